This is an optimization exercise on Yosys and OpenROAD, whose aim is small area, a short achievable clock period and few clock cycles per item, not a production implementation. In this exercise RTL edits were held to simulation tests only and were not proved equivalent to the original. The runs stand in the order in which they began. Some may have run side by side, so a run need not build on the results above it, and the first need not be the original design. The series may have gaps, and a smaller design here may also do less where the tests do not look. Power is estimated from default activity; no workload was simulated.

--- config.mk ---
export PLATFORM = sky130hd
export DESIGN_NAME = BCDConvert
export DESIGN_NICKNAME = BCDConvert
export VERILOG_FILES = /design/flow/design.v
export SDC_FILE = /design/flow/constraint.sdc
export NUM_CORES = 4
export LEC_CHECK = 0
export CAP_MARGIN = 20
export CORE_MARGIN = 2
export CORE_UTILIZATION = 40
export SLEW_MARGIN = 20
--- constraint.sdc ---
create_clock -name core_clock -period 5.0 [get_ports {clk}]
set_input_delay 1.0000 -clock core_clock [delete_from_list [all_inputs] [get_ports {clk}]]
set_output_delay 1.0000 -clock core_clock [all_outputs]
set_load 0.01 [all_outputs]
--- design.v ---
module BCDConvert(
    input           clk,
    input           rst,
    input           en,
    input   [11:0]  bin_d_in,
    output  [15:0]  bcd_d_out,
    output          rdy
    );
    reg [11:0] bin_q;
    reg        rdy_q;
    always @(posedge clk) begin
        bin_q <= bin_d_in;
        if (rst) rdy_q <= 1'b0;
        else     rdy_q <= en;
    end
    reg [27:0] s;
    integer i;
    always @(*) begin
        s = {16'b0, bin_q};
        for (i = 0; i < 12; i = i + 1) begin
            if (s[15:12] > 4) s[15:12] = s[15:12] + 3;
            if (s[19:16] > 4) s[19:16] = s[19:16] + 3;
            if (s[23:20] > 4) s[23:20] = s[23:20] + 3;
            if (s[27:24] > 4) s[27:24] = s[27:24] + 3;
            s = s << 1;
        end
    end
    assign bcd_d_out = s[27:12];
    assign rdy       = rdy_q;
endmodule
--- run.sh ---
#!/bin/bash
# synth_recipe.tcl (not shown) runs the flow's synth.tcl, then flattens the netlist and writes it again
# the make line also repeats each setting of config.mk as NAME=value (left out here)
make -C /OpenROAD-flow-scripts/flow DESIGN_CONFIG=/design/flow/config.mk WORK_HOME=/design/flow/orfs CLKGATE_MAP_FILE= SYNTH_SCRIPT=/design/flow/synth_recipe.tcl finish
==> impl_metrics.json, run 1 <==
{
  "final_cells": 616,
  "setup_ws_ns": -2.08,
  "fin_crit_sh_pct": 142,
  "syn_avg_cell_area_um2": 7.45,
  "post-route-min-period_ns": 7.08,
  "routed_wl_um": 9950,
  "numCtsBuffers": 3,
  "nFillCells": 446,
  "total_leakage_power_nw": 2.17,
  "path_buf_inv": 5,
  "io_pins": 32,
  "placed_area_um2": 4240,
  "async_flop_share_pct": 0,
  "clock_path_buffers": 2,
  "grt_use_total_pct": 25.1,
  "synth-seq-area-share_pct": 9.84,
  "initial_core_util_pct": 41.4,
  "drt_iter0_drc": 197,
  "antenna_found_initial": 0,
  "whs_ns": 1.18,
  "utilization_pct": 78.4,
  "dp_hpwl_um": 6320,
  "final_cell_mix": "buf_4 (147), nor2_1 (29), buf_6 (24), nand2_1 (19), clkdlybuf4s50_1 (16)",
  "grt_max_degree": 13,
  "status": "failed layout checks",
  "synth_nets": 383,
  "dp_slack_ns": -2.10,
  "grt_pass1_wl_um": 15200,
  "hold_viol": 0,
  "cp.arrival_ns": 6.08,
  "setup_viol": 13,
  "drive_above_1_share_pct": 57.1,
  "irDropWorstVdd_v": 0.000917,
  "ys_seq_elements": 13,
  "overflow": 0,
  "final_common_cell": "buf_4",
  "drt_pass1_iterations": 5,
  "syn2layout_area_growth_pct": 89.4,
  "path_class": "reg -> out",
  "max_freq_mhz": 141,
  "drc": 0,
  "crit_cells": 29,
  "worst_path_most_repeated_cell": "ha_4",
  "place.gp.congestion": 0.864,
  "violations": "negative setup slack",
  "tritoncts": "done",
  "die_w_um": 85.3,
  "critical_path.top_delay_family": "compound AO/OA/AOI/OAI gates",
  "insertedDiodeCount": 0,
  "final_cell_area_um2": 5010,
  "holdCritPathClass": "in -> reg",
  "nets": 568,
  "cap_violations": 0,
  "report.final.slew_viol_count": 0,
  "num_rows": 29,
  "yosysWarnings": 1,
  "crit_path_end": "bcd_d_out[6]",
  "power.total_mw": 3.23,
  "place_inst": 570,
  "critical-path-max-stage-delay_ns": 0.41,
  "root_buffer": "clkbuf_8",
  "via_count": 3575,
  "die_h_um": 85.3,
  "critPathLaunchType": "register",
  "dieArea_um2": 7280,
  "clkTransAtPathRegs_ns": 0.06,
  "core_um2": 6390,
  "clkSinkCount": 13,
  "io_buffers": 30,
  "crit_path_end_kind": "primary output",
  "power_density_nw_per_um2": 644,
  "required_ns": 4.00,
  "viasPerCell": 5.80,
  "antenna_left": 0,
  "ys_types": 85,
  "wl_per_cell_um": 16.1,
  "synth_edf_count": 0,
  "fin_setup_tns_ns": -23.66,
  "htreeDepth": 1,
  "critPathLaunch": "bin_q[9]",
  "critPathSlowestCell": "o32a_4",
  "grt_setup_unrepaired": "yes",
  "grt_pass1_vias": 3311,
  "netlist_area_um2": 2640,
  "cp_max_fo": 8,
  "synthCells": 355,
  "cts_hold_buf": 0,
  "synth_flop_cell": "dfxtp_1"
}
-- metal layers --
| layer | track usage, % | routed length (µm) |
|---|---|---|
| met1 | 33.9 | 4410 |
| met2 | 42.2 | 4820 |
| met3 | 2.72 | 538 |
| met4 | 6.93 | 170 |
| met5 | 0 | 0 |
-- layout make-up --
type	instances	area, µm²	area share [%]
repair buffers	201	1650	32.9
clock buffers	4	45.0	0.900
multi-input cells	304	2890	57.6
well taps	77	96.3	1.92
flip-flops and latches	13	263	5.25
inverters	17	68.8	1.37
-- flip-flops by register name (all words and copies together), names as in the netlist --
| register | cells |
|---|---|
| bin_q | 12 |
| rdy_q | 1 |
-- report_power, final --
group          switching, mW  total, mW  internal [mW]
Sequential           0.00591      0.115          0.109
Clock                 0.0441      0.101         0.0565
Combinational           1.37       3.01           1.64
-- cell usage after synthesis, types with 3 or more instances --
cell,number,share of area (%)
a211o_1,3,0.99
a211oi_1,3,0.85
a21o_1,4,1.1
a21oi_1,17,3.2
a221o_1,4,1.5
a22oi_1,5,1.4
a31o_1,3,0.99
a31oi_1,4,0.95
a32oi_1,3,0.99
and2_1,5,1.2
and3_1,7,1.7
buf_4,5,1.4
clkbuf_1,11,1.6
dfxtp_1,13,9.8
ha_1,13,6.2
inv_1,17,2.4
mux2i_1,11,4.2
nand2_1,21,3.0
nand2b_1,6,1.4
nand3_1,10,1.9
nand4_1,3,0.71
nor2_1,38,5.4
nor2b_1,3,0.71
nor3_1,10,1.9
nor4_1,4,0.95
o2111ai_1,3,0.99
o211ai_1,4,1.1
o21a_1,4,1.1
o21ai_0,22,4.2
o21ai_1,3,0.57
o22ai_1,3,0.71
o2bb2ai_1,4,1.3
o31ai_1,6,1.7
or2_2,4,0.95
xnor2_1,12,4.0
xor2_1,3,0.99
-- worst min path at each step --
stage | startpoint | endpoint | slack, ns | cells past startpoint
finish | bin_d_in[10] | bin_q[10] | 1.18 | 1
global route | bin_d_in[1] | bin_q[1] | 1.18 | 1
CTS | bin_d_in[10] | bin_q[10] | 1.17 | 1
detailed placement | bin_d_in[10] | bin_q[10] | 1.45 | 1
global placement | bin_d_in[10] | bin_q[10] | 1.44 | 1
floorplan | bin_d_in[0] | bin_q[0] | 1.03 | 0
-- what timing repair did --
item,in CTS,in global routing
hold endpoints to repair,0,0
cloned,0,0
gates resized for setup,105,49
pin swaps,48,29
buffers inserted,31,19
endpoints found under the setup margin,14,14
-- cells by family (layout without fill, tap and decap cells) --
logic type / Yosys count / in the layout / synth area share (%)
AO/OA/AOI/OAI: 132 / 132 / 38.8
XOR/XNOR: 19 / 19 / 8.94
adder cells (fa/ha/maj): 13 / 13 / 6.15
buffers and inverters: 38 / 222 / 6.77
flip-flops: 13 / 13 / 9.84
multiplexers: 14 / 14 / 5.44
other: 1 / 1 / 0.142
AND/OR/NAND/NOR: 125 / 125 / 23.9
Testbench counts, summed over its fixed seeds: cycles 3,200, items 1,600.
==> run 2: changes to the inputs <==
==> design.v (replaced) <==
module BCDConvert(
    input           clk,
    input           rst,
    input           en,
    input   [11:0]  bin_d_in,
    output  [15:0]  bcd_d_out,
    output          rdy
    );
    wire [11:0] b = bin_d_in;
    reg         rdy_q;
    reg  [13:0] q;
    wire w1 = ((~b[11] & b[9]) | (b[11] & b[10] & ~b[9]));
    wire w2 = ((b[10] & (~b[11] | b[9])));
    wire w3 = ((b[11] & ~b[10] & ~b[9]));
    wire w4 = ((b[11] & (b[10] | b[9])));
    wire w5 = ((~w3 & ~w2 & b[8]) | (w2 & w1 & ~b[8]) | (w3 & ~b[8]));
    wire w6 = ((w1 & (~w2 | b[8])) | (w3 & ~b[8]));
    wire w7 = ((w2 & ~w1 & ~b[8]) | (w3 & b[8]));
    wire w8 = (w3 | (w2 & (w1 | b[8])));
    wire w9 = ((~w7 & ~w6 & b[7]) | (w6 & w5 & ~b[7]) | (w7 & ~b[7]));
    wire w10 = ((w5 & (~w6 | b[7])) | (w7 & ~b[7]));
    wire w11 = ((w6 & ~w5 & ~b[7]) | (w7 & b[7]));
    wire w12 = (w7 | (w6 & (w5 | b[7])));
    wire w13 = ((~w11 & ~w10 & b[6]) | (w10 & w9 & ~b[6]) | (w11 & ~b[6]));
    wire w14 = ((w9 & (~w10 | b[6])) | (w11 & ~b[6]));
    wire w15 = ((w10 & ~w9 & ~b[6]) | (w11 & b[6]));
    wire w16 = (w11 | (w10 & (w9 | b[6])));
    wire w17 = ((~w4 & w12) | (w4 & w8 & ~w12));
    wire w18 = ((w8 & (~w4 | w12)));
    wire w19 = ((w4 & ~w8 & ~w12));
    wire w20 = ((w4 & (w8 | w12)));
    wire w21 = ((~w15 & ~w14 & b[5]) | (w14 & w13 & ~b[5]) | (w15 & ~b[5]));
    wire w22 = ((w13 & (~w14 | b[5])) | (w15 & ~b[5]));
    wire w23 = ((w14 & ~w13 & ~b[5]) | (w15 & b[5]));
    wire w24 = (w15 | (w14 & (w13 | b[5])));
    wire w25 = ((~w19 & ~w18 & w16) | (w18 & w17 & ~w16) | (w19 & ~w16));
    wire w26 = ((w17 & (~w18 | w16)) | (w19 & ~w16));
    wire w27 = ((w18 & ~w17 & ~w16) | (w19 & w16));
    wire w28 = (w19 | (w18 & (w17 | w16)));
    wire w29 = ((~q[3] & ~q[2] & q[0]) | (q[2] & q[1] & ~q[0]) | (q[3] & ~q[0]));
    wire w30 = ((q[1] & (~q[2] | q[0])) | (q[3] & ~q[0]));
    wire w31 = ((q[2] & ~q[1] & ~q[0]) | (q[3] & q[0]));
    wire w32 = (q[3] | (q[2] & (q[1] | q[0])));
    wire w33 = ((~q[7] & ~q[6] & q[4]) | (q[6] & q[5] & ~q[4]) | (q[7] & ~q[4]));
    wire w34 = ((q[5] & (~q[6] | q[4])) | (q[7] & ~q[4]));
    wire w35 = ((q[6] & ~q[5] & ~q[4]) | (q[7] & q[4]));
    wire w36 = (q[7] | (q[6] & (q[5] | q[4])));
    wire w37 = ((~w31 & ~w30 & q[13]) | (w30 & w29 & ~q[13]) | (w31 & ~q[13]));
    wire w38 = ((w29 & (~w30 | q[13])) | (w31 & ~q[13]));
    wire w39 = ((w30 & ~w29 & ~q[13]) | (w31 & q[13]));
    wire w40 = (w31 | (w30 & (w29 | q[13])));
    wire w41 = ((~w35 & ~w34 & w32) | (w34 & w33 & ~w32) | (w35 & ~w32));
    wire w42 = ((w33 & (~w34 | w32)) | (w35 & ~w32));
    wire w43 = ((w34 & ~w33 & ~w32) | (w35 & w32));
    wire w44 = (w35 | (w34 & (w33 | w32)));
    wire w45 = ((~q[9] & w36) | (q[9] & q[8] & ~w36));
    wire w46 = ((q[8] & (~q[9] | w36)));
    wire w47 = ((q[9] & ~q[8] & ~w36));
    wire w48 = ((q[9] & (q[8] | w36)));
    wire w49 = ((~w39 & ~w38 & q[12]) | (w38 & w37 & ~q[12]) | (w39 & ~q[12]));
    wire w50 = ((w37 & (~w38 | q[12])) | (w39 & ~q[12]));
    wire w51 = ((w38 & ~w37 & ~q[12]) | (w39 & q[12]));
    wire w52 = (w39 | (w38 & (w37 | q[12])));
    wire w53 = ((~w43 & ~w42 & w40) | (w42 & w41 & ~w40) | (w43 & ~w40));
    wire w54 = ((w41 & (~w42 | w40)) | (w43 & ~w40));
    wire w55 = ((w42 & ~w41 & ~w40) | (w43 & w40));
    wire w56 = (w43 | (w42 & (w41 | w40)));
    wire w57 = ((~w47 & ~w46 & w44) | (w46 & w45 & ~w44) | (w47 & ~w44));
    wire w58 = ((w45 & (~w46 | w44)) | (w47 & ~w44));
    wire w59 = ((w46 & ~w45 & ~w44) | (w47 & w44));
    wire w60 = (w47 | (w46 & (w45 | w44)));
    wire w61 = ((~w51 & ~w50 & q[11]) | (w50 & w49 & ~q[11]) | (w51 & ~q[11]));
    wire w62 = ((w49 & (~w50 | q[11])) | (w51 & ~q[11]));
    wire w63 = ((w50 & ~w49 & ~q[11]) | (w51 & q[11]));
    wire w64 = (w51 | (w50 & (w49 | q[11])));
    wire w65 = ((~w55 & ~w54 & w52) | (w54 & w53 & ~w52) | (w55 & ~w52));
    wire w66 = ((w53 & (~w54 | w52)) | (w55 & ~w52));
    wire w67 = ((w54 & ~w53 & ~w52) | (w55 & w52));
    wire w68 = (w55 | (w54 & (w53 | w52)));
    wire w69 = ((~w59 & ~w58 & w56) | (w58 & w57 & ~w56) | (w59 & ~w56));
    wire w70 = ((w57 & (~w58 | w56)) | (w59 & ~w56));
    wire w71 = ((w58 & ~w57 & ~w56) | (w59 & w56));
    wire w72 = (w59 | (w58 & (w57 | w56)));
    always @(posedge clk) begin
        q[0] <= b[4];
        q[1] <= w21;
        q[2] <= w22;
        q[3] <= w23;
        q[4] <= w24;
        q[5] <= w25;
        q[6] <= w26;
        q[7] <= w27;
        q[8] <= w28;
        q[9] <= w20;
        q[10] <= b[0];
        q[11] <= b[1];
        q[12] <= b[2];
        q[13] <= b[3];
        rdy_q <= en & ~rst;
    end
    assign bcd_d_out = {1'b0, w48, w60, w72, w71, w70, w69, w68, w67, w66, w65, w64, w63, w62, w61, q[10]};
    assign rdy = rdy_q;
endmodule
==> run 2 against run 1 <==
Against the previous run: the run now finishes clean; combinational power fell by 85%; utilization down 34 points; hold slack improved by 0.018 ns; synthesized cell count rose by 2.3%.
==> impl_metrics.json, run 2 <==
{
  "grt_pass1_wl_um": 9770,
  "drc": 0,
  "async_flop_share_pct": 0,
  "nFillCells": 616,
  "whs_ns": 1.20,
  "synth_nets": 378,
  "whs_endpoint": "q[0]",
  "post-cts-setup-buffers": 0,
  "synth_edf_count": 0,
  "dieArea_um2": 6670,
  "wl_per_cell_um": 13.6,
  "hold_path_depth": 1,
  "holdCritPathClass": "in -> reg",
  "status": "timing/DRC/antenna clean",
  "max_freq_mhz": 234,
  "die_h_um": 81.7,
  "netlist_area_um2": 2410,
  "cp.arrival_ns": 3.27,
  "cts_resized": 0,
  "reg.largest.list": "q: 14 flops, rdy_q: 1 flops",
  "synth_commonest_cells": "nor2_1 (36), o21ai_0 (35), a21oi_1 (27)",
  "yosysTopAreaCell": "dfxtp_1",
  "dp_slack_ns": 1.02,
  "clkSinkCount": 15,
  "synth_top_area_share_pct": 12.4,
  "insertedDiodeCount": 0,
  "regMostFlops": "q",
  "tightestPinTransition_ns": 0.958,
  "synth_flop_cell": "dfxtp_1",
  "tritoncts": "done",
  "intPower_uw": 400,
  "grt_setup_unrepaired": "no",
  "irDropWorstVdd_v": 0.000137,
  "yosysWarnings": 1,
  "regArea_um2": 300,
  "p_clk_share_pct": 12.7,
  "synthCells": 363,
  "hold_viol": 0,
  "required_ns": 4.00,
  "crit_path_end_kind": "primary output",
  "power_density_nw_per_um2": 281,
  "largest_register_ffs": 14,
  "grt_use_total_pct": 17.5,
  "cp_max_fo": 23,
  "ys_types": 70,
  "htreeDepth": 1,
  "synth_area_leaders": "dfxtp_1 (12%), o21ai_0 (7.3%), buf_4 (5.9%)",
  "drt_iter0_drc": 220,
  "pwr-share-seq_pct": 23.5,
  "setup_ws_ns": 0.733,
  "core_um2": 5890,
  "die_w_um": 81.7,
  "path_class": "reg -> out",
  "dp_hpwl_um": 4000,
  "critPathLaunchType": "register",
  "synth_most_common_cell": "nor2_1",
  "initial_core_util_pct": 41.0,
  "final_common_cell": "nor2_1",
  "io_pins": 32,
  "clock_path_buffers": 2,
  "numCtsBuffers": 3,
  "antenna_found_initial": 0,
  "switching_share_pct": 45.1,
  "switchingPower_uw": 329,
  "power.total_uw": 729,
  "drive_above_1_share_pct": 6.00,
  "num_rows": 28,
  "grt_max_degree": 24,
  "multi_input_area_um2": 1790,
  "fin_setup_tns_ns": 0,
  "synth-seq-area-share_pct": 12.4,
  "syn_avg_cell_area_um2": 6.65,
  "place_inst": 421,
  "clkTransAtPathRegs_ns": 0.06,
  "fin_crit_sh_pct": 85.3,
  "slew_headroom_pct": 36.1,
  "io_buffers": 30,
  "drt_pass1_iterations": 4,
  "viasPerCell": 5.94,
  "grt_pass1_vias": 2162,
  "hold_start": "bin_d_in[4]",
  "routed_wl_um": 5760,
  "report.final.slew_viol_count": 0,
  "overflow": 0,
  "via_count": 2525,
  "cap_violations": 0,
  "nets": 366,
  "root_buffer": "clkbuf_8",
  "final_cell_mix": "nor2_1 (36), o21ai_0 (35), clkdlybuf4s50_1 (30), a21oi_1 (27), nand2_1 (23)",
  "place.gp.congestion": 0.879,
  "syn2layout_area_growth_pct": 7.41,
  "ys_seq_elements": 15,
  "post-route-min-period_ns": 4.27,
  "combPwrFrac_pct": 63.8,
  "cts_hold_buf": 0,
  "antenna_left": 0,
  "final_cells": 425,
  "total_leakage_power_nw": 0.892,
  "setup_viol": 0
}
==> run 2: how the worst max path moves through the flow <==
stage | startpoint | end | slack (ns) | cells after the start
CTS | q[2] | bcd_d_out[9] | 0.74 | 8
finish | q[2] | bcd_d_out[9] | 0.73 | 8
global route | q[2] | bcd_d_out[9] | 0.51 | 8
detailed placement | q[2] | bcd_d_out[9] | 1.02 | 8
floorplan | q[13] | bcd_d_out[7] | 2.04 | 10
global placement | q[2] | bcd_d_out[9] | 1.06 | 8
==> run 2: power by group through the flow <==
| stage | Clock [mW] | Combinational, mW | Sequential, mW |
|---|---|---|---|
| global route | 0.103 | 0.517 | 0.177 |
| finish | 0.0924 | 0.465 | 0.172 |
| floorplan | 0 | 0.410 | 0.142 |
| detailed placement | 0 | 0.460 | 0.173 |
| global placement | 0 | 0.458 | 0.173 |
| CTS | 0.0952 | 0.463 | 0.170 |
==> run 2: metal layers <==
layer	routed length (µm)	global-route usage [%]	up-vias
li1	-	-	1315
met1	2780	23.8	1163
met2	2770	29.9	42
met3	163	1.54	5
met4	44	4.17	0
met5	0	0	-
==> run 2: cell families (layout without fill, tap and decap cells) <==
group                    after synthesis  after routing  synth area share [%]
AO/OA/AOI/OAI                        137            137                  38.6
AND/OR/NAND/NOR                      135            135                  29.9
buffers and inverters                 61             48                  13.3
flip-flops                            15             15                  12.4
XOR/XNOR                               6              6                  2.18
multiplexers                           5              5                  2.13
adder cells (fa/ha/maj)                3              3                  1.24
other                                  1              1                 0.155
==> run 2: worst max-delay path, cell delays in order, from the launching register on <==
cell and delay [ns]:
dfxtp_1 0.75, o21ai_1 0.21, and2_1 0.35, a2111oi_4 0.40, nor3_2 0.14, or4_1 0.42
o2111ai_1 0.09, o21a_1 0.14, clkdlybuf4s50_1 0.52
==> run 2: final cells by class <==
type | instances | share of cell area [%]
repair buffers | 32 | 12.2
clock buffers | 3 | 1.59
well taps | 75 | 3.62
multi-input cells | 287 | 69.1
clock inverters | 1 | 0.193
inverters | 12 | 1.74
flip-flops and latches | 15 | 11.6
==> run 2: metrics by stage <==
step | util, % | cell area [µm²]
2_1_floorplan | - | 2410
6_report | 44.0 | 2590
3_5_place_dp | 43.3 | 2550
4_1_cts | 44.0 | 2590
5_1_grt | 44.0 | 2590
3_3_place_gp | 43.3 | 2550
Testbench counts for the RTL of run 2, summed over its fixed seeds: cycles 3,200, items 1,600.
==> run 3: changes to the inputs <==
--- a/config.mk
+++ b/config.mk
@@ -5,6 +5,7 @@
 export SDC_FILE = /design/flow/constraint.sdc
 export NUM_CORES = 4
 export LEC_CHECK = 0
+export ABC_AREA = 1
 export CAP_MARGIN = 20
 export CORE_MARGIN = 2
 export CORE_UTILIZATION = 40
==> run 3 against run 2 <==
Against the previous run: still clean on timing, DRC and antenna; sequential cell count unchanged; sequential share of layout area increased by 4.6 points; critical path depth increased by 3; utilization increased by 6.0 points; synthesized area decreased by 35%; clock-buffer cell count increased by 1.
==> impl_metrics.json, run 3 <==
{
  "final_cells": 357,
  "final_cell_mix": "nand2_1 (101), nand3_1 (43), inv_1 (42), clkdlybuf4s50_1 (30)",
  "cts_hold_buf": 0,
  "reg.largest.list": "q: 14 flops, rdy_q: 1 flops",
  "clock_path_buffers": 2,
  "synth_edf_count": 0,
  "critPathLaunch": "q[4]",
  "max_freq_mhz": 306,
  "async_flop_share_pct": 0,
  "insertedDiodeCount": 0,
  "core_um2": 3720,
  "required_ns": 4.00,
  "clkTransAtPathRegs_ns": 0.06,
  "htreeDepth": 1,
  "num_rows": 22,
  "grt_setup_unrepaired": "no",
  "irDropWorstVdd_v": 0.000178,
  "regArea_um2": 300,
  "cp_max_fo": 6,
  "netlist_area_um2": 1570,
  "antenna_found_initial": 0,
  "nets": 325,
  "yosysTopAreaCell": "nand2_1",
  "setup_viol": 0,
  "syn2layout_area_growth_pct": 18.1,
  "utilization_pct": 50.0,
  "largest_register_ffs": 14,
  "crit_path_end_kind": "primary output",
  "die_h_um": 66.7,
  "post-route-min-period_ns": 3.27,
  "dp_hpwl_um": 2430,
  "drive_above_1_share_pct": 7.77,
  "wl_per_cell_um": 7.93,
  "syn_avg_cell_area_um2": 5.40,
  "die_w_um": 66.7,
  "place.gp.congestion": 0.838,
  "drt_iter0_drc": 58,
  "synth_area_leaders": "nand2_1 (24%), dfxtp_1 (19%), nand3_1 (14%)",
  "synth_flop_cell": "dfxtp_1",
  "antenna_left": 0,
  "path_class": "reg -> out",
  "overflow": 0,
  "via_count": 1687,
  "grt_max_degree": 9,
  "cap_violations": 0,
  "power_density_nw_per_um2": 366,
  "io_pins": 32,
  "root_buffer": "clkbuf_8",
  "dieArea_um2": 4450,
  "place_inst": 353,
  "synth_nets": 306,
  "yosysWarnings": 1,
  "nFillCells": 395,
  "synth-seq-area-share_pct": 19.1,
  "synth_commonest_cells": "nand2_1 (101), nand3_1 (43), inv_1 (42)",
  "clkSinkCount": 15,
  "final_common_cell": "nand2_1",
  "grt_pass1_vias": 1425,
  "report.final.slew_viol_count": 0,
  "synth_top_area_share_pct": 24.1,
  "drc": 0,
  "cp.arrival_ns": 2.27,
  "synthCells": 291,
  "drt_pass1_iterations": 4,
  "fin_setup_tns_ns": 0,
  "initial_core_util_pct": 42.3,
  "critPathLaunchType": "register",
  "hold_viol": 0,
  "holdCritPathClass": "in -> reg",
  "post-cts-setup-buffers": 0,
  "grt_pass1_wl_um": 5270,
  "viasPerCell": 4.73,
  "numCtsBuffers": 3,
  "status": "timing/DRC/antenna clean",
  "cts_resized": 0,
  "fin_crit_sh_pct": 65.4,
  "regMostFlops": "q",
  "ys_seq_elements": 15,
  "hold_start": "bin_d_in[0]",
  "grt_use_total_pct": 14.2,
  "ys_types": 22,
  "multi_input_area_um2": 972,
  "synth_most_common_cell": "nand2_1",
  "tritoncts": "done",
  "total_leakage_power_nw": 0.994,
  "io_buffers": 30,
  "routed_wl_um": 2830
}
## run 3: worst paths after layout
check / endpoint / slack, ns / cells past startpoint
worst max-delay path: bcd_d_out[11] / 1.73 / 11
worst min-delay path: q[10] / 1.20 / 1
## run 3: per-stage QoR
step           setup slack [ns]  area [µm²]  power, mW  hold WS (ns)
4_1_cts                    1.69        1860      0.689          1.19
5_1_grt                    1.40        1860      0.759          1.19
2_1_floorplan              2.53        1570      0.508          1.03
3_3_place_gp               1.95        1810      0.594          1.45
6_report                   1.73        1860      0.680          1.20
3_5_place_dp               1.95        1810      0.593          1.45
## run 3: layout make-up
type	count	area share (%)
clock buffers	4	2.42
inverters	48	9.70
multi-input cells	212	52.3
flip-flops and latches	15	16.2
well taps	48	3.23
repair buffers	30	16.2
## run 3: per-layer routing
layer | track usage [%] | wire length (µm)
met1 | 17.8 | 1420
met2 | 26.4 | 1330
met3 | 1.52 | 60
met4 | 2.30 | 15
met5 | 0 | 0
## run 3: kinds of logic after synthesis
logic type / after synthesis / share of synthesized area [%]
DFF: 15 / 19.1
buffers and inverters: 64 / 19.1
AOI/OAI and AO/OA: 34 / 12.9
other: 1 / 0.238
and+or+nand+nor: 177 / 48.7
## run 3: worst max-delay path, stage by stage, from the launching register on
cell and delay [ns]:
dfxtp_1 0.36, inv_2 0.07, nand2_1 0.08, nand3_1 0.15, o21ai_0 0.17, nand2_1 0.13
nor2_2 0.16, nand2_1 0.06, nand2_1 0.10, inv_1 0.06, o22ai_1 0.15, clkdlybuf4s50_1 0.55
## run 3: power breakdown
group / total [mW] / leakage (nW) / switching (mW) / internal [mW]
logic: 0.441 / 0.845 / 0.241 / 0.200
clock network: 0.0922 / 0.0228 / 0.0360 / 0.0562
registers: 0.147 / 0.126 / 0.0124 / 0.135
total: 0.680 / 0.994 / 0.290 / 0.390
==> run 4: changes to the inputs <==
==> flow/run.sh (new file) <==
#!/bin/bash
# Standard synthesis and layout; the only change is that the port buffers
# are the platform's smallest buffer (buf_1) instead of the default choice.
set -euo pipefail
bash standard.sh synth > synth.log 2>&1
bash standard.sh "BUFFER_PORTS_ARGS=-buffer_cell sky130_fd_sc_hd__buf_1" finish > layout.log 2>&1
==> standard.sh (new file) <==
#!/bin/bash
# synth_recipe.tcl (not shown) runs the flow's synth.tcl, then flattens the netlist and writes it again
# the make line also repeats each setting of config.mk as NAME=value (left out here)
make -C /OpenROAD-flow-scripts/flow DESIGN_CONFIG=/design/flow/config.mk WORK_HOME=/design/flow/orfs CLKGATE_MAP_FILE= SYNTH_SCRIPT=/design/flow/synth_recipe.tcl "${@:-finish}"
removed: run.sh
==> run 4 against run 3 <==
Against the previous run: sequential share of layout area increased by 1.8 points; maximum frequency increased by 12%; global-route usage decreased by 0.81 points; utilization decreased by 5.0 points; die area unchanged; first-iteration DRC count decreased by 10%; total power decreased by 11%; hold slack got worse by 0.35 ns; sequential power about the same; cell count unchanged; clock power about the same; critical path type unchanged; critical endpoint unchanged; largest power group unchanged; highest routed layer unchanged.
==> impl_metrics.json, run 4 <==
{
  "netlist_area_um2": 1570,
  "synth_flop_cell": "dfxtp_1",
  "path_class": "reg -> out",
  "synthAdderAreaFrac_pct": 0,
  "grt_pass1_wl_um": 4930,
  "hold_viol": 0,
  "ys_seq_elements": 15,
  "holdCritPathClass": "in -> reg",
  "synth_area_leaders": "nand2_1 (24%), dfxtp_1 (19%), nand3_1 (14%)",
  "drt_pass1_iterations": 4,
  "fin_crit_sh_pct": 58.3,
  "synth_nets": 306,
  "dp_hpwl_um": 2330,
  "place.gp.congestion": 0.834,
  "irDropWorstVdd_v": 0.000136,
  "total_leakage_power_nw": 0.917,
  "wl_per_cell_um": 7.59,
  "synth_compound_area_share_pct": 12.9,
  "synth-seq-area-share_pct": 19.1,
  "cts_resized": 0,
  "die_w_um": 66.7,
  "overflow": 0,
  "dieArea_um2": 4450,
  "setup_viol": 0,
  "crit_path_end_kind": "primary output",
  "tritoncts": "done",
  "final_common_cell": "nand2_1",
  "clock_path_buffers": 2,
  "largest_register_ffs": 14,
  "whs_endpoint": "q[10]",
  "via_count": 1665,
  "nets": 325,
  "numCtsBuffers": 3,
  "htreeDepth": 1,
  "clkSinkCount": 15,
  "reg.largest.list": "q: 14 flops, rdy_q: 1 flops",
  "post-cts-setup-buffers": 0,
  "clkTransAtPathRegs_ns": 0.06,
  "initial_core_util_pct": 42.3,
  "drive_above_1_share_pct": 8.09,
  "drt_iter0_drc": 52,
  "ys_types": 22,
  "grt_max_degree": 10,
  "final_cell_mix": "nand2_1 (101), nand3_1 (43), inv_1 (42), buf_1 (30)",
  "routed_wl_um": 2710,
  "synth_edf_count": 0,
  "antenna_found_initial": 0,
  "required_ns": 4.00,
  "async_flop_share_pct": 0,
  "num_rows": 22,
  "utilization_pct": 45.0,
  "max_freq_mhz": 343,
  "insertedDiodeCount": 0,
  "cts_hold_buf": 0,
  "yosysWarnings": 1,
  "hold_path_depth": 1,
  "fin_setup_tns_ns": 0,
  "io_pins": 32,
  "syn2layout_area_growth_pct": 6.28,
  "grt_pass1_vias": 1358,
  "hold_start": "bin_d_in[0]",
  "cap_violations": 0,
  "synthCells": 291,
  "cp_max_fo": 6,
  "synthMuxAreaShare_pct": 0,
  "grt_use_total_pct": 13.4,
  "synth_top_family_by_area": "simple AND/OR/NAND/NOR gates",
  "regMostFlops": "q",
  "power_density_nw_per_um2": 361,
  "die_h_um": 66.7,
  "post-route-min-period_ns": 2.92,
  "synth_commonest_cells": "nand2_1 (101), nand3_1 (43), inv_1 (42)",
  "io_buffers": 30,
  "root_buffer": "clkbuf_8",
  "synthXorXnorAreaFrac_pct": 0,
  "synth-simple-area-share_pct": 48.7,
  "core_um2": 3720,
  "synth_top_area_share_pct": 24.1,
  "critPathLaunchType": "register",
  "status": "timing/DRC/antenna clean",
  "cp.arrival_ns": 1.92,
  "syn_avg_cell_area_um2": 5.40,
  "viasPerCell": 4.66,
  "yosysTopAreaCell": "nand2_1",
  "drc": 0,
  "synth_most_common_cell": "nand2_1",
  "antenna_left": 0,
  "grt_setup_unrepaired": "no",
  "report.final.slew_viol_count": 0
}
==> run 4: cell count changes in the layout (fill, tap and decap cells not counted) <==
cell             before  now
buf_1                 0   30
clkbuf_1              1    0
clkdlybuf4s50_1      30    0
clkinv_2              0    1
==> run 4: logic make-up after synthesis <==
kind of cell | after synthesis
AND/OR/NAND/NOR | 177
flip-flops | 15
other | 1
buffers and inverters | 64
AO/OA/AOI/OAI | 34
==> run 4: metrics by stage <==
step | power [mW] | worst slack, ns | std cells | hold WS, ns | area (µm²)
after floorplan | 0.508 | 2.53 | 291 | 1.03 | 1570
after global routing | 0.677 | 1.83 | 357 | 0.831 | 1670
final | 0.603 | 2.08 | 357 | 0.848 | 1670
after detailed placement | 0.516 | 2.34 | 353 | 1.10 | 1630
after CTS | 0.613 | 2.07 | 357 | 0.837 | 1670
after global placement | 0.515 | 2.35 | 353 | 1.09 | 1630
==> run 4: final cells by class <==
class | count | area, µm²
Inverter | 48 | 180
Sequential cell | 15 | 300
Clock inverter | 1 | 5.00
Timing Repair Buffer | 30 | 113
Fill cell | 425 | 2040
Multi-Input combinational cell | 212 | 972
Tap cell | 48 | 60.1
Clock buffer | 3 | 41.3
==> run 4: critical path, cell delays in order, from the launching register on <==
cell and delay, ns:
dfxtp_1 0.36, inv_2 0.08, nand2_1 0.08, nand3_1 0.15, o21ai_0 0.18, nand2_1 0.13
nor2_2 0.16, nand2_1 0.07, nand2_1 0.10, inv_1 0.06, o22ai_1 0.15, buf_1 0.16
==> run 4: worst max path at each step <==
stage | startpoint | slack, ns | end | depth (start not counted)
finish | q[4] | 2.08 | bcd_d_out[11] | 11
CTS | q[4] | 2.07 | bcd_d_out[11] | 11
detailed placement | q[4] | 2.34 | bcd_d_out[11] | 11
global placement | q[4] | 2.35 | bcd_d_out[11] | 11
global route | q[4] | 1.83 | bcd_d_out[9] | 11
floorplan | q[3] | 2.53 | bcd_d_out[12] | 12
==> run 4: per-layer routing <==
metal / global-route usage (%) / part of all wire (%)
met2: 24.0 / 45
met5: 0 / 0
met1: 16.8 / 52
met4: 3.83 / 0.63
met3: 1.52 / 3.1
==> run 4: report_power, final <==
| group | internal [mW] | switching (mW) | leakage [nW] |
|---|---|---|---|
| Combinational | 0.124 | 0.240 | 0.766 |
| Clock | 0.0549 | 0.0371 | 0.0255 |
| Sequential | 0.135 | 0.0123 | 0.126 |
==> run 5: changes to the inputs <==
==> design.v (replaced) <==
module BCDConvert(
    input           clk,
    input           rst,
    input           en,
    input   [11:0]  bin_d_in,
    output  [15:0]  bcd_d_out,
    output          rdy
    );
    reg         rdy_q;
    reg  [13:0] q;
    wire [13:0] nx;
    wire p27 = bin_d_in[10] & bin_d_in[11];
    wire p28 = ~bin_d_in[9] & ~p27;
    wire p29 = bin_d_in[9] & bin_d_in[10];
    wire p30 = ~bin_d_in[11] & p29;
    wire p31 = bin_d_in[11] & p28;
    wire p32 = ~p30 & ~p31;
    wire p33 = ~bin_d_in[8] & ~p32;
    wire p34 = p28 & ~p33;
    wire p35 = ~bin_d_in[11] & ~p33;
    wire p36 = bin_d_in[9] & ~p35;
    wire p37 = ~p34 & ~p36;
    wire p38 = ~bin_d_in[7] & p37;
    wire p39 = ~bin_d_in[9] & bin_d_in[11];
    wire p40 = bin_d_in[10] & ~p39;
    wire p41 = ~p31 & ~p40;
    wire p42 = bin_d_in[8] & p40;
    wire p43 = ~p41 & ~p42;
    wire p44 = ~p33 & p43;
    wire p45 = ~bin_d_in[7] & p44;
    wire p46 = bin_d_in[8] & p41;
    wire p47 = ~p33 & ~p46;
    wire p48 = ~p45 & p47;
    wire p49 = ~p38 & ~p48;
    wire p50 = ~bin_d_in[6] & p49;
    wire p51 = ~p38 & ~p43;
    wire p52 = p48 & ~p51;
    wire p53 = p37 & ~p52;
    wire p54 = ~p44 & ~p53;
    wire p55 = ~bin_d_in[7] & ~p54;
    wire p56 = bin_d_in[7] & p54;
    wire p57 = ~p55 & ~p56;
    wire p58 = p50 & p57;
    wire p59 = bin_d_in[6] & p52;
    wire p60 = ~p58 & ~p59;
    wire p61 = ~p49 & ~p52;
    wire p62 = ~p58 & ~p61;
    wire p63 = ~bin_d_in[6] & p62;
    wire p64 = p57 & ~p63;
    wire p65 = ~p50 & ~p64;
    wire p66 = ~bin_d_in[5] & p65;
    wire p67 = bin_d_in[6] & p61;
    wire p68 = ~p63 & ~p67;
    wire p69 = p66 & p68;
    wire p70 = p65 & ~p69;
    assign nx[4] = ~p60 | p70;
    wire p72 = ~bin_d_in[5] & nx[4];
    wire p73 = bin_d_in[5] & ~nx[4];
    assign nx[1] = p72 | p73;
    wire p75 = p68 & ~p72;
    assign nx[2] = ~p66 & ~p75;
    wire p77 = bin_d_in[5] & ~p60;
    assign nx[3] = p69 | p77;
    wire p79 = bin_d_in[11] & p54;
    wire p80 = ~p29 & p79;
    wire p81 = p32 & ~p42;
    wire p82 = ~p79 & ~p81;
    wire p83 = p29 & p79;
    wire p84 = ~p27 & ~p54;
    wire p85 = ~p83 & ~p84;
    wire p86 = ~p62 & p82;
    wire p87 = p85 & p86;
    wire p88 = p82 & ~p87;
    assign nx[8] = p80 | p88;
    wire p90 = ~p62 & nx[8];
    wire p91 = p62 & ~nx[8];
    assign nx[5] = p90 | p91;
    wire p93 = p85 & ~p90;
    assign nx[6] = ~p86 & ~p93;
    wire p95 = p62 & p80;
    assign nx[7] = p87 | p95;
    assign nx[9] = p27 & ~p80;
    assign nx[0] = bin_d_in[4];
    assign nx[10] = bin_d_in[0];
    assign nx[11] = bin_d_in[1];
    assign nx[12] = bin_d_in[2];
    assign nx[13] = bin_d_in[3];
    wire s32 = ~q[0] & q[2];
    wire s33 = q[1] & ~s32;
    wire s34 = ~q[0] & q[3];
    wire s35 = ~s33 & ~s34;
    wire s36 = ~q[1] & s32;
    wire s37 = q[2] & ~s36;
    wire s38 = ~q[3] & ~s37;
    wire s39 = ~q[0] & ~s38;
    wire s40 = q[0] & ~q[2];
    wire s41 = ~q[3] & s40;
    wire s42 = ~s39 & ~s41;
    wire s43 = ~q[13] & s42;
    wire s44 = ~s35 & ~s43;
    wire s45 = q[0] & q[3];
    wire s46 = ~s36 & ~s45;
    wire s47 = ~s44 & s46;
    wire s48 = ~q[13] & ~s47;
    wire s49 = q[13] & s47;
    wire s50 = ~s48 & ~s49;
    wire s51 = ~q[13] & ~s46;
    wire s52 = ~s42 & ~s48;
    wire s53 = ~s51 & ~s52;
    wire s54 = ~q[12] & ~s53;
    wire s55 = s50 & s54;
    wire s56 = ~s35 & s43;
    wire s57 = q[13] & ~s46;
    wire s58 = ~s56 & ~s57;
    wire s59 = q[12] & ~s58;
    wire s60 = ~s55 & ~s59;
    wire s61 = ~q[12] & ~s58;
    wire s62 = ~s50 & ~s54;
    wire s63 = ~s61 & ~s62;
    wire s64 = ~q[11] & ~s63;
    wire s65 = ~s53 & ~s55;
    wire s66 = s58 & ~s65;
    wire s67 = ~q[12] & ~s66;
    wire s68 = q[12] & s66;
    wire s69 = ~s67 & ~s68;
    wire s70 = s64 & s69;
    wire s71 = ~s63 & ~s70;
    assign bcd_d_out[4] = ~s60 | s71;
    wire s73 = q[11] & bcd_d_out[4];
    wire s74 = ~q[11] & ~bcd_d_out[4];
    assign bcd_d_out[1] = ~s73 & ~s74;
    wire s76 = ~q[11] & ~s60;
    wire s77 = ~s64 & ~s69;
    assign bcd_d_out[2] = s76 | s77;
    wire s79 = q[11] & ~s60;
    assign bcd_d_out[3] = s70 | s79;
    wire s81 = ~q[4] & q[6];
    wire s82 = q[5] & ~s81;
    wire s83 = ~q[4] & q[7];
    wire s84 = ~s82 & ~s83;
    wire s85 = s38 & ~s84;
    wire s86 = ~q[5] & s81;
    wire s87 = q[6] & ~s86;
    wire s88 = ~q[7] & ~s87;
    wire s89 = ~q[4] & ~s88;
    wire s90 = q[4] & ~q[6];
    wire s91 = ~q[7] & s90;
    wire s92 = ~s89 & ~s91;
    wire s93 = s85 & s92;
    wire s94 = q[4] & q[7];
    wire s95 = ~s86 & ~s94;
    wire s96 = ~s38 & ~s95;
    wire s97 = ~s93 & ~s96;
    wire s98 = s38 & ~s95;
    wire s99 = ~s85 & ~s92;
    wire s100 = ~s98 & ~s99;
    wire s101 = ~s38 & s84;
    wire s102 = ~s85 & ~s101;
    wire s103 = ~s92 & s102;
    wire s104 = s47 & s103;
    wire s105 = ~s100 & ~s104;
    wire s106 = s97 & ~s105;
    wire s107 = s47 & ~s106;
    wire s108 = s97 & ~s102;
    wire s109 = ~s98 & ~s108;
    wire s110 = ~s107 & ~s109;
    wire s111 = s47 & ~s97;
    wire s112 = ~s110 & ~s111;
    wire s113 = s66 & ~s112;
    wire s114 = ~s47 & s106;
    wire s115 = ~s107 & ~s114;
    wire s116 = s113 & s115;
    wire s117 = ~s112 & ~s116;
    wire s118 = ~s47 & ~s97;
    wire s119 = ~s104 & ~s118;
    assign bcd_d_out[8] = s117 | ~s119;
    wire s121 = s66 & bcd_d_out[8];
    wire s122 = ~s66 & ~bcd_d_out[8];
    assign bcd_d_out[5] = s121 | s122;
    wire s124 = ~s113 & ~s115;
    wire s125 = s66 & ~s119;
    assign bcd_d_out[6] = s124 | s125;
    wire s127 = ~s66 & ~s119;
    assign bcd_d_out[7] = s116 | s127;
    wire s129 = ~s84 & ~s93;
    wire s130 = s95 & ~s129;
    wire s131 = q[8] & s130;
    wire s132 = ~q[9] & s131;
    wire s133 = q[9] & s88;
    wire s134 = ~q[9] & ~s88;
    wire s135 = ~s133 & ~s134;
    wire s136 = ~q[8] & s133;
    wire s137 = ~s130 & s136;
    wire s138 = ~s135 & ~s137;
    wire s139 = ~s132 & s138;
    wire s140 = s106 & s139;
    wire s141 = q[8] & ~s133;
    wire s142 = ~s136 & ~s141;
    wire s143 = ~s130 & ~s142;
    wire s144 = s131 & s135;
    assign bcd_d_out[13] = ~s142 & ~s144;
    wire s146 = s130 & ~bcd_d_out[13];
    wire s147 = ~s143 & ~s146;
    wire s148 = s140 & ~s147;
    wire s149 = s139 & ~s148;
    wire s150 = ~s137 & ~s144;
    assign bcd_d_out[12] = s149 | ~s150;
    wire s152 = ~s106 & ~bcd_d_out[12];
    wire s153 = s106 & bcd_d_out[12];
    assign bcd_d_out[9] = s152 | s153;
    wire s155 = ~s147 & ~s153;
    assign bcd_d_out[10] = ~s140 & ~s155;
    wire s157 = ~s106 & ~s150;
    assign bcd_d_out[11] = s148 | s157;
    assign bcd_d_out[14] = q[9] & ~s136;
    assign bcd_d_out[15] = 1'b0;
    assign bcd_d_out[0] = q[10];
    always @(posedge clk) begin
        q     <= nx;
        rdy_q <= en & ~rst;
    end
    assign rdy = rdy_q;
endmodule
==> run 5 against run 4 <==
Against the previous run: still clean on timing, DRC and antenna; wire length shrank 17%; worst setup slack got worse by 0.58 ns; non-clock buffer count unchanged; die area decreased by 12%; critical path depth increased by 9; critical endpoint is now bcd_d_out[5]; largest cell class unchanged.
==> impl_metrics.json, run 5 <==
{
  "status": "timing/DRC/antenna clean",
  "reg.largest.list": "q: 14 flops, rdy_q: 1 flops",
  "grt_use_met2_pct": 21.9,
  "ys_seq_elements": 15,
  "nets": 281,
  "synth_flop_cell": "dfxtp_1",
  "critPathLaunch": "q[0]",
  "synth_most_common_cell": "nand2_1",
  "p_clk_share_pct": 9.6,
  "core_um2": 3310,
  "grt_use_total_pct": 12.9,
  "overflow": 0,
  "fin_crit_sh_pct": 70.0,
  "grt_pass1_wl_um": 4390,
  "cts_resized": 0,
  "grt_pass1_vias": 1189,
  "wl_per_cell_um": 7.41,
  "routed_wl_um": 2250,
  "syn2layout_area_growth_pct": 13.3,
  "drt_pass1_iterations": 4,
  "grtUsageMet1_pct": 17.1,
  "post-cts-setup-buffers": 0,
  "drive_above_1_share_pct": 11.3,
  "netlist_area_um2": 1370,
  "dp_slack_ns": 1.79,
  "viasPerCell": 4.43,
  "switchingPower_uw": 336,
  "synth_top_area_share_pct": 22.0,
  "async_flop_share_pct": 0,
  "largest_register_ffs": 14,
  "num_rows": 21,
  "intPower_uw": 329,
  "place.gp.congestion": 0.779,
  "combPwrFrac_pct": 68.3,
  "hold_viol": 0,
  "regMostFlops": "q",
  "dp_hpwl_um": 2000,
  "pwr-share-seq_pct": 22.1,
  "critPathLaunchType": "register",
  "setup_viol": 0,
  "die_h_um": 62.5,
  "dieArea_um2": 3900,
  "switching_share_pct": 50.5,
  "synth_edf_count": 0,
  "grt_setup_unrepaired": "no",
  "grt_util_met3_pct": 1.44,
  "grt_busiest_layer": "met2",
  "final_cell_mix": "nand2_1 (62), inv_1 (49), buf_1 (30), nand3_1 (16), dfxtp_1 (15)",
  "report.final.slew_viol_count": 0,
  "insertedDiodeCount": 0,
  "clkSinkCount": 15,
  "final_cells": 303,
  "drt_iter0_drc": 46,
  "holdCritPathClass": "in -> reg",
  "synth_area_leaders": "dfxtp_1 (22%), nand2_1 (17%), inv_1 (13%)",
  "synth_commonest_cells": "nand2_1 (62), inv_1 (49), nand3_1 (16)",
  "clock_path_buffers": 2,
  "io_buffers": 30,
  "post-route-min-period_ns": 3.50,
  "cp.arrival_ns": 2.50,
  "yosysWarnings": 1,
  "via_count": 1342,
  "die_w_um": 62.5,
  "tritoncts": "done",
  "yosysTopAreaCell": "dfxtp_1",
  "crit_path_end_kind": "primary output",
  "crit_path_end": "bcd_d_out[5]",
  "htreeDepth": 1,
  "utilization_pct": 46.8,
  "syn_avg_cell_area_um2": 6.08,
  "grt_max_degree": 9,
  "path_class": "reg -> out",
  "cts_hold_buf": 0,
  "drc": 0,
  "final_common_cell": "nand2_1",
  "clkTransAtPathRegs_ns": 0.08,
  "power_density_nw_per_um2": 429,
  "initial_core_util_pct": 41.3,
  "place_inst": 299,
  "synth-seq-area-share_pct": 22.0,
  "numCtsBuffers": 3,
  "setup_ws_ns": 1.50,
  "io_pins": 32,
  "total_leakage_power_nw": 0.860,
  "synth_nets": 248,
  "fin_setup_tns_ns": 0,
  "max_freq_mhz": 286,
  "ys_types": 32,
  "cap_violations": 0,
  "required_ns": 4.00,
  "cp_max_fo": 5,
  "root_buffer": "clkbuf_4",
  "antenna_left": 0,
  "synthCells": 225,
  "antenna_found_initial": 0,
  "irDropWorstVdd_v": 0.000124
}
-- run 5: cell types whose count changed after synthesis, moves of 5 or more --
cell / previous run / this run
buf_4: 16 / 2
ha_1: 0 / 8
inv_1: 42 / 49
nand2_1: 101 / 62
nand3_1: 43 / 16
nand4_1: 7 / 1
nor2_1: 15 / 10
-- run 5: critical path: stages (launching register included) --
cell,delay (ns)
dfxtp_1,0.35
o21ai_1,0.15
nand2_1,0.10
nand2_1,0.11
nand3_1,0.08
nand2_1,0.08
nand2_2,0.07
inv_2,0.07
nand3b_1,0.09
nand2_1,0.07
nand3_1,0.12
ha_1,0.21
inv_1,0.05
nand2_1,0.06
a21oi_1,0.16
nand2_1,0.09
nand2_1,0.08
nand2_1,0.07
nand2_1,0.07
nand2_1,0.04
buf_1,0.12
-- run 5: worst min-delay path by stage --
stage                startpoint    end  slack, ns  cells past startpoint
floorplan           bin_d_in[4]   q[0]       1.03                      0
global placement    bin_d_in[1]  q[11]       1.09                      1
detailed placement  bin_d_in[1]  q[11]       1.09                      1
CTS                 bin_d_in[1]  q[11]       0.80                      1
global route        bin_d_in[2]  q[12]       0.80                      1
finish              bin_d_in[4]   q[0]       0.82                      1
-- run 5: layout make-up --
type / instances / area, µm²
fill: 390 / 1760
multi-input combinational: 153 / 846
sequential: 15 / 300
tap: 46 / 57.6
timing repair buffer: 30 / 113
clock buffer: 4 / 26.3
inverter: 55 / 206
-- run 5: stage by stage --
stage	hold slack (ns)	cell area (µm²)	power, mW
6_report	0.817	1550	0.665
5_1_grt	0.796	1550	0.757
4_1_cts	0.805	1550	0.675
3_5_place_dp	1.09	1520	0.609
3_3_place_gp	1.09	1520	0.607
2_1_floorplan	1.03	1370	0.496
-- run 5: cell families after synthesis --
kind of cell | after synthesis | share of synthesized area (%)
AOI/OAI and AO/OA | 35 | 15.6
other | 1 | 0.274
DFF | 15 | 22.0
and+or+nand+nor | 109 | 38.7
adders and majority gates | 8 | 7.32
buffers and inverters | 57 | 16.2
-- run 5: power by group through the flow --
stage	registers, mW	logic, mW	clock network [mW]
finish	0.147	0.454	0.0636
global route	0.150	0.532	0.0754
CTS	0.147	0.460	0.0676
detailed placement	0.150	0.459	0
global placement	0.150	0.457	0
floorplan	0.149	0.348	0
-- run 5: layer usage --
layer  share of wire (%)  vias to the layer above
met4                 1.0                        0
met1                  52                      557
met5                   0                        -
met3                 2.7                        2
li1                    -                      766
met2                  45                       17
Testbench counts for the RTL of run 5, summed over its fixed seeds: cycles 3,200, items 1,600.
==> run 6: changes to the inputs <==
==> design.v: back to that of run 2 <==
--- a/config.mk
+++ b/config.mk
@@ -9,4 +9,6 @@
 export CAP_MARGIN = 20
 export CORE_MARGIN = 2
 export CORE_UTILIZATION = 40
+export CTS_BUF_LIST = sky130_fd_sc_hd__clkbuf_4
+export CTS_CLUSTER_SIZE = 30
 export SLEW_MARGIN = 20
==> run 6 against run 5 <==
Against the previous run: still clean on timing, DRC and antenna; sequential share of layout area shrank 1.2 points; die area grew 14%; sequential cell count unchanged; synthesized cell count rose by 29%; maximum frequency grew 18%; clock-buffer cell count is 1 lower; cell count increased by 18%; clock power rose by 1%; global-route usage rose by 0.51 points; critical path depth is 9 lower; synthesized area rose by 15%; largest power group unchanged.
==> impl_metrics.json, run 6 <==
{
  "status": "timing/DRC/antenna clean",
  "root_buffer": "clkbuf_4",
  "final_cells": 357,
  "cts_hold_buf": 0,
  "cap_violations": 0,
  "cts_resized": 0,
  "drt_pass1_iterations": 4,
  "reg.largest.list": "q: 14 flops, rdy_q: 1 flops",
  "total_leakage_power_nw": 0.910,
  "holdCritPathClass": "in -> reg",
  "irDropWorstVdd_v": 0.000121,
  "clkTransAtPathRegs_ns": 0.09,
  "hold_viol": 0,
  "cp.arrival_ns": 1.97,
  "synth_edf_count": 0,
  "post-route-min-period_ns": 2.97,
  "cp_max_fo": 6,
  "top_layer": "met4",
  "dp_hpwl_um": 2330,
  "dieArea_um2": 4450,
  "setup_viol": 0,
  "grt_setup_unrepaired": "no",
  "wl_per_cell_um": 7.62,
  "synth_nets": 306,
  "multi_input_area_um2": 972,
  "fin_crit_sh_pct": 59.3,
  "fin_setup_tns_ns": 0,
  "drt_iter0_drc": 51,
  "routed_wl_um": 2720,
  "place_inst": 353,
  "grt_use_total_pct": 13.4,
  "regArea_um2": 300,
  "place.gp.congestion": 0.834,
  "numCtsBuffers": 3,
  "drive_above_1_share_pct": 8.09,
  "synth_flop_cell": "dfxtp_1",
  "nFillCells": 424,
  "required_ns": 4.00,
  "overflow": 0,
  "setup_ws_ns": 2.03,
  "die_h_um": 66.7,
  "grt_max_degree": 10,
  "htreeDepth": 1,
  "yosysTopAreaCell": "nand2_1",
  "dp_slack_ns": 2.34,
  "crit_path_end_kind": "primary output",
  "ys_seq_elements": 15,
  "io_buffers": 30,
  "combPwrFrac_pct": 63.3,
  "netlist_area_um2": 1570,
  "power_density_nw_per_um2": 348,
  "synth_most_common_cell": "nand2_1",
  "synthCells": 291,
  "syn_avg_cell_area_um2": 5.40,
  "wl_met1_um": 1410,
  "synth-seq-area-share_pct": 19.1,
  "ys_types": 22,
  "final_cell_mix": "nand2_1 (101), nand3_1 (43), inv_1 (42), buf_1 (30)",
  "synth_top_area_share_pct": 24.1,
  "critPathLaunchType": "register",
  "clock_path_buffers": 2,
  "final_common_cell": "nand2_1",
  "async_flop_share_pct": 0,
  "switchingPower_uw": 287,
  "via_count": 1662,
  "intPower_uw": 288,
  "met2_length_um": 1210,
  "initial_core_util_pct": 42.3,
  "io_pins": 32,
  "antenna_found_initial": 0,
  "post-cts-setup-buffers": 0,
  "grt_pass1_wl_um": 4940,
  "viasPerCell": 4.66,
  "dr_wl_met3_um": 78,
  "drc": 0,
  "die_w_um": 66.7,
  "yosysWarnings": 1,
  "regMostFlops": "q",
  "antenna_left": 0,
  "grt_pass1_vias": 1365,
  "core_um2": 3720,
  "switching_share_pct": 49.9,
  "num_rows": 22,
  "p_clk_share_pct": 11.2,
  "synth_commonest_cells": "nand2_1 (101), nand3_1 (43), inv_1 (42)",
  "path_class": "reg -> out",
  "report.final.slew_viol_count": 0,
  "clkSinkCount": 15,
  "tritoncts": "done",
  "nets": 325,
  "insertedDiodeCount": 0,
  "largest_register_ffs": 14,
  "max_freq_mhz": 337,
  "syn2layout_area_growth_pct": 5.09,
  "pwr-share-seq_pct": 25.5,
  "synth_area_leaders": "nand2_1 (24%), dfxtp_1 (19%), nand3_1 (14%)"
}
## run 6: cell count changes after synthesis, moves of 5 or more
cell,delta
ha_1,-8
nand2_1,+39
buf_4,+14
inv_1,-7
nand4_1,+6
nor2_1,+5
nand3_1,+27
## run 6: cell type report
| cell class | instances | share of cell area [%] |
|---|---|---|
| sequential | 15 | 18.2 |
| clock inverter | 1 | 0.303 |
| multi-input combinational | 212 | 58.8 |
| clock buffer | 3 | 1.36 |
| tap | 48 | 3.63 |
| timing repair buffer | 30 | 6.81 |
| inverter | 48 | 10.9 |
## run 6: per-stage QoR
stage / hold slack [ns] / util [%] / power [mW] / area, µm²
2_1_floorplan: 1.03 / - / 0.508 / 1570
3_3_place_gp: 1.09 / 43.7 / 0.515 / 1630
3_5_place_dp: 1.10 / 43.7 / 0.516 / 1630
4_1_cts: 0.794 / 44.5 / 0.584 / 1650
5_1_grt: 0.779 / 44.5 / 0.649 / 1650
6_report: 0.811 / 44.5 / 0.575 / 1650
## run 6: kinds of logic (layout without fill, tap and decap cells)
| group | Yosys count | count (layout) | synth area share (%) |
|---|---|---|---|
| AOI/OAI and AO/OA | 34 | 34 | 12.9 |
| buffers and inverters | 64 | 82 | 19.1 |
| DFF | 15 | 15 | 19.1 |
| other | 1 | 1 | 0.238 |
| and+or+nand+nor | 177 | 177 | 48.7 |
## run 6: per-layer routing
| metal | GRT usage, % | vias up |
|---|---|---|
| met5 | 0 | - |
| met1 | 16.8 | 686 |
| met4 | 3.83 | 0 |
| met3 | 1.52 | 2 |
| li1 | - | 951 |
| met2 | 24.0 | 23 |
## run 6: final timing paths
check	startpoint	end	slack (ns)	cells past startpoint
worst max-delay path	q[4]	bcd_d_out[11]	2.03	11
worst min-delay path	bin_d_in[0]	q[10]	0.81	1
## run 6: worst max-delay path, stage by stage (launching register included)
cell and delay [ns]:
dfxtp_1 0.38, inv_2 0.08, nand2_1 0.08, nand3_1 0.15
o21ai_0 0.18, nand2_1 0.13, nor2_2 0.16, nand2_1 0.07
nand2_1 0.10, inv_1 0.06, o22ai_1 0.15, buf_1 0.16
## run 6: power by group through the flow
stage	combinational (mW)	clock (mW)	sequential, mW
detailed placement	0.367	0	0.149
global placement	0.365	0	0.150
global route	0.425	0.0744	0.150
CTS	0.368	0.0696	0.147
floorplan	0.361	0	0.147
finish	0.364	0.0643	0.147
Testbench counts for the RTL of run 6, summed over its fixed seeds: cycles 3,200, items 1,600.
==> run 7: changes to the inputs <==
==> design.v (replaced) <==
module BCDConvert(
    input           clk,
    input           rst,
    input           en,
    input   [11:0]  bin_d_in,
    output  [15:0]  bcd_d_out,
    output          rdy
    );
    reg         rdy_q;
    reg  [13:0] q;
    wire [13:0] nx;
    wire p27 = ~bin_d_in[9] & bin_d_in[11];
    wire p28 = bin_d_in[10] & ~p27;
    wire p29 = bin_d_in[9] & ~bin_d_in[11];
    wire p30 = ~bin_d_in[8] & ~p29;
    wire p31 = p28 & p30;
    wire p32 = bin_d_in[8] & ~bin_d_in[10];
    wire p33 = p27 & p32;
    wire p34 = ~p31 & ~p33;
    wire p35 = bin_d_in[7] & ~p34;
    wire p36 = p27 & ~p32;
    wire p37 = ~bin_d_in[8] & bin_d_in[10];
    wire p38 = p29 & ~p37;
    wire p39 = ~p36 & ~p38;
    wire p40 = ~bin_d_in[7] & ~p39;
    wire p41 = ~bin_d_in[10] & p27;
    wire p42 = p28 & p29;
    wire p43 = ~p41 & ~p42;
    wire p44 = ~bin_d_in[8] & ~p43;
    wire p45 = bin_d_in[8] & ~p28;
    wire p46 = ~p41 & p45;
    wire p47 = ~p44 & ~p46;
    wire p48 = p40 & p47;
    wire p49 = ~p35 & ~p48;
    wire p50 = bin_d_in[6] & ~p49;
    wire p51 = ~bin_d_in[7] & ~p34;
    wire p52 = ~p40 & ~p47;
    wire p53 = ~p51 & ~p52;
    wire p54 = ~bin_d_in[6] & ~p53;
    wire p55 = p40 & ~p47;
    wire p56 = bin_d_in[7] & p39;
    wire p57 = p34 & p56;
    wire p58 = ~p51 & ~p57;
    wire p59 = ~p55 & p58;
    wire p60 = p54 & p59;
    wire p61 = ~p50 & ~p60;
    wire p62 = ~bin_d_in[5] & ~p61;
    wire p63 = ~bin_d_in[6] & ~p49;
    wire p64 = ~p54 & ~p59;
    wire p65 = ~p63 & ~p64;
    wire p66 = ~bin_d_in[5] & ~p65;
    wire p67 = p54 & ~p59;
    wire p68 = bin_d_in[6] & p49;
    wire p69 = p53 & p68;
    wire p70 = ~p63 & ~p67;
    wire p71 = ~p69 & p70;
    wire p72 = ~p66 & ~p71;
    wire p73 = ~p62 & ~p72;
    wire p74 = ~bin_d_in[4] & ~p73;
    wire p75 = p66 & ~p71;
    wire p76 = bin_d_in[5] & p61;
    wire p77 = p65 & p76;
    wire p78 = ~p62 & ~p75;
    wire p79 = ~p77 & p78;
    wire p80 = p74 & ~p79;
    wire p81 = bin_d_in[5] & ~p61;
    wire p82 = p66 & p71;
    wire p83 = ~p81 & ~p82;
    wire p84 = ~bin_d_in[4] & ~p83;
    wire p85 = bin_d_in[4] & p73;
    wire p86 = p83 & p85;
    wire p87 = ~p80 & ~p84;
    assign nx[1] = p86 | ~p87;
    wire p89 = ~p74 & ~p79;
    assign nx[2] = p84 | p89;
    wire p91 = bin_d_in[4] & ~p83;
    wire p92 = p74 & p79;
    assign nx[3] = p91 | p92;
    wire p94 = ~bin_d_in[4] & p79;
    wire p95 = ~p73 & ~p94;
    assign nx[4] = ~p83 | p95;
    wire p97 = ~bin_d_in[6] & p59;
    wire p98 = ~p53 & ~p97;
    wire p99 = p49 & ~p98;
    wire p100 = ~bin_d_in[9] & ~bin_d_in[10];
    wire p101 = bin_d_in[11] & ~p100;
    wire p102 = p28 & ~p30;
    wire p103 = ~p41 & ~p102;
    wire p104 = ~bin_d_in[7] & p47;
    wire p105 = ~p39 & ~p104;
    wire p106 = p34 & ~p105;
    wire p107 = p103 & p106;
    wire p108 = p101 & p107;
    wire p109 = p99 & p108;
    wire p110 = p101 & p106;
    wire p111 = ~p103 & ~p110;
    wire p112 = p99 & p111;
    wire p113 = ~p101 & ~p106;
    wire p114 = ~p110 & ~p113;
    wire p115 = ~p107 & ~p114;
    wire p116 = ~p112 & p115;
    wire p117 = ~p109 & ~p116;
    wire p118 = ~bin_d_in[5] & p71;
    wire p119 = ~p65 & ~p118;
    wire p120 = p61 & ~p119;
    wire p121 = ~p117 & p120;
    wire p122 = ~p108 & ~p111;
    wire p123 = ~p99 & p122;
    wire p124 = p112 & p115;
    wire p125 = ~p109 & ~p123;
    wire p126 = ~p124 & p125;
    wire p127 = p121 & ~p126;
    wire p128 = ~p99 & p108;
    wire p129 = p112 & ~p115;
    wire p130 = ~p128 & ~p129;
    wire p131 = p120 & ~p130;
    wire p132 = p117 & p130;
    wire p133 = ~p120 & p132;
    wire p134 = ~p131 & ~p133;
    assign nx[5] = p127 | ~p134;
    wire p136 = ~p121 & ~p126;
    assign nx[6] = p131 | p136;
    wire p138 = ~p120 & ~p130;
    wire p139 = p121 & p126;
    assign nx[7] = p138 | p139;
    wire p141 = p120 & p126;
    wire p142 = ~p117 & ~p141;
    assign nx[8] = ~p130 | p142;
    wire p144 = p99 & p114;
    assign nx[9] = ~p122 & ~p144;
    assign nx[10] = p101 & ~p107;
    assign nx[0] = bin_d_in[3];
    assign nx[11] = bin_d_in[0];
    assign nx[12] = bin_d_in[1];
    assign nx[13] = bin_d_in[2];
    wire s32 = ~q[0] & q[3];
    wire s33 = ~q[0] & q[2];
    wire s34 = q[1] & ~s33;
    wire s35 = ~s32 & ~s34;
    wire s36 = ~q[13] & ~s35;
    wire s37 = q[1] & s33;
    wire s38 = q[0] & ~q[2];
    wire s39 = ~q[3] & s38;
    wire s40 = ~s32 & ~s39;
    wire s41 = ~s37 & s40;
    wire s42 = s36 & s41;
    wire s43 = q[0] & q[3];
    wire s44 = ~q[1] & s33;
    wire s45 = ~s43 & ~s44;
    wire s46 = q[13] & ~s45;
    wire s47 = ~s42 & ~s46;
    wire s48 = ~s36 & ~s41;
    wire s49 = ~q[13] & ~s45;
    wire s50 = ~s48 & ~s49;
    wire s51 = ~q[12] & ~s50;
    wire s52 = ~s35 & ~s42;
    wire s53 = s45 & ~s52;
    wire s54 = q[13] & ~s53;
    wire s55 = ~q[13] & s53;
    wire s56 = ~s54 & ~s55;
    wire s57 = s51 & ~s56;
    wire s58 = ~s50 & ~s57;
    assign bcd_d_out[4] = ~s47 | s58;
    wire s60 = q[12] & bcd_d_out[4];
    wire s61 = ~q[12] & ~bcd_d_out[4];
    assign bcd_d_out[1] = ~s60 & ~s61;
    wire s63 = ~q[12] & ~s47;
    wire s64 = ~s51 & s56;
    assign bcd_d_out[2] = s63 | s64;
    wire s66 = q[12] & ~s47;
    assign bcd_d_out[3] = s57 | s66;
    wire s68 = q[2] & ~s44;
    wire s69 = ~q[3] & ~s68;
    wire s70 = ~q[4] & q[7];
    wire s71 = ~q[4] & q[6];
    wire s72 = q[5] & ~s71;
    wire s73 = ~s70 & ~s72;
    wire s74 = s69 & ~s73;
    wire s75 = q[5] & s71;
    wire s76 = q[4] & ~q[6];
    wire s77 = ~q[7] & s76;
    wire s78 = ~s70 & ~s77;
    wire s79 = ~s75 & s78;
    wire s80 = s74 & s79;
    wire s81 = q[4] & q[7];
    wire s82 = ~q[5] & s71;
    wire s83 = ~s81 & ~s82;
    wire s84 = ~s69 & ~s83;
    wire s85 = ~s80 & ~s84;
    wire s86 = ~s74 & ~s79;
    wire s87 = s69 & ~s83;
    wire s88 = ~s86 & ~s87;
    wire s89 = s53 & ~s88;
    wire s90 = ~s73 & ~s80;
    wire s91 = s83 & ~s90;
    wire s92 = s69 & ~s91;
    wire s93 = ~s69 & s91;
    wire s94 = ~s92 & ~s93;
    wire s95 = s89 & s94;
    wire s96 = ~s88 & ~s95;
    assign bcd_d_out[8] = ~s85 | s96;
    wire s98 = s53 & bcd_d_out[8];
    wire s99 = ~s53 & ~bcd_d_out[8];
    assign bcd_d_out[5] = s98 | s99;
    wire s101 = s53 & ~s85;
    wire s102 = ~s89 & ~s94;
    assign bcd_d_out[6] = s101 | s102;
    wire s104 = ~s53 & ~s85;
    assign bcd_d_out[7] = s95 | s104;
    wire s106 = q[6] & ~s82;
    wire s107 = ~q[7] & ~s106;
    wire s108 = ~q[8] & q[10];
    wire s109 = ~q[9] & s108;
    wire s110 = s107 & s109;
    wire s111 = q[8] & ~q[10];
    wire s112 = q[9] & ~s108;
    wire s113 = s107 & s112;
    wire s114 = s111 & s113;
    wire s115 = ~s110 & ~s114;
    wire s116 = ~s109 & ~s113;
    wire s117 = s115 & ~s116;
    wire s118 = ~s108 & ~s111;
    wire s119 = s116 & ~s118;
    wire s120 = ~s110 & ~s119;
    wire s121 = s112 & ~s117;
    assign bcd_d_out[13] = s109 | s121;
    wire s123 = ~s107 & ~bcd_d_out[13];
    wire s124 = s115 & ~s123;
    wire s125 = s91 & ~s120;
    wire s126 = s124 & s125;
    wire s127 = ~s120 & ~s126;
    assign bcd_d_out[12] = s117 | s127;
    wire s129 = ~s91 & ~bcd_d_out[12];
    wire s130 = s91 & bcd_d_out[12];
    assign bcd_d_out[9] = s129 | s130;
    wire s132 = s124 & ~s130;
    assign bcd_d_out[10] = ~s125 & ~s132;
    wire s134 = ~s91 & s117;
    assign bcd_d_out[11] = s126 | s134;
    assign bcd_d_out[14] = q[10] & ~s109;
    assign bcd_d_out[15] = 1'b0;
    assign bcd_d_out[0] = q[11];
    always @(posedge clk) begin
        q     <= nx;
        rdy_q <= en & ~rst;
    end
    assign rdy = rdy_q;
endmodule
--- a/config.mk
+++ b/config.mk
@@ -9,6 +9,4 @@
 export CAP_MARGIN = 20
 export CORE_MARGIN = 2
 export CORE_UTILIZATION = 40
-export CTS_BUF_LIST = sky130_fd_sc_hd__clkbuf_4
-export CTS_CLUSTER_SIZE = 30
 export SLEW_MARGIN = 20
==> run 7 against run 6 <==
Against the previous run: global-route usage is 0.33 points higher; utilization is 2.8 points higher; total power is 4.4% higher; first-iteration DRC count is 3.9% lower; sequential cell count stayed put; critical path type unchanged; largest cell class unchanged; largest power group unchanged; highest routed layer unchanged.
==> impl_metrics.json, run 7 <==
{
  "synth_edf_count": 0,
  "netlist_area_um2": 1410,
  "post-route-min-period_ns": 3.12,
  "nets": 307,
  "grt_use_met2_pct": 24.2,
  "power_density_nw_per_um2": 377,
  "async_flop_share_pct": 0,
  "io_buffers": 30,
  "ys_seq_elements": 15,
  "report.final.slew_viol_count": 0,
  "fin_crit_sh_pct": 62.4,
  "grt_use_total_pct": 13.7,
  "synth-simple-area-share_pct": 42.1,
  "place.gp.congestion": 0.838,
  "synthXorXnorAreaFrac_pct": 2.48,
  "grt_setup_unrepaired": "no",
  "synth_most_common_cell": "nand2_1",
  "yosysTopAreaCell": "nand2_1",
  "initial_core_util_pct": 41.9,
  "cts_resized": 0,
  "synthCells": 255,
  "critPathLaunchType": "register",
  "dieArea_um2": 4020,
  "critical_path.top_delay_family": "simple AND/OR/NAND/NOR gates",
  "final_cell_mix": "nand2_1 (83), inv_1 (53), buf_1 (30), nor2_1 (24), nand3_1 (17)",
  "synth_top_area_share_pct": 22.1,
  "clock_path_buffers": 2,
  "viasPerCell": 4.39,
  "grt_pass1_wl_um": 4710,
  "synth_top_family_by_area": "simple AND/OR/NAND/NOR gates",
  "drt_iter0_drc": 49,
  "die_h_um": 63.4,
  "routed_wl_um": 2490,
  "synth-seq-area-share_pct": 21.3,
  "die_w_um": 63.4,
  "reg.largest.list": "q: 14 flops, rdy_q: 1 flops",
  "clkSinkCount": 15,
  "worstPathCellList": "inv_1 -> nor2_1 -> nand2_1 -> nand2_1 -> nand2_1 -> o21ai_0 -> nand2_1 -> o21ai_0 -> nand2_1 -> ha_1 -> o21ai_0 -> inv_1 -> buf_1",
  "antenna_left": 0,
  "final_common_cell": "nand2_1",
  "tritoncts": "done",
  "synth_nets": 274,
  "critical-path-max-stage-delay_ns": 0.33,
  "worst_path_most_repeated_cell": "nand2_1",
  "fin_setup_tns_ns": 0,
  "clkTransAtPathRegs_ns": 0.08,
  "drc": 0,
  "crit_cells": 13,
  "syn2layout_area_growth_pct": 12.9,
  "path_buf_inv": 3,
  "hold_viol": 0,
  "numCtsBuffers": 3,
  "setup_viol": 0,
  "critPathLaunch": "q[2]",
  "cp.arrival_ns": 2.12,
  "dp_hpwl_um": 2160,
  "core_um2": 3360,
  "path_class": "reg -> out",
  "drive_above_1_share_pct": 6.27,
  "wl_per_cell_um": 7.48,
  "status": "timing/DRC/antenna clean",
  "synth_flop_cell": "dfxtp_1",
  "holdCritPathClass": "in -> reg",
  "insertedDiodeCount": 0,
  "irDropWorstVdd_v": 0.0000906,
  "critPathSlowestCell": "dfxtp_1",
  "largest_register_ffs": 14,
  "synth_area_leaders": "nand2_1 (22%), dfxtp_1 (21%), inv_1 (14%)",
  "grt_busiest_layer": "met2",
  "num_rows": 21,
  "required_ns": 4.00,
  "yosysWarnings": 1,
  "synth_commonest_cells": "nand2_1 (83), inv_1 (53), nor2_1 (24)",
  "grt_max_degree": 9,
  "total_leakage_power_nw": 0.880,
  "antenna_found_initial": 0,
  "syn_avg_cell_area_um2": 5.53,
  "crit_path_end_kind": "primary output",
  "post-cts-setup-buffers": 0,
  "crit_path_end": "bcd_d_out[10]",
  "power.total_uw": 601,
  "max_freq_mhz": 321,
  "regMostFlops": "q",
  "synthAdderAreaFrac_pct": 3.55,
  "cap_violations": 0,
  "root_buffer": "clkbuf_4",
  "cts_hold_buf": 0,
  "grtUsageMet1_pct": 17.1,
  "ys_types": 26,
  "overflow": 0,
  "grt_util_met3_pct": 1.07,
  "io_pins": 32,
  "htreeDepth": 1,
  "synth_compound_area_share_pct": 14.6,
  "drt_pass1_iterations": 4,
  "via_count": 1462,
  "synthMuxAreaShare_pct": 0,
  "cp_max_fo": 4,
  "grt_pass1_vias": 1276
}
run 7: cell types whose count changed in the layout (fill, tap and decap cells not counted), moves of 5 or more:
| cell | change |
|---|---|
| nand3_1 | -26 |
| nand2_1 | -18 |
| inv_1 | +11 |
| nor2_1 | +9 |
| o21ai_0 | +6 |
| o21ai_1 | -6 |
| inv_2 | -5 |
run 7: power by group:
group / switching (mW) / internal (mW)
clock network: 0.0329 / 0.0308
registers: 0.0112 / 0.141
logic: 0.250 / 0.134
total: 0.294 / 0.307
run 7: how the worst min path moves through the flow:
stage / cells after the start / startpoint / end
finish: 1 / bin_d_in[3] / q[0]
global route: 1 / bin_d_in[3] / q[0]
CTS: 1 / bin_d_in[1] / q[12]
detailed placement: 1 / bin_d_in[1] / q[12]
global placement: 1 / bin_d_in[1] / q[12]
floorplan: 0 / bin_d_in[3] / q[0]
run 7: per-layer routing:
layer  share of wire [%]  up-vias
met5                   0        -
met3                 1.8        2
met2                  44       15
met1                  53      593
li1                    -      852
met4                 1.1        0
run 7: cell families after synthesis:
logic type | count (synthesis)
and+or+nand+nor | 140
buffers and inverters | 57
AOI/OAI and AO/OA | 34
DFF | 15
xor gates and xnor gates | 4
adders and majority gates | 4
other | 1
run 7: per-stage QoR:
step / utilization [%] / worst slack (ns) / hold WS (ns) / std cells / area, µm²
2_1_floorplan: - / 2.33 / 1.03 / 255 / 1410
3_3_place_gp: 46.5 / 2.18 / 1.09 / 329 / 1570
3_5_place_dp: 46.5 / 2.16 / 1.09 / 329 / 1570
4_1_cts: 47.3 / 1.84 / 0.805 / 333 / 1590
5_1_grt: 47.3 / 1.59 / 0.793 / 333 / 1590
6_report: 47.3 / 1.88 / 0.819 / 333 / 1590
run 7: cell type report:
| cell class | count | area [µm²] |
|---|---|---|
| multi-input cells | 183 | 888 |
| clock buffers | 4 | 26.3 |
| repair buffers | 30 | 113 |
| flip-flops and latches | 15 | 300 |
| fillers | 390 | 1770 |
| inverters | 55 | 206 |
| well taps | 46 | 57.6 |
Testbench counts for the RTL of run 7, summed over its fixed seeds: cycles 3,200, items 1,600.
==> run 8: changes to the inputs <==
==> design.v (replaced) <==
module BCDConvert(
    input           clk,
    input           rst,
    input           en,
    input   [11:0]  bin_d_in,
    output  [15:0]  bcd_d_out,
    output          rdy
    );
    reg         rdy_q;
    reg  [14:0] q;
    wire [14:0] nx;
    wire p28 = ~bin_d_in[9] & bin_d_in[11];
    wire p29 = ~bin_d_in[10] & p28;
    wire p30 = bin_d_in[8] & p29;
    wire p31 = bin_d_in[9] & ~bin_d_in[11];
    wire p32 = bin_d_in[10] & ~p28;
    wire p33 = ~bin_d_in[8] & p32;
    wire p34 = ~p31 & p33;
    wire p35 = ~p30 & ~p34;
    wire p36 = bin_d_in[7] & ~p35;
    wire p37 = ~p29 & ~p32;
    wire p38 = bin_d_in[8] & p37;
    wire p39 = ~bin_d_in[8] & p29;
    wire p40 = p31 & p33;
    wire p41 = ~p39 & ~p40;
    wire p42 = ~p38 & p41;
    wire p43 = bin_d_in[10] & p28;
    wire p44 = ~p31 & ~p43;
    wire p45 = ~p33 & ~p44;
    wire p46 = ~p39 & ~p45;
    wire p47 = ~bin_d_in[7] & ~p46;
    wire p48 = p42 & p47;
    wire p49 = ~p36 & ~p48;
    wire p50 = bin_d_in[6] & ~p49;
    wire p51 = ~p42 & p47;
    wire p52 = ~bin_d_in[7] & ~p35;
    wire p53 = p35 & p46;
    wire p54 = bin_d_in[7] & p53;
    wire p55 = ~p52 & ~p54;
    wire p56 = ~p51 & p55;
    wire p57 = ~p42 & ~p47;
    wire p58 = ~p52 & ~p57;
    wire p59 = ~bin_d_in[6] & ~p58;
    wire p60 = p56 & p59;
    wire p61 = ~p50 & ~p60;
    wire p62 = bin_d_in[5] & ~p61;
    wire p63 = ~bin_d_in[6] & ~p49;
    wire p64 = ~p56 & ~p59;
    wire p65 = ~p63 & ~p64;
    wire p66 = ~bin_d_in[5] & ~p65;
    wire p67 = ~p56 & p59;
    wire p68 = p49 & p58;
    wire p69 = bin_d_in[6] & p68;
    wire p70 = ~p67 & ~p69;
    wire p71 = ~p63 & p70;
    wire p72 = p66 & p71;
    wire p73 = ~p62 & ~p72;
    wire p74 = ~bin_d_in[4] & ~p73;
    wire p75 = ~bin_d_in[5] & ~p61;
    wire p76 = ~p66 & ~p71;
    wire p77 = ~p75 & ~p76;
    wire p78 = ~bin_d_in[4] & ~p77;
    wire p79 = p61 & p65;
    wire p80 = bin_d_in[5] & p79;
    wire p81 = p61 & p71;
    wire p82 = ~bin_d_in[5] & ~p79;
    wire p83 = ~p81 & p82;
    wire p84 = ~p80 & ~p83;
    wire p85 = ~p78 & ~p84;
    wire p86 = ~p74 & ~p85;
    wire p87 = bin_d_in[4] & ~p73;
    wire p88 = p78 & p84;
    wire p89 = ~p87 & ~p88;
    wire p90 = p86 & p89;
    wire p91 = bin_d_in[3] & ~p90;
    wire p92 = ~bin_d_in[3] & p89;
    wire p93 = p73 & p77;
    wire p94 = bin_d_in[4] & p93;
    wire p95 = p78 & ~p84;
    wire p96 = ~p74 & ~p95;
    wire p97 = ~p94 & p96;
    wire p98 = ~p86 & ~p97;
    wire p99 = p92 & ~p98;
    assign nx[1] = ~p91 & ~p99;
    wire p101 = ~bin_d_in[3] & ~p89;
    wire p102 = ~bin_d_in[3] & ~p86;
    wire p103 = ~p97 & ~p102;
    assign nx[2] = p101 | p103;
    wire p105 = bin_d_in[3] & ~p89;
    wire p106 = p97 & p102;
    assign nx[3] = p105 | p106;
    wire p108 = p92 & p97;
    assign nx[4] = ~p90 & ~p108;
    wire p110 = p73 & p84;
    wire p111 = ~bin_d_in[4] & p110;
    wire p112 = ~p93 & ~p111;
    wire p113 = ~bin_d_in[5] & p81;
    wire p114 = ~p79 & ~p113;
    wire p115 = p49 & p56;
    wire p116 = ~bin_d_in[6] & p115;
    wire p117 = ~p68 & ~p116;
    wire p118 = ~bin_d_in[8] & ~p31;
    wire p119 = ~p29 & p118;
    wire p120 = ~p37 & ~p119;
    wire p121 = ~bin_d_in[9] & ~bin_d_in[10];
    wire p122 = bin_d_in[11] & ~p121;
    wire p123 = ~bin_d_in[7] & p35;
    wire p124 = p42 & p123;
    wire p125 = ~p53 & ~p124;
    wire p126 = p122 & ~p125;
    wire p127 = ~p120 & p126;
    wire p128 = p117 & p127;
    wire p129 = ~p122 & p125;
    wire p130 = p120 & ~p126;
    wire p131 = ~p117 & p130;
    wire p132 = ~p129 & p131;
    wire p133 = ~p128 & ~p132;
    wire p134 = p114 & ~p133;
    wire p135 = ~p127 & ~p130;
    wire p136 = p117 & p135;
    wire p137 = ~p117 & p127;
    wire p138 = p129 & p131;
    wire p139 = ~p137 & ~p138;
    wire p140 = ~p136 & p139;
    wire p141 = p120 & p126;
    wire p142 = ~p129 & ~p141;
    wire p143 = ~p131 & ~p142;
    wire p144 = ~p137 & ~p143;
    wire p145 = ~p114 & ~p144;
    wire p146 = p140 & p145;
    wire p147 = ~p134 & ~p146;
    wire p148 = ~p114 & ~p133;
    wire p149 = ~p140 & ~p145;
    wire p150 = ~p148 & ~p149;
    wire p151 = p147 & p150;
    wire p152 = p112 & p151;
    wire p153 = ~p112 & ~p147;
    wire p154 = p133 & p144;
    wire p155 = p114 & p154;
    wire p156 = ~p140 & p145;
    wire p157 = ~p148 & ~p156;
    wire p158 = ~p155 & p157;
    wire p159 = ~p112 & ~p150;
    wire p160 = ~p158 & p159;
    wire p161 = ~p153 & ~p160;
    assign nx[5] = p152 | ~p161;
    wire p163 = ~p158 & ~p159;
    assign nx[6] = p153 | p163;
    wire p165 = p112 & ~p147;
    wire p166 = p158 & p159;
    assign nx[7] = p165 | p166;
    wire p168 = p147 & p158;
    wire p169 = ~p112 & p168;
    assign nx[8] = ~p151 & ~p169;
    wire p171 = ~p120 & ~p125;
    wire p172 = p122 & ~p171;
    wire p173 = p133 & p140;
    wire p174 = ~p114 & p173;
    wire p175 = ~p154 & ~p174;
    wire p176 = ~p172 & p175;
    wire p177 = p172 & ~p175;
    wire p178 = ~p117 & ~p129;
    wire p179 = ~p127 & p178;
    wire p180 = ~p135 & ~p179;
    wire p181 = p177 & p180;
    assign nx[9] = p176 | p181;
    assign nx[10] = ~p177 & p180;
    assign nx[11] = p177 & ~p180;
    wire p185 = ~p175 & ~p180;
    assign nx[12] = p172 & ~p185;
    assign nx[0] = bin_d_in[2];
    assign nx[13] = bin_d_in[0];
    assign nx[14] = bin_d_in[1];
    wire s33 = ~q[0] & q[3];
    wire s34 = ~q[0] & q[2];
    wire s35 = q[1] & ~s34;
    wire s36 = ~s33 & ~s35;
    wire s37 = q[0] & ~q[3];
    wire s38 = ~q[1] & q[2];
    wire s39 = ~q[0] & ~s38;
    wire s40 = ~s37 & ~s39;
    wire s41 = q[14] & ~s40;
    wire s42 = s36 & s41;
    wire s43 = ~q[14] & ~s36;
    wire s44 = q[1] & s34;
    wire s45 = ~q[2] & s37;
    wire s46 = ~s33 & ~s45;
    wire s47 = ~s44 & s46;
    wire s48 = s43 & ~s47;
    wire s49 = ~q[14] & s40;
    wire s50 = ~s48 & ~s49;
    assign bcd_d_out[1] = s42 | ~s50;
    wire s52 = ~s43 & ~s47;
    assign bcd_d_out[2] = s49 | s52;
    wire s54 = ~s36 & s47;
    wire s55 = ~q[14] & ~s54;
    assign bcd_d_out[3] = ~s41 & ~s55;
    wire s57 = ~q[14] & s50;
    assign bcd_d_out[4] = ~s42 & ~s57;
    wire s59 = ~q[4] & q[7];
    wire s60 = ~q[4] & q[6];
    wire s61 = q[5] & ~s60;
    wire s62 = ~s59 & ~s61;
    wire s63 = q[2] & ~s40;
    wire s64 = ~q[3] & ~s63;
    wire s65 = q[4] & ~q[7];
    wire s66 = ~q[5] & q[6];
    wire s67 = ~q[4] & ~s66;
    wire s68 = ~s65 & ~s67;
    wire s69 = ~s64 & ~s68;
    wire s70 = s62 & s69;
    wire s71 = ~s62 & s64;
    wire s72 = q[5] & s60;
    wire s73 = ~q[6] & s65;
    wire s74 = ~s59 & ~s73;
    wire s75 = ~s72 & s74;
    wire s76 = s71 & ~s75;
    wire s77 = s64 & s68;
    wire s78 = ~s76 & ~s77;
    assign bcd_d_out[5] = s70 | ~s78;
    wire s80 = ~s71 & ~s75;
    assign bcd_d_out[6] = s77 | s80;
    wire s82 = s61 & s74;
    wire s83 = s64 & ~s82;
    assign bcd_d_out[7] = ~s69 & ~s83;
    wire s85 = s64 & s78;
    assign bcd_d_out[8] = ~s70 & ~s85;
    wire s87 = ~q[8] & q[11];
    wire s88 = ~q[8] & q[10];
    wire s89 = q[9] & ~s88;
    wire s90 = ~s87 & ~s89;
    wire s91 = q[6] & ~s68;
    wire s92 = ~q[7] & ~s91;
    wire s93 = q[8] & ~q[11];
    wire s94 = ~q[9] & q[10];
    wire s95 = ~q[8] & ~s94;
    wire s96 = ~s93 & ~s95;
    wire s97 = ~s92 & ~s96;
    wire s98 = s90 & s97;
    wire s99 = ~s90 & s92;
    wire s100 = q[9] & s88;
    wire s101 = ~q[10] & s93;
    wire s102 = ~s87 & ~s101;
    wire s103 = ~s100 & s102;
    wire s104 = s99 & ~s103;
    wire s105 = s92 & s96;
    wire s106 = ~s104 & ~s105;
    assign bcd_d_out[9] = s98 | ~s106;
    wire s108 = ~s99 & ~s103;
    assign bcd_d_out[10] = s105 | s108;
    wire s110 = s89 & s102;
    wire s111 = s92 & ~s110;
    assign bcd_d_out[11] = ~s97 & ~s111;
    wire s113 = s92 & s106;
    assign bcd_d_out[12] = ~s98 & ~s113;
    wire s115 = q[10] & ~s96;
    assign bcd_d_out[13] = q[11] | s115;
    assign bcd_d_out[15] = 1'b0;
    assign bcd_d_out[0] = q[13];
    assign bcd_d_out[14] = q[12];
    always @(posedge clk) begin
        q     <= nx;
        rdy_q <= en & ~rst;
    end
    assign rdy = rdy_q;
endmodule
==> run 8 against run 7 <==
Against the previous run: still clean; global-route usage down 0.62 points; die area up 19%; sequential power up 18%; combinational power up 16%; first-iteration DRC count down 33%; sequential share of layout area down 1.9 points; wire length up 21%; critical path type is now in -> reg.
==> impl_metrics.json, run 8 <==
{
  "die_h_um": 69.1,
  "synth_compound_area_share_pct": 11.8,
  "io_buffers": 30,
  "synthXorXnorAreaFrac_pct": 0,
  "synth-simple-area-share_pct": 50.2,
  "final_cell_mix": "nand2_1 (81), inv_1 (49), nand3_1 (30), buf_1 (30), nor2_1 (28)",
  "synth_top_area_share_pct": 18.9,
  "insertedDiodeCount": 0,
  "clkSinkCount": 16,
  "placed_area_um2": 1850,
  "antenna_found_initial": 0,
  "switchingPower_uw": 346,
  "fin_setup_tns_ns": 0,
  "via_count": 1694,
  "holdCritPathClass": "in -> reg",
  "report.final.slew_viol_count": 0,
  "nFillCells": 449,
  "grt_setup_unrepaired": "no",
  "grt_pass1_vias": 1505,
  "synth_commonest_cells": "nand2_1 (81), inv_1 (49), nand3_1 (30)",
  "cp.arrival_ns": 3.30,
  "max_freq_mhz": 315,
  "drc": 0,
  "crit_path_end_kind": "register",
  "path_class": "in -> reg",
  "synthAdderAreaFrac_pct": 4.43,
  "required_ns": 5.13,
  "synth_most_common_cell": "nand2_1",
  "largest_register_ffs": 15,
  "hold_viol": 0,
  "cts_hold_buf": 0,
  "netlist_area_um2": 1690,
  "die_w_um": 69.1,
  "ys_types": 27,
  "routed_wl_um": 3020,
  "place.gp.congestion": 0.812,
  "grt_max_degree": 9,
  "combPwrFrac_pct": 62.3,
  "grt_use_total_pct": 13.1,
  "syn_avg_cell_area_um2": 5.65,
  "core_um2": 4030,
  "drt_iter0_drc": 33,
  "initial_core_util_pct": 42.0,
  "nets": 353,
  "intPower_uw": 368,
  "ys_seq_elements": 16,
  "num_rows": 23,
  "dieArea_um2": 4770,
  "numCtsBuffers": 3,
  "final_common_cell": "nand2_1",
  "fin_crit_sh_pct": 63.4,
  "dp_hpwl_um": 2630,
  "root_buffer": "clkbuf_8",
  "cap_violations": 0,
  "syn2layout_area_growth_pct": 11.4,
  "post-route-min-period_ns": 3.17,
  "htreeDepth": 1,
  "grt_pass1_wl_um": 5580,
  "switching_share_pct": 48.5,
  "status": "timing/DRC/antenna clean",
  "tritoncts": "done",
  "critPathLaunchType": "input port",
  "wl_per_cell_um": 7.93,
  "pwr-share-seq_pct": 25.1,
  "post-cts-setup-buffers": 0,
  "clkTransAtPathRegs_ns": 0.06,
  "setup_viol": 0,
  "cp_max_fo": 5,
  "power_density_nw_per_um2": 378,
  "drive_above_1_share_pct": 16.1,
  "reg.largest.list": "q: 15 flops, rdy_q: 1 flops",
  "p_clk_share_pct": 12.6,
  "whs_ns": 0.848,
  "overflow": 0,
  "final_cell_area_um2": 1890,
  "synthCells": 300,
  "antenna_left": 0,
  "synth_area_leaders": "dfxtp_1 (19%), nand2_1 (18%), inv_1 (11%)",
  "yosysWarnings": 1,
  "total_leakage_power_nw": 1.06,
  "synth_nets": 321,
  "synth_top_family_by_area": "simple AND/OR/NAND/NOR gates",
  "clock_path_buffers": 2,
  "synth_edf_count": 0,
  "drt_pass1_iterations": 4,
  "io_pins": 32,
  "synthMuxAreaShare_pct": 0,
  "synth_flop_cell": "dfxtp_1",
  "synth-seq-area-share_pct": 18.9,
  "viasPerCell": 4.46,
  "regMostFlops": "q",
  "cts_resized": 0,
  "async_flop_share_pct": 0,
  "yosysTopAreaCell": "dfxtp_1",
  "irDropWorstVdd_v": 0.000111
}
==> run 8: cell count changes after synthesis, moves of 3 or more <==
cell | previous run | this run
nor2_1 | 24 | 28
inv_2 | 1 | 10
a31oi_1 | 1 | 4
inv_1 | 53 | 49
o22ai_1 | 6 | 3
nand2_2 | 8 | 23
xor2_1 | 4 | 0
nor2_2 | 0 | 8
nand3_1 | 17 | 30
nand2_4 | 0 | 4
==> run 8: path summary, 6_finish.rpt <==
check	slack (ns)	endpoint	from	cells after the start
setup / recovery	1.83	q[5]	bin_d_in[9]	21
hold / removal	0.85	q[0]	bin_d_in[2]	1
==> run 8: critical path, stage by stage <==
cell and delay (ns):
buf_1 0.12, nor2_1 0.20, inv_1 0.06, ha_1 0.21
nand2_4 0.09, o21ai_1 0.10, nor2_1 0.13, nand2_1 0.06
nand2_1 0.09, inv_1 0.04, nor2_1 0.17, inv_1 0.07
ha_1 0.29, nand3_1 0.11, nand2_1 0.07, nor2_2 0.12
nand3_1 0.09, nand2_2 0.10, nor2_2 0.05, nand2_1 0.05
nand3_1 0.06
==> run 8: final cells by class <==
type | instances | area, µm² | share of cell area (%)
tap | 50 | 62.6 | 3.31
inverter | 59 | 221 | 11.7
timing repair buffer | 30 | 113 | 5.96
clock buffer | 3 | 41.3 | 2.19
multi-input combinational | 222 | 1130 | 59.8
sequential | 16 | 320 | 17.0
==> run 8: cells by family (layout without fill, tap and decap cells) <==
| logic type | count (synthesis) | after routing |
|---|---|---|
| fa+ha+maj | 6 | 6 |
| simple gates | 182 | 182 |
| compound gates | 33 | 33 |
| flops | 16 | 16 |
| other cells | 1 | 1 |
| buf+inv | 62 | 92 |
==> run 8: per-stage QoR <==
step	util (%)	worst slack [ns]	power, mW	std cells
after detailed placement	45.8	1.57	0.630	377
after global routing	46.9	1.49	0.801	380
after CTS	46.9	1.82	0.721	380
after global placement	45.8	1.63	0.626	377
final	46.9	1.83	0.714	380
after floorplan	-	1.91	0.528	300
==> run 8: per-layer routing <==
metal	vias to the layer above	global-route usage, %	part of all wire [%]
met4	0	4.58	0
li1	981	-	-
met3	0	1.46	2.5
met1	691	16.9	53
met5	-	0	0
met2	22	22.5	45
==> run 8: power by group through the flow <==
stage               sequential (mW)  combinational, mW  clock, mW
finish                        0.179              0.445     0.0902
global route                  0.184              0.517     0.0997
CTS                           0.179              0.449     0.0929
detailed placement            0.182              0.448          0
global placement              0.182              0.444          0
floorplan                     0.178              0.350          0
Testbench counts for the RTL of run 8, summed over its fixed seeds: cycles 3,200, items 1,600.
==> run 9: changes to the inputs <==
==> design.v (replaced) <==
module BCDConvert(
    input           clk,
    input           rst,
    input           en,
    input   [11:0]  bin_d_in,
    output  [15:0]  bcd_d_out,
    output          rdy
    );
    reg         rdy_q;
    reg  [13:0] q;
    wire [13:0] nx;
    bcd_pre  u_pre  (.b(bin_d_in), .s(nx));
    bcd_post u_post (.s(q), .d(bcd_d_out));
    always @(posedge clk) begin
        q     <= nx;
        rdy_q <= en & ~rst;
    end
    assign rdy = rdy_q;
endmodule
module bcd_pre(input [11:0] b, output [13:0] s);
    wire n27 = ~b[9] & b[11];
    wire n28 = b[10] & ~n27;
    wire n29 = b[9] & ~b[11];
    wire n30 = b[10] & b[11];
    wire n31 = ~b[9] & n30;
    wire n32 = ~n29 & ~n31;
    wire n33 = n28 & n32;
    wire n34 = ~b[8] & n33;
    wire n35 = ~b[10] & b[11];
    wire n36 = ~b[9] & n35;
    wire n37 = b[8] & n36;
    wire n38 = ~n34 & ~n37;
    wire n39 = ~b[8] & n28;
    wire n40 = ~n32 & ~n39;
    wire n41 = ~b[8] & n36;
    wire n42 = ~n40 & ~n41;
    wire n43 = n38 & n42;
    wire n44 = b[7] & n43;
    wire n45 = ~n28 & ~n36;
    wire n46 = b[8] & n45;
    wire n47 = n28 & ~n32;
    wire n48 = ~b[8] & n47;
    wire n49 = ~n46 & ~n48;
    wire n50 = ~n41 & n49;
    wire n51 = ~n42 & ~n50;
    wire n52 = ~b[7] & n51;
    wire n53 = ~n44 & ~n52;
    wire n54 = ~b[7] & ~n38;
    wire n55 = n53 & ~n54;
    wire n56 = ~b[7] & ~n42;
    wire n57 = ~n50 & ~n56;
    wire n58 = ~n54 & ~n57;
    wire n59 = ~b[6] & ~n58;
    wire n60 = ~n55 & ~n59;
    wire n61 = ~n42 & n50;
    wire n62 = ~b[7] & n61;
    wire n63 = b[7] & ~n38;
    wire n64 = ~n62 & ~n63;
    wire n65 = ~b[6] & ~n64;
    wire n66 = ~n60 & ~n65;
    wire n67 = n58 & n64;
    wire n68 = b[6] & n67;
    wire n69 = ~n55 & ~n58;
    wire n70 = ~b[6] & n69;
    wire n71 = ~n68 & ~n70;
    wire n72 = ~n65 & n71;
    wire n73 = ~n66 & n72;
    wire n74 = ~b[5] & n73;
    wire n75 = n55 & ~n58;
    wire n76 = ~b[6] & n75;
    wire n77 = b[6] & ~n64;
    wire n78 = ~n76 & ~n77;
    wire n79 = b[5] & ~n78;
    wire n80 = ~n74 & ~n79;
    wire n81 = ~b[5] & ~n66;
    wire n82 = ~n72 & ~n81;
    wire n83 = ~b[5] & ~n78;
    wire n84 = ~n82 & ~n83;
    wire n85 = n80 & n84;
    wire n86 = b[4] & n85;
    wire n87 = n66 & n78;
    wire n88 = b[5] & n87;
    wire n89 = ~n66 & ~n72;
    wire n90 = ~b[5] & n89;
    wire n91 = ~n88 & ~n90;
    wire n92 = ~n83 & n91;
    wire n93 = ~n84 & ~n92;
    wire n94 = ~b[4] & n93;
    wire n95 = ~n86 & ~n94;
    wire n96 = ~b[4] & ~n80;
    assign s[1] = ~n95 | n96;
    wire n98 = ~b[4] & ~n84;
    wire n99 = ~n92 & ~n98;
    assign s[2] = n96 | n99;
    wire n101 = ~n84 & n92;
    wire n102 = ~b[4] & n101;
    wire n103 = b[4] & ~n80;
    assign s[3] = n102 | n103;
    wire n105 = ~b[4] & n92;
    wire n106 = ~n84 & ~n105;
    assign s[4] = ~n80 | n106;
    wire n108 = ~b[8] & n32;
    wire n109 = n28 & ~n108;
    wire n110 = ~n36 & ~n109;
    wire n111 = ~b[9] & ~b[10];
    wire n112 = b[11] & ~n111;
    wire n113 = ~b[7] & n50;
    wire n114 = ~n42 & ~n113;
    wire n115 = n38 & ~n114;
    wire n116 = n112 & n115;
    wire n117 = ~n110 & ~n116;
    wire n118 = ~n112 & ~n115;
    wire n119 = ~n110 & n112;
    wire n120 = n115 & n119;
    wire n121 = ~n118 & ~n120;
    wire n122 = n117 & n121;
    wire n123 = ~b[6] & n55;
    wire n124 = ~n58 & ~n123;
    wire n125 = n64 & ~n124;
    wire n126 = n122 & n125;
    wire n127 = n110 & n112;
    wire n128 = n115 & n127;
    wire n129 = ~n125 & n128;
    wire n130 = ~n126 & ~n129;
    wire n131 = n117 & n125;
    wire n132 = ~n121 & ~n131;
    wire n133 = n125 & n128;
    wire n134 = ~n132 & ~n133;
    wire n135 = n130 & n134;
    wire n136 = ~b[5] & n72;
    wire n137 = ~n66 & ~n136;
    wire n138 = n78 & ~n137;
    wire n139 = n135 & ~n138;
    wire n140 = ~n117 & ~n128;
    wire n141 = ~n125 & n140;
    wire n142 = n117 & ~n121;
    wire n143 = n125 & n142;
    wire n144 = ~n141 & ~n143;
    wire n145 = ~n133 & n144;
    wire n146 = ~n134 & ~n145;
    wire n147 = n138 & n146;
    wire n148 = ~n139 & ~n147;
    wire n149 = ~n130 & n138;
    assign s[5] = ~n148 | n149;
    wire n151 = ~n134 & n138;
    wire n152 = ~n145 & ~n151;
    assign s[6] = n149 | n152;
    wire n154 = ~n134 & n145;
    wire n155 = n138 & n154;
    wire n156 = ~n130 & ~n138;
    assign s[7] = n155 | n156;
    wire n158 = n138 & n145;
    wire n159 = ~n134 & ~n158;
    assign s[8] = ~n130 | n159;
    wire n161 = n121 & n125;
    wire n162 = n117 & ~n161;
    assign s[9] = n128 | n162;
    wire n164 = n110 & n115;
    assign s[10] = n112 & ~n164;
    assign s[0] = b[3];
    assign s[11] = b[0];
    assign s[12] = b[1];
    assign s[13] = b[2];
endmodule
module bcd_post(input [13:0] s, output [15:0] d);
    wire n32 = ~s[0] & s[2];
    wire n33 = s[1] & ~n32;
    wire n34 = ~s[0] & s[3];
    wire n35 = ~n33 & ~n34;
    wire n36 = ~s[2] & ~s[3];
    wire n37 = s[0] & n36;
    wire n38 = s[1] & s[2];
    wire n39 = ~s[0] & n38;
    wire n40 = ~n37 & ~n39;
    wire n41 = ~n34 & n40;
    wire n42 = ~n35 & n41;
    wire n43 = ~s[13] & n42;
    wire n44 = ~s[1] & s[2];
    wire n45 = ~s[0] & n44;
    wire n46 = s[0] & s[3];
    wire n47 = ~n45 & ~n46;
    wire n48 = s[13] & ~n47;
    wire n49 = ~n43 & ~n48;
    wire n50 = ~s[13] & ~n35;
    wire n51 = ~n41 & ~n50;
    wire n52 = ~s[13] & ~n47;
    wire n53 = ~n51 & ~n52;
    wire n54 = n49 & n53;
    wire n55 = s[12] & n54;
    wire n56 = n35 & n47;
    wire n57 = s[13] & n56;
    wire n58 = ~n35 & ~n41;
    wire n59 = ~s[13] & n58;
    wire n60 = ~n57 & ~n59;
    wire n61 = ~n52 & n60;
    wire n62 = ~n53 & ~n61;
    wire n63 = ~s[12] & n62;
    wire n64 = ~n55 & ~n63;
    wire n65 = ~s[12] & ~n49;
    assign d[1] = ~n64 | n65;
    wire n67 = ~s[12] & ~n53;
    wire n68 = ~n61 & ~n67;
    assign d[2] = n65 | n68;
    wire n70 = ~n53 & n61;
    wire n71 = ~s[12] & n70;
    wire n72 = s[12] & ~n49;
    assign d[3] = n71 | n72;
    wire n74 = ~s[12] & n61;
    wire n75 = ~n53 & ~n74;
    assign d[4] = ~n49 | n75;
    wire n77 = ~s[4] & s[6];
    wire n78 = s[5] & ~n77;
    wire n79 = ~s[4] & s[7];
    wire n80 = ~n78 & ~n79;
    wire n81 = ~s[6] & ~s[7];
    wire n82 = s[4] & n81;
    wire n83 = s[5] & s[6];
    wire n84 = ~s[4] & n83;
    wire n85 = ~n82 & ~n84;
    wire n86 = ~n79 & n85;
    wire n87 = ~n80 & n86;
    wire n88 = ~s[0] & ~s[1];
    wire n89 = s[2] & ~n88;
    wire n90 = ~s[3] & ~n89;
    wire n91 = n87 & n90;
    wire n92 = ~s[5] & s[6];
    wire n93 = ~s[4] & n92;
    wire n94 = s[4] & s[7];
    wire n95 = ~n93 & ~n94;
    wire n96 = ~n90 & ~n95;
    wire n97 = ~n91 & ~n96;
    wire n98 = ~n80 & n90;
    wire n99 = ~n86 & ~n98;
    wire n100 = n90 & ~n95;
    wire n101 = ~n99 & ~n100;
    wire n102 = n97 & n101;
    wire n103 = ~s[13] & n41;
    wire n104 = ~n35 & ~n103;
    wire n105 = n47 & ~n104;
    wire n106 = n102 & ~n105;
    wire n107 = n80 & n95;
    wire n108 = ~n90 & n107;
    wire n109 = ~n80 & ~n86;
    wire n110 = n90 & n109;
    wire n111 = ~n108 & ~n110;
    wire n112 = ~n100 & n111;
    wire n113 = ~n101 & ~n112;
    wire n114 = n105 & n113;
    wire n115 = ~n106 & ~n114;
    wire n116 = ~n97 & n105;
    assign d[5] = ~n115 | n116;
    wire n118 = ~n101 & n105;
    wire n119 = ~n112 & ~n118;
    assign d[6] = n116 | n119;
    wire n121 = ~n101 & n112;
    wire n122 = n105 & n121;
    wire n123 = ~n97 & ~n105;
    assign d[7] = n122 | n123;
    wire n125 = n105 & n112;
    wire n126 = ~n101 & ~n125;
    assign d[8] = ~n97 | n126;
    wire n128 = ~s[8] & s[10];
    wire n129 = s[9] & ~n128;
    wire n130 = s[8] & ~s[10];
    wire n131 = s[9] & s[10];
    wire n132 = ~s[8] & n131;
    wire n133 = ~n130 & ~n132;
    wire n134 = n129 & n133;
    wire n135 = ~s[4] & ~s[5];
    wire n136 = s[6] & ~n135;
    wire n137 = ~s[7] & ~n136;
    wire n138 = n134 & n137;
    wire n139 = ~s[9] & s[10];
    wire n140 = ~s[8] & n139;
    wire n141 = ~n137 & n140;
    wire n142 = ~n138 & ~n141;
    wire n143 = n129 & n137;
    wire n144 = ~n133 & ~n143;
    wire n145 = n137 & n140;
    wire n146 = ~n144 & ~n145;
    wire n147 = n142 & n146;
    wire n148 = n86 & n90;
    wire n149 = ~n80 & ~n148;
    wire n150 = n95 & ~n149;
    wire n151 = n147 & ~n150;
    wire n152 = ~n129 & ~n140;
    wire n153 = ~n137 & n152;
    wire n154 = n129 & ~n133;
    wire n155 = n137 & n154;
    wire n156 = ~n153 & ~n155;
    wire n157 = ~n145 & n156;
    wire n158 = ~n146 & ~n157;
    wire n159 = n150 & n158;
    wire n160 = ~n151 & ~n159;
    wire n161 = ~n142 & n150;
    assign d[9] = ~n160 | n161;
    wire n163 = ~n146 & n150;
    wire n164 = ~n157 & ~n163;
    assign d[10] = n161 | n164;
    wire n166 = ~n146 & n157;
    wire n167 = n150 & n166;
    wire n168 = ~n142 & ~n150;
    assign d[11] = n167 | n168;
    wire n170 = n150 & n157;
    wire n171 = ~n146 & ~n170;
    assign d[12] = ~n142 | n171;
    wire n173 = n133 & n137;
    wire n174 = n129 & ~n173;
    assign d[13] = n140 | n174;
    wire n176 = ~s[8] & ~s[9];
    assign d[14] = s[10] & ~n176;
    assign d[15] = 1'b0;
    assign d[0] = s[11];
endmodule
==> flow/run.sh (replaced) <==
#!/bin/bash
# Layout flow: the standard flow (standard.sh), with two changes.
# 1. Synthesis is the standard one (ORFS synthesis, then flatten and rename as
#    synth_recipe.tcl does), except that the two logic submodules bcd_pre and
#    bcd_post are kept apart until after technology mapping, and each is mapped
#    by ABC with its own script (flow/abc_pre.script, flow/abc_post.script).
#    The registers are all in the top module and are mapped as usual.
# 2. The port buffers are the platform's smallest buffer (buf_1).
set -euo pipefail
W=$(pwd)
sed "s#SYNTH_SCRIPT=[^ ]*#SYNTH_SCRIPT=$W/flow/synth.tcl#" standard.sh > own.sh
export MY_ABC_PRE=$W/flow/abc_pre.script
export MY_ABC_POST=$W/flow/abc_post.script
bash own.sh "SYNTH_KEEP_MODULES=bcd_pre bcd_post" synth > synth.log 2>&1
bash own.sh "SYNTH_KEEP_MODULES=bcd_pre bcd_post" "BUFFER_PORTS_ARGS=-buffer_cell sky130_fd_sc_hd__buf_1" finish > layout.log 2>&1
==> flow/abc_post.script (new file) <==
strash
dch
amap
topo
stime -c
buffer -c
upsize -c
dnsize -c
==> flow/abc_pre.script (new file) <==
strash
dc2
dch
amap
topo
stime -c
buffer -c
upsize -c
dnsize -c
==> flow/synth.tcl (new file) <==
proc synth {args} { yosys synth -nofsm -noshare {*}$args }
# Same as synth_recipe.tcl (the standard synthesis), except that the technology-mapping abc call
# of ORFS synth.tcl is run once per module: bcd_pre with the ABC script in MY_ABC_PRE,
# bcd_post with the one in MY_ABC_POST, the top module (registers) with ORFS's own script.
proc abc {args} {
  set i [lsearch -exact $args -script]
  foreach {sel var} {bcd_pre MY_ABC_PRE bcd_post MY_ABC_POST BCDConvert NONE} {
    set a $args
    if { $i >= 0 && [info exists ::env($var)] } {
      lset a [expr {$i + 1}] $::env($var)
    }
    puts "abc on $sel: [lindex $a [expr {$i + 1}]]"
    yosys abc {*}$a $sel
  }
}
source $::env(SCRIPTS_DIR)/synth.tcl
# left out here: clear keep_hierarchy, flatten, clean up, hide names made inside functions, write 1_2_yosys.v
==> run 9 against run 8 <==
Against the previous run: still clean on timing, DRC and antenna; utilization fell by 0.25 points; total power fell by 12%; sequential share of layout area rose by 2.2 points; via count fell by 20%; synthesized area fell by 16%; critical path depth fell by 12; cell area fell by 17%; wire length fell by 20%; first-iteration DRC count rose by 110%; critical endpoint is now bcd_d_out[4]; largest cell class unchanged; highest routed layer unchanged.
==> impl_metrics.json, run 9 <==
{
  "post-route-min-period_ns": 3.07,
  "antenna_found_initial": 0,
  "final_cell_area_um2": 1570,
  "critPathLaunch": "q[0]",
  "switching_share_pct": 48.8,
  "synthCells": 206,
  "path_class": "reg -> out",
  "yosysWarnings": 1,
  "syn_avg_cell_area_um2": 6.88,
  "pwr-share-seq_pct": 25.5,
  "yosysTopAreaCell": "dfxtp_1",
  "grt_setup_unrepaired": "no",
  "p_clk_share_pct": 9.8,
  "die_h_um": 63.5,
  "root_buffer": "clkbuf_4",
  "irDropWorstVdd_v": 0.000129,
  "largest_register_ffs": 14,
  "dieArea_um2": 4030,
  "synth_area_leaders": "dfxtp_1 (21%), nor2_1 (8.5%), inv_1 (8.0%)",
  "synth-seq-area-share_pct": 21.2,
  "insertedDiodeCount": 0,
  "final_common_cell": "nor2_1",
  "synth_top_area_share_pct": 21.2,
  "place.gp.congestion": 0.730,
  "clkTransAtPathRegs_ns": 0.08,
  "io_pins": 32,
  "io_buffers": 30,
  "intPower_uw": 323,
  "drt_iter0_drc": 70,
  "grt_use_total_pct": 12.9,
  "power_density_nw_per_um2": 403,
  "initial_core_util_pct": 42.1,
  "dp_hpwl_um": 2080,
  "required_ns": 4.00,
  "status": "timing/DRC/antenna clean",
  "routed_wl_um": 2420,
  "critPathLaunchType": "register",
  "combPwrFrac_pct": 64.7,
  "post-cts-setup-buffers": 0,
  "synth_flop_cell": "dfxtp_1",
  "tritoncts": "done",
  "fin_crit_sh_pct": 61.3,
  "setup_viol": 0,
  "synth_most_common_cell": "nor2_1",
  "cts_hold_buf": 0,
  "netlist_area_um2": 1420,
  "die_w_um": 63.5,
  "reg.largest.list": "q: 14 flops, rdy_q: 1 flops",
  "viasPerCell": 4.87,
  "holdCritPathClass": "in -> reg",
  "report.final.slew_viol_count": 0,
  "cp.arrival_ns": 2.07,
  "drc": 0,
  "switchingPower_uw": 308,
  "regArea_um2": 300,
  "nFillCells": 373,
  "ys_seq_elements": 15,
  "regMostFlops": "q",
  "core_um2": 3360,
  "grt_pass1_vias": 1189,
  "drt_pass1_iterations": 6,
  "final_cell_mix": "nor2_1 (32), inv_1 (30), buf_1 (30), nand2_1 (17), dfxtp_1 (15)",
  "crit_path_end_kind": "primary output",
  "htreeDepth": 1,
  "numCtsBuffers": 3,
  "max_freq_mhz": 326,
  "hold_viol": 0,
  "multi_input_area_um2": 913,
  "num_rows": 21,
  "ys_types": 41,
  "clkSinkCount": 15,
  "hold_start": "bin_d_in[1]",
  "cp_max_fo": 4,
  "wl_per_cell_um": 8.65,
  "total_leakage_power_nw": 0.643,
  "cap_violations": 0,
  "clock_path_buffers": 2,
  "placed_area_um2": 1540,
  "nets": 250,
  "synth_commonest_cells": "nor2_1 (32), inv_1 (30), nand2_1 (17)",
  "overflow": 0,
  "via_count": 1363,
  "synth_nets": 221,
  "syn2layout_area_growth_pct": 10.7,
  "async_flop_share_pct": 0,
  "antenna_left": 0,
  "grt_pass1_wl_um": 4460,
  "fin_setup_tns_ns": 0,
  "drive_above_1_share_pct": 20.1,
  "cts_resized": 0,
  "grt_max_degree": 9,
  "synth_edf_count": 0
}
run 9: changes by cell type after synthesis, sizes merged, moves of 5 or more:
cell and change:
a21oi +5, ha -6, inv -18, nand2 -85, nand3 -29, nor2 +6, o221ai +6, o22ai +8
run 9: Yosys stat by module, one instance, submodules excluded:
| module | times used | cells | area [µm²] |
|---|---|---|---|
| bcd_pre | 1 | 93 | 611 |
| bcd_post | 1 | 96 | 495 |
| BCDConvert | 1 | 17 | 310 |
run 9: area by class of cell:
type | count | area share (%)
inverters | 42 | 10.1
multi-input cells | 143 | 58.3
repair buffers | 30 | 7.18
flip-flops and latches | 15 | 19.2
clock buffers | 4 | 1.68
well taps | 46 | 3.67
run 9: cell families after synthesis:
kind of cell | Yosys count | share of synthesized area [%]
buf+inv | 48 | 14.3
compound gates | 67 | 38.8
simple gates | 75 | 25.4
other cells | 1 | 0.265
flops | 15 | 21.2
run 9: final timing paths:
check	end	depth (start not counted)	slack (ns)
hold / removal	q[12]	1	0.82
setup / recovery	bcd_d_out[4]	9	1.93
run 9: power groups by stage:
| stage | Clock [mW] | Sequential (mW) | Combinational [mW] |
|---|---|---|---|
| floorplan | 0 | 0.160 | 0.322 |
| global placement | 0 | 0.164 | 0.409 |
| detailed placement | 0 | 0.164 | 0.411 |
| CTS | 0.0655 | 0.161 | 0.412 |
| global route | 0.0718 | 0.165 | 0.466 |
| finish | 0.0619 | 0.161 | 0.408 |
run 9: through the flow:
step           util [%]  hold slack [ns]  cells  total power [mW]  worst slack (ns)
5_1_grt            46.6            0.808    280             0.703              1.55
4_1_cts            46.6            0.806    280             0.639              1.92
3_3_place_gp       45.8             1.09    276             0.573              1.71
6_report           46.6            0.817    280             0.631              1.93
3_5_place_dp       45.8             1.10    276             0.574              1.70
2_1_floorplan         -             1.07    206             0.482              2.08
run 9: critical path, stage by stage, from the launching register on:
cell and delay [ns]:
dfxtp_1 0.33, inv_2 0.08, nor3_1 0.05, a311oi_2 0.40, inv_2 0.04, a222oi_1 0.47
inv_1 0.11, nor2_1 0.10, o21ai_1 0.06, buf_1 0.14
run 9: metal layers:
layer	routed length, µm	up-vias	global-route usage (%)
li1	-	750	-
met1	1240	591	17.1
met2	1130	22	21.8
met3	55	0	1.07
met4	0	0	4.08
met5	0	-	0
Testbench counts for the RTL of run 9, summed over its fixed seeds: cycles 3,200, items 1,600.
==> run 10: changes to the inputs <==
--- a/design.v
+++ b/design.v
@@ -163,152 +163,131 @@
     assign s[13] = b[2];
 endmodule
 module bcd_post(input [13:0] s, output [15:0] d);
-    wire n32 = ~s[0] & s[2];
-    wire n33 = s[1] & ~n32;
-    wire n34 = ~s[0] & s[3];
-    wire n35 = ~n33 & ~n34;
-    wire n36 = ~s[2] & ~s[3];
-    wire n37 = s[0] & n36;
-    wire n38 = s[1] & s[2];
-    wire n39 = ~s[0] & n38;
-    wire n40 = ~n37 & ~n39;
-    wire n41 = ~n34 & n40;
-    wire n42 = ~n35 & n41;
-    wire n43 = ~s[13] & n42;
-    wire n44 = ~s[1] & s[2];
-    wire n45 = ~s[0] & n44;
-    wire n46 = s[0] & s[3];
-    wire n47 = ~n45 & ~n46;
-    wire n48 = s[13] & ~n47;
-    wire n49 = ~n43 & ~n48;
-    wire n50 = ~s[13] & ~n35;
-    wire n51 = ~n41 & ~n50;
-    wire n52 = ~s[13] & ~n47;
-    wire n53 = ~n51 & ~n52;
-    wire n54 = n49 & n53;
-    wire n55 = s[12] & n54;
-    wire n56 = n35 & n47;
-    wire n57 = s[13] & n56;
-    wire n58 = ~n35 & ~n41;
-    wire n59 = ~s[13] & n58;
-    wire n60 = ~n57 & ~n59;
-    wire n61 = ~n52 & n60;
-    wire n62 = ~n53 & ~n61;
-    wire n63 = ~s[12] & n62;
-    wire n64 = ~n55 & ~n63;
-    wire n65 = ~s[12] & ~n49;
-    assign d[1] = ~n64 | n65;
-    wire n67 = ~s[12] & ~n53;
-    wire n68 = ~n61 & ~n67;
-    assign d[2] = n65 | n68;
-    wire n70 = ~n53 & n61;
-    wire n71 = ~s[12] & n70;
-    wire n72 = s[12] & ~n49;
-    assign d[3] = n71 | n72;
-    wire n74 = ~s[12] & n61;
-    wire n75 = ~n53 & ~n74;
-    assign d[4] = ~n49 | n75;
-    wire n77 = ~s[4] & s[6];
-    wire n78 = s[5] & ~n77;
-    wire n79 = ~s[4] & s[7];
-    wire n80 = ~n78 & ~n79;
-    wire n81 = ~s[6] & ~s[7];
-    wire n82 = s[4] & n81;
-    wire n83 = s[5] & s[6];
-    wire n84 = ~s[4] & n83;
-    wire n85 = ~n82 & ~n84;
-    wire n86 = ~n79 & n85;
-    wire n87 = ~n80 & n86;
-    wire n88 = ~s[0] & ~s[1];
-    wire n89 = s[2] & ~n88;
-    wire n90 = ~s[3] & ~n89;
+    wire n32 = s[0] & s[3];
+    wire n33 = ~s[0] & s[2];
+    wire n34 = ~s[1] & n33;
+    wire n35 = ~n32 & ~n34;
+    wire n36 = ~s[13] & ~n35;
+    wire n37 = s[1] & n33;
+    wire n38 = s[0] & ~s[2];
+    wire n39 = ~s[3] & ~n38;
+    wire n40 = ~n32 & ~n39;
+    wire n41 = ~n37 & ~n40;
+    wire n42 = ~s[0] & s[3];
+    wire n43 = s[1] & ~n33;
+    wire n44 = ~n42 & ~n43;
+    wire n45 = ~s[13] & ~n44;
+    wire n46 = ~n41 & ~n45;
+    wire n47 = ~n36 & ~n46;
+    wire n48 = s[13] & ~n35;
+    wire n49 = n41 & n45;
+    wire n50 = ~n48 & ~n49;
+    wire n51 = n47 & n50;
+    wire n52 = s[12] & ~n51;
+    wire n53 = ~s[12] & n50;
+    wire n54 = n35 & n44;
+    wire n55 = s[13] & ~n54;
+    wire n56 = ~s[13] & n35;
+    wire n57 = n40 & ~n44;
+    wire n58 = n56 & ~n57;
+    wire n59 = ~n55 & ~n58;
+    wire n60 = ~n47 & n59;
+    wire n61 = n53 & ~n60;
+    assign d[1] = ~n52 & ~n61;
+    wire n63 = ~s[12] & ~n50;
+    wire n64 = ~s[12] & ~n47;
+    wire n65 = n59 & ~n64;
+    assign d[2] = n63 | n65;
+    wire n67 = s[12] & ~n50;
+    wire n68 = ~n59 & n64;
+    assign d[3] = n67 | n68;
+    wire n70 = n53 & ~n59;
+    assign d[4] = ~n51 & ~n70;
+    wire n72 = n41 & n56;
+    wire n73 = ~n54 & ~n72;
+    wire n74 = ~s[0] & ~s[1];
+    wire n75 = s[2] & ~n74;
+    wire n76 = ~s[3] & ~n75;
+    wire n77 = s[4] & s[7];
+    wire n78 = ~s[4] & s[6];
+    wire n79 = ~s[5] & n78;
+    wire n80 = ~n77 & ~n79;
+    wire n81 = ~n76 & ~n80;
+    wire n82 = s[5] & n78;
+    wire n83 = ~s[4] & s[7];
+    wire n84 = s[4] & ~s[7];
+    wire n85 = ~s[6] & n84;
+    wire n86 = ~n83 & ~n85;
+    wire n87 = ~n82 & n86;
+    wire n88 = s[5] & ~n78;
+    wire n89 = ~n83 & ~n88;
+    wire n90 = n76 & ~n89;
     wire n91 = n87 & n90;
-    wire n92 = ~s[5] & s[6];
-    wire n93 = ~s[4] & n92;
-    wire n94 = s[4] & s[7];
+    wire n92 = ~n81 & ~n91;
+    wire n93 = n76 & ~n80;
+    wire n94 = ~n87 & ~n90;
     wire n95 = ~n93 & ~n94;
-    wire n96 = ~n90 & ~n95;
-    wire n97 = ~n91 & ~n96;
-    wire n98 = ~n80 & n90;
-    wire n99 = ~n86 & ~n98;
-    wire n100 = n90 & ~n95;
-    wire n101 = ~n99 & ~n100;
-    wire n102 = n97 & n101;
-    wire n103 = ~s[13] & n41;
-    wire n104 = ~n35 & ~n103;
-    wire n105 = n47 & ~n104;
-    wire n106 = n102 & ~n105;
-    wire n107 = n80 & n95;
-    wire n108 = ~n90 & n107;
-    wire n109 = ~n80 & ~n86;
-    wire n110 = n90 & n109;
-    wire n111 = ~n108 & ~n110;
-    wire n112 = ~n100 & n111;
-    wire n113 = ~n101 & ~n112;
-    wire n114 = n105 & n113;
-    wire n115 = ~n106 & ~n114;
-    wire n116 = ~n97 & n105;
-    assign d[5] = ~n115 | n116;
-    wire n118 = ~n101 & n105;
-    wire n119 = ~n112 & ~n118;
-    assign d[6] = n116 | n119;
-    wire n121 = ~n101 & n112;
-    wire n122 = n105 & n121;
-    wire n123 = ~n97 & ~n105;
-    assign d[7] = n122 | n123;
-    wire n125 = n105 & n112;
-    wire n126 = ~n101 & ~n125;
-    assign d[8] = ~n97 | n126;
-    wire n128 = ~s[8] & s[10];
-    wire n129 = s[9] & ~n128;
-    wire n130 = s[8] & ~s[10];
-    wire n131 = s[9] & s[10];
-    wire n132 = ~s[8] & n131;
-    wire n133 = ~n130 & ~n132;
-    wire n134 = n129 & n133;
-    wire n135 = ~s[4] & ~s[5];
-    wire n136 = s[6] & ~n135;
-    wire n137 = ~s[7] & ~n136;
-    wire n138 = n134 & n137;
-    wire n139 = ~s[9] & s[10];
-    wire n140 = ~s[8] & n139;
-    wire n141 = ~n137 & n140;
-    wire n142 = ~n138 & ~n141;
-    wire n143 = n129 & n137;
-    wire n144 = ~n133 & ~n143;
-    wire n145 = n137 & n140;
-    wire n146 = ~n144 & ~n145;
-    wire n147 = n142 & n146;
-    wire n148 = n86 & n90;
-    wire n149 = ~n80 & ~n148;
-    wire n150 = n95 & ~n149;
-    wire n151 = n147 & ~n150;
-    wire n152 = ~n129 & ~n140;
-    wire n153 = ~n137 & n152;
-    wire n154 = n129 & ~n133;
-    wire n155 = n137 & n154;
-    wire n156 = ~n153 & ~n155;
-    wire n157 = ~n145 & n156;
-    wire n158 = ~n146 & ~n157;
-    wire n159 = n150 & n158;
-    wire n160 = ~n151 & ~n159;
-    wire n161 = ~n142 & n150;
-    assign d[9] = ~n160 | n161;
-    wire n163 = ~n146 & n150;
-    wire n164 = ~n157 & ~n163;
-    assign d[10] = n161 | n164;
-    wire n166 = ~n146 & n157;
-    wire n167 = n150 & n166;
-    wire n168 = ~n142 & ~n150;
-    assign d[11] = n167 | n168;
-    wire n170 = n150 & n157;
-    wire n171 = ~n146 & ~n170;
-    assign d[12] = ~n142 | n171;
-    wire n173 = n133 & n137;
-    wire n174 = n129 & ~n173;
-    assign d[13] = n140 | n174;
-    wire n176 = ~s[8] & ~s[9];
-    assign d[14] = s[10] & ~n176;
+    wire n96 = n92 & n95;
+    wire n97 = n73 & n96;
+    wire n98 = ~n73 & ~n92;
+    wire n99 = n80 & n89;
+    wire n100 = ~n76 & n99;
+    wire n101 = ~n87 & n90;
+    wire n102 = ~n93 & ~n101;
+    wire n103 = ~n100 & n102;
+    wire n104 = ~n73 & ~n95;
+    wire n105 = ~n103 & n104;
+    wire n106 = ~n98 & ~n105;
+    assign d[5] = n97 | ~n106;
+    wire n108 = ~n103 & ~n104;
+    assign d[6] = n98 | n108;
+    wire n110 = n73 & ~n92;
+    wire n111 = n103 & n104;
+    assign d[7] = n110 | n111;
+    wire n113 = n92 & n103;
+    wire n114 = ~n73 & n113;
+    assign d[8] = ~n96 & ~n114;
+    wire n116 = n80 & n87;
+    wire n117 = n76 & n116;
+    wire n118 = ~n99 & ~n117;
+    wire n119 = s[8] & ~s[10];
+    wire n120 = ~s[4] & ~s[5];
+    wire n121 = s[6] & ~n120;
+    wire n122 = ~s[7] & ~n121;
+    wire n123 = s[9] & n122;
+    wire n124 = n119 & ~n123;
+    wire n125 = ~s[8] & s[10];
+    wire n126 = ~s[9] & ~n122;
+    wire n127 = n125 & ~n126;
+    wire n128 = ~n124 & ~n127;
+    wire n129 = ~n118 & ~n128;
+    wire n130 = ~s[9] & n125;
+    wire n131 = ~n119 & n122;
+    wire n132 = s[9] & ~n125;
+    wire n133 = ~n131 & n132;
+    assign d[13] = n130 | n133;
+    wire n135 = ~n122 & d[13];
+    wire n136 = n122 & ~d[13];
+    wire n137 = ~n135 & ~n136;
+    wire n138 = n129 & n137;
+    wire n139 = s[9] & n131;
+    wire n140 = ~n125 & ~n139;
+    wire n141 = ~n127 & ~n140;
+    wire n142 = ~n118 & ~n141;
+    wire n143 = n128 & n140;
+    wire n144 = n118 & ~n143;
+    wire n145 = ~n142 & ~n144;
+    assign d[9] = n138 | n145;
+    wire n147 = ~n118 & n141;
+    wire n148 = ~n129 & n137;
+    assign d[10] = n147 | n148;
+    wire n150 = n118 & n141;
+    wire n151 = n129 & ~n137;
+    assign d[11] = n150 | n151;
+    wire n153 = ~n137 & n142;
+    assign d[12] = ~n143 & ~n153;
+    wire n155 = ~s[8] & ~s[9];
+    assign d[14] = s[10] & ~n155;
     assign d[15] = 1'b0;
     assign d[0] = s[11];
 endmodule
==> flow/abc_post.script (replaced) <==
strash
balance -l
resub -K 6 -l
rewrite -l
resub -K 6 -N 2 -l
refactor -l
resub -K 8 -l
balance -l
resub -K 8 -N 2 -l
rewrite -l
resub -K 10 -l
rewrite -z -l
resub -K 10 -N 2 -l
balance -l
resub -K 12 -l
refactor -z -l
resub -K 12 -N 2 -l
rewrite -z -l
balance -l
dch
map -B 0.9
topo
stime -c
buffer -c
upsize -c
dnsize -c
==> flow/abc_pre.script (replaced) <==
strash
dch
map -a
topo
stime -c
buffer -c
upsize -c
dnsize -c
==> run 10 against run 9 <==
Against the previous run: sequential share of layout area grew 1.1 points; synthesized area shrank 5.7%; utilization grew 1.2 points; sequential power shrank 3%; critical path depth grew 2; non-clock buffer count is the same; sequential cell count is the same; cell count grew 8.2%; first-iteration DRC count shrank 61%; combinational power shrank 12%; die area shrank 5.4%; global-route usage grew 0.30 points; critical path type unchanged.
==> impl_metrics.json, run 10 <==
{
  "worstPathCellList": "o21ai_0 -> nand2_1 -> inv_1 -> nand2_1 -> nor2_1 -> a21oi_1 -> inv_1 -> o21ai_0 -> nand2_1 -> inv_1 -> buf_1",
  "utilization_pct": 47.9,
  "async_flop_share_pct": 0,
  "holdCritPathClass": "in -> reg",
  "drive_above_1_share_pct": 10.0,
  "reg.largest.list": "q: 14 flops, rdy_q: 1 flops",
  "synthCells": 231,
  "io_pins": 32,
  "grt_max_degree": 10,
  "regMostFlops": "q",
  "dieArea_um2": 3820,
  "place.gp.congestion": 0.741,
  "antenna_found_initial": 0,
  "critical_path.top_delay_family": "compound AO/OA/AOI/OAI gates",
  "post-route-min-period_ns": 2.84,
  "synth_commonest_cells": "inv_1 (55), nand2_1 (38), nor2_1 (28)",
  "core_um2": 3100,
  "critPathLaunchType": "register",
  "critical-path-max-stage-delay_ns": 0.38,
  "synth_most_common_cell": "inv_1",
  "synth_nets": 246,
  "cp_max_fo": 5,
  "ys_seq_elements": 15,
  "dp_hpwl_um": 1970,
  "total_leakage_power_nw": 0.761,
  "synth_top_area_share_pct": 22.5,
  "io_buffers": 30,
  "post-cts-setup-buffers": 0,
  "grt_pass1_vias": 1065,
  "status": "timing/DRC/antenna clean",
  "nFillCells": 362,
  "tritoncts": "done",
  "die_h_um": 61.8,
  "power_density_nw_per_um2": 391,
  "drt_iter0_drc": 27,
  "final_cells": 303,
  "irDropWorstVdd_v": 0.000131,
  "antenna_left": 0,
  "die_w_um": 61.8,
  "netlist_area_um2": 1340,
  "multi_input_area_um2": 779,
  "final_cell_mix": "inv_1 (55), nand2_1 (38), buf_1 (30), nor2_1 (28), dfxtp_1 (15)",
  "wl_per_cell_um": 7.41,
  "viasPerCell": 4.48,
  "synth-seq-area-share_pct": 22.5,
  "path_buf_inv": 4,
  "setup_ws_ns": 2.16,
  "hold_viol": 0,
  "syn2layout_area_growth_pct": 11.2,
  "htreeDepth": 1,
  "overflow": 0,
  "insertedDiodeCount": 0,
  "cap_violations": 0,
  "clkTransAtPathRegs_ns": 0.08,
  "grt_setup_unrepaired": "no",
  "drc": 0,
  "path_class": "reg -> out",
  "report.final.slew_viol_count": 0,
  "crit_path_end": "bcd_d_out[5]",
  "crit_cells": 11,
  "drt_pass1_iterations": 4,
  "initial_core_util_pct": 43.0,
  "synth_flop_cell": "dfxtp_1",
  "required_ns": 4.00,
  "crit_path_end_kind": "primary output",
  "place_inst": 299,
  "yosysWarnings": 1,
  "routed_wl_um": 2250,
  "via_count": 1356,
  "synth_area_leaders": "dfxtp_1 (22%), inv_1 (15%), nand2_1 (11%)",
  "setup_viol": 0,
  "largest_register_ffs": 14,
  "ys_types": 28,
  "grt_pass1_wl_um": 3900,
  "clkSinkCount": 15,
  "max_freq_mhz": 353,
  "dp_slack_ns": 1.91,
  "cp.arrival_ns": 1.84,
  "syn_avg_cell_area_um2": 5.78,
  "numCtsBuffers": 3,
  "cts_resized": 0,
  "root_buffer": "clkbuf_4",
  "final_common_cell": "inv_1",
  "regArea_um2": 300,
  "critPathSlowestCell": "dfxtp_1",
  "fin_crit_sh_pct": 56.7,
  "synth_edf_count": 0,
  "yosysTopAreaCell": "dfxtp_1",
  "num_rows": 20,
  "fin_setup_tns_ns": 0,
  "critPathLaunch": "q[0]",
  "cts_hold_buf": 0,
  "clock_path_buffers": 2,
  "nets": 275,
  "grt_use_total_pct": 13.1
}
## run 10: changes by cell type after synthesis, sizes merged, moves of 3 or more
cell	delta
nand3	+14
inv	+15
o21ai	+6
o22ai	-4
nor2	-6
o21a	-3
or2	-3
o221ai	-6
nand2	+20
a31oi	-3
## run 10: cell type report
type	count	area share, %
well taps	44	3.71
multi-input cells	154	52.5
clock inverters	1	0.337
inverters	56	14.2
flip-flops and latches	15	20.2
repair buffers	30	7.58
clock buffers	3	1.52
## run 10: worst min-delay path by stage
stage / start / endpoint / slack [ns] / cells after the start
3_3_place_gp: bin_d_in[1] / q[12] / 1.09 / 1
6_report: bin_d_in[1] / q[12] / 0.81 / 1
2_1_floorplan: rst / rdy_q / 1.07 / 1
4_1_cts: bin_d_in[0] / q[11] / 0.80 / 1
3_5_place_dp: bin_d_in[0] / q[11] / 1.10 / 1
5_1_grt: bin_d_in[1] / q[12] / 0.79 / 1
## run 10: per-stage QoR
stage	instance area, µm²	hold slack [ns]	total power [mW]
finish	1490	0.806	0.581
CTS	1490	0.798	0.588
floorplan	1340	1.07	0.441
global route	1490	0.791	0.656
detailed placement	1460	1.10	0.523
global placement	1460	1.09	0.523
## run 10: report_power, final
group	total, mW	leakage [nW]	internal [mW]	switching, mW
Sequential	0.156	0.126	0.141	0.0149
Combinational	0.360	0.618	0.127	0.233
Clock	0.0645	0.0177	0.0297	0.0348
Total	0.581	0.761	0.298	0.283
## run 10: cell families (layout without fill, tap and decap cells)
family	count (synthesis)	count (layout)	synth area share, %
simple gates	101	101	34.2
xor+xnor	1	1	0.656
compound gates	51	51	23.2
other cells	1	1	0.281
buf+inv	62	90	19.1
flops	15	15	22.5
## run 10: metal layers
metal / up-vias / part of all wire (%) / global-route usage, %
li1: 782 / - / -
met1: 549 / 52 / 17.4
met2: 21 / 44 / 22.0
met3: 4 / 2.4 / 1.24
met4: 0 / 1.8 / 5.47
met5: - / 0 / 0
## run 10: per-module statistics from Yosys, one instance, submodules excluded
module      cell area (µm²)  flops+latches  cells inside
bcd_post                492              0           106
bcd_pre                 533              0           108
BCDConvert              310             15            17
Testbench counts for the RTL of run 10, summed over its fixed seeds: cycles 3,200, items 1,600.
==> run 11: changes to the inputs <==
==> design.v (replaced) <==
module BCDConvert(
    input           clk,
    input           rst,
    input           en,
    input   [11:0]  bin_d_in,
    output  [15:0]  bcd_d_out,
    output          rdy
    );
    reg         rdy_q;
    reg  [13:0] q;
    wire [13:0] nx;
    bcd_pre  u_pre  (.b(bin_d_in), .s(nx));
    bcd_post u_post (.s(q), .d(bcd_d_out));
    always @(posedge clk) begin
        q     <= nx;
        rdy_q <= en & ~rst;
    end
    assign rdy = rdy_q;
endmodule
module bcd_pre(input [11:0] b, output [13:0] s);
    wire n27 = ~b[9] & b[11];
    wire n28 = ~b[10] & n27;
    wire n29 = b[8] & n28;
    wire n30 = b[10] & ~n27;
    wire n31 = ~n29 & ~n30;
    wire n32 = b[9] & ~b[11];
    wire n33 = ~b[8] & ~n32;
    wire n34 = ~n28 & ~n33;
    wire n35 = ~n31 & ~n34;
    wire n36 = b[7] & n35;
    wire n37 = ~b[8] & b[10];
    wire n38 = n32 & n37;
    wire n39 = ~b[8] & ~n28;
    wire n40 = n31 & ~n39;
    wire n41 = ~n38 & ~n40;
    wire n42 = b[8] & ~b[10];
    wire n43 = n27 & ~n42;
    wire n44 = n32 & ~n37;
    wire n45 = ~n43 & ~n44;
    wire n46 = ~b[7] & ~n45;
    wire n47 = n41 & n46;
    wire n48 = ~n36 & ~n47;
    wire n49 = b[6] & ~n48;
    wire n50 = ~b[7] & n35;
    wire n51 = ~n41 & ~n46;
    wire n52 = ~n50 & ~n51;
    wire n53 = ~b[6] & ~n52;
    wire n54 = ~n41 & n46;
    wire n55 = ~n35 & n45;
    wire n56 = b[7] & n55;
    wire n57 = ~n54 & ~n56;
    wire n58 = ~n50 & n57;
    wire n59 = n53 & n58;
    wire n60 = ~n49 & ~n59;
    wire n61 = ~b[5] & ~n60;
    wire n62 = ~b[6] & ~n48;
    wire n63 = ~n53 & ~n58;
    wire n64 = ~n62 & ~n63;
    wire n65 = ~b[5] & ~n64;
    wire n66 = n48 & n52;
    wire n67 = b[6] & n66;
    wire n68 = n48 & n58;
    wire n69 = ~b[6] & ~n66;
    wire n70 = ~n68 & n69;
    wire n71 = ~n67 & ~n70;
    wire n72 = ~n65 & ~n71;
    wire n73 = ~n61 & ~n72;
    wire n74 = b[5] & ~n60;
    wire n75 = n65 & n71;
    wire n76 = ~n74 & ~n75;
    wire n77 = n73 & n76;
    wire n78 = b[4] & ~n77;
    wire n79 = ~b[4] & n76;
    wire n80 = n60 & n64;
    wire n81 = b[5] & n80;
    wire n82 = n65 & ~n71;
    wire n83 = ~n61 & ~n82;
    wire n84 = ~n81 & n83;
    wire n85 = ~n73 & ~n84;
    wire n86 = n79 & ~n85;
    assign s[1] = ~n78 & ~n86;
    wire n88 = ~b[4] & ~n76;
    wire n89 = ~b[4] & ~n73;
    wire n90 = ~n84 & ~n89;
    assign s[2] = n88 | n90;
    wire n92 = b[4] & ~n76;
    wire n93 = n84 & n89;
    assign s[3] = n92 | n93;
    wire n95 = n79 & n84;
    assign s[4] = ~n77 & ~n95;
    wire n97 = n60 & n71;
    wire n98 = ~b[5] & n97;
    wire n99 = ~n80 & ~n98;
    wire n100 = ~b[6] & n68;
    wire n101 = ~n66 & ~n100;
    wire n102 = ~b[9] & ~b[10];
    wire n103 = b[11] & ~n102;
    wire n104 = n30 & ~n33;
    wire n105 = ~n28 & ~n104;
    wire n106 = ~n35 & n41;
    wire n107 = ~b[7] & n106;
    wire n108 = ~n55 & ~n107;
    wire n109 = n105 & ~n108;
    wire n110 = n103 & n109;
    wire n111 = n101 & n110;
    wire n112 = ~n103 & n108;
    wire n113 = n103 & ~n108;
    wire n114 = ~n105 & n113;
    wire n115 = ~n112 & ~n114;
    wire n116 = ~n105 & ~n113;
    wire n117 = ~n101 & n116;
    wire n118 = n115 & n117;
    wire n119 = ~n111 & ~n118;
    wire n120 = ~n101 & n110;
    wire n121 = ~n115 & ~n117;
    wire n122 = ~n120 & ~n121;
    wire n123 = n119 & n122;
    wire n124 = n99 & ~n123;
    wire n125 = ~n99 & n119;
    wire n126 = ~n115 & n117;
    wire n127 = ~n110 & ~n116;
    wire n128 = n101 & n127;
    wire n129 = ~n120 & ~n128;
    wire n130 = ~n126 & n129;
    wire n131 = ~n122 & ~n130;
    wire n132 = n125 & ~n131;
    assign s[5] = ~n124 & ~n132;
    wire n134 = ~n99 & ~n119;
    wire n135 = ~n99 & ~n122;
    wire n136 = ~n130 & ~n135;
    assign s[6] = n134 | n136;
    wire n138 = n99 & ~n119;
    wire n139 = n130 & n135;
    assign s[7] = n138 | n139;
    wire n141 = n125 & n130;
    assign s[8] = ~n123 & ~n141;
    wire n143 = ~n101 & ~n112;
    wire n144 = ~n110 & n143;
    assign s[9] = ~n127 & ~n144;
    assign s[10] = n103 & ~n109;
    assign s[0] = b[3];
    assign s[11] = b[0];
    assign s[12] = b[1];
    assign s[13] = b[2];
endmodule
module bcd_post(input [13:0] s, output [15:0] d);
    wire n32 = s[0] & s[3];
    wire n33 = ~s[0] & s[2];
    wire n34 = ~s[1] & n33;
    wire n35 = ~n32 & ~n34;
    wire n36 = ~s[13] & ~n35;
    wire n37 = s[1] & n33;
    wire n38 = s[0] & ~s[2];
    wire n39 = ~s[3] & ~n38;
    wire n40 = ~n32 & ~n39;
    wire n41 = ~n37 & ~n40;
    wire n42 = ~s[0] & s[3];
    wire n43 = s[1] & ~n33;
    wire n44 = ~n42 & ~n43;
    wire n45 = ~s[13] & ~n44;
    wire n46 = ~n41 & ~n45;
    wire n47 = ~n36 & ~n46;
    wire n48 = s[13] & ~n35;
    wire n49 = n41 & n45;
    wire n50 = ~n48 & ~n49;
    wire n51 = n47 & n50;
    wire n52 = s[12] & ~n51;
    wire n53 = ~s[12] & n50;
    wire n54 = n35 & n44;
    wire n55 = s[13] & ~n54;
    wire n56 = ~s[13] & n35;
    wire n57 = n40 & ~n44;
    wire n58 = n56 & ~n57;
    wire n59 = ~n55 & ~n58;
    wire n60 = ~n47 & n59;
    wire n61 = n53 & ~n60;
    assign d[1] = ~n52 & ~n61;
    wire n63 = ~s[12] & ~n50;
    wire n64 = ~s[12] & ~n47;
    wire n65 = n59 & ~n64;
    assign d[2] = n63 | n65;
    wire n67 = s[12] & ~n50;
    wire n68 = ~n59 & n64;
    assign d[3] = n67 | n68;
    wire n70 = n53 & ~n59;
    assign d[4] = ~n51 & ~n70;
    wire n72 = n41 & n56;
    wire n73 = ~n54 & ~n72;
    wire n74 = ~s[0] & ~s[1];
    wire n75 = s[2] & ~n74;
    wire n76 = ~s[3] & ~n75;
    wire n77 = s[4] & s[7];
    wire n78 = ~s[4] & s[6];
    wire n79 = ~s[5] & n78;
    wire n80 = ~n77 & ~n79;
    wire n81 = ~n76 & ~n80;
    wire n82 = s[5] & n78;
    wire n83 = ~s[4] & s[7];
    wire n84 = s[4] & ~s[7];
    wire n85 = ~s[6] & n84;
    wire n86 = ~n83 & ~n85;
    wire n87 = ~n82 & n86;
    wire n88 = s[5] & ~n78;
    wire n89 = ~n83 & ~n88;
    wire n90 = n76 & ~n89;
    wire n91 = n87 & n90;
    wire n92 = ~n81 & ~n91;
    wire n93 = n76 & ~n80;
    wire n94 = ~n87 & ~n90;
    wire n95 = ~n93 & ~n94;
    wire n96 = n92 & n95;
    wire n97 = n73 & n96;
    wire n98 = ~n73 & ~n92;
    wire n99 = n80 & n89;
    wire n100 = ~n76 & n99;
    wire n101 = ~n87 & n90;
    wire n102 = ~n93 & ~n101;
    wire n103 = ~n100 & n102;
    wire n104 = ~n73 & ~n95;
    wire n105 = ~n103 & n104;
    wire n106 = ~n98 & ~n105;
    assign d[5] = n97 | ~n106;
    wire n108 = ~n103 & ~n104;
    assign d[6] = n98 | n108;
    wire n110 = n73 & ~n92;
    wire n111 = n103 & n104;
    assign d[7] = n110 | n111;
    wire n113 = n92 & n103;
    wire n114 = ~n73 & n113;
    assign d[8] = ~n96 & ~n114;
    wire n116 = n80 & n87;
    wire n117 = n76 & n116;
    wire n118 = ~n99 & ~n117;
    wire n119 = s[8] & ~s[10];
    wire n120 = ~s[4] & ~s[5];
    wire n121 = s[6] & ~n120;
    wire n122 = ~s[7] & ~n121;
    wire n123 = s[9] & n122;
    wire n124 = n119 & ~n123;
    wire n125 = ~s[8] & s[10];
    wire n126 = ~s[9] & ~n122;
    wire n127 = n125 & ~n126;
    wire n128 = ~n124 & ~n127;
    wire n129 = ~n118 & ~n128;
    wire n130 = ~s[9] & n125;
    wire n131 = ~n119 & n122;
    wire n132 = s[9] & ~n125;
    wire n133 = ~n131 & n132;
    assign d[13] = n130 | n133;
    wire n135 = ~n122 & d[13];
    wire n136 = n122 & ~d[13];
    wire n137 = ~n135 & ~n136;
    wire n138 = n129 & n137;
    wire n139 = s[9] & n131;
    wire n140 = ~n125 & ~n139;
    wire n141 = ~n127 & ~n140;
    wire n142 = ~n118 & ~n141;
    wire n143 = n128 & n140;
    wire n144 = n118 & ~n143;
    wire n145 = ~n142 & ~n144;
    assign d[9] = n138 | n145;
    wire n147 = ~n118 & n141;
    wire n148 = ~n129 & n137;
    assign d[10] = n147 | n148;
    wire n150 = n118 & n141;
    wire n151 = n129 & ~n137;
    assign d[11] = n150 | n151;
    wire n153 = ~n137 & n142;
    assign d[12] = ~n143 & ~n153;
    wire n155 = ~s[8] & ~s[9];
    assign d[14] = s[10] & ~n155;
    assign d[15] = 1'b0;
    assign d[0] = s[11];
endmodule
==> flow/abc_pre.script (replaced) <==
strash
balance -l
resub -K 6 -l
rewrite -l
resub -K 6 -N 2 -l
refactor -l
resub -K 8 -l
balance -l
resub -K 8 -N 2 -l
rewrite -l
resub -K 10 -l
rewrite -z -l
resub -K 10 -N 2 -l
balance -l
resub -K 12 -l
refactor -z -l
resub -K 12 -N 2 -l
rewrite -z -l
balance -l
dch
map -D 1500
topo
stime -c
buffer -c
upsize -c
dnsize -c
==> run 11 against run 10 <==
Against the previous run: die area down 0.61%; non-clock buffer count unchanged; sequential cell count is the same; clock power is 2% lower; combinational power rose by 5%; total power grew 2.7%; clock-buffer cell count up 1; utilization shrank 0.32 points; synthesized area down 0.66%; synthesized cell count shrank 3.9%; highest routed layer unchanged.
==> impl_metrics.json, run 11 <==
{
  "status": "timing/DRC/antenna clean",
  "synth_most_common_cell": "nand2_1",
  "synth_top_area_share_pct": 22.6,
  "synth-seq-area-share_pct": 22.6,
  "report.final.slew_viol_count": 0,
  "largest_register_ffs": 14,
  "grt_max_degree": 9,
  "die_h_um": 61.6,
  "tritoncts": "done",
  "holdCritPathClass": "in -> reg",
  "synth_nets": 237,
  "power_density_nw_per_um2": 404,
  "initial_core_util_pct": 42.7,
  "cp.arrival_ns": 1.86,
  "cp_max_fo": 5,
  "io_pins": 32,
  "post-cts-setup-buffers": 0,
  "post-route-min-period_ns": 2.86,
  "antenna_found_initial": 0,
  "numCtsBuffers": 3,
  "num_rows": 20,
  "place.gp.congestion": 0.811,
  "clkTransAtPathRegs_ns": 0.08,
  "nets": 266,
  "ys_seq_elements": 15,
  "drt_pass1_iterations": 4,
  "dieArea_um2": 3790,
  "regMostFlops": "q",
  "synth_commonest_cells": "nand2_1 (61), inv_1 (35), nand3_1 (16)",
  "final_cell_mix": "nand2_1 (61), inv_1 (35), buf_1 (30), nand3_1 (16)",
  "via_count": 1353,
  "required_ns": 4.00,
  "reg.largest.list": "q: 14 flops, rdy_q: 1 flops",
  "dp_hpwl_um": 1910,
  "root_buffer": "clkbuf_4",
  "total_leakage_power_nw": 0.740,
  "cts_hold_buf": 0,
  "antenna_left": 0,
  "cap_violations": 0,
  "netlist_area_um2": 1330,
  "fin_crit_sh_pct": 57.2,
  "yosysWarnings": 1,
  "synth_edf_count": 0,
  "hold_viol": 0,
  "wl_per_cell_um": 7.63,
  "insertedDiodeCount": 0,
  "grt_pass1_vias": 1008,
  "fin_setup_tns_ns": 0,
  "overflow": 0,
  "viasPerCell": 4.60,
  "max_freq_mhz": 350,
  "yosysTopAreaCell": "dfxtp_1",
  "synth_flop_cell": "dfxtp_1",
  "final_common_cell": "nand2_1",
  "ys_types": 30,
  "utilization_pct": 47.5,
  "routed_wl_um": 2240,
  "core_um2": 3100,
  "grt_pass1_wl_um": 3730,
  "synthCells": 222,
  "cts_resized": 0,
  "critPathLaunchType": "register",
  "drc": 0,
  "syn2layout_area_growth_pct": 11.2,
  "synth_area_leaders": "dfxtp_1 (23%), nand2_1 (17%), inv_1 (9.9%)",
  "grt_setup_unrepaired": "no",
  "htreeDepth": 1,
  "syn_avg_cell_area_um2": 5.97,
  "clkSinkCount": 15,
  "io_buffers": 30,
  "async_flop_share_pct": 0,
  "drive_above_1_share_pct": 11.2,
  "irDropWorstVdd_v": 0.0000838,
  "drt_iter0_drc": 49,
  "grt_use_total_pct": 12.5,
  "path_class": "reg -> out",
  "crit_path_end_kind": "primary output",
  "setup_viol": 0,
  "clock_path_buffers": 2,
  "die_w_um": 61.6
}
-- run 11: cell types whose count changed after synthesis, sizes merged, moves of 3 or more --
cell   delta
o22ai     -4
inv      -16
a21oi     -5
nor2     -16
o21ai     +3
nand2    +22
-- run 11: final cells by class --
| type | instances | area, µm² |
|---|---|---|
| tap | 44 | 55.1 |
| sequential | 15 | 300 |
| timing repair buffer | 30 | 113 |
| fill | 339 | 1630 |
| multi-input combinational | 161 | 831 |
| clock buffer | 4 | 26.3 |
| inverter | 40 | 150 |
-- run 11: worst max-delay path: stages (launching register included) --
cell and delay, ns:
dfxtp_1 0.38, o21ai_0 0.12, nand2_1 0.15, inv_1 0.07, nand2_1 0.07, nor2_1 0.04, a21oi_1 0.26, inv_1 0.09
o21ai_0 0.15, nand2_1 0.07, inv_1 0.04, buf_1 0.14
-- run 11: worst paths after layout --
| check | start | end | slack, ns | cells after the start |
|---|---|---|---|---|
| worst min-delay path | bin_d_in[2] | q[13] | 0.81 | 1 |
| worst max-delay path | q[0] | bcd_d_out[5] | 2.14 | 11 |
-- run 11: per-layer routing --
metal	global-route usage (%)	share of wire, %	wire, µm	up-vias
met5	0	0	0	-
met4	5.47	1.8	41	0
met3	1.26	2.6	59	4
met2	20.3	43	974	21
met1	16.8	52	1170	553
li1	-	-	-	775
-- run 11: modules after synthesis, one instance, submodules excluded --
module	flip-flops and latches	copies in the design
bcd_post	0	1
bcd_pre	0	1
BCDConvert	15	1
-- run 11: per-stage QoR --
stage / hold slack (ns) / setup WS [ns] / instance area [µm²] / std cells / total power, mW
floorplan: 1.07 / 2.27 / 1330 / 222 / 0.455
global placement: 1.09 / 1.91 / 1450 / 290 / 0.539
detailed placement: 1.09 / 1.91 / 1450 / 290 / 0.539
CTS: 0.805 / 2.12 / 1480 / 294 / 0.603
global route: 0.799 / 1.86 / 1480 / 294 / 0.676
finish: 0.811 / 2.14 / 1480 / 294 / 0.596
-- run 11: power by group --
group | internal (mW) | switching (mW)
combinational | 0.133 | 0.244
clock | 0.0309 | 0.0326
sequential | 0.142 | 0.0145
total | 0.305 | 0.291
-- run 11: kinds of logic (layout without fill, tap and decap cells) --
kind of cell | after synthesis | in the layout | synth area share (%)
buffers and inverters | 46 | 74 | 14.7
flip-flops | 15 | 15 | 22.6
other | 1 | 1 | 0.283
XOR/XNOR | 1 | 1 | 0.660
AO/OA/AOI/OAI | 49 | 49 | 24.4
AND/OR/NAND/NOR | 110 | 110 | 37.3
Testbench counts for the RTL of run 11, summed over its fixed seeds: cycles 3,200, items 1,600.

[what the ideal ports hide]
In the flow no input, the clock included, has a driving cell. The finished layouts below were timed again as built, in two steps.
Step 1: set_driving_cell puts a clkbuf_16 on clk and a buf_2 on each other input, an assumption about the parent block.
Step 2 also shifts input and output timing later by t, the mid clock arrival at the registers, as if the neighbouring blocks saw the same clock.
a / b / c = ideal / step 1 / step 2; a / b = the first two.
run | shift t [ns] | slack for setup (ns) | latest minus earliest clock arrival (ns) | worst slew at a driven data input, ns
run 1 | 0.278 | -2.085 / -2.115 / -1.837 | 0.003 / 0.003 | 0.03
run 2 | 0.263 | 0.733 / 0.708 / 0.971 | 0.005 / 0.004 | 0.03
run 3 | 0.256 | 1.728 / 1.710 / 1.965 | 0.004 / 0.005 | 0.03
run 4 | 0.260 | 2.084 / 2.061 / 2.320 | 0.005 / 0.005 | 0.03
run 5 | 0.286 | 1.500 / 1.479 / 1.766 | 0.002 / 0.001 | 0.03
run 6 | 0.289 | 2.034 / 2.014 / 2.303 | 0.007 / 0.007 | 0.03
run 7 | 0.286 | 1.882 / 1.861 / 2.143 | 0.002 / 0.002 | 0.03
run 8 | 0.259 | 1.830 / 1.830 / 1.571 | 0.001 / 0.001 | 0.03
run 9 | 0.281 | 1.934 / 1.917 / 1.695 | 0.003 / 0.003 | 0.03
run 10 | 0.295 | 2.165 / 2.145 / 1.905 | 0.005 / 0.005 | 0.03
run 11 | 0.290 | 2.140 / 2.121 / 1.887 | 0.002 / 0.002 | 0.03
For run 10, which loses most, drivers alone change the setup slack by -0.020 ns; drivers and shift together by -0.260 ns.
